Context: an optimization exercise on an open-source flow, tuned for a short achievable clock period and few clock cycles per item. The choices shown serve that exercise and are no tape-out recipe.
RTL that was checked went through simulation tests only; none was proved equivalent to the original.
The runs stand in the order in which they began. Some may have run side by side, so a run need not build on the results above it, and the first need not be the original design.
Some runs may be left out. An edit can pass the tests and still lose a function that they never use.
The RTL of run 2 was laid out without a check of its function.

==> flow/design.v <==
`timescale 1ns / 1ps
module multiplier(
    input wire CLK,
    input wire[31:0] A,
    input wire[31:0] B,
    output wire[63:0] P
    );
    integer i;
    reg[63:0] buffer[0:5];
    wire[63:0] res = A * B;
    always @(posedge CLK) begin
        buffer[5] <= res;
        for(i=0; i<5; i=i+1) begin
            buffer[i] <= buffer[i+1];
        end
    end
    assign P = buffer[0];
endmodule
module divider(
    input wire aclk,
    input wire s_axis_dividend_tvalid,
    input wire[31:0] s_axis_dividend_tdata,
    input wire s_axis_divisor_tvalid,
    input wire[31:0] s_axis_divisor_tdata,
    output wire m_axis_dout_tvalid,
    output wire[63:0] m_axis_dout_tdata
    );
    integer i;
    reg[63:0] buffer[0:22];
    reg valid[0:22];
    wire[31:0] quo = (s_axis_divisor_tdata == 32'd0) ? 32'hFFFF_FFFF :
                     s_axis_dividend_tdata / s_axis_divisor_tdata;
    wire[31:0] rem = (s_axis_divisor_tdata == 32'd0) ? s_axis_dividend_tdata :
                     s_axis_dividend_tdata % s_axis_divisor_tdata;
    wire[63:0] res = {quo, rem};
    always @(posedge aclk) begin
        buffer[22] <= res;
        valid[22] <= s_axis_dividend_tvalid & s_axis_divisor_tvalid;
        for(i=0; i<22; i=i+1) begin
            buffer[i] <= buffer[i+1];
            valid[i] <= valid[i+1];
        end
    end
    assign m_axis_dout_tvalid = valid[0];
    assign m_axis_dout_tdata = buffer[0];
endmodule
`timescale 1ns / 1ps
module add_32(    input [31:0] a, 
				  input [31:0] b, 
				  output [31:0]c
    );
    assign c=a+b;
endmodule
`timescale 1ns / 1ps
module MUX2T1_32(input[31:0]I0,
				 input[31:0]I1,
				 input s,
				 output[31:0]o
    );
    assign o = s ? I1 : I0;
endmodule
`timescale 1ns / 1ps
module MUX8T1_32(
    input [2:0]s,
    input [31:0]I0, I1, I2, I3, I4, I5, I6, I7, 
    output [31:0]o
    );
    wire s0 = s == 3'b000;
    wire s1 = s == 3'b001;
    wire s2 = s == 3'b010;
    wire s3 = s == 3'b011;
    wire s4 = s == 3'b100;
    wire s5 = s == 3'b101;
    wire s6 = s == 3'b110;
    wire s7 = s == 3'b111;
    assign o  = {32{s0}} & I0 |
                {32{s1}} & I1 |
                {32{s2}} & I2 |
                {32{s3}} & I3 |
                {32{s4}} & I4 |
                {32{s5}} & I5 |
                {32{s6}} & I6 |
                {32{s7}} & I7;
endmodule
`timescale 1ns / 1ps
module cmp_32(  input [31:0] a,
                input [31:0] b,
                input [2:0] ctrl,
                output c
    );
    localparam cmp_EQ  = 3'b001;
    localparam cmp_NE  = 3'b010;
    localparam cmp_LT  = 3'b011;
    localparam cmp_LTU = 3'b100;
    localparam cmp_GE  = 3'b101;
    localparam cmp_GEU = 3'b110;
    wire res_EQ  = a == b;
    wire res_NE  = ~res_EQ;
    wire res_LT  = (a[31] & ~b[31]) || (~(a[31] ^ b[31]) && a < b);
    wire res_LTU = a < b;
    wire res_GE  = ~res_LT;
    wire res_GEU = ~res_LTU;
    wire EQ  = ctrl == cmp_EQ ; 
    wire NE  = ctrl == cmp_NE ; 
    wire LT  = ctrl == cmp_LT ; 
    wire LTU = ctrl == cmp_LTU;
    wire GE  = ctrl == cmp_GE ; 
    wire GEU = ctrl == cmp_GEU;
    assign c = EQ  & res_EQ  |
               NE  & res_NE  |
               LT  & res_LT  |
               LTU & res_LTU |
               GE  & res_GE  |
               GEU & res_GEU ;
endmodule
`timescale 1ns / 1ps
module REG32(
                    input clk,
					input rst,
					input CE,
					input [31:0]D,
					output reg[31:0]Q
					);
	always @(posedge clk or posedge rst)
		if (rst)  Q <= 32'h00000000;
		else if (CE) Q <= D;
endmodule
`timescale 1ns / 1ps
module    REG_ID(input clk,                                       
                    input rst,
                    input EN,                                        
                    input flush,                                     
                    input [31:0] PCOUT,                              
                    input [31:0] IR,                                 
                    output reg[31:0] IR_ID,                          
                    output reg[31:0] PCurrent_ID,                    
                    output reg valid
                );
    always @(posedge clk or posedge rst) begin
        if(rst) begin
            IR_ID <= 32'h00000013;                             
            PCurrent_ID <= 32'h00000000;                      
            valid <= 0;
        end
        else if(flush) begin
            PCurrent_ID <= PCOUT;                        
            IR_ID <= 32'h00000013;               
            valid <= 0;
        end
        else if(EN)begin
            IR_ID <= IR;                        
            PCurrent_ID <= PCOUT;              
            valid <= 1;
        end
    end
endmodule
`timescale 1ns / 1ps
module ImmGen(
            input  wire [2:0] ImmSel,
            input  wire [31:0] inst_field,
            output[31:0] Imm_out
    );
    parameter Imm_type_I = 3'b001;
    parameter Imm_type_B = 3'b010;
    parameter Imm_type_J = 3'b011;
    parameter Imm_type_S = 3'b100;
    parameter Imm_type_U = 3'b101;
    wire I = ImmSel == Imm_type_I;
    wire B = ImmSel == Imm_type_B;
    wire J = ImmSel == Imm_type_J;
    wire S = ImmSel == Imm_type_S;
    wire U = ImmSel == Imm_type_U;
    wire[31:0] Imm_I = {{20{inst_field[31]}}, inst_field[31:20]};
    wire[31:0] Imm_B = {{20{inst_field[31]}}, inst_field[7], inst_field[30:25], inst_field[11:8], 1'b0};
    wire[31:0] Imm_J = {{12{inst_field[31]}}, inst_field[19:12], inst_field[20], inst_field[30:21],1'b0};
    wire[31:0] Imm_S = {{20{inst_field[31]}}, inst_field[31:25], inst_field[11:7]};
    wire[31:0] Imm_U = {inst_field[31:12], 12'b0};
    assign Imm_out = {32{I}} & Imm_I |
                     {32{B}} & Imm_B |
                     {32{J}} & Imm_J |
                     {32{S}} & Imm_S |
                     {32{U}} & Imm_U ;
endmodule
`timescale 1ns / 1ps
module     Regs(input clk,
				input rst,
				input [4:0] R_addr_A, 
				input [4:0] R_addr_B, 
				input [4:0] Wt_addr, 
				input [31:0]Wt_data, 
				input L_S, 
				output [31:0] rdata_A, 
				output [31:0] rdata_B,
				input [4:0] Debug_addr,          
				output[31:0] Debug_regs         
			  );
reg [31:0] register [1:31]; 				 
integer i;
	assign rdata_A = (R_addr_A == 0)? 0 : register[R_addr_A]; 	  
	assign rdata_B = (R_addr_B == 0)? 0 : register[R_addr_B];     
	always @(negedge clk or posedge rst) 
      begin
		if (rst) 	 begin 			 
		    for (i=1; i<32; i=i+1)
		    register[i] <= 0;	 
		end 
		else begin
		     if ((Wt_addr != 0) && (L_S == 1)) 	 
		     register[Wt_addr] <= Wt_data;
		end
	end
    assign Debug_regs = (Debug_addr == 0) ? 0 : register[Debug_addr];                
endmodule
`timescale 1ns / 1ps
module FU_ALU(
    input clk, EN,
    input[3:0] ALUControl,
    input[31:0] ALUA, ALUB,
    output[31:0] res,
    output zero, overflow
);
    reg state;
    reg[3:0] Control;
    reg[31:0] A, B;
    reg[31:0] res_reg;
    wire[31:0] res_wire;
    always@(posedge clk) begin  
        if(EN) begin  
            Control <= ALUControl;  
            A <= ALUA;  
            B <= ALUB;
            state <= 1;  
        end
        else state <= 0;
        res_reg <= res_wire;
    end
    localparam ALU_ADD  = 4'b0001;
    localparam ALU_SUB  = 4'b0010;
    localparam ALU_AND  = 4'b0011;
    localparam ALU_OR   = 4'b0100;
    localparam ALU_XOR  = 4'b0101;
    localparam ALU_SLL  = 4'b0110;
    localparam ALU_SRL  = 4'b0111;
    localparam ALU_SLT  = 4'b1000;
    localparam ALU_SLTU = 4'b1001;
    localparam ALU_SRA  = 4'b1010;
    localparam ALU_Ap4  = 4'b1011;
    localparam ALU_Bout = 4'b1100;
    wire[4:0] shamt = B[4:0];  
    wire[32:0] res_subu = {1'b0,A} - {1'b0,B};
    wire[31:0] res_ADD  = A + B;
    wire[31:0] res_SUB  = A - B;
    wire[31:0] res_AND  = A & B;
    wire[31:0] res_OR   = A | B;
    wire[31:0] res_XOR  = A ^ B;
    wire[31:0] res_SLL  = A << shamt;
    wire[31:0] res_SRL  = A >> shamt;
    wire add_of = A[31] & B[31] & ~res_ADD[31] |  
                  ~A[31] & ~B[31] & res_ADD[31];  
    wire sub_of = ~A[31] & B[31] & res_SUB[31] |  
                  A[31] & ~B[31] & ~res_SUB[31];  
    wire[31:0] res_SLT  = {31'b0, res_SUB[31] ^ sub_of};
    wire[31:0] res_SLTU = {31'b0, res_subu[32]};
    wire[31:0] res_SRA  = {{32{A[31]}}, A} >> shamt;
    wire[31:0] res_Ap4  = A + 4;
    wire[31:0] res_Bout = B;
    wire ADD  = Control == ALU_ADD ;
    wire SUB  = Control == ALU_SUB ;
    wire AND  = Control == ALU_AND ;
    wire OR   = Control == ALU_OR  ;
    wire XOR  = Control == ALU_XOR ;
    wire SLL  = Control == ALU_SLL ;
    wire SRL  = Control == ALU_SRL ;
    wire SLT  = Control == ALU_SLT ;
    wire SLTU = Control == ALU_SLTU;
    wire SRA  = Control == ALU_SRA ;
    wire Ap4  = Control == ALU_Ap4 ;
    wire Bout = Control == ALU_Bout;
    assign zero = ~|res_wire;
    assign overflow = (Control == ALU_ADD && add_of) | 
                    (Control == ALU_SUB && sub_of);
    assign res_wire = {32{ADD }} & res_ADD  |
                 {32{SUB }} & res_SUB  |
                 {32{AND }} & res_AND  |
                 {32{OR  }} & res_OR   |
                 {32{XOR }} & res_XOR  |
                 {32{SLL }} & res_SLL  |
                 {32{SRL }} & res_SRL  |
                 {32{SLT }} & res_SLT  |
                 {32{SLTU}} & res_SLTU |
                 {32{SRA }} & res_SRA  |
                 {32{Ap4 }} & res_Ap4  |
                 {32{Bout}} & res_Bout ;
    assign res = res_reg;
endmodule
`timescale 1ns / 1ps
module FU_mem(
    input clk, EN, mem_w,
    input[2:0] bhw,
    input[31:0] rs1_data, rs2_data, imm,
    output[31:0] mem_data,
    output dmem_en,
    output dmem_we,
    output[31:0] dmem_addr,
    output[31:0] dmem_wdata,
    input[31:0] dmem_rdata
);
    reg state;
    reg mem_w_reg;
    reg[2:0] bhw_reg;
    reg[31:0] rs1_data_reg, rs2_data_reg, imm_reg,addr;
    reg [31:0] mem_data_reg;
    reg access;
    always@(posedge clk) begin
        if(EN & ~|state) begin  
            mem_w_reg <= mem_w;
            bhw_reg <= bhw;
            rs1_data_reg <= rs1_data;
            rs2_data_reg <= rs2_data;
            imm_reg <= imm;
            state <= 1'b1;
        end
        else begin
            addr <= rs1_data_reg + imm_reg;
            state <= 1'b0;
        end
        access <= state;
        mem_data_reg <= (access & ~mem_w_reg) ? dmem_rdata : 32'b0;
    end
    assign dmem_en = access;
    assign dmem_we = access & mem_w_reg;
    assign dmem_addr = addr;
    assign dmem_wdata = rs2_data_reg;
    assign mem_data = mem_data_reg;
endmodule
`timescale 1ns / 1ps
module FU_mul(
    input clk, EN,
    input[31:0] A, B,
    output[31:0] res
);
    reg[6:0] state;  
    reg[31:0] A_reg, B_reg;
    always@(posedge clk) begin
        if(EN) begin  
            A_reg <= A;
            B_reg <= B;
            state <= 7'b1000000;  
        end
        else state <= {1'b0, {state[6:1]}}; 
    end
    wire [63:0] mulres;
    multiplier mul(.CLK(clk),.A(A_reg),.B(B_reg),.P(mulres));
    assign res = mulres[31:0];  
endmodule
`timescale 1ns / 1ps
module FU_div(
    input clk, EN,
    input[31:0] A, B,
    output[31:0] res
);
    wire res_valid;
    wire[63:0] divres;
    reg [23:0] state;  
    reg A_valid, B_valid;
    reg[31:0] A_reg, B_reg;
    always@(posedge clk) begin
        if(EN) begin  
            A_reg <= A;
            B_reg <= B;
            A_valid <= 1'b1;
            B_valid <= 1'b1;
            state <= 24'b1 << 23;  
        end
        else if(res_valid) begin
            A_valid <= 0;
            B_valid <= 0;
            state <= 0;
        end
        else state <= {1'b0, {state[23:1]}};
    end
    divider div(.aclk(clk),
        .s_axis_dividend_tvalid(A_valid),
        .s_axis_dividend_tdata(A_reg),
        .s_axis_divisor_tvalid(B_valid), 
        .s_axis_divisor_tdata(B_reg),
        .m_axis_dout_tvalid(res_valid), 
        .m_axis_dout_tdata(divres)
    );
    assign res = divres[63:32];  
endmodule
`timescale 1ns / 1ps
module FU_jump(
	input clk, EN, JALR,
	input[2:0] cmp_ctrl,
	input[31:0] rs1_data, rs2_data, imm, PC,
	output[31:0] PC_jump, PC_wb,
	output cmp_res
);
    reg state; 
	reg JALR_reg;
	reg[2:0] cmp_ctrl_reg;
	reg[31:0] rs1_data_reg, rs2_data_reg, imm_reg, PC_reg;
	always@(posedge clk) begin
        if(EN & ~state) begin
            JALR_reg <= JALR;
            cmp_ctrl_reg <= cmp_ctrl;
            rs1_data_reg <= rs1_data;
            rs2_data_reg <= rs2_data;
            imm_reg <= imm;
            PC_reg <= PC;
            state <= 1;
        end
        else state <= 0;
    end
    cmp_32 cmp(.a(rs1_data_reg), .b(rs2_data_reg), .ctrl(cmp_ctrl_reg), .c(cmp_res));
    add_32 add(.a(JALR_reg? rs1_data_reg : PC_reg), .b(imm_reg), .c(PC_jump)); 
    add_32 add2(.a(PC_reg), .b(32'h4), .c(PC_wb));
endmodule
`timescale 1ns / 1ps
module CtrlUnit(
    input clk,
    input rst,
    input[31:0] inst,
    input valid_ID,
    input cmp_res_FU,
    output reg_IF_en, branch_ctrl,
    output reg_ID_en, reg_ID_flush,
    output[2:0] ImmSel,
    output ALU_en, MEM_en, MUL_en, DIV_en, JUMP_en,
    output[3:0] JUMP_op,
    output[3:0] ALU_op,
    output ALUSrcA,
    output ALUSrcB,
    output MEM_we,
    output reg[2:0] write_sel,
    output reg[4:0] rd_ctrl,
    output reg reg_write
);
    wire[6:0] funct7 = inst[31:25];
    wire[2:0] funct3 = inst[14:12];
    wire[6:0] opcode = inst[6:0];
    wire[4:0] rd = inst[11:7];
    wire[4:0] rs1 = inst[19:15];
    wire[4:0] rs2 = inst[24:20];
    wire Rop = opcode == 7'b0110011;
    wire Iop = opcode == 7'b0010011;
    wire Bop = opcode == 7'b1100011;
    wire Lop = opcode == 7'b0000011;
    wire Sop = opcode == 7'b0100011;
    wire funct7_0  = funct7 == 7'h0;
    wire funct7_1  = funct7 == 7'h1;
    wire funct7_32 = funct7 == 7'h20;
    wire funct3_0 = funct3 == 3'h0;
    wire funct3_1 = funct3 == 3'h1;
    wire funct3_2 = funct3 == 3'h2;
    wire funct3_3 = funct3 == 3'h3;
    wire funct3_4 = funct3 == 3'h4;
    wire funct3_5 = funct3 == 3'h5;
    wire funct3_6 = funct3 == 3'h6;
    wire funct3_7 = funct3 == 3'h7;
    wire ADD  = Rop & funct3_0 & funct7_0;
    wire SUB  = Rop & funct3_0 & funct7_32;
    wire SLL  = Rop & funct3_1 & funct7_0;
    wire SLT  = Rop & funct3_2 & funct7_0;
    wire SLTU = Rop & funct3_3 & funct7_0;
    wire XOR  = Rop & funct3_4 & funct7_0;
    wire SRL  = Rop & funct3_5 & funct7_0;
    wire SRA  = Rop & funct3_5 & funct7_32;
    wire OR   = Rop & funct3_6 & funct7_0;
    wire AND  = Rop & funct3_7 & funct7_0;
    wire MUL    = Rop & funct3_0 & funct7_1;
    wire MULH   = Rop & funct3_1 & funct7_1;
    wire MULHSU = Rop & funct3_2 & funct7_1;
    wire MULHU  = Rop & funct3_3 & funct7_1;
    wire DIV    = Rop & funct3_4 & funct7_1;
    wire DIVU   = Rop & funct3_5 & funct7_1;
    wire REM    = Rop & funct3_6 & funct7_1;
    wire REMU    = Rop & funct3_7 & funct7_1;
    wire ADDI  = Iop & funct3_0;	
    wire SLTI  = Iop & funct3_2;
    wire SLTIU = Iop & funct3_3;
    wire XORI  = Iop & funct3_4;
    wire ORI   = Iop & funct3_6;
    wire ANDI  = Iop & funct3_7;
    wire SLLI  = Iop & funct3_1 & funct7_0;
    wire SRLI  = Iop & funct3_5 & funct7_0;
    wire SRAI  = Iop & funct3_5 & funct7_32;
    wire BEQ = Bop & funct3_0;
    wire BNE = Bop & funct3_1;
    wire BLT = Bop & funct3_4;
    wire BGE = Bop & funct3_5;
    wire BLTU = Bop & funct3_6;
    wire BGEU = Bop & funct3_7;
    wire LB =  Lop & funct3_0;
    wire LH =  Lop & funct3_1;
    wire LW =  Lop & funct3_2;
    wire LBU = Lop & funct3_4;
    wire LHU = Lop & funct3_5;
    wire SB = Sop & funct3_0;
    wire SH = Sop & funct3_1;
    wire SW = Sop & funct3_2;
    wire LUI   = opcode == 7'b0110111;
    wire AUIPC = opcode == 7'b0010111;
    wire JAL  =  opcode == 7'b1101111;
    wire JALR = (opcode == 7'b1100111) && funct3_0;
    wire R_valid = AND | OR | ADD | XOR | SLL | SRL | SRA | SUB | SLT | SLTU 
        | MUL | MULH | MULHSU | MULHU | DIV | DIVU | REM | REMU;
    wire I_valid = ANDI | ORI | ADDI | XORI | SLLI | SRLI | SRAI | SLTI | SLTIU;
    wire B_valid = BEQ | BNE | BLT | BGE | BLTU | BGEU;
    wire L_valid = LW | LH | LB | LHU | LBU;
    wire S_valid = SW | SH | SB;
    wire rd_used = R_valid | I_valid | JAL | JALR | L_valid | LUI | AUIPC;
    wire use_ALU = AND | OR | ADD | XOR | SLL | SRL | SRA | SUB | SLT | SLTU
        | I_valid | LUI | AUIPC;
    wire use_MEM = L_valid | S_valid;
    wire use_MUL = MUL | MULH | MULHSU | MULHU;
    wire use_DIV = DIV | DIVU | REM | REMU;
    wire use_JUMP = B_valid | JAL | JALR;
    wire[2:0] use_FU =  {3{use_ALU}}  & 3'd1 |
                        {3{use_MEM}}  & 3'd2 |
                        {3{use_MUL}}  & 3'd3 |
                        {3{use_DIV}}  & 3'd4 |
                        {3{use_JUMP}} & 3'd5 ;
    reg B_in_FU, J_in_FU;  
    reg[5:0] FU_status;  
    reg[2:0] reservation_reg [0:31];  
    reg[4:0] FU_write_to [5:0];  
    reg[5:0] FU_writeback_en;  
    reg[4:0] FU_delay_cycles [5:0];  
    reg reg_ID_flush_next;
    integer i;
    wire [4:0] latency [5:0];
    assign latency[1] = reservation_reg[0] == 3'd1 ? 0 :
                 reservation_reg[1] == 3'd1 ? 1 :
                 reservation_reg[2] == 3'd1 ? 2 :
                 reservation_reg[3] == 3'd1 ? 3 :
                 reservation_reg[4] == 3'd1 ? 4 :
                 reservation_reg[5] == 3'd1 ? 5 :
                 reservation_reg[6] == 3'd1 ? 6 :
                 reservation_reg[7] == 3'd1 ? 7 :
                 reservation_reg[8] == 3'd1 ? 8 :
                 reservation_reg[9] == 3'd1 ? 9 :
                 reservation_reg[10] == 3'd1 ? 10 :
                 reservation_reg[11] == 3'd1 ? 11 :
                 reservation_reg[12] == 3'd1 ? 12 :
                 reservation_reg[13] == 3'd1 ? 13 :
                 reservation_reg[14] == 3'd1 ? 14 :
                 reservation_reg[15] == 3'd1 ? 15 :
                 reservation_reg[16] == 3'd1 ? 16 :
                 reservation_reg[17] == 3'd1 ? 17 :
                 reservation_reg[18] == 3'd1 ? 18 :
                 reservation_reg[19] == 3'd1 ? 19 :
                 reservation_reg[20] == 3'd1 ? 20 :
                 reservation_reg[21] == 3'd1 ? 21 :
                 reservation_reg[22] == 3'd1 ? 22 :
                 reservation_reg[23] == 3'd1 ? 23 :
                 reservation_reg[24] == 3'd1 ? 24 :
                 reservation_reg[25] == 3'd1 ? 25 :
                 reservation_reg[26] == 3'd1 ? 26 :
                 reservation_reg[27] == 3'd1 ? 27 :
                 reservation_reg[28] == 3'd1 ? 28 :
                 reservation_reg[29] == 3'd1 ? 29 :
                 reservation_reg[30] == 3'd1 ? 30 :
                 reservation_reg[31] == 3'd1 ? 31 : 0;
    assign latency[2] = reservation_reg[0] == 3'd2 ? 0 :
                 reservation_reg[1] == 3'd2 ? 1 :
                 reservation_reg[2] == 3'd2 ? 2 :
                 reservation_reg[3] == 3'd2 ? 3 :
                 reservation_reg[4] == 3'd2 ? 4 :
                 reservation_reg[5] == 3'd2 ? 5 :
                 reservation_reg[6] == 3'd2 ? 6 :
                 reservation_reg[7] == 3'd2 ? 7 :
                 reservation_reg[8] == 3'd2 ? 8 :
                 reservation_reg[9] == 3'd2 ? 9 :
                 reservation_reg[10] == 3'd2 ? 10 :
                 reservation_reg[11] == 3'd2 ? 11 :
                 reservation_reg[12] == 3'd2 ? 12 :
                 reservation_reg[13] == 3'd2 ? 13 :
                 reservation_reg[14] == 3'd2 ? 14 :
                 reservation_reg[15] == 3'd2 ? 15 :
                 reservation_reg[16] == 3'd2 ? 16 :
                 reservation_reg[17] == 3'd2 ? 17 :
                 reservation_reg[18] == 3'd2 ? 18 :
                 reservation_reg[19] == 3'd2 ? 19 :
                 reservation_reg[20] == 3'd2 ? 20 :
                 reservation_reg[21] == 3'd2 ? 21 :
                 reservation_reg[22] == 3'd2 ? 22 :
                 reservation_reg[23] == 3'd2 ? 23 :
                 reservation_reg[24] == 3'd2 ? 24 :
                 reservation_reg[25] == 3'd2 ? 25 :
                 reservation_reg[26] == 3'd2 ? 26 :
                 reservation_reg[27] == 3'd2 ? 27 :
                 reservation_reg[28] == 3'd2 ? 28 :
                 reservation_reg[29] == 3'd2 ? 29 :
                 reservation_reg[30] == 3'd2 ? 30 :
                 reservation_reg[31] == 3'd2 ? 31 : 0;
    assign latency[3] = reservation_reg[0] == 3'd3 ? 0 :
                 reservation_reg[1] == 3'd3 ? 1 :
                 reservation_reg[2] == 3'd3 ? 2 :
                 reservation_reg[3] == 3'd3 ? 3 :
                 reservation_reg[4] == 3'd3 ? 4 :
                 reservation_reg[5] == 3'd3 ? 5 :
                 reservation_reg[6] == 3'd3 ? 6 :
                 reservation_reg[7] == 3'd3 ? 7 :
                 reservation_reg[8] == 3'd3 ? 8 :
                 reservation_reg[9] == 3'd3 ? 9 :
                 reservation_reg[10] == 3'd3 ? 10 :
                 reservation_reg[11] == 3'd3 ? 11 :
                 reservation_reg[12] == 3'd3 ? 12 :
                 reservation_reg[13] == 3'd3 ? 13 :
                 reservation_reg[14] == 3'd3 ? 14 :
                 reservation_reg[15] == 3'd3 ? 15 :
                 reservation_reg[16] == 3'd3 ? 16 :
                 reservation_reg[17] == 3'd3 ? 17 :
                 reservation_reg[18] == 3'd3 ? 18 :
                 reservation_reg[19] == 3'd3 ? 19 :
                 reservation_reg[20] == 3'd3 ? 20 :
                 reservation_reg[21] == 3'd3 ? 21 :
                 reservation_reg[22] == 3'd3 ? 22 :
                 reservation_reg[23] == 3'd3 ? 23 :
                 reservation_reg[24] == 3'd3 ? 24 :
                 reservation_reg[25] == 3'd3 ? 25 :
                 reservation_reg[26] == 3'd3 ? 26 :
                 reservation_reg[27] == 3'd3 ? 27 :
                 reservation_reg[28] == 3'd3 ? 28 :
                 reservation_reg[29] == 3'd3 ? 29 :
                 reservation_reg[30] == 3'd3 ? 30 :
                 reservation_reg[31] == 3'd3 ? 31 : 0;
    assign latency[4] = reservation_reg[0] == 3'd4 ? 0 :
                 reservation_reg[1] == 3'd4 ? 1 :
                 reservation_reg[2] == 3'd4 ? 2 :
                 reservation_reg[3] == 3'd4 ? 3 :
                 reservation_reg[4] == 3'd4 ? 4 :
                 reservation_reg[5] == 3'd4 ? 5 :
                 reservation_reg[6] == 3'd4 ? 6 :
                 reservation_reg[7] == 3'd4 ? 7 :
                 reservation_reg[8] == 3'd4 ? 8 :
                 reservation_reg[9] == 3'd4 ? 9 :
                 reservation_reg[10] == 3'd4 ? 10 :
                 reservation_reg[11] == 3'd4 ? 11 :
                 reservation_reg[12] == 3'd4 ? 12 :
                 reservation_reg[13] == 3'd4 ? 13 :
                 reservation_reg[14] == 3'd4 ? 14 :
                 reservation_reg[15] == 3'd4 ? 15 :
                 reservation_reg[16] == 3'd4 ? 16 :
                 reservation_reg[17] == 3'd4 ? 17 :
                 reservation_reg[18] == 3'd4 ? 18 :
                 reservation_reg[19] == 3'd4 ? 19 :
                 reservation_reg[20] == 3'd4 ? 20 :
                 reservation_reg[21] == 3'd4 ? 21 :
                 reservation_reg[22] == 3'd4 ? 22 :
                 reservation_reg[23] == 3'd4 ? 23 :
                 reservation_reg[24] == 3'd4 ? 24 :
                 reservation_reg[25] == 3'd4 ? 25 :
                 reservation_reg[26] == 3'd4 ? 26 :
                 reservation_reg[27] == 3'd4 ? 27 :
                 reservation_reg[28] == 3'd4 ? 28 :
                 reservation_reg[29] == 3'd4 ? 29 :
                 reservation_reg[30] == 3'd4 ? 30 :
                 reservation_reg[31] == 3'd4 ? 31 : 0;
    assign latency[5] = reservation_reg[0] == 3'd5 ? 0 :
                 reservation_reg[1] == 3'd5 ? 1 :
                 reservation_reg[2] == 3'd5 ? 2 :
                 reservation_reg[3] == 3'd5 ? 3 :
                 reservation_reg[4] == 3'd5 ? 4 :
                 reservation_reg[5] == 3'd5 ? 5 :
                 reservation_reg[6] == 3'd5 ? 6 :
                 reservation_reg[7] == 3'd5 ? 7 :
                 reservation_reg[8] == 3'd5 ? 8 :
                 reservation_reg[9] == 3'd5 ? 9 :
                 reservation_reg[10] == 3'd5 ? 10 :
                 reservation_reg[11] == 3'd5 ? 11 :
                 reservation_reg[12] == 3'd5 ? 12 :
                 reservation_reg[13] == 3'd5 ? 13 :
                 reservation_reg[14] == 3'd5 ? 14 :
                 reservation_reg[15] == 3'd5 ? 15 :
                 reservation_reg[16] == 3'd5 ? 16 :
                 reservation_reg[17] == 3'd5 ? 17 :
                 reservation_reg[18] == 3'd5 ? 18 :
                 reservation_reg[19] == 3'd5 ? 19 :
                 reservation_reg[20] == 3'd5 ? 20 :
                 reservation_reg[21] == 3'd5 ? 21 :
                 reservation_reg[22] == 3'd5 ? 22 :
                 reservation_reg[23] == 3'd5 ? 23 :
                 reservation_reg[24] == 3'd5 ? 24 :
                 reservation_reg[25] == 3'd5 ? 25 :
                 reservation_reg[26] == 3'd5 ? 26 :
                 reservation_reg[27] == 3'd5 ? 27 :
                 reservation_reg[28] == 3'd5 ? 28 :
                 reservation_reg[29] == 3'd5 ? 29 :
                 reservation_reg[30] == 3'd5 ? 30 :
                 reservation_reg[31] == 3'd5 ? 31 : 0;
    wire WAW = (FU_status[1] & rd != 5'b0 & rd_used & rd == FU_write_to[1] & FU_delay_cycles[use_FU] < latency[1])|
               (FU_status[2] & rd != 5'b0 & rd_used & rd == FU_write_to[2] & FU_delay_cycles[use_FU] < latency[2])|
               (FU_status[3] & rd != 5'b0 & rd_used & rd == FU_write_to[3] & FU_delay_cycles[use_FU] < latency[3])|
               (FU_status[4] & rd != 5'b0 & rd_used & rd == FU_write_to[4] & FU_delay_cycles[use_FU] < latency[4])|
               (FU_status[5] & rd != 5'b0 & rd_used & rd == FU_write_to[5] & FU_delay_cycles[use_FU] < latency[5]);
    wire RAW_rs1 = (FU_status[1] & rs1 != 5'b0 & rs1 == FU_write_to[1])| 
                   (FU_status[2] & rs1 != 5'b0 & rs1 == FU_write_to[2])|
                   (FU_status[3] & rs1 != 5'b0 & rs1 == FU_write_to[3])|
                   (FU_status[4] & rs1 != 5'b0 & rs1 == FU_write_to[4])|
                   (FU_status[5] & rs1 != 5'b0 & rs1 == FU_write_to[5]);
    wire RAW_rs2 = (FU_status[1] & rs2 != 5'b0 & rs2 == FU_write_to[1])|
                   (FU_status[2] & rs2 != 5'b0 & rs2 == FU_write_to[2])|
                   (FU_status[3] & rs2 != 5'b0 & rs2 == FU_write_to[3])|
                   (FU_status[4] & rs2 != 5'b0 & rs2 == FU_write_to[4])|
                   (FU_status[5] & rs2 != 5'b0 & rs2 == FU_write_to[5]);
    wire WB_structure_hazard = |reservation_reg[(FU_delay_cycles[use_FU])];
    wire FU_structure_hazard = FU_status[use_FU] & (reservation_reg[0]!=use_FU);
    wire FU_hazard = WAW|RAW_rs1|RAW_rs2|WB_structure_hazard|FU_structure_hazard;
    always @(posedge clk or posedge rst) begin
        if(rst) begin
            B_in_FU <= 0;
            J_in_FU <= 0;
            FU_status <= 6'b0;
            FU_writeback_en <= 6'b0;
            for (i=0; i<32; i=i+1)
                reservation_reg[i] <= 0;
            for (i=0; i<6; i=i+1)
                FU_write_to[i] <= 0;
            FU_delay_cycles[1] <= 5'd1;          
            FU_delay_cycles[2] <= 5'd2;          
            FU_delay_cycles[3] <= 5'd7;          
            FU_delay_cycles[4] <= 5'd24;         
            FU_delay_cycles[5] <= 5'd2;          
            reg_write <= 0;
            rd_ctrl <= 0;
            write_sel <= 0;
        end
        else begin  
            reg_write <= FU_writeback_en[reservation_reg[0]];
            rd_ctrl <= FU_write_to[reservation_reg[0]];
            write_sel <= reservation_reg[0];
            if (reservation_reg[0] != 0) begin   
                FU_writeback_en[reservation_reg[0]] <= 1'b0;  
                FU_status[reservation_reg[0]] <= 1'b0;  
                FU_write_to[reservation_reg[0]] <= 5'b0;  
            end
            if (use_FU == 3'b0 | reg_ID_flush_next | FU_hazard  | reg_ID_flush) begin
                for (i=0; i<31; i=i+1)
                    reservation_reg[i] <= reservation_reg[i+1];
                reservation_reg[31] <= 32'b0;
                B_in_FU <= 0;
                J_in_FU <= 0;
            end
            else if(valid_ID) begin   
                for (i=0; i<31; i=i+1)
                    reservation_reg[i] <= reservation_reg[i+1];
                reservation_reg[31] <= 32'b0;
                FU_status[use_FU] <= 1'b1;  
                reservation_reg[FU_delay_cycles[use_FU]-1] <= use_FU;  
                if(rd_used)begin
                    FU_write_to[use_FU] <= rd;
                    FU_writeback_en[use_FU] <= 1'b1;
                end
                B_in_FU <= B_valid;
                J_in_FU <= JAL | JALR;
            end
        end
    end
    assign reg_IF_en = ~FU_hazard | branch_ctrl;
    assign reg_ID_en = reg_IF_en;
    assign branch_ctrl = (B_in_FU & cmp_res_FU) |  J_in_FU;
    always @ (posedge clk or posedge rst) begin
        if (rst) begin
            reg_ID_flush_next <= 0;
        end
        else begin
            reg_ID_flush_next <= branch_ctrl;
        end
    end
    assign reg_ID_flush = branch_ctrl;
    localparam Imm_type_I = 3'b001;
    localparam Imm_type_B = 3'b010;
    localparam Imm_type_J = 3'b011;
    localparam Imm_type_S = 3'b100;
    localparam Imm_type_U = 3'b101;
    assign ImmSel = {3{JALR | L_valid | I_valid}} & Imm_type_I |
                    {3{B_valid}}                  & Imm_type_B |
                    {3{JAL}}                      & Imm_type_J |
                    {3{S_valid}}                  & Imm_type_S |
                    {3{LUI | AUIPC}}              & Imm_type_U ;
    assign ALU_en = reg_IF_en & use_ALU & valid_ID & ~reg_ID_flush;
    assign MEM_en = reg_IF_en & use_MEM & valid_ID & ~reg_ID_flush;
    assign MUL_en = reg_IF_en & use_MUL & valid_ID & ~reg_ID_flush;
    assign DIV_en = reg_IF_en & use_DIV & valid_ID & ~reg_ID_flush;
    assign JUMP_en = reg_IF_en & use_JUMP & valid_ID & ~reg_ID_flush;
    localparam JUMP_BEQ  = 4'b0_001;
    localparam JUMP_BNE  = 4'b0_010;
    localparam JUMP_BLT  = 4'b0_011;
    localparam JUMP_BGE  = 4'b0_101;
    localparam JUMP_BLTU = 4'b0_100;
    localparam JUMP_BGEU = 4'b0_110;
    localparam JUMP_JAL  = 4'b0_000;
    localparam JUMP_JALR = 4'b1_000;
    assign JUMP_op ={4{BEQ}}  & JUMP_BEQ  |
                    {4{BNE}}  & JUMP_BNE  |
                    {4{BLT}}  & JUMP_BLT  |
                    {4{BGE}}  & JUMP_BGE  |
                    {4{BLTU}} & JUMP_BLTU |
                    {4{BGEU}} & JUMP_BGEU |
                    {4{JAL}}  & JUMP_JAL  |
                    {4{JALR}} & JUMP_JALR ;
    localparam ALU_ADD  = 4'b0001;
    localparam ALU_SUB  = 4'b0010;
    localparam ALU_AND  = 4'b0011;
    localparam ALU_OR   = 4'b0100;
    localparam ALU_XOR  = 4'b0101;
    localparam ALU_SLL  = 4'b0110;
    localparam ALU_SRL  = 4'b0111;
    localparam ALU_SLT  = 4'b1000;
    localparam ALU_SLTU = 4'b1001;
    localparam ALU_SRA  = 4'b1010;
    localparam ALU_Ap4  = 4'b1011;
    localparam ALU_Bout = 4'b1100;
    assign ALU_op = {4{ADD | ADDI | AUIPC}} & ALU_ADD  |
                    {4{SUB}}                & ALU_SUB  |
                    {4{AND | ANDI}}         & ALU_AND  |
                    {4{OR | ORI}}           & ALU_OR   |
                    {4{XOR | XORI}}         & ALU_XOR  |
                    {4{SLL | SLLI}}         & ALU_SLL  |
                    {4{SRL | SRLI}}         & ALU_SRL  |
                    {4{SLT | SLTI}}         & ALU_SLT  |
                    {4{SLTU | SLTIU}}       & ALU_SLTU |
                    {4{SRA | SRAI}}         & ALU_SRA  |
                    {4{LUI}}                & ALU_Bout ;
    assign ALUSrcA = AUIPC;
    assign ALUSrcB = I_valid | LUI | AUIPC;
    assign MEM_we = S_valid;
endmodule
`timescale 1ns / 1ps
module  RV32core(
        input clk,   
        input rst,   
        output[31:0] imem_addr,
        input[31:0] imem_data,
        output dmem_en,
        output dmem_we,
        output[31:0] dmem_addr,
        output[31:0] dmem_wdata,
        input[31:0] dmem_rdata,
        output wb_en,
        output[4:0] wb_rd,
        output[31:0] wb_data
    );
    wire debug_clk = clk;
    wire[4:0] debug_addr = 5'b0;
    wire[31:0] debug_regs;
        wire [31:0] PC_IF, next_PC_IF, PC_4_IF, inst_IF;
        REG32 REG_PC(.clk(debug_clk),.rst(rst),.CE(reg_IF_EN),.D(next_PC_IF),.Q(PC_IF));
        add_32 add_IF(.a(PC_IF),.b(32'd4),.c(PC_4_IF));
        MUX2T1_32 mux_IF(.I0(PC_4_IF),.I1(PC_jump_FU),.s(branch_ctrl),.o(next_PC_IF));
        assign imem_addr = PC_IF;
        assign inst_IF = imem_data;
    wire valid_ID;
    wire[31:0]inst_ID, PC_ID, Imm_out_ID, rs1_data_ID, rs2_data_ID, ALUA_ID, ALUB_ID;
    REG_ID reg_ID(.clk(debug_clk),.rst(rst),.EN(reg_ID_EN),
        .flush(reg_ID_flush),.PCOUT(PC_IF),.IR(inst_IF),
        .IR_ID(inst_ID),.PCurrent_ID(PC_ID),.valid(valid_ID));
            wire reg_IF_EN, reg_ID_EN, reg_ID_flush, FU_ALU_EN, FU_mem_EN, FU_mul_EN, FU_div_EN, FU_jump_EN;
            wire RegWrite_ctrl, ALUSrcA_ctrl, ALUSrcB_ctrl, mem_w_ctrl, branch_ctrl;
            wire[2:0] ImmSel_ctrl, DatatoReg_ctrl;
            wire[3:0] ALUControl_ctrl, Jump_ctrl;
            wire[4:0] rd_ctrl;
            CtrlUnit ctrl(
                .clk(debug_clk),
                .rst(rst),
                .inst(inst_ID),
                .valid_ID(valid_ID),
                .cmp_res_FU(cmp_res_FU),
                .reg_IF_en(reg_IF_EN),
                .branch_ctrl(branch_ctrl),
                .reg_ID_en(reg_ID_EN),
                .reg_ID_flush(reg_ID_flush),
                .ImmSel(ImmSel_ctrl),
                .ALU_en(FU_ALU_EN),
                .MEM_en(FU_mem_EN),
                .MUL_en(FU_mul_EN),
                .DIV_en(FU_div_EN),
                .JUMP_en(FU_jump_EN),
                .JUMP_op(Jump_ctrl),
                .ALU_op(ALUControl_ctrl),
                .MEM_we(mem_w_ctrl),
                .ALUSrcA(ALUSrcA_ctrl),
                .ALUSrcB(ALUSrcB_ctrl),
                .write_sel(DatatoReg_ctrl),
                .reg_write(RegWrite_ctrl),
                .rd_ctrl(rd_ctrl));
        ImmGen imm_gen(.ImmSel(ImmSel_ctrl), .inst_field(inst_ID), .Imm_out(Imm_out_ID));
        Regs register(
            .clk(debug_clk),.rst(rst),
            .R_addr_A(inst_ID[19:15]),.rdata_A(rs1_data_ID),
            .R_addr_B(inst_ID[24:20]),.rdata_B(rs2_data_ID),
            .L_S(RegWrite_ctrl),.Wt_addr(rd_ctrl),.Wt_data(wt_data_WB),
            .Debug_addr(debug_addr[4:0]),.Debug_regs(debug_regs));
        MUX2T1_32 mux_imm_ALU_ID_A(.I0(rs1_data_ID),.I1(PC_ID),.s(ALUSrcA_ctrl),.o(ALUA_ID));       
        MUX2T1_32 mux_imm_ALU_ID_B(.I0(rs2_data_ID),.I1(Imm_out_ID),.s(ALUSrcB_ctrl),.o(ALUB_ID));  
    wire cmp_res_FU;
    wire[31:0]ALUout_FU, mem_data_FU, mulres_FU, divres_FU, PC_jump_FU, PC_wb_FU;
    FU_ALU alu(.clk(debug_clk),.EN(FU_ALU_EN),
        .ALUControl(ALUControl_ctrl),.ALUA(ALUA_ID),.ALUB(ALUB_ID),.res(ALUout_FU),
        .zero(),.overflow());
    FU_mem mem(.clk(debug_clk),.EN(FU_mem_EN),
        .mem_w(mem_w_ctrl),.bhw(inst_ID[14:12]),.rs1_data(rs1_data_ID),.rs2_data(rs2_data_ID),
        .imm(Imm_out_ID),.mem_data(mem_data_FU),
        .dmem_en(dmem_en),.dmem_we(dmem_we),.dmem_addr(dmem_addr),
        .dmem_wdata(dmem_wdata),.dmem_rdata(dmem_rdata));
    FU_mul mu(.clk(debug_clk),.EN(FU_mul_EN),
        .A(rs1_data_ID),.B(rs2_data_ID),.res(mulres_FU));
    FU_div du(.clk(debug_clk),.EN(FU_div_EN),
        .A(rs1_data_ID),.B(rs2_data_ID),.res(divres_FU));
    FU_jump ju(.clk(debug_clk),.EN(FU_jump_EN),
        .JALR(Jump_ctrl[3]),.cmp_ctrl(Jump_ctrl[2:0]),.rs1_data(rs1_data_ID),.rs2_data(rs2_data_ID),
        .imm(Imm_out_ID),.PC(PC_ID),.PC_jump(PC_jump_FU),.PC_wb(PC_wb_FU),.cmp_res(cmp_res_FU));
    wire[31:0]ALUout_WB, mem_data_WB, mulres_WB, divres_WB, PC_wb_WB, wt_data_WB;
        MUX8T1_32 mux_DtR(
        .s(DatatoReg_ctrl),
        .I0(32'h0000_0000),
        .I1(ALUout_FU),
        .I2(mem_data_FU),
        .I3(mulres_FU),
        .I4(divres_FU),
        .I5(PC_wb_FU),
        .I6(32'h0000_0000),
        .I7(32'h0000_0000),
        .o(wt_data_WB));
    assign wb_en = RegWrite_ctrl;
    assign wb_rd = rd_ctrl;
    assign wb_data = wt_data_WB;
endmodule
==> flow/run.sh <==
#!/bin/bash
# synth_recipe.tcl (not shown) runs the flow's synth.tcl, then flattens the netlist and writes it again
# the make line also repeats each setting of config.mk as NAME=value (left out here)
make -C /OpenROAD-flow-scripts/flow DESIGN_CONFIG=/design/flow/config.mk WORK_HOME=/design/flow/orfs CLKGATE_MAP_FILE= SYNTH_SCRIPT=/design/flow/synth_recipe.tcl finish
==> flow/config.mk <==
export PLATFORM = sky130hd
export DESIGN_NAME = RV32core
export DESIGN_NICKNAME = RV32core
export VERILOG_FILES = /design/flow/design.v
export SDC_FILE = /design/flow/constraint.sdc
export NUM_CORES = 4
export LEC_CHECK = 0
export CAP_MARGIN = 20
export CORE_MARGIN = 2
export CORE_UTILIZATION = 30
export PLACE_DENSITY = 0.5
export SLEW_MARGIN = 20
==> flow/constraint.sdc <==
create_clock -name core_clock -period 100.0 [get_ports {clk}]
set_input_delay 20.0000 -clock core_clock [delete_from_list [all_inputs] [get_ports {clk}]]
set_output_delay 20.0000 -clock core_clock [all_outputs]
set_load 0.01 [all_outputs]
==> flow_summary_export.csv, run 1 <==
group,metric,value,unit
run_status,status,"finished clean",
global_route,grt_max_degree,155,
drt,ant_nets,0,
synthesis,postSynthCellCount,16600,
final_layout,max_flop_register,"register.register",
drt,met1Wirelength,305,mm
final_layout,layout_common_cells,"nand2_1 (1774), nor2_1 (1405), a21oi_1 (1234)",
clocking,cts.clk_slew.worst_paths,70,ps
critical_path,slowest_stage,"o21ai_0",
drt,firstDrtPassIters,7,
place,dp_hpwl,495,mm
job,cap_violations,0,
critical_path,startpoint,"du.B_reg[31]",
sta,timing.final.crit_share,0.871,
final_layout,final_common_cell,"nand2_1",
drt,num_vias,135000,
clocking,cts_made_buffers,298,
clocking,clk_latency,1000,ps
final_layout,syn2layout_area_growth,13.8,%
clocking,cts_resized,0,
critical_path,critPathMaxFanout,42,
synthesis,synthDistinctLibCells,120,
global_route,grt_pass1_wl,991,mm
final_layout,fin_nets,17900,
global_route,antenna_found_initial,91,
drt,highest_layer,"met5",
synthesis,syn_area_per_cell,9.31,um^2
floorplanning,die_h,722,um
drt,route.detailed.drc,0,
sta,slew_viol_final,0,
floorplanning,die-area,522000,um^2
floorplanning,start_util,0.301,
floorplanning,design.core.area,513000,um^2
clocking,cts_sinks,2691,
synthesis,synth_edf_count,457,
sta,skew,138,ps
clocking,htreeDepth,5,
clocking,root_buffer,"clkbuf_16",
clocking,hold_buffers,0,
floorplanning,io_pins,202,
place,port-buffer-count,201,
floorplanning,num_rows,263,
final_layout,nFillCells,52600,
drt,drtIter0Drc,18500,
sta,worstMarginPinSlew,1360,ps
critical_path,path_class,"reg -> reg",
synthesis,synth_ff_type,"dfxtp_1",
sta,setup_viol,0,
drt,vias_per_cell,5.71,
sta,final-hold-violation-count,0,
final_layout,drive_gt1_frac,0.0892,
sta,rsz0062_at_grt,"false",
clocking,cts_setup_buffers,0,
clocking,cts_tree,"done",
critical_path,cp-end-kind,"register",
clocking,clockBufferDepth,4,
sta,slew_headroom,0.0867,
synthesis,ys_warn_count,23,
final_layout,largest_reg_flops,992,
drt,met2WireLength,291,mm
min_path,hold_start,"du.div.buffer[15][57]",
global_route,grt_overflow,0,
place,gp_congestion,0.974,
final_layout,fin_cells,23600,
drt,routed_wirelength,712,mm
sta,tns,0,ps
place,dpl.cell_count,23000,
final_layout,largestRegisters,"register.register x992, du.div.buffer x736, mu.mul.buffer x192",
sta,finalCriticalPeriod,87130,ps
sta,setup_slack,12870,ps
floorplanning,die_w,722,um
final_layout,finish.utilization,0.343,
min_path,hold_path_class,"reg -> reg",
global_route,grt_pass1_vias,127000,
critical_path,arrival,87980,ps
place,dp_slack,14330,ps
synthesis,synth_area,155000,um^2
synthesis,yosysSeqAreaShare,0.418,
critical_path,cp.required,100850,ps
critical_path,r2r-start,"du.B_reg[31]",
critical_path,critPathLaunchType,"register",
drt,met3_length,77.0,mm
synthesis,synth_seq_cells,2691,
critical_path,crit_top_cell,"a21oi_1",
sta,fmaxAchievable,11.5,MHz
synthesis,async_flop_share,0.460,
global_route,track_usage,0.264,
drt,avgRoutedWirePerCell,30.2,um
critical_path,critical_path.max_stage_delay,810,ps
## Yosys cell counts (70+ instances only)
master    count  share of area
o211ai_1     96         0.0047
and2_1      203         0.0082
nand2b_1    108         0.0044
a22o_1      276          0.016
nor2_1     1480          0.036
mux2i_1     148         0.0096
a222oi_1     70         0.0045
a21oi_1    1320          0.043
a211oi_1     79         0.0038
dfxtp_1     995           0.13
a21o_1      258          0.013
or3_1        82         0.0033
o21a_1      157         0.0076
edfxtp_1    457          0.089
xor2_1      229          0.013
o21ai_0    1037          0.034
and3_1       85         0.0034
nand3_1     310          0.010
inv_1       885          0.021
xnor2_1     416          0.024
mux2_2      223          0.016
ha_1        883          0.071
dfrtp_1     244          0.039
a22oi_1     416          0.020
fa_1        412          0.053
nor3_1      304         0.0098
nor2b_1      88         0.0036
dfrtn_1     992           0.16
clkbuf_1    883          0.021
nand2_1    1783          0.043
a31oi_1     115         0.0046
nand4_1     225         0.0091
a221oi_1    300          0.017
## through the flow
step	area [um^2]	hold WS, ps
after floorplan	155000	310
after global placement	166000	310
after detailed placement	166000	312
after CTS	176000	294
after global routing	176000	305
final	176000	299
## metal layers
layer / global-route usage / vias up
met5: 0 / -
met4: 0.125 / 24
met3: 0.0708 / 1501
met2: 0.376 / 7389
met1: 0.368 / 66700
li1: - / 59100
## logic make-up after synthesis
group / after synthesis / share of synthesized area
fa+ha+maj: 1295 / 0.125
buf+inv: 1885 / 0.0462
xor+xnor: 645 / 0.0365
simple gates: 5048 / 0.150
compound gates: 4674 / 0.198
flops: 2691 / 0.418
mux: 382 / 0.0274
## layout make-up
cell class | instances | area [um^2] | area share
diodes | 104 | 260 | 0.00148
clock buffers | 405 | 8420 | 0.0478
clock inverters | 133 | 1620 | 0.00919
inverters | 892 | 3350 | 0.0190
multi-input cells | 12000 | 84400 | 0.479
flip-flops and latches | 2691 | 64700 | 0.367
well taps | 6757 | 8450 | 0.0480
repair buffers | 570 | 4940 | 0.0280
## worst paths after layout
kind / end / slack [ps] / depth (start not counted)
min in group asynchronous: ctrl.rd_ctrl[3] / 19950 / 3
worst min register to register: du.div.buffer[14][57] / 300 / 0
max in group asynchronous: register.register[17][4] / 26830 / 6
worst max-delay path: du.div.buffer[22][32] / 12870 / 310
worst max register to register: du.div.buffer[22][32] / 12870 / 310
worst min-delay path: du.div.buffer[14][57] / 300 / 0
## critical path: cells and delay by family (launching register included)
family / cells / cell delay [ps]
and+or+nand+nor: 69 / 18510
muxes: 6 / 2170
buffers and inverters: 24 / 5060
DFF: 1 / 520
AOI/OAI and AO/OA: 180 / 50520
adders and majority gates: 31 / 9850
Testbench counts, summed over its fixed seeds: cycles 86,881, instrs 35,431.
Power of run 1 is not shown: the default activity estimate is doubtful for this run.
==> inputs of run 2 (changes only) <==
==> flow/design.v (replaced) <==
`timescale 1ns / 1ps
module FU_div(
    input clk,
    input rst,
    input start,             
    input[4:0] start_rd,
    input[63:0] start_ra,    
    input[31:0] start_d,     
    input[1:0] start_cnt,    
    output reg busy,
    output fin,              
    output reg[4:0] rd,
    output[31:0] q
);
    reg[63:0] ra;
    reg[31:0] d;
    reg[1:0] cnt;
    reg[63:0] t;
    reg[32:0] r33;
    reg[33:0] diff;
    integer i;
    always @* begin
        t = ra;
        for (i = 0; i < 8; i = i + 1) begin
            r33 = t[63:31];
            diff = {1'b0, r33} - {2'b0, d};
            if (!diff[33]) t = {diff[31:0], t[30:0], 1'b1};
            else t = {t[62:0], 1'b0};
        end
    end
    assign fin = busy & (cnt == 2'd0);
    assign q = t[31:0];
    always @(posedge clk or posedge rst) begin
        if (rst) begin
            busy <= 1'b0;
            cnt <= 2'd0;
            rd <= 5'd0;
        end else if (start) begin
            busy <= 1'b1;
            cnt <= start_cnt;
            rd <= start_rd;
        end else begin
            if (fin) busy <= 1'b0;
            cnt <= cnt - 2'd1;
        end
    end
    always @(posedge clk) begin
        if (start) begin
            ra <= start_ra;
            d <= start_d;
        end else begin
            ra <= t;
        end
    end
endmodule
`timescale 1ns / 1ps
module  RV32core(
        input clk,   
        input rst,   
        output[31:0] imem_addr,
        input[31:0] imem_data,
        output dmem_en,
        output dmem_we,
        output[31:0] dmem_addr,
        output[31:0] dmem_wdata,
        input[31:0] dmem_rdata,
        output wb_en,
        output[4:0] wb_rd,
        output[31:0] wb_data
    );
    reg[31:0] pc;            
    reg[31:0] ir, ir_pc;     
    reg ir_v;
    reg p1_wen, p1_load;     
    reg[4:0] p1_rd;
    reg[31:0] p1_data;
    reg m_en, m_we;          
    reg[31:0] m_addr, m_wdata;
    reg w_en;                
    reg[4:0] w_rd;
    reg[31:0] w_data;
    reg[31:0] rf[1:31];
    assign imem_addr = pc;
    assign dmem_en = m_en;
    assign dmem_we = m_we;
    assign dmem_addr = m_addr;
    assign dmem_wdata = m_wdata;
    assign wb_en = w_en;
    assign wb_rd = w_rd;
    assign wb_data = w_data;
    wire[6:0] op = ir[6:0];
    wire[2:0] f3 = ir[14:12];
    wire[4:0] rd = ir[11:7];
    wire[4:0] rs1 = ir[19:15];
    wire[4:0] rs2 = ir[24:20];
    wire is_op    = op == 7'b0110011;
    wire is_opi   = op == 7'b0010011;
    wire is_lui   = op == 7'b0110111;
    wire is_auipc = op == 7'b0010111;
    wire is_load  = op == 7'b0000011;
    wire is_store = op == 7'b0100011;
    wire is_br    = op == 7'b1100011;
    wire is_jal   = op == 7'b1101111;
    wire is_jalr  = op == 7'b1100111;
    wire is_m     = is_op & ir[25];
    wire is_div   = is_m & f3[2];
    wire is_mul   = is_m & ~f3[2];
    wire use1 = is_op | is_opi | is_load | is_store | is_br | is_jalr;
    wire use2 = is_op | is_store | is_br;
    wire wrd  = (is_op | is_opi | is_lui | is_auipc | is_load | is_jal | is_jalr) & (rd != 5'd0);
    wire[31:0] imm_i = {{20{ir[31]}}, ir[31:20]};
    wire[31:0] imm_s = {{20{ir[31]}}, ir[31:25], ir[11:7]};
    wire[31:0] imm_b = {{20{ir[31]}}, ir[7], ir[30:25], ir[11:8], 1'b0};
    wire[31:0] imm_j = {{12{ir[31]}}, ir[19:12], ir[20], ir[30:21], 1'b0};
    wire[31:0] imm_u = {ir[31:12], 12'b0};
    wire[31:0] rf1 = (rs1 == 5'd0) ? 32'd0 : rf[rs1];
    wire[31:0] rf2 = (rs2 == 5'd0) ? 32'd0 : rf[rs2];
    wire[31:0] a = (p1_wen & (p1_rd == rs1)) ? p1_data :
                   (w_en & (w_rd == rs1)) ? w_data : rf1;
    wire[31:0] b = (p1_wen & (p1_rd == rs2)) ? p1_data :
                   (w_en & (w_rd == rs2)) ? w_data : rf2;
    wire d_busy, d_fin;
    wire[4:0] d_rd;
    wire[31:0] d_q;
    wire lu_haz = p1_wen & p1_load & ((use1 & (rs1 == p1_rd)) | (use2 & (rs2 == p1_rd)));
    wire d_wen = d_rd != 5'd0;
    wire dv_haz = d_busy & d_wen & ((use1 & (rs1 == d_rd)) | (use2 & (rs2 == d_rd)) | (wrd & (rd == d_rd)));
    wire ds_haz = is_div & d_busy & ~d_fin;
    wire dp_haz = d_fin & d_wen & wrd;
    wire stall = lu_haz | dv_haz | ds_haz | dp_haz;
    wire go = ir_v & ~stall;
    wire[31:0] opb = is_op ? b : imm_i;
    wire[4:0] sh = opb[4:0];
    wire sub = is_op & ir[30];
    wire[31:0] sum = sub ? a - opb : a + opb;
    wire lts = $signed(a) < $signed(opb);
    wire ltu = a < opb;
    reg[31:0] alu;
    always @* begin
        case (f3)
            3'd0: alu = sum;
            3'd1: alu = a << sh;
            3'd2: alu = {31'd0, lts};
            3'd3: alu = {31'd0, ltu};
            3'd4: alu = a ^ opb;
            3'd5: alu = ir[30] ? $unsigned($signed(a) >>> sh) : a >> sh;
            3'd6: alu = a | opb;
            default: alu = a & opb;
        endcase
    end
    wire[31:0] mul = a * b;
    function [5:0] clz(input [31:0] v);
        integer k;
        begin
            clz = 6'd32;
            for (k = 0; k < 32; k = k + 1)
                if (v[k]) clz = 6'd31 - k;
        end
    endfunction
    wire dz = b == 32'd0;
    wire dlt = a < b;
    wire div_long = ~dz & ~dlt;
    wire[5:0] clz_a = clz(a);
    wire[5:0] clz_b = clz(b);
    wire[4:0] dsteps = clz_b[4:0] - clz_a[4:0];        
    wire[1:0] dcnt = dsteps[4:3];
    wire[63:0] dra = {32'd0, a} << {~dcnt, 3'b000};
    wire[31:0] div_imm = dz ? 32'hFFFF_FFFF : 32'd0;
    reg br_c;
    always @* begin
        case (f3)
            3'd0: br_c = a == b;
            3'd1: br_c = a != b;
            3'd4: br_c = $signed(a) < $signed(b);
            3'd5: br_c = $signed(a) >= $signed(b);
            3'd6: br_c = a < b;
            default: br_c = a >= b;
        endcase
    end
    wire taken = is_jal | is_jalr | (is_br & br_c);
    wire[31:0] jalr_t = a + imm_i;
    wire[31:0] target = is_jalr ? {jalr_t[31:1], 1'b0} : ir_pc + (is_jal ? imm_j : imm_b);
    wire[31:0] pc4 = ir_pc + 32'd4;
    reg[31:0] res;
    always @* begin
        if (is_lui) res = imm_u;
        else if (is_auipc) res = ir_pc + imm_u;
        else if (is_jal | is_jalr) res = pc4;
        else if (is_mul) res = mul;
        else if (is_div) res = div_imm;
        else res = alu;
    end
    wire[31:0] ea = a + (is_store ? imm_s : imm_i);
    FU_div du(.clk(clk), .rst(rst),
        .start(go & is_div & div_long), .start_rd(rd), .start_ra(dra), .start_d(b),
        .start_cnt(dcnt),
        .busy(d_busy), .fin(d_fin), .rd(d_rd), .q(d_q));
    always @(posedge clk or posedge rst) begin
        if (rst) begin
            pc <= 32'd0;
            ir_v <= 1'b0;
            p1_wen <= 1'b0;
            p1_load <= 1'b0;
            m_en <= 1'b0;
            m_we <= 1'b0;
            w_en <= 1'b0;
        end else begin
            if (go & taken) begin
                pc <= target;
                ir_v <= 1'b0;
            end else if (~(ir_v & stall)) begin
                pc <= pc + 32'd4;
                ir_v <= 1'b1;
            end
            if (d_fin & d_wen) begin
                p1_wen <= 1'b1;
                p1_load <= 1'b0;
            end else begin
                p1_wen <= go & wrd & ~(is_div & div_long);
                p1_load <= is_load;
            end
            m_en <= go & (is_load | is_store);
            m_we <= go & is_store;
            w_en <= p1_wen;
        end
    end
    always @(posedge clk) begin
        if (~(ir_v & stall)) begin
            ir <= imem_data;
            ir_pc <= pc;
        end
        if (d_fin & d_wen) begin
            p1_rd <= d_rd;
            p1_data <= d_q;
        end else begin
            p1_rd <= rd;
            p1_data <= res;
        end
        m_addr <= ea;
        m_wdata <= b;
        w_rd <= p1_rd;
        w_data <= p1_load ? dmem_rdata : p1_data;
    end
    integer i;
    always @(posedge clk or posedge rst) begin
        if (rst) begin
            for (i = 1; i < 32; i = i + 1)
                rf[i] <= 32'd0;
        end else if (w_en) begin
            rf[w_rd] <= w_data;
        end
    end
endmodule
==> run 2 against run 1 <==
Compared with the run above:
- worst hold slack gained 93 ps
- largest cell class unchanged
- highest routed layer unchanged
- wire length shrank 16%
- maximum frequency grew to 2.5 times the previous value
- critical path type unchanged
- cell count shrank 29%
==> flow_summary_export.csv, run 2 <==
group,metric,value,unit
clocking,root_buffer,"clkbuf_16",
clocking,cts_tree,"done",
critical_path,crit_top_cell,"a21oi_1",
synthesis,synthDistinctLibCells,94,
drt,route.detailed.drc,0,
floorplanning,die_h,609,um
clocking,cts_made_buffers,167,
critical_path,arrival,34900,ps
final_layout,max_flop_register,"rf",
synthesis,yosysSeqAreaShare,0.300,
final_layout,multi_input_area,71500,um^2
critical_path,critical_path.max_stage_delay,920,ps
sta,final-hold-violation-count,0,
clocking,hold_buffers,0,
clocking,clk_latency,950,ps
sta,tns,0,ps
drt,vias_per_cell,6.27,
clocking,cts_setup_buffers,0,
final_layout,fin_nets,13000,
final_layout,largest_reg_flops,992,
floorplanning,die_w,609,um
place,gp_congestion,1.07,
drt,firstDrtPassIters,9,
drt,drtIter0Drc,16300,
sta,slew_viol_final,0,
clocking,clockBufferDepth,4,
run_status,status,"finished clean",
min_path,hold_path_class,"reg -> reg",
global_route,track_usage,0.311,
sta,slew_headroom,0.101,
job,cap_violations,0,
sta,setup_viol,0,
sta,rsz0062_at_grt,"false",
floorplanning,num_rows,222,
place,port-buffer-count,201,
synthesis,yosysMostFrequentCell,"mux2_2",
synthesis,synth_area_leaders,"dfrtp_1 (24%), mux2_2 (12%), fa_1 (7.7%)",
sta,worstMarginPinSlew,1340,ps
final_layout,nFillCells,37700,
floorplanning,design.core.area,365000,um^2
synthesis,syn_area_per_cell,9.20,um^2
synthesis,ys_warn_count,3,
synthesis,synth_seq_cells,1336,
final_layout,layout_common_cells,"mux2_2 (1218), dfrtp_1 (1037), nand2_1 (954)",
synthesis,async_flop_share,0.777,
critical_path,cp.required,100700,ps
critical_path,cp-end-kind,"register",
drt,num_vias,106000,
sta,finalCriticalPeriod,34210,ps
drt,avgRoutedWirePerCell,35.5,um
critical_path,path_class,"reg -> reg",
final_layout,syn2layout_area_growth,13.6,%
synthesis,synth_ff_type,"dfrtp_1",
final_layout,seqCellArea,32900,um^2
final_layout,drive_gt1_frac,0.182,
global_route,grt_max_degree,149,
final_layout,final_common_cell,"mux2_2",
clocking,cts_sinks,1336,
critical_path,critPathBufInv,10,
floorplanning,die-area,371000,um^2
global_route,grt_overflow,0,
final_layout,largestRegisters,"rf x992, du.ra x64",
sta,timing.final.crit_share,0.342,
synthesis,synthTopCellsByCount,"mux2_2 (1218), dfrtp_1 (1038), nand2_1 (967)",
drt,routed_wirelength,598,mm
synthesis,yosysTopAreaCellShare,0.237,
critical_path,critPathLaunchType,"register",
clocking,htreeDepth,4,
synthesis,postSynthCellCount,11900,
synthesis,synth_area_leader_cell,"dfrtp_1",
clocking,cts_resized,0,
synthesis,synth_edf_count,96,
floorplanning,start_util,0.301,
critical_path,critPathMaxFanout,41,
place,dp_hpwl,406,mm
critical_path,critPathTopFamily,"compound AO/OA/AOI/OAI gates",
global_route,grt_pass1_wl,818,mm
global_route,grt_pass1_vias,100000,
drt,ant_nets,0,
floorplanning,io_pins,202,
critical_path,slowest_stage,"a2111oi_0",
sta,skew,129,ps
clocking,cts.clk_slew.worst_paths,60,ps
sta,fmaxAchievable,29.2,MHz
global_route,antenna_found_initial,65,
synthesis,synth_area,110000,um^2
-- run 2: changes by cell type after synthesis, sizes merged, moves of 213 or more --
cell	delta
mux2	+995
dfrtn	-992
nand2	-817
dfrtp	+794
dfxtp	-793
nor2	-738
a21oi	-701
o21ai	-579
edfxtp	-361
ha	-269
a22oi	+224
a221oi	-222
a22o	-213
-- run 2: through the flow --
stage	hold WS, ps	area [um^2]	std cells	setup slack, ps	util
2_1_floorplan	373	110000	11900	50790	-
5_1_grt	403	125000	16800	63210	0.341
3_3_place_gp	386	119000	16500	65990	0.326
6_report	392	125000	16900	65790	0.342
3_5_place_dp	385	119000	16500	65780	0.326
4_1_cts	392	125000	16800	65640	0.341
-- run 2: final timing paths --
path,startpoint,endpoint,slack (ps),cells after the start
worst max-delay path,du.d[1],du.ra[54],65790,118
max in group asynchronous,rst,rf[30][21],77350,5
worst max register to register,du.d[1],du.ra[54],65790,118
worst min register to register,p1_rd[2],w_rd[2],390,0
worst min-delay path,p1_rd[2],w_rd[2],390,0
min in group asynchronous,rst,rf[13][6],19610,2
-- run 2: kinds of logic after synthesis --
family / after synthesis / share of synthesized area
muxes: 1397 / 0.142
DFF: 1336 / 0.300
and+or+nand+nor: 3027 / 0.131
buffers and inverters: 1702 / 0.0587
xor gates and xnor gates: 464 / 0.0372
AOI/OAI and AO/OA: 2968 / 0.184
adders and majority gates: 1036 / 0.147
-- run 2: metal layers --
metal,GRT usage,part of all wire
met5,0,0.00055
met4,0.214,0.084
met3,0.109,0.13
met2,0.427,0.39
met1,0.405,0.40
-- run 2: area by class of cell --
cell class / instances / area share
Clock buffer: 239 / 0.0398
Antenna cell: 48 / 0.000963
Clock inverter: 63 / 0.00587
Multi-Input combinational cell: 8892 / 0.573
Sequential cell: 1336 / 0.264
Timing Repair Buffer: 624 / 0.0421
Tap cell: 4816 / 0.0483
Inverter: 847 / 0.0256
Power of run 2 is left out: the tool's default activity adds up to more than one toggle a clock period on the data nets, which glitch-free logic cannot reach.
==> inputs of run 3 (changes only) <==
--- a/flow/design.v
+++ b/flow/design.v
@@ -1,4 +1,4 @@
 `timescale 1ns / 1ps
-module FU_div(
+module FU_div #(parameter LK = 2)(
     input clk,
     input rst,
@@ -7,5 +7,5 @@
     input[63:0] start_ra,    
     input[31:0] start_d,     
-    input[1:0] start_cnt,    
+    input[4-LK:0] start_cnt,    
     output reg busy,
     output fin,              
@@ -15,5 +15,5 @@
     reg[63:0] ra;
     reg[31:0] d;
-    reg[1:0] cnt;
+    reg[4-LK:0] cnt;
     reg[63:0] t;
     reg[32:0] r33;
@@ -22,5 +22,5 @@
     always @* begin
         t = ra;
-        for (i = 0; i < 8; i = i + 1) begin
+        for (i = 0; i < (1 << LK); i = i + 1) begin
             r33 = t[63:31];
             diff = {1'b0, r33} - {2'b0, d};
@@ -29,10 +29,10 @@
         end
     end
-    assign fin = busy & (cnt == 2'd0);
+    assign fin = busy & (cnt == 0);
     assign q = t[31:0];
     always @(posedge clk or posedge rst) begin
         if (rst) begin
             busy <= 1'b0;
-            cnt <= 2'd0;
+            cnt <= 0;
             rd <= 5'd0;
         end else if (start) begin
@@ -42,5 +42,5 @@
         end else begin
             if (fin) busy <= 1'b0;
-            cnt <= cnt - 2'd1;
+            cnt <= cnt - 1'b1;
         end
     end
@@ -72,4 +72,5 @@
     reg[31:0] ir, ir_pc;     
     reg ir_v;
+    reg ir_pred;             
     reg p1_wen, p1_load;     
     reg[4:0] p1_rd;
@@ -78,8 +79,12 @@
     reg[31:0] m_addr, m_wdata;
     reg w_en;                
-    reg[4:0] w_rd;
-    reg[31:0] w_data;
-    reg[31:0] rf[1:31];
-    assign imem_addr = pc;
+    reg[4:0] w_rd;           
+    reg[31:0] w_data;        
+    reg[4:0] wi_rd;
+    reg[31:0] wi_data;
+    reg[31:0] pc_o;          
+    reg[31:0] rf[1:31];      
+    reg[31:1] rf_ok;
+    assign imem_addr = pc_o;
     assign dmem_en = m_en;
     assign dmem_we = m_we;
@@ -114,10 +119,10 @@
     wire[31:0] imm_j = {{12{ir[31]}}, ir[19:12], ir[20], ir[30:21], 1'b0};
     wire[31:0] imm_u = {ir[31:12], 12'b0};
-    wire[31:0] rf1 = (rs1 == 5'd0) ? 32'd0 : rf[rs1];
-    wire[31:0] rf2 = (rs2 == 5'd0) ? 32'd0 : rf[rs2];
+    wire[31:0] rf1 = ((rs1 == 5'd0) | ~rf_ok[rs1]) ? 32'd0 : rf[rs1];
+    wire[31:0] rf2 = ((rs2 == 5'd0) | ~rf_ok[rs2]) ? 32'd0 : rf[rs2];
     wire[31:0] a = (p1_wen & (p1_rd == rs1)) ? p1_data :
-                   (w_en & (w_rd == rs1)) ? w_data : rf1;
+                   (w_en & (wi_rd == rs1)) ? wi_data : rf1;
     wire[31:0] b = (p1_wen & (p1_rd == rs2)) ? p1_data :
-                   (w_en & (w_rd == rs2)) ? w_data : rf2;
+                   (w_en & (wi_rd == rs2)) ? wi_data : rf2;
     wire d_busy, d_fin;
     wire[4:0] d_rd;
@@ -134,6 +139,7 @@
     wire sub = is_op & ir[30];
     wire[31:0] sum = sub ? a - opb : a + opb;
-    wire lts = $signed(a) < $signed(opb);
     wire ltu = a < opb;
+    wire lts = (a[31] ^ opb[31]) ? a[31] : ltu;
+    wire[63:0] sra = {{32{ir[30] & a[31]}}, a} >> sh;
     reg[31:0] alu;
     always @* begin
@@ -144,5 +150,5 @@
             3'd3: alu = {31'd0, ltu};
             3'd4: alu = a ^ opb;
-            3'd5: alu = ir[30] ? $unsigned($signed(a) >>> sh) : a >> sh;
+            3'd5: alu = sra[31:0];
             3'd6: alu = a | opb;
             default: alu = a & opb;
@@ -164,7 +170,11 @@
     wire[5:0] clz_b = clz(b);
     wire[4:0] dsteps = clz_b[4:0] - clz_a[4:0];        
-    wire[1:0] dcnt = dsteps[4:3];
-    wire[63:0] dra = {32'd0, a} << {~dcnt, 3'b000};
+    localparam LK = 2;                                 
+    wire[4-LK:0] dcnt = dsteps[4:LK];
+    wire[4:0] dskip = {~dcnt, {LK{1'b0}}};             
+    wire[63:0] dra = {32'd0, a} << dskip;
     wire[31:0] div_imm = dz ? 32'hFFFF_FFFF : 32'd0;
+    wire b_ltu = a < b;
+    wire b_lts = (a[31] ^ b[31]) ? a[31] : b_ltu;
     reg br_c;
     always @* begin
@@ -172,14 +182,22 @@
             3'd0: br_c = a == b;
             3'd1: br_c = a != b;
-            3'd4: br_c = $signed(a) < $signed(b);
-            3'd5: br_c = $signed(a) >= $signed(b);
-            3'd6: br_c = a < b;
-            default: br_c = a >= b;
+            3'd4: br_c = b_lts;
+            3'd5: br_c = ~b_lts;
+            3'd6: br_c = b_ltu;
+            default: br_c = ~b_ltu;
         endcase
     end
     wire taken = is_jal | is_jalr | (is_br & br_c);
+    wire x_redir = go & (ir_pred ? (is_br & ~br_c) : taken);
     wire[31:0] jalr_t = a + imm_i;
     wire[31:0] target = is_jalr ? {jalr_t[31:1], 1'b0} : ir_pc + (is_jal ? imm_j : imm_b);
     wire[31:0] pc4 = ir_pc + 32'd4;
+    wire[31:0] x_target = ir_pred ? pc4 : target;
+    wire fetch_ok = ~x_redir & ~(ir_v & stall);
+    wire[31:0] pc_early = x_redir ? x_target : fetch_ok ? pc + 32'd4 : pc;
+    wire f_pred;
+    wire[31:0] pc_next;
+    FetchPD fpd(.fi(imem_data), .pc(pc), .pc_early(pc_early), .en(fetch_ok),
+        .pc_next(pc_next), .pred(f_pred));
     reg[31:0] res;
     always @* begin
@@ -192,12 +210,22 @@
     end
     wire[31:0] ea = a + (is_store ? imm_s : imm_i);
-    FU_div du(.clk(clk), .rst(rst),
+    wire x_wen = go & wrd & ~(is_div & div_long);
+    wire d_out = d_fin & d_wen;
+    wire ent_v = x_wen | d_out;
+    wire ent_load = x_wen & is_load;
+    wire[4:0] ent_rd = x_wen ? rd : d_rd;
+    wire[31:0] ent_data = x_wen ? res : d_q;
+    FU_div #(.LK(LK)) du(.clk(clk), .rst(rst),
         .start(go & is_div & div_long), .start_rd(rd), .start_ra(dra), .start_d(b),
         .start_cnt(dcnt),
         .busy(d_busy), .fin(d_fin), .rd(d_rd), .q(d_q));
+    wire w_en_n = p1_wen | (ent_v & ~ent_load);
+    wire[4:0] w_rd_n = p1_wen ? p1_rd : ent_rd;
+    wire[31:0] w_data_n = (p1_wen & p1_load) ? dmem_rdata : p1_wen ? p1_data : ent_data;
     always @(posedge clk or posedge rst) begin
         if (rst) begin
-            pc <= 32'd0;
+            pc_o <= 32'd0;
             ir_v <= 1'b0;
+            ir_pred <= 1'b0;
             p1_wen <= 1'b0;
             p1_load <= 1'b0;
@@ -206,22 +234,26 @@
             w_en <= 1'b0;
         end else begin
-            if (go & taken) begin
-                pc <= target;
+            pc_o <= pc_next;
+            if (x_redir) begin
                 ir_v <= 1'b0;
+                ir_pred <= 1'b0;
             end else if (~(ir_v & stall)) begin
-                pc <= pc + 32'd4;
                 ir_v <= 1'b1;
+                ir_pred <= f_pred;
             end
-            if (d_fin & d_wen) begin
-                p1_wen <= 1'b1;
+            if (p1_wen | ent_load) begin
+                p1_wen <= ent_v;
+                p1_load <= ent_load;
+            end else begin
+                p1_wen <= 1'b0;
                 p1_load <= 1'b0;
-            end else begin
-                p1_wen <= go & wrd & ~(is_div & div_long);
-                p1_load <= is_load;
             end
             m_en <= go & (is_load | is_store);
             m_we <= go & is_store;
-            w_en <= p1_wen;
-        end
+            w_en <= w_en_n;
+        end
+    end
+    always @(posedge clk) begin
+        pc <= rst ? 32'd0 : pc_next;
     end
     always @(posedge clk) begin
@@ -230,24 +262,44 @@
             ir_pc <= pc;
         end
-        if (d_fin & d_wen) begin
-            p1_rd <= d_rd;
-            p1_data <= d_q;
-        end else begin
-            p1_rd <= rd;
-            p1_data <= res;
-        end
+        p1_rd <= ent_rd;
+        p1_data <= ent_data;
         m_addr <= ea;
         m_wdata <= b;
-        w_rd <= p1_rd;
-        w_data <= p1_load ? dmem_rdata : p1_data;
-    end
-    integer i;
+        w_rd <= w_rd_n;
+        w_data <= w_data_n;
+        if (w_en_n) begin
+            wi_rd <= w_rd_n;
+            wi_data <= w_data_n;
+        end
+    end
     always @(posedge clk or posedge rst) begin
-        if (rst) begin
-            for (i = 1; i < 32; i = i + 1)
-                rf[i] <= 32'd0;
-        end else if (w_en) begin
-            rf[w_rd] <= w_data;
-        end
+        if (rst) rf_ok <= 31'd0;
+        else if (w_en) rf_ok[wi_rd] <= 1'b1;
+    end
+    always @(posedge clk) begin
+        if (w_en) rf[wi_rd] <= wi_data;
     end
 endmodule
+module FetchPD(
+    input[31:0] fi,          
+    input[31:0] pc,          
+    input[31:0] pc_early,    
+    input en,                
+    output[31:0] pc_next,
+    output pred
+);
+    wire f_jal = fi[6:0] == 7'b1101111;
+    wire f_jalr0 = (fi[6:0] == 7'b1100111) & (fi[19:15] == 5'd0);
+    wire f_br = fi[6:0] == 7'b1100011;
+    wire[11:1] imm_j = {fi[20], fi[30:21]};                  
+    wire[11:1] imm_b = {fi[7], fi[30:25], fi[11:8]};         
+    wire j_short = fi[19:12] == {8{fi[31]}};                 
+    wire[11:0] sj = {1'b0, pc[11:1]} + {1'b0, imm_j};
+    wire[11:0] sb = {1'b0, pc[11:1]} + {1'b0, imm_b};
+    wire j_ok = j_short & (sj[11] == fi[31]);
+    wire b_ok = sb[11] == fi[31];
+    assign pred = (f_jal & j_ok) | f_jalr0 | (f_br & fi[31] & b_ok);
+    wire[31:0] ta = {{20{fi[31]}}, fi[31:21], 1'b0};
+    wire[31:0] target = f_jalr0 ? ta : {pc[31:12], f_jal ? sj[10:0] : sb[10:0], 1'b0};
+    assign pc_next = (en & pred) ? target : pc_early;
+endmodule
--- a/flow/config.mk
+++ b/flow/config.mk
@@ -11,2 +11,3 @@
 export PLACE_DENSITY = 0.5
 export SLEW_MARGIN = 20
+export SYNTH_HIERARCHICAL = 1
==> run 3 against run 2 <==
Compared with the run above:
- global-route usage is 3.3 points lower
- sequential share of layout area is 6.8 points higher
- sequential cell count is 112 higher
- design area is 1.8% lower
- worst hold slack better by 79 ps
- largest cell class unchanged
- cell count is 9.0% lower
- die area is 1.3% lower
- critical endpoint is now pc[22]
- still clean on timing, DRC and antenna
- maximum frequency is 49% higher
- highest routed layer unchanged
- critical path depth is 108 lower
==> flow_summary_export.csv, run 3 <==
group,metric,value,unit
run_status,status,"finished clean",
synthesis,yosysTopAreaCellShare,0.312,
floorplanning,num_rows,220,
floorplanning,io_pins,202,
final_layout,fin_nets,11400,
drt,num_vias,91800,
synthesis,synth_seq_cells,1448,
critical_path,r2r-start,"du.d[1]",
synthesis,async_flop_share,0.0546,
synthesis,syn_area_per_cell,10.5,um^2
clocking,clk_latency,920,ps
place,dp_slack,76240,ps
clocking,cts_sinks,1448,
final_layout,layout_common_cells,"edfxtp_1 (1125), nand2_1 (864), nor2_1 (847)",
synthesis,yosysSeqAreaShare,0.375,
final_layout,final_common_cell,"edfxtp_1",
floorplanning,design.core.area,359000,um^2
drt,firstDrtPassIters,8,
synthesis,yosysMostFrequentCell,"edfxtp_1",
sta,setup_viol,0,
synthesis,synth_top_family_by_area,"compound AO/OA/AOI/OAI gates",
clocking,cts_made_buffers,175,
floorplanning,die-area,366000,um^2
critical_path,critPathLaunchType,"input pin",
sta,slew_viol_final,0,
floorplanning,die_w,605,um
drt,ant_nets,0,
clocking,cts_resized,0,
synthesis,synth_area_leaders,"edfxtp_1 (31%), fa_1 (7.8%), mux4_2 (7.5%)",
critical_path,critPathMaxFanout,28,
synthesis,synth_edf_count,1125,
sta,timing.final.crit_share,0.229,
synthesis,synth_area,108000,um^2
global_route,grt_pass1_vias,89500,
place,dpl-instance-area,117000,um^2
place,gp_congestion,1.05,
sta,worstMarginPinSlew,1330,ps
clocking,hold_buffers,0,
critical_path,cp.required,100770,ps
global_route,grt_pass1_wl,716,mm
synthesis,synthTopCellsByCount,"edfxtp_1 (1125), nor2_1 (877), nand2_1 (866)",
global_route,use_met2,0.430,
clocking,clockBufferDepth,4,
sta,fmaxAchievable,43.7,MHz
drt,routed_wirelength,524,mm
critical_path,arrival,23660,ps
synthesis,synth-compound-area-share,0.147,
global_route,met3_usage,0.0597,
global_route,antenna_found_initial,35,
synthesis,synth_area_leader_cell,"edfxtp_1",
sta,skew,85.4,ps
place,port-buffer-count,201,
synthesis,yosys.area_share.simple,0.113,
floorplanning,start_util,0.302,
global_route,grt_max_degree,86,
synthesis,synth_xor_area_frac,0.0334,
clocking,cts.clk_slew.worst_paths,60,ps
sta,final-hold-violation-count,0,
final_layout,largestRegisters,"rf x992, du.ra x64",
synthesis,synth_adder_area_share,0.137,
final_layout,syn2layout_area_growth,13.0,%
sta,finalCriticalPeriod,22880,ps
synthesis,ys_warn_count,8,
floorplanning,die_h,605,um
sta,rsz0062_at_grt,"false",
clocking,root_buffer,"clkbuf_16",
min_path,hold_path_class,"reg -> reg",
global_route,use_met1,0.358,
final_layout,fin_area,122000,um^2
final_layout,largest_reg_flops,992,
synthesis,synthMuxAreaShare,0.139,
job,cap_violations,0,
min_path,hold_start,"pc[0]",
final_layout,max_flop_register,"rf",
drt,avgRoutedWirePerCell,34.1,um
sta,setup_slack,77120,ps
clocking,cts_tree,"done",
drt,vias_per_cell,5.99,
global_route,track_usage,0.278,
critical_path,startpoint,"imem_data[27]",
sta,slew_headroom,0.109,
final_layout,drive_gt1_frac,0.129,
critical_path,path_class,"in -> reg",
place,dp_hpwl,378,mm
clocking,cts_setup_buffers,0,
synthesis,synthDistinctLibCells,119,
clocking,htreeDepth,4,
sta,tns,0,ps
global_route,grt_overflow,0,
synthesis,synth_ff_type,"edfxtp_1",
drt,drtIter0Drc,12100,
critical_path,cp-end-kind,"register",
synthesis,postSynthCellCount,10400,
global_route,grt-busiest-layer,"met2",
drt,route.detailed.drc,0,
-- run 3: cell count changes after synthesis, sizes merged, moves of 310 or more --
cell / before / now
mux2: 1219 / 165
clkbuf: 697 / 387
dfrtp: 1038 / 79
mux4: 9 / 362
a22oi: 640 / 112
edfxtp: 96 / 1125
mux2i: 169 / 504
-- run 3: routing by layer --
| layer | up-vias | wire (um) | part of all wire |
|---|---|---|---|
| li1 | 38100 | - | - |
| met1 | 47200 | 208000 | 0.40 |
| met2 | 5255 | 232000 | 0.44 |
| met3 | 1234 | 48600 | 0.093 |
| met4 | 8 | 35200 | 0.067 |
| met5 | - | 52 | 0.000099 |
-- run 3: logic make-up after synthesis --
| family | Yosys count |
|---|---|
| xor+xnor | 406 |
| mux | 1031 |
| buf+inv | 1438 |
| other cells | 1 |
| compound gates | 2404 |
| fa+ha+maj | 937 |
| simple gates | 2692 |
| flops | 1448 |
-- run 3: per-module statistics from Yosys (local to each module, per instance), excerpt --
module	times used	flops+latches	cells inside	cell area, um^2
FetchPD	1	0	245	1620
RV32core	1	1343	8794	95600
-- run 3: path summary, 6_finish.rpt --
check                             endpoint  slack [ps]  depth (start not counted)
worst max-delay path                pc[22]       77120                         10
worst min-delay path              ir_pc[0]         470                          0
worst max register to register  wi_data[0]       83650                         52
worst min register to register    ir_pc[0]         470                          0
max in group asynchronous          ir_pred       79120                          4
min in group asynchronous             ir_v       19630                          3
-- run 3: critical path, stage by stage --
cell and delay [ps]:
clkdlybuf4s50_1 460, ha_1 490, nand2_1 190, o21ai_0 490, a311oi_2 240, xor2_1 240, a32oi_4 490, buf_4 490
mux2_2 410, nor2b_1 130
-- run 3: metrics by stage --
stage	cells	util	hold WS, ps
finish	15300	0.341	471
detailed placement	15000	0.324	450
global placement	15000	0.324	472
floorplan	10400	-	408
global route	15300	0.341	481
CTS	15300	0.340	464
-- run 3: cell type report --
class / instances / area (um^2)
Fill cell: 36100 / 237000
Multi-Input combinational cell: 7474 / 62300
Antenna cell: 15 / 37.5
Inverter: 743 / 2790
Tap cell: 4773 / 5970
Clock inverter: 95 / 967
Sequential cell: 1448 / 40700
Clock buffer: 223 / 4790
Timing Repair Buffer: 571 / 4910
Testbench counts for the RTL of run 3, summed over its fixed seeds: cycles 38,698, instrs 35,431.
Power of run 3 is not shown: the default activity estimate is doubtful for this run.
==> inputs of run 4 (changes only) <==
==> flow/flow/run.sh (new file) <==
#!/bin/bash
cp standard.sh standard_sh.txt
export SETUP_SLACK_MARGIN=78.5
export BUFFER_PORTS_ARGS="-buffer_cell sky130_fd_sc_hd__buf_4"
bash standard.sh > standard.log 2>&1
==> flow/standard.sh (new file) <==
#!/bin/bash
# synth_recipe.tcl (not shown) runs the flow's synth.tcl, then flattens the netlist and writes it again
# the make line also repeats each setting of config.mk as NAME=value (left out here)
make -C /OpenROAD-flow-scripts/flow DESIGN_CONFIG=/design/flow/config.mk WORK_HOME=/design/flow/orfs CLKGATE_MAP_FILE= SYNTH_SCRIPT=/design/flow/synth_recipe.tcl "${@:-finish}"
removed: flow/run.sh
==> run 4 against run 3 <==
Compared with the run above:
- via count down 0.40%
- worst setup slack better by 1100 ps
- cell count about the same
- critical path type unchanged
==> flow_summary_export.csv, run 4 <==
group,metric,value,unit
clocking,hold_buffers,0,
synthesis,synth_area_leader_cell,"edfxtp_1",
global_route,antenna_found_initial,50,
clocking,cts_made_buffers,174,
floorplanning,die_h,605,um
sta,final-hold-violation-count,0,
sta,rsz0062_at_grt,"true",
place,dp_hpwl,374,mm
floorplanning,io_pins,202,
final_layout,largest_reg_flops,992,
synthesis,synth_seq_cells,1448,
floorplanning,die_w,605,um
sta,worstMarginPinSlew,1350,ps
clocking,cts_tree,"done",
min_path,hold_start,"du.ra[8]",
synthesis,yosysMostFrequentCell,"edfxtp_1",
drt,firstDrtPassIters,11,
drt,routed_wirelength,527,mm
clocking,clk_latency,950,ps
synthesis,yosysSeqAreaShare,0.375,
synthesis,yosysTopAreaCellShare,0.312,
floorplanning,die-area,366000,um^2
sta,skew,118,ps
critical_path,r2r_cells,52,
synthesis,synth_area_leaders,"edfxtp_1 (31%), fa_1 (7.8%), mux4_2 (7.5%)",
sta,slew_headroom,0.0900,
floorplanning,num_rows,220,
synthesis,synthDistinctLibCells,119,
clocking,htreeDepth,4,
global_route,grt_max_degree,97,
drt,avgRoutedWirePerCell,34.3,um
synthesis,ys_warn_count,8,
final_layout,multi_input_area,62500,um^2
place,gp_congestion,1.07,
clocking,root_buffer,"clkbuf_16",
sta,setup_viol,0,
final_layout,drive_gt1_frac,0.150,
critical_path,r2r-start,"du.d[1]",
clocking,cts_sinks,1448,
sta,fmaxAchievable,45.9,MHz
place,port-buffer-count,201,
final_layout,syn2layout_area_growth,13.0,%
sta,tns,0,ps
drt,vias_per_cell,5.96,
min_path,holdPathEnd,"du.ra[12]",
final_layout,fin_nets,11400,
sta,slew_viol_final,0,
global_route,grt_pass1_wl,723,mm
drt,route.detailed.drc,0,
clocking,clockBufferDepth,4,
drt,ant_nets,0,
synthesis,synth_edf_count,1125,
final_layout,final_common_cell,"edfxtp_1",
critical_path,path_class,"in -> reg",
min_path,hold_path_depth,1,
final_layout,layout_common_cells,"edfxtp_1 (1125), nand2_1 (863), nor2_1 (847)",
synthesis,syn_area_per_cell,10.5,um^2
floorplanning,design.core.area,359000,um^2
synthesis,synth_area,108000,um^2
sta,timing.final.crit_share,0.218,
final_layout,nFillCells,36000,
critical_path,arrival,22560,ps
final_layout,max_flop_register,"rf",
critical_path,cp-end-kind,"register",
drt,drtIter0Drc,12300,
global_route,track_usage,0.280,
sta,finalCriticalPeriod,21800,ps
critical_path,critPathMaxFanout,6,
critical_path,critPathLaunchType,"input pin",
sta,hold_slack,453,ps
synthesis,postSynthCellCount,10400,
synthesis,synthTopCellsByCount,"edfxtp_1 (1125), nor2_1 (877), nand2_1 (866)",
drt,num_vias,91500,
clocking,cts.clk_slew.worst_paths,60,ps
global_route,grt_overflow,0,
job,cap_violations,0,
synthesis,async_flop_share,0.0546,
min_path,hold_path_class,"reg -> reg",
floorplanning,start_util,0.302,
run_status,status,"finished clean",
final_layout,finish.utilization,0.341,
synthesis,synth_ff_type,"edfxtp_1",
global_route,grt_pass1_vias,89500,
final_layout,seqCellArea,40700,um^2
critical_path,cp.required,100750,ps
final_layout,largestRegisters,"rf x992, du.ra x64",
critical_path,regToRegEndpoint,"wi_data[0]",
critical_path,regToRegSetupSlack,83590,ps
[run 4: cell counts after synthesis]
Identical to the previous run, type by type.
[run 4: worst max-delay path by stage]
stage	start	to	slack, ps	depth (start not counted)
5_1_grt	imem_data[27]	pc[3]	78110	11
6_report	imem_data[27]	pc[13]	78200	12
2_1_floorplan	imem_data[27]	pc[24]	77710	11
3_3_place_gp	imem_data[25]	pc[22]	76490	10
4_1_cts	imem_data[27]	pc[21]	78250	12
3_5_place_dp	imem_data[25]	pc[17]	76540	10
[run 4: critical path, stage by stage]
cell and delay [ps]:
buf_8 100, ha_4 210, a2111o_1 380, a21o_1 210
a311oi_2 350, xor2_2 250, a32oi_4 170, buf_6 170
buf_12 120, buf_16 140, mux2_4 310, nor2b_1 130
[run 4: layer usage]
metal	GRT usage	vias to the layer above	share of wire
li1	-	38100	-
met1	0.361	46700	0.40
met2	0.433	5268	0.44
met3	0.0599	1306	0.093
met4	0.167	22	0.070
met5	0	-	0.00028
[run 4: logic make-up (layout without fill, tap and decap cells)]
| family | Yosys count | count (layout) | synth area share |
|---|---|---|---|
| other | 1 | 29 | 0.0000346 |
| buffers and inverters | 1438 | 1628 | 0.0547 |
| AND/OR/NAND/NOR | 2692 | 2692 | 0.113 |
| AO/OA/AOI/OAI | 2404 | 2404 | 0.147 |
| adder cells (fa/ha/maj) | 937 | 937 | 0.137 |
| XOR/XNOR | 406 | 406 | 0.0334 |
| flip-flops | 1448 | 1448 | 0.375 |
| multiplexers | 1031 | 1031 | 0.139 |
[run 4: final cells by class]
type                       instances  area share
clock inverter                   102     0.00886
multi-input combinational       7474       0.511
clock buffer                     212      0.0382
timing repair buffer             571      0.0376
antenna                           25    0.000511
inverter                         743      0.0228
sequential                      1448       0.332
tap                             4773      0.0488
[run 4: per-module statistics from Yosys (local to each module, per instance), a selection]
module / copies in the design / cell area (um^2) / cells / flops+latches
RV32core: 1 / 95600 / 8794 / 1343
FetchPD: 1 / 1620 / 245 / 0
[run 4: timing repair]
item,CTS,global route
endpoints found under the setup margin,72,61
pin swaps,3,2
gates resized for setup,61,10
setup buffers,15,7
gates cloned,3,0
[run 4: stage by stage]
stage | setup WS (ps) | std cells | cell area [um^2]
after floorplan | 77710 | 10400 | 108000
after global placement | 76490 | 15000 | 116000
after detailed placement | 76540 | 15000 | 116000
after CTS | 78250 | 15300 | 122000
after global routing | 78110 | 15300 | 122000
final | 78200 | 15300 | 122000
Power of run 4 is not shown: the default activity estimate is doubtful for this run.
==> inputs of run 5 (changes only) <==
--- a/flow/design.v
+++ b/flow/design.v
@@ -83,8 +83,7 @@
     reg[4:0] wi_rd;
     reg[31:0] wi_data;
-    reg[31:0] pc_o;          
     reg[31:0] rf[1:31];      
     reg[31:1] rf_ok;
-    assign imem_addr = pc_o;
+    assign imem_addr = pc;
     assign dmem_en = m_en;
     assign dmem_we = m_we;
@@ -189,14 +188,16 @@
     end
     wire taken = is_jal | is_jalr | (is_br & br_c);
-    wire x_redir = go & (ir_pred ? (is_br & ~br_c) : taken);
+    wire x_redir = go & (ir_pred ? (~taken | (pc != target)) : taken);
     wire[31:0] jalr_t = a + imm_i;
     wire[31:0] target = is_jalr ? {jalr_t[31:1], 1'b0} : ir_pc + (is_jal ? imm_j : imm_b);
     wire[31:0] pc4 = ir_pc + 32'd4;
-    wire[31:0] x_target = ir_pred ? pc4 : target;
+    wire[31:0] x_target = taken ? target : pc4;
     wire fetch_ok = ~x_redir & ~(ir_v & stall);
     wire[31:0] pc_early = x_redir ? x_target : fetch_ok ? pc + 32'd4 : pc;
     wire f_pred;
     wire[31:0] pc_next;
+    wire xr_v = go & wrd & ~is_load & ~(is_div & div_long);
     FetchPD fpd(.fi(imem_data), .pc(pc), .pc_early(pc_early), .en(fetch_ok),
+        .xr_v(xr_v), .xr_rd(rd), .xr_zero(res == 32'd0), .xr_neg(res[31]),
         .pc_next(pc_next), .pred(f_pred));
     reg[31:0] res;
@@ -225,5 +226,5 @@
     always @(posedge clk or posedge rst) begin
         if (rst) begin
-            pc_o <= 32'd0;
+            pc <= 32'd0;
             ir_v <= 1'b0;
             ir_pred <= 1'b0;
@@ -234,5 +235,5 @@
             w_en <= 1'b0;
         end else begin
-            pc_o <= pc_next;
+            pc <= pc_next;
             if (x_redir) begin
                 ir_v <= 1'b0;
@@ -255,7 +256,4 @@
     end
     always @(posedge clk) begin
-        pc <= rst ? 32'd0 : pc_next;
-    end
-    always @(posedge clk) begin
         if (~(ir_v & stall)) begin
             ir <= imem_data;
@@ -286,4 +284,8 @@
     input[31:0] pc_early,    
     input en,                
+    input xr_v,              
+    input[4:0] xr_rd,        
+    input xr_zero,
+    input xr_neg,
     output[31:0] pc_next,
     output pred
@@ -294,10 +296,20 @@
     wire[11:1] imm_j = {fi[20], fi[30:21]};                  
     wire[11:1] imm_b = {fi[7], fi[30:25], fi[11:8]};         
-    wire j_short = fi[19:12] == {8{fi[31]}};                 
-    wire[11:0] sj = {1'b0, pc[11:1]} + {1'b0, imm_j};
-    wire[11:0] sb = {1'b0, pc[11:1]} + {1'b0, imm_b};
-    wire j_ok = j_short & (sj[11] == fi[31]);
-    wire b_ok = sb[11] == fi[31];
-    assign pred = (f_jal & j_ok) | f_jalr0 | (f_br & fi[31] & b_ok);
+    wire[10:0] sj = pc[11:1] + imm_j;
+    wire[10:0] sb = pc[11:1] + imm_b;
+    wire er_hit = xr_v & (fi[24:20] == 5'd0) & (fi[19:15] == xr_rd);
+    reg er_taken;
+    always @* begin
+        case (fi[14:12])
+            3'd0: er_taken = xr_zero;
+            3'd1: er_taken = ~xr_zero;
+            3'd4: er_taken = xr_neg;
+            3'd5: er_taken = ~xr_neg;
+            3'd6: er_taken = 1'b0;
+            default: er_taken = 1'b1;
+        endcase
+    end
+    wire br_pred = er_hit ? er_taken : fi[31];
+    assign pred = f_jal | f_jalr0 | (f_br & br_pred);
     wire[31:0] ta = {{20{fi[31]}}, fi[31:21], 1'b0};
     wire[31:0] target = f_jalr0 ? ta : {pc[31:12], f_jal ? sj[10:0] : sb[10:0], 1'b0};
==> flow/flow/run.sh (replaced) <==
#!/bin/bash
cp standard.sh standard_sh.txt
export SETUP_SLACK_MARGIN=79.3
export BUFFER_PORTS_ARGS="-buffer_cell sky130_fd_sc_hd__buf_4"
bash standard.sh > standard.log 2>&1
==> run 5 against run 4 <==
Compared with the run above:
- still clean
- cell count up 1.4%
- via count up 1.6%
- maximum frequency up 0.72%
- design area up 0.81%
- synthesized cell count up 1.1%
- clock skew down 17 ps
- worst setup slack better by 160 ps
- largest cell class unchanged
- highest routed layer unchanged
==> flow_summary_export.csv, run 5 <==
group,metric,value,unit
job,cap_violations,0,
final_layout,largestRegisters,"rf x992, du.ra x64",
drt,met1Wirelength,224,mm
clocking,cts_made_buffers,171,
synthesis,synth_area_leader_cell,"edfxtp_1",
floorplanning,design.core.area,362000,um^2
drt,routed_wirelength,551,mm
sta,rsz0062_at_grt,"true",
drt,met2WireLength,237,mm
floorplanning,die_w,606,um
synthesis,synth_seq_cells,1416,
min_path,hold_path_class,"reg -> reg",
place,gp_congestion,1.05,
sta,skew,101,ps
final_layout,final_common_cell,"edfxtp_1",
drt,firstDrtPassIters,9,
clocking,clk_latency,950,ps
global_route,grt_overflow,0,
drt,route.detailed.drc,0,
clocking,cts_tree,"done",
clocking,cts_sinks,1416,
critical_path,critPathLaunchType,"input pin",
clocking,clockBufferDepth,4,
place,port-buffer-count,201,
final_layout,fin_nets,11600,
final_layout,drive_gt1_frac,0.159,
synthesis,yosysTopAreaCellShare,0.310,
global_route,grt_pass1_vias,90200,
final_layout,fin_cells,15600,
synthesis,ys_warn_count,9,
clocking,hold_buffers,0,
floorplanning,die-area,368000,um^2
critical_path,cp-end-kind,"register",
sta,setup_viol,0,
synthesis,syn_area_per_cell,10.4,um^2
floorplanning,io_pins,202,
synthesis,postSynthCellCount,10500,
critical_path,arrival,22410,ps
critical_path,critical_path.max_stage_delay,360,ps
final_layout,nFillCells,36400,
drt,drtIter0Drc,12200,
sta,final-hold-violation-count,0,
critical_path,path_class,"in -> reg",
critical_path,startpoint,"imem_data[4]",
final_layout,seqCellArea,40200,um^2
sta,hold_slack,493,ps
final_layout,syn2layout_area_growth,13.3,%
final_layout,multi_input_area,63600,um^2
final_layout,max_flop_register,"rf",
clocking,cts.clk_slew.worst_paths,60,ps
clocking,root_buffer,"clkbuf_16",
synthesis,synth_area_leaders,"edfxtp_1 (31%), fa_1 (7.7%), mux2i_1 (7.2%)",
global_route,track_usage,0.291,
sta,worstMarginPinSlew,1380,ps
synthesis,synth_area,109000,um^2
floorplanning,start_util,0.301,
final_layout,largest_reg_flops,992,
drt,avgRoutedWirePerCell,35.4,um
drt,num_vias,92900,
drt,highest_layer,"met5",
sta,finalCriticalPeriod,21650,ps
drt,met3_length,52.3,mm
sta,slew_viol_final,0,
place,dp_hpwl,393,mm
place,dpl-instance-area,116000,um^2
global_route,antenna_found_initial,43,
synthesis,async_flop_share,0.0558,
place,dpl.cell_count,15200,
critical_path,critPathMaxFanout,5,
drt,ant_nets,0,
run_status,status,"finished clean",
critical_path,cp.required,100760,ps
min_path,hold_start,"rf_ok[12]",
critical_path,slowest_stage,"fa_2",
final_layout,layout_common_cells,"edfxtp_1 (1125), nor2_1 (855), nand2_1 (828)",
floorplanning,die_h,606,um
synthesis,synth_ff_type,"edfxtp_1",
sta,timing.final.crit_share,0.216,
floorplanning,num_rows,221,
critical_path,crit_chain,"buf_6, nand4b_1, buf_6, nor2_4, buf_12, mux2_4, ha_4, fa_2, nand3_2, nand2_4, a31oi_4, xor2_1, o21ai_1, mux2_4",
synthesis,yosysMostFrequentCell,"edfxtp_1",
final_layout,fin_area,123000,um^2
global_route,grt_max_degree,112,
synthesis,synth_edf_count,1125,
synthesis,synthDistinctLibCells,146,
sta,tns,0,ps
sta,fmaxAchievable,46.2,MHz
drt,vias_per_cell,5.97,
global_route,grt_pass1_wl,746,mm
clocking,htreeDepth,4,
sta,slew_headroom,0.0704,
synthesis,yosysSeqAreaShare,0.367,
synthesis,synthTopCellsByCount,"edfxtp_1 (1125), nor2_1 (890), nand2_1 (831)",
run 5: repair_timing:
item                                    4_1_cts  5_1_grt
buffers inserted                             51        3
endpoints found under the setup margin      169      169
gates resized for setup                     278       35
cloned                                        3        0
pin swaps                                    16        9
run 5: cell families after synthesis:
family,share of synthesized area
xor gates and xnor gates,0.0364
other,0.0000344
muxes,0.145
AOI/OAI and AO/OA,0.143
and+or+nand+nor,0.115
adders and majority gates,0.136
DFF,0.367
buffers and inverters,0.0574
run 5: through the flow:
step	worst slack, ps	util
2_1_floorplan	77840	-
3_3_place_gp	77100	0.322
3_5_place_dp	77120	0.322
4_1_cts	78390	0.340
5_1_grt	78270	0.341
6_report	78350	0.341
run 5: final cells by class:
type | count | area share
diodes | 32 | 0.000649
multi-input cells | 7675 | 0.515
clock buffers | 225 | 0.0381
well taps | 4794 | 0.0486
inverters | 724 | 0.0221
repair buffers | 608 | 0.0431
flip-flops and latches | 1416 | 0.326
clock inverters | 86 | 0.00619
run 5: per-layer routing:
metal	vias up	global-route usage
met4	8	0.169
li1	38600	-
met5	-	0
met2	5509	0.440
met3	1212	0.0632
met1	47600	0.383
run 5: critical path, delay by kind of cell:
kind / cells / cell delay (ps)
mux: 2 / 580
compound gates: 2 / 250
buf+inv: 3 / 390
xor+xnor: 1 / 160
fa+ha+maj: 2 / 560
simple gates: 4 / 440
run 5: Yosys stat by module (local to each module, per instance), a selection:
module    copies in the design  area, um^2
FetchPD                      1        1530
RV32core                     1       96200
run 5: path summary, 6_finish.rpt:
kind,endpoint,slack (ps),cells past startpoint
setup / recovery,pc[9],78350,14
setup reg to reg,pc[4],83450,47
max in group asynchronous,pc[11],79570,3
hold / removal,rf_ok[12],490,1
min in group asynchronous,m_we,19140,2
hold reg to reg,rf_ok[12],490,1
Testbench counts for the RTL of run 5, summed over its fixed seeds: cycles 37,674, instrs 35,431.
Power of run 5 is not shown: the default activity estimate is doubtful for this run.
==> inputs of run 6 (changes only) <==
--- a/flow/config.mk
+++ b/flow/config.mk
@@ -8,6 +8,6 @@
 export CAP_MARGIN = 20
 export CORE_MARGIN = 2
-export CORE_UTILIZATION = 30
-export PLACE_DENSITY = 0.5
+export CORE_UTILIZATION = 45
+export PLACE_DENSITY = 0.65
 export SLEW_MARGIN = 20
 export SYNTH_HIERARCHICAL = 1
==> run 6 against run 5 <==
Compared with the run above:
- via count rose by 0.82%
- non-clock buffer count fell by 23
- maximum frequency rose by 0.12%
- synthesized cell count did not move
- worst setup slack improved by 27 ps
- count of clock-buffer cells in the layout fell by 26
- first-iteration DRC count rose by 14%
- cell count fell by 11%
- critical endpoint unchanged
- highest routed layer unchanged
==> flow_summary_export.csv, run 6 <==
group,metric,value,unit
run_status,status,"finished clean",
sta,setup_slack,78380,ps
floorplanning,start_util,0.453,
drt,routed_wirelength,486,mm
synthesis,synthDistinctLibCells,146,
critical_path,path_depth,12,
clocking,htreeDepth,4,
sta,skew,75.2,ps
synthesis,synth_ff_type,"edfxtp_1",
synthesis,synthTopCellsByCount,"edfxtp_1 (1125), nor2_1 (890), nand2_1 (831)",
global_route,track_usage,0.386,
place,dp_slack,77090,ps
critical_path,regToRegSetupSlack,82990,ps
critical_path,r2r_cells,48,
sta,slew_viol_final,0,
sta,rsz0062_at_grt,"true",
critical_path,critPathLaunchType,"input pin",
critical_path,crit_chain,"buf_6, nand4b_1, nor2_4, mux2_4, ha_4, fa_2, nand3_2, nand2_4, a31oi_4, xor2_1, o21ai_1, mux2_4",
floorplanning,die_w,496,um
min_path,hold_path_depth,1,
clocking,root_buffer,"clkbuf_16",
floorplanning,num_rows,180,
synthesis,synth_edf_count,1125,
critical_path,critPathTopFamily,"simple AND/OR/NAND/NOR gates",
clocking,clk_latency,880,ps
clocking,clockBufferDepth,3,
global_route,antenna_found_initial,32,
critical_path,cp-end-kind,"register",
critical_path,startpoint,"imem_data[4]",
drt,num_vias,93700,
drt,route.detailed.drc,0,
final_layout,largestRegisters,"rf x992, du.ra x64",
synthesis,postSynthCellCount,10500,
final_layout,largest_reg_flops,992,
synthesis,yosysMostFrequentCell,"edfxtp_1",
sta,final-hold-violation-count,0,
final_layout,layout_common_cells,"edfxtp_1 (1125), nor2_1 (854), nand2_1 (825)",
floorplanning,die-area,246000,um^2
global_route,grt_pass1_vias,90200,
floorplanning,die_h,496,um
synthesis,yosysSeqAreaShare,0.367,
synthesis,synth_area_leaders,"edfxtp_1 (31%), fa_1 (7.7%), mux2i_1 (7.2%)",
min_path,hold_start,"du.ra[6]",
critical_path,arrival,22350,ps
synthesis,synth_seq_cells,1416,
sta,fmaxAchievable,46.3,MHz
job,cap_violations,0,
sta,slew_headroom,0.161,
synthesis,yosysTopAreaCellShare,0.310,
critical_path,critPathBufInv,1,
place,gp_congestion,1.09,
synthesis,ys_warn_count,9,
critical_path,path_class,"in -> reg",
drt,drtIter0Drc,13900,
final_layout,max_flop_register,"rf",
min_path,hold_path_class,"reg -> reg",
critical_path,cp.required,100730,ps
global_route,grt_max_degree,113,
floorplanning,design.core.area,241000,um^2
critical_path,regToRegEndpoint,"pc[31]",
critical_path,critPathMaxFanout,5,
clocking,cts_sinks,1416,
final_layout,fin_nets,11600,
floorplanning,io_pins,202,
clocking,hold_buffers,0,
clocking,cts.clk_slew.worst_paths,60,ps
place,dp_hpwl,342,mm
min_path,holdPathEnd,"du.ra[10]",
critical_path,r2r-start,"ir[20]",
critical_path,crit_top_cell,"mux2_4",
global_route,grt_overflow,0,
place,dpl.cell_count,13500,
sta,timing.final.crit_share,0.216,
final_layout,drive_gt1_frac,0.156,
drt,avgRoutedWirePerCell,35.0,um
place,port-buffer-count,201,
clocking,cts_made_buffers,156,
final_layout,fin_cells,13900,
global_route,grt_pass1_wl,676,mm
critical_path,critical_path.max_stage_delay,350,ps
drt,firstDrtPassIters,10,
sta,worstMarginPinSlew,1250,ps
drt,vias_per_cell,6.75,
synthesis,synth_area_leader_cell,"edfxtp_1",
sta,finalCriticalPeriod,21620,ps
clocking,cts_tree,"done",
sta,setup_viol,0,
synthesis,syn_area_per_cell,10.4,um^2
final_layout,syn2layout_area_growth,10.8,%
sta,tns,0,ps
drt,ant_nets,0,
final_layout,nFillCells,21600,
synthesis,synth_area,109000,um^2
final_layout,final_common_cell,"edfxtp_1",
critical_path,slowest_stage,"fa_2",
synthesis,async_flop_share,0.0558,
run 6: cell counts after synthesis:
Identical to the previous run, type by type.
run 6: modules after synthesis (local to each module, per instance), a selection:
module / times used / area, um^2
FetchPD: 1 / 1530
RV32core: 1 / 96200
run 6: worst max-delay path by stage:
| stage | to | slack (ps) |
|---|---|---|
| 3_5_place_dp | pc[11] | 77090 |
| 2_1_floorplan | pc[9] | 77840 |
| 6_report | pc[9] | 78380 |
| 5_1_grt | pc[9] | 78320 |
| 3_3_place_gp | pc[11] | 77090 |
| 4_1_cts | pc[9] | 78420 |
run 6: stage by stage:
stage | hold WS [ps] | cell area, um^2 | utilization
final | 493 | 121000 | 0.501
after global routing | 493 | 121000 | 0.501
after CTS | 490 | 120000 | 0.501
after detailed placement | 466 | 114000 | 0.474
after global placement | 461 | 114000 | 0.474
after floorplan | 452 | 109000 | -
run 6: kinds of logic (layout without fill, tap and decap cells):
| kind of cell | count (synthesis) | after routing | synth area share |
|---|---|---|---|
| buf+inv | 1386 | 1596 | 0.0574 |
| compound gates | 2371 | 2371 | 0.143 |
| simple gates | 2694 | 2697 | 0.115 |
| xor+xnor | 447 | 447 | 0.0364 |
| other cells | 1 | 16 | 0.0000344 |
| mux | 1226 | 1226 | 0.145 |
| fa+ha+maj | 930 | 930 | 0.136 |
| flops | 1416 | 1416 | 0.367 |
run 6: per-layer routing:
layer  global-route usage  up-vias  part of all wire  wire length [um]
met2                0.568     6850              0.42            206000
li1                     -    38500                 -                 -
met5                    0        -           0.00024               118
met3                0.116     1647              0.13             63100
met4                0.234       18             0.074             35700
met1                0.499    46700              0.37            180000
run 6: final cells by class:
type / count / area (um^2) / share of cell area
diodes: 12 / 30.0 / 0.000249
multi-input cells: 7675 / 63600 / 0.527
well taps: 3185 / 3990 / 0.0330
inverters: 724 / 2720 / 0.0226
repair buffers: 585 / 4990 / 0.0414
flip-flops and latches: 1416 / 40200 / 0.333
clock buffers: 199 / 4150 / 0.0344
clock inverters: 88 / 930 / 0.00771
run 6: repair_timing:
action,4_1_cts,5_1_grt
buffers inserted,47,8
cloned,3,0
setup endpoints to repair,169,169
gates resized for setup,286,33
pin swaps,17,19
Power of run 6 is not shown: the default activity estimate is doubtful for this run.
==> inputs of run 7 (changes only) <==
--- a/flow/design.v
+++ b/flow/design.v
@@ -8,4 +8,5 @@
     input[31:0] start_d,     
     input[4-LK:0] start_cnt,    
+    input hold,              
     output reg busy,
     output fin,              
@@ -16,4 +17,5 @@
     reg[31:0] d;
     reg[4-LK:0] cnt;
+    reg done;                
     reg[63:0] t;
     reg[32:0] r33;
@@ -29,17 +31,20 @@
         end
     end
-    assign fin = busy & (cnt == 0);
-    assign q = t[31:0];
+    assign fin = busy & ((cnt == 0) | done);
+    assign q = done ? ra[31:0] : t[31:0];
     always @(posedge clk or posedge rst) begin
         if (rst) begin
             busy <= 1'b0;
+            done <= 1'b0;
             cnt <= 0;
             rd <= 5'd0;
         end else if (start) begin
             busy <= 1'b1;
+            done <= 1'b0;
             cnt <= start_cnt;
             rd <= start_rd;
         end else begin
-            if (fin) busy <= 1'b0;
+            if (fin & ~hold) busy <= 1'b0;
+            done <= fin & hold;
             cnt <= cnt - 1'b1;
         end
@@ -49,5 +54,5 @@
             ra <= start_ra;
             d <= start_d;
-        end else begin
+        end else if (~done) begin
             ra <= t;
         end
@@ -131,6 +136,5 @@
     wire dv_haz = d_busy & d_wen & ((use1 & (rs1 == d_rd)) | (use2 & (rs2 == d_rd)) | (wrd & (rd == d_rd)));
     wire ds_haz = is_div & d_busy & ~d_fin;
-    wire dp_haz = d_fin & d_wen & wrd;
-    wire stall = lu_haz | dv_haz | ds_haz | dp_haz;
+    wire stall = lu_haz | dv_haz | ds_haz;
     wire go = ir_v & ~stall;
     wire[31:0] opb = is_op ? b : imm_i;
@@ -212,5 +216,5 @@
     wire[31:0] ea = a + (is_store ? imm_s : imm_i);
     wire x_wen = go & wrd & ~(is_div & div_long);
-    wire d_out = d_fin & d_wen;
+    wire d_out = d_fin & d_wen & ~x_wen;
     wire ent_v = x_wen | d_out;
     wire ent_load = x_wen & is_load;
@@ -219,5 +223,5 @@
     FU_div #(.LK(LK)) du(.clk(clk), .rst(rst),
         .start(go & is_div & div_long), .start_rd(rd), .start_ra(dra), .start_d(b),
-        .start_cnt(dcnt),
+        .start_cnt(dcnt), .hold(x_wen & d_wen),
         .busy(d_busy), .fin(d_fin), .rd(d_rd), .q(d_q));
     wire w_en_n = p1_wen | (ent_v & ~ent_load);
@@ -226,5 +230,4 @@
     always @(posedge clk or posedge rst) begin
         if (rst) begin
-            pc <= 32'd0;
             ir_v <= 1'b0;
             ir_pred <= 1'b0;
@@ -235,5 +238,4 @@
             w_en <= 1'b0;
         end else begin
-            pc <= pc_next;
             if (x_redir) begin
                 ir_v <= 1'b0;
@@ -256,4 +258,7 @@
     end
     always @(posedge clk) begin
+        pc <= rst ? 32'd0 : pc_next;
+    end
+    always @(posedge clk) begin
         if (~(ir_v & stall)) begin
             ir <= imem_data;
@@ -313,5 +318,11 @@
     assign pred = f_jal | f_jalr0 | (f_br & br_pred);
     wire[31:0] ta = {{20{fi[31]}}, fi[31:21], 1'b0};
-    wire[31:0] target = f_jalr0 ? ta : {pc[31:12], f_jal ? sj[10:0] : sb[10:0], 1'b0};
-    assign pc_next = (en & pred) ? target : pc_early;
+    wire sel_j = en & f_jal;
+    wire sel_a = en & f_jalr0;
+    wire sel_b = en & f_br & br_pred;
+    wire sel_e = ~(sel_j | sel_a | sel_b);
+    wire[31:0] tj = {pc[31:12], sj, 1'b0};
+    wire[31:0] tb = {pc[31:12], sb, 1'b0};
+    assign pc_next = ({32{sel_j}} & tj) | ({32{sel_b}} & tb) |
+                     ({32{sel_a}} & ta) | ({32{sel_e}} & pc_early);
 endmodule
--- a/flow/config.mk
+++ b/flow/config.mk
@@ -8,6 +8,6 @@
 export CAP_MARGIN = 20
 export CORE_MARGIN = 2
-export CORE_UTILIZATION = 45
-export PLACE_DENSITY = 0.65
+export CORE_UTILIZATION = 30
+export PLACE_DENSITY = 0.5
 export SLEW_MARGIN = 20
 export SYNTH_HIERARCHICAL = 1
==> run 7 against run 6 <==
Compared with the run above:
- cell count is 11% higher
- synthesized area is 0.52% higher
- register-to-register slack better by 430 ps
- wire length is 5.4% higher
- worst hold slack worse by 1.8 ps
- clock skew is 0.60 ps higher
- count of clock-buffer cells in the layout is 5 higher
- sequential share of layout area is 0.71 points lower
==> flow_summary_export.csv, run 7 <==
group,metric,value,unit
run_status,status,"finished clean",
sta,final-hold-violation-count,0,
final_layout,fin_cells,15400,
drt,firstDrtPassIters,8,
synthesis,synth_ff_type,"edfxtp_1",
sta,tns,0,ps
global_route,antenna_found_initial,36,
drt,route.detailed.drc,0,
final_layout,layout_common_cells,"edfxtp_1 (1189), nor2_1 (860), nand2_1 (802)",
global_route,grt_overflow,0,
clocking,htreeDepth,4,
sta,skew,75.8,ps
final_layout,syn2layout_area_growth,14.3,%
synthesis,yosysTopAreaCellShare,0.326,
sta,slew_headroom,0.0703,
clocking,cts.clk_slew.worst_paths,70,ps
drt,vias_per_cell,5.91,
critical_path,critPathMaxFanout,2,
clocking,cts_sinks,1417,
global_route,track_usage,0.268,
synthesis,yosysSeqAreaShare,0.370,
synthesis,synth_area_leaders,"edfxtp_1 (33%), mux4_2 (8.4%), fa_1 (7.7%)",
clocking,cts_tree,"done",
floorplanning,die_w,608,um
final_layout,nFillCells,36200,
place,dp_hpwl,361,mm
place,gp_congestion,1.01,
place,port-buffer-count,201,
clocking,root_buffer,"clkbuf_16",
synthesis,postSynthCellCount,10300,
clocking,clk_latency,910,ps
sta,hold_slack,491,ps
job,cap_violations,0,
sta,fmaxAchievable,46.7,MHz
synthesis,syn_area_per_cell,10.6,um^2
clocking,cts_made_buffers,170,
global_route,grt_pass1_vias,89900,
synthesis,synth_area,109000,um^2
place,dpl.cell_count,15000,
floorplanning,io_pins,202,
sta,timing.final.crit_share,0.214,
drt,drtIter0Drc,11000,
critical_path,path_class,"reg -> out",
global_route,grt_max_degree,96,
sta,setup_viol,0,
floorplanning,start_util,0.302,
sta,slew_viol_final,0,
critical_path,cp.required,80000,ps
drt,avgRoutedWirePerCell,33.3,um
synthesis,async_flop_share,0.0339,
critical_path,critPathLaunchType,"register",
critical_path,cp-end-kind,"primary output",
final_layout,fin_area,125000,um^2
sta,finalCriticalPeriod,21410,ps
min_path,hold_path_class,"reg -> reg",
clocking,clockBufferDepth,4,
critical_path,arrival,1410,ps
drt,num_vias,90800,
final_layout,max_flop_register,"rf",
synthesis,synth_seq_cells,1417,
final_layout,final_common_cell,"edfxtp_1",
synthesis,ys_warn_count,9,
final_layout,seqCellArea,40800,um^2
final_layout,multi_input_area,64200,um^2
final_layout,largestRegisters,"rf x992, du.ra x64",
floorplanning,design.core.area,363000,um^2
floorplanning,die-area,370000,um^2
sta,rsz0062_at_grt,"true",
drt,routed_wirelength,512,mm
final_layout,largest_reg_flops,992,
synthesis,synth_area_leader_cell,"edfxtp_1",
final_layout,fin_nets,11400,
synthesis,yosysMostFrequentCell,"edfxtp_1",
synthesis,synthTopCellsByCount,"edfxtp_1 (1189), nor2_1 (887), nand2_1 (815)",
floorplanning,die_h,608,um
synthesis,synth_edf_count,1189,
floorplanning,num_rows,221,
drt,ant_nets,0,
global_route,grt_pass1_wl,709,mm
place,dpl-instance-area,118000,um^2
final_layout,drive_gt1_frac,0.183,
sta,worstMarginPinSlew,1390,ps
synthesis,synthDistinctLibCells,119,
==> run 7: area by class of cell <==
class                           count  area share
Multi-Input combinational cell   7458       0.514
Sequential cell                  1417       0.326
Tap cell                         4794      0.0480
Timing Repair Buffer              615      0.0434
Clock buffer                      204      0.0362
Inverter                          771      0.0231
Clock inverter                    103     0.00913
Antenna cell                       17    0.000340
==> run 7: logic make-up (layout without fill, tap and decap cells) <==
logic type | after synthesis | in the layout | share of synthesized area
buffers and inverters | 1436 | 1693 | 0.0540
XOR/XNOR | 461 | 461 | 0.0372
AO/OA/AOI/OAI | 2386 | 2387 | 0.148
multiplexers | 1077 | 1077 | 0.148
flip-flops | 1417 | 1417 | 0.370
AND/OR/NAND/NOR | 2593 | 2594 | 0.108
other | 1 | 21 | 0.0000343
adder cells (fa/ha/maj) | 935 | 935 | 0.136
==> run 7: worst paths after layout <==
check                          start            to  slack [ps]  depth (start not counted)
min                        du.cnt[0]     du.cnt[0]         490                          1
min reg2reg                du.cnt[0]     du.cnt[0]         490                          1
min in group asynchronous        rst       ir_pred       19470                          2
max in group asynchronous        rst          w_en       79700                          3
max                            pc[3]  imem_addr[3]       78590                          2
max reg2reg                   ir[21]        pc[28]       83420                         48
==> run 7: repair_timing <==
item | CTS | global route
gates resized for setup | 313 | 62
endpoints found under the setup margin | 168 | 169
setup buffers | 51 | 10
hold buffers | 0 | 0
cloned | 5 | 1
pin swaps | 23 | 21
==> run 7: layer usage <==
metal / vias to the layer above / share of wire / GRT usage / wire length (um)
li1: 38400 / - / - / -
met5: - / 0.000068 / 0 / 35
met1: 46700 / 0.39 / 0.339 / 200000
met3: 999 / 0.082 / 0.0470 / 42100
met4: 6 / 0.060 / 0.140 / 30800
met2: 4706 / 0.47 / 0.438 / 239000
==> run 7: metrics by stage <==
stage / utilization / setup slack, ps
final: 0.345 / 78590
after global routing: 0.345 / 78590
after CTS: 0.343 / 78560
after detailed placement: 0.324 / 77560
after global placement: 0.324 / 77530
after floorplan: - / 78330
==> run 7: worst max-delay path, stage by stage (launching register included) <==
cell and delay, ps:
dfxtp_2 320, buf_12 130, buf_6 110
==> run 7: Yosys stat by module (local to each module, per instance), excerpt <==
module | cells inside | copies in the design | area, um^2
RV32core | 8698 | 1 | 95600
FetchPD | 197 | 1 | 1470
Testbench counts for the RTL of run 7, summed over its fixed seeds: cycles 37,586, instrs 35,431.
Power of run 7 is not shown: the default activity estimate is doubtful for this run.
==> inputs of run 8 (changes only) <==
--- a/flow/design.v
+++ b/flow/design.v
@@ -202,5 +202,5 @@
     wire[31:0] pc_next;
     wire xr_v = go & wrd & ~is_load & ~(is_div & div_long);
-    FetchPD fpd(.fi(imem_data), .pc(pc), .pc_early(pc_early), .en(fetch_ok),
+    FetchPD fpd(.fi(imem_data), .pc(pc), .pc_early(pc_early), .en(fetch_ok), .rst(rst),
         .xr_v(xr_v), .xr_rd(rd), .xr_zero(res == 32'd0), .xr_neg(res[31]),
         .pc_next(pc_next), .pred(f_pred));
@@ -234,7 +234,4 @@
             p1_wen <= 1'b0;
             p1_load <= 1'b0;
-            m_en <= 1'b0;
-            m_we <= 1'b0;
-            w_en <= 1'b0;
         end else begin
             if (x_redir) begin
@@ -252,11 +249,11 @@
                 p1_load <= 1'b0;
             end
-            m_en <= go & (is_load | is_store);
-            m_we <= go & is_store;
-            w_en <= w_en_n;
         end
     end
     always @(posedge clk) begin
-        pc <= rst ? 32'd0 : pc_next;
+        pc <= pc_next;
+        m_en <= ~rst & go & (is_load | is_store);
+        m_we <= ~rst & go & is_store;
+        w_en <= ~rst & w_en_n;
     end
     always @(posedge clk) begin
@@ -289,4 +286,5 @@
     input[31:0] pc_early,    
     input en,                
+    input rst,               
     input xr_v,              
     input[4:0] xr_rd,        
@@ -299,8 +297,9 @@
     wire f_jalr0 = (fi[6:0] == 7'b1100111) & (fi[19:15] == 5'd0);
     wire f_br = fi[6:0] == 7'b1100011;
+    localparam FW = 10;      
     wire[11:1] imm_j = {fi[20], fi[30:21]};                  
     wire[11:1] imm_b = {fi[7], fi[30:25], fi[11:8]};         
-    wire[10:0] sj = pc[11:1] + imm_j;
-    wire[10:0] sb = pc[11:1] + imm_b;
+    wire[FW-1:1] sj = pc[FW-1:1] + imm_j[FW-1:1];
+    wire[FW-1:1] sb = pc[FW-1:1] + imm_b[FW-1:1];
     wire er_hit = xr_v & (fi[24:20] == 5'd0) & (fi[19:15] == xr_rd);
     reg er_taken;
@@ -318,10 +317,11 @@
     assign pred = f_jal | f_jalr0 | (f_br & br_pred);
     wire[31:0] ta = {{20{fi[31]}}, fi[31:21], 1'b0};
-    wire sel_j = en & f_jal;
-    wire sel_a = en & f_jalr0;
-    wire sel_b = en & f_br & br_pred;
-    wire sel_e = ~(sel_j | sel_a | sel_b);
-    wire[31:0] tj = {pc[31:12], sj, 1'b0};
-    wire[31:0] tb = {pc[31:12], sb, 1'b0};
+    wire en_r = en & ~rst;
+    wire sel_j = en_r & f_jal;
+    wire sel_a = en_r & f_jalr0;
+    wire sel_b = en_r & f_br & br_pred;
+    wire sel_e = ~rst & ~(sel_j | sel_a | sel_b);
+    wire[31:0] tj = {pc[31:FW], sj, 1'b0};
+    wire[31:0] tb = {pc[31:FW], sb, 1'b0};
     assign pc_next = ({32{sel_j}} & tj) | ({32{sel_b}} & tb) |
                      ({32{sel_a}} & ta) | ({32{sel_e}} & pc_early);
==> run 8 against run 7 <==
Compared with the run above:
- sequential cell count unchanged
- first-iteration DRC count increased by 2.4%
- synthesized area grew 0.40%
- via count increased by 0.85%
- critical path type unchanged
- clock skew rose by 7.5 ps
- largest cell class unchanged
- still clean
==> flow_summary_export.csv, run 8 <==
group,metric,value,unit
final_layout,layout_common_cells,"edfxtp_1 (1189), nor2_1 (842), inv_1 (769)",
clocking,cts_tree,"done",
sta,fmaxAchievable,46.9,MHz
synthesis,synth_ff_type,"edfxtp_1",
drt,route.detailed.drc,0,
sta,skew,83.3,ps
clocking,cts.clk_slew.worst_paths,60,ps
final_layout,max_flop_register,"rf",
drt,firstDrtPassIters,8,
synthesis,yosysTopAreaCellShare,0.325,
synthesis,ys_warn_count,9,
drt,routed_wirelength,520,mm
min_path,hold_path_class,"reg -> reg",
synthesis,synth_area,110000,um^2
sta,worstMarginPinSlew,1330,ps
critical_path,critPathTopFamily,"flip-flops",
synthesis,syn_area_per_cell,10.6,um^2
synthesis,synth_area_leaders,"edfxtp_1 (33%), mux4_2 (8.4%), fa_1 (7.7%)",
floorplanning,die-area,371000,um^2
drt,avgRoutedWirePerCell,33.7,um
sta,final-hold-violation-count,0,
clocking,clockBufferDepth,4,
final_layout,largestRegisters,"rf x992, du.ra x64",
final_layout,multi_input_area,64100,um^2
sta,rsz0062_at_grt,"true",
clocking,htreeDepth,4,
sta,slew_headroom,0.112,
clocking,root_buffer,"clkbuf_16",
synthesis,synth_seq_cells,1417,
critical_path,critPathLaunchType,"register",
synthesis,synth_area_leader_cell,"edfxtp_1",
synthesis,synthTopCellsByCount,"edfxtp_1 (1189), nor2_1 (879), inv_1 (772)",
critical_path,cp-end-kind,"primary output",
clocking,cts_sinks,1417,
place,gp_congestion,1.03,
clocking,clk_latency,900,ps
floorplanning,die_h,609,um
final_layout,drive_gt1_frac,0.178,
critical_path,crit_chain,"buf_6",
synthesis,synthDistinctLibCells,131,
global_route,grt_overflow,0,
final_layout,final_common_cell,"edfxtp_1",
place,port-buffer-count,201,
sta,tns,0,ps
global_route,antenna_found_initial,31,
floorplanning,start_util,0.301,
final_layout,syn2layout_area_growth,13.7,%
final_layout,fin_nets,11500,
place,dp_hpwl,369,mm
floorplanning,design.core.area,365000,um^2
floorplanning,num_rows,222,
drt,num_vias,91600,
critical_path,slowest_stage,"dfxtp_4",
critical_path,critical_path.max_stage_delay,390,ps
sta,slew_viol_final,0,
critical_path,cp.required,80000,ps
final_layout,nFillCells,36500,
critical_path,critPathMaxFanout,2,
global_route,grt_pass1_vias,90400,
drt,vias_per_cell,5.93,
synthesis,yosysMostFrequentCell,"edfxtp_1",
sta,finalCriticalPeriod,21340,ps
job,cap_violations,0,
floorplanning,io_pins,202,
synthesis,async_flop_share,0.0318,
synthesis,postSynthCellCount,10400,
final_layout,seqCellArea,40800,um^2
clocking,hold_buffers,0,
critical_path,path_class,"reg -> out",
global_route,grt_max_degree,75,
critical_path,arrival,1340,ps
floorplanning,die_w,609,um
sta,setup_viol,0,
sta,timing.final.crit_share,0.213,
run_status,status,"finished clean",
global_route,grt_pass1_wl,718,mm
synthesis,yosysSeqAreaShare,0.369,
synthesis,synth_edf_count,1189,
final_layout,largest_reg_flops,992,
clocking,cts_made_buffers,170,
drt,ant_nets,0,
drt,drtIter0Drc,11300,
global_route,track_usage,0.272,
critical_path,critPathBufInv,1,
-- run 8: cell count changes in the layout (fill, tap and decap cells not counted), moves of 22 or more --
cell / before / now
nand3_1: 154 / 195
o211ai_1: 76 / 99
a31oi_1: 48 / 83
nand2_1: 802 / 743
inv_1: 733 / 769
o22ai_1: 72 / 49
xnor2_1: 304 / 282
and3_1: 43 / 82
a21o_1: 171 / 149
a22oi_1: 157 / 119
a221oi_1: 67 / 37
and2_1: 27 / 53
o21ai_1: 13 / 39
-- run 8: worst paths after layout --
path | start | end | slack, ps | cells past startpoint
max | pc[3] | imem_addr[3] | 78660 | 1
min | du.cnt[0] | du.cnt[0] | 450 | 1
max reg2reg | register | pc[23] | 83740 | 46
min reg2reg | du.cnt[0] | du.cnt[0] | 450 | 1
max in group asynchronous | rst | p1_load | 79950 | 2
min in group asynchronous | rst | du.rd[3] | 19240 | 2
-- run 8: modules after synthesis, one instance, submodules excluded, excerpt --
module / cells inside / times used / area, um^2 / flops+latches
RV32core: 8769 / 1 / 95900 / 1311
FetchPD: 172 / 1 / 1340 / 0
-- run 8: per-layer routing --
| metal | global-route usage | vias up | routed length (um) |
|---|---|---|---|
| met2 | 0.441 | 4836 | 241000 |
| met3 | 0.0438 | 1065 | 41600 |
| met4 | 0.151 | 10 | 33600 |
| met5 | 0 | - | 73 |
| met1 | 0.346 | 47100 | 204000 |
| li1 | - | 38600 | - |
-- run 8: logic make-up after synthesis --
logic type / share of synthesized area
buf+inv: 0.0559
compound gates: 0.149
simple gates: 0.108
flops: 0.369
other cells: 0.0000341
xor+xnor: 0.0365
fa+ha+maj: 0.135
mux: 0.147
-- run 8: through the flow --
step	cell area (um^2)	cells	hold WS (ps)	utilization	worst slack, ps
after floorplan	110000	10400	424	-	78430
after global placement	118000	15100	456	0.323	77390
after detailed placement	118000	15100	449	0.323	77390
after CTS	125000	15400	456	0.341	78610
after global routing	125000	15400	516	0.342	78630
final	125000	15500	454	0.342	78660
-- run 8: final cells by class --
class | instances | share of cell area
multi-input cells | 7469 | 0.514
flip-flops and latches | 1417 | 0.327
well taps | 4816 | 0.0483
repair buffers | 614 | 0.0420
clock buffers | 226 | 0.0382
inverters | 813 | 0.0245
clock inverters | 83 | 0.00640
diodes | 21 | 0.000421
repair inverters | 1 | 0.0000401
-- run 8: what timing repair did --
action | CTS | global route
gates resized for setup | 309 | 44
buffers inserted | 42 | 5
gates cloned | 6 | 1
endpoints found under the setup margin | 169 | 170
pin swaps | 8 | 14
Testbench counts for the RTL of run 8, summed over its fixed seeds: cycles 37,586, instrs 35,431.
Power of run 8 is not shown: the default activity estimate is doubtful for this run.
==> inputs of run 9 (changes only) <==
==> flow/flow/run.sh (replaced) <==
#!/bin/bash
cp standard.sh standard_sh.txt
export SETUP_SLACK_MARGIN=79.5
export BUFFER_PORTS_ARGS="-buffer_cell sky130_fd_sc_hd__buf_4"
bash standard.sh > standard.log 2>&1
--- a/flow/config.mk
+++ b/flow/config.mk
@@ -8,6 +8,6 @@
 export CAP_MARGIN = 20
 export CORE_MARGIN = 2
-export CORE_UTILIZATION = 30
-export PLACE_DENSITY = 0.5
+export CORE_UTILIZATION = 45
+export PLACE_DENSITY = 0.65
 export SLEW_MARGIN = 20
 export SYNTH_HIERARCHICAL = 1
==> run 9 against run 8 <==
Compared with the run above:
- non-clock buffer count shrank 30
- critical path depth grew 1
- cell count shrank 11%
- critical endpoint is now wb_en
- core utilization grew 16 points
- sequential cell count is the same
- wire length shrank 6.8%
- register-to-register slack lost 950 ps
- via count grew 1.3%
- worst setup slack lost 89 ps
- critical path type unchanged
- die area shrank 33%
- synthesized cell count is the same
==> flow_summary_export.csv, run 9 <==
group,metric,value,unit
critical_path,critPathMaxFanout,2,
sta,finalCriticalPeriod,21430,ps
floorplanning,num_rows,181,
drt,vias_per_cell,6.73,
synthesis,yosysTopAreaCellShare,0.325,
sta,setup_viol,0,
critical_path,arrival,1430,ps
synthesis,syn_area_per_cell,10.6,um^2
drt,routed_wirelength,485,mm
synthesis,synth_area_leaders,"edfxtp_1 (33%), mux4_2 (8.4%), fa_1 (7.7%)",
final_layout,nFillCells,21500,
min_path,hold_path_class,"reg -> reg",
synthesis,yosysMostFrequentCell,"edfxtp_1",
clocking,cts.clk_slew.worst_paths,60,ps
global_route,grt_pass1_vias,90400,
critical_path,critical_path.max_stage_delay,320,ps
synthesis,synth_area_leader_cell,"edfxtp_1",
final_layout,fin_nets,11400,
place,gp_congestion,1.06,
critical_path,cp-end-kind,"primary output",
global_route,grt_pass1_wl,677,mm
sta,rsz0062_at_grt,"true",
sta,final-hold-violation-count,0,
critical_path,crit_chain,"buf_6, buf_6",
floorplanning,die_h,498,um
final_layout,largestRegisters,"rf x992, du.ra x64",
synthesis,synthTopCellsByCount,"edfxtp_1 (1189), nor2_1 (879), inv_1 (772)",
drt,ant_nets,0,
final_layout,seqCellArea,40800,um^2
floorplanning,die-area,248000,um^2
floorplanning,io_pins,202,
final_layout,syn2layout_area_growth,11.7,%
final_layout,max_flop_register,"rf",
critical_path,path_class,"reg -> out",
sta,timing.final.crit_share,0.214,
synthesis,async_flop_share,0.0318,
synthesis,synth_ff_type,"edfxtp_1",
sta,skew,92.5,ps
synthesis,postSynthCellCount,10400,
critical_path,regToRegSetupSlack,82790,ps
clocking,clk_latency,870,ps
drt,drtIter0Drc,13600,
final_layout,largest_reg_flops,992,
critical_path,critPathLaunchType,"register",
sta,tns,0,ps
drt,num_vias,92800,
sta,slew_viol_final,0,
clocking,cts_made_buffers,158,
synthesis,synthDistinctLibCells,131,
place,dp_hpwl,347,mm
global_route,antenna_found_initial,35,
drt,route.detailed.drc,0,
place,port-buffer-count,201,
global_route,track_usage,0.381,
clocking,htreeDepth,4,
final_layout,multi_input_area,64100,um^2
critical_path,cp.required,80000,ps
synthesis,yosysSeqAreaShare,0.369,
drt,avgRoutedWirePerCell,35.2,um
floorplanning,die_w,498,um
synthesis,synth_edf_count,1189,
global_route,grt_overflow,0,
critical_path,slowest_stage,"dfxtp_2",
sta,slew_headroom,0.152,
clocking,cts_sinks,1417,
synthesis,synth_seq_cells,1417,
synthesis,synth_area,110000,um^2
floorplanning,design.core.area,243000,um^2
sta,fmaxAchievable,46.7,MHz
final_layout,final_common_cell,"edfxtp_1",
clocking,root_buffer,"clkbuf_16",
critical_path,crit_top_cell,"buf_6",
drt,firstDrtPassIters,12,
floorplanning,start_util,0.452,
clocking,clockBufferDepth,3,
final_layout,drive_gt1_frac,0.174,
clocking,cts_tree,"done",
global_route,grt_max_degree,104,
synthesis,ys_warn_count,9,
final_layout,layout_common_cells,"edfxtp_1 (1189), nor2_1 (842), inv_1 (770)",
run_status,status,"finished clean",
job,cap_violations,0,
sta,worstMarginPinSlew,1270,ps
## run 9: cell counts after synthesis
No cell type changed its count.
## run 9: cell families (layout without fill, tap and decap cells)
logic type | after synthesis | after routing | synth area share
AND/OR/NAND/NOR | 2580 | 2582 | 0.108
buffers and inverters | 1485 | 1689 | 0.0559
XOR/XNOR | 449 | 449 | 0.0365
AO/OA/AOI/OAI | 2429 | 2429 | 0.149
other | 1 | 16 | 0.0000341
flip-flops | 1417 | 1417 | 0.369
adder cells (fa/ha/maj) | 933 | 933 | 0.135
multiplexers | 1071 | 1071 | 0.147
## run 9: per-stage QoR
stage / area [um^2] / setup slack [ps] / utilization / instances / hold WS [ps]
2_1_floorplan: 110000 / 78430 / - / 10400 / 424
3_3_place_gp: 115000 / 76880 / 0.475 / 13400 / 461
3_5_place_dp: 115000 / 76910 / 0.475 / 13400 / 468
4_1_cts: 122000 / 78520 / 0.503 / 13800 / 475
5_1_grt: 123000 / 78530 / 0.505 / 13800 / 489
6_report: 123000 / 78570 / 0.505 / 13800 / 494
## run 9: routing by layer
metal | vias up | GRT usage | part of all wire
met3 | 1479 | 0.0979 | 0.11
met2 | 6211 | 0.578 | 0.44
met1 | 46700 | 0.488 | 0.37
met5 | - | 0 | 0.00031
li1 | 38400 | - | -
met4 | 24 | 0.233 | 0.075
## run 9: cell type report
class,instances,area share
clock buffers,196,0.0341
multi-input cells,7468,0.523
inverters,813,0.0250
clock inverters,95,0.0108
repair inverters,1,0.0000408
flip-flops and latches,1417,0.332
repair buffers,584,0.0423
diodes,12,0.000245
well taps,3202,0.0327
## run 9: timing repair
item | in CTS | in global routing
setup endpoints to repair | 169 | 172
hold buffers | 0 | 0
pin swaps | 3 | 19
gates cloned | 5 | 1
buffers inserted | 37 | 5
gates resized for setup | 306 | 54
## run 9: path summary, 6_finish.rpt
kind | start | endpoint | cells after the start
setup reg to reg | register | pc[10] | 44
min in group asynchronous | rst | rf_ok[30] | 2
hold reg to reg | du.cnt[0] | du.cnt[0] | 1
max in group asynchronous | rst | p1_load | 2
setup / recovery | w_en | wb_en | 2
hold / removal | du.cnt[0] | du.cnt[0] | 1
## run 9: per-module statistics from Yosys (local to each module, per instance), a selection
module    copies in the design  cells  flops+latches  cell area [um^2]
RV32core                     1   8769           1311             95900
FetchPD                      1    172              0              1340
## run 9: critical path: cells and delay by family, from the launching register on
family                 cells  cell delay, ps
buffers and inverters      2             250
flip-flops                 1             320
Power of run 9 is not shown: the default activity estimate is doubtful for this run.
==> inputs of run 10 (changes only) <==
--- a/flow/design.v
+++ b/flow/design.v
@@ -75,4 +75,5 @@
     );
     reg[31:0] pc;            
+    reg[31:0] pc_i;          
     reg[31:0] ir, ir_pc;     
     reg ir_v;
@@ -84,4 +85,5 @@
     reg[31:0] m_addr, m_wdata;
     reg w_en;                
+    reg wi_en;               
     reg[4:0] w_rd;           
     reg[31:0] w_data;        
@@ -126,7 +128,7 @@
     wire[31:0] rf2 = ((rs2 == 5'd0) | ~rf_ok[rs2]) ? 32'd0 : rf[rs2];
     wire[31:0] a = (p1_wen & (p1_rd == rs1)) ? p1_data :
-                   (w_en & (wi_rd == rs1)) ? wi_data : rf1;
+                   (wi_en & (wi_rd == rs1)) ? wi_data : rf1;
     wire[31:0] b = (p1_wen & (p1_rd == rs2)) ? p1_data :
-                   (w_en & (wi_rd == rs2)) ? wi_data : rf2;
+                   (wi_en & (wi_rd == rs2)) ? wi_data : rf2;
     wire d_busy, d_fin;
     wire[4:0] d_rd;
@@ -192,5 +194,5 @@
     end
     wire taken = is_jal | is_jalr | (is_br & br_c);
-    wire x_redir = go & (ir_pred ? (~taken | (pc != target)) : taken);
+    wire x_redir = go & (ir_pred ? (~taken | (pc_i != target)) : taken);
     wire[31:0] jalr_t = a + imm_i;
     wire[31:0] target = is_jalr ? {jalr_t[31:1], 1'b0} : ir_pc + (is_jal ? imm_j : imm_b);
@@ -198,9 +200,9 @@
     wire[31:0] x_target = taken ? target : pc4;
     wire fetch_ok = ~x_redir & ~(ir_v & stall);
-    wire[31:0] pc_early = x_redir ? x_target : fetch_ok ? pc + 32'd4 : pc;
+    wire[31:0] pc_early = x_redir ? x_target : fetch_ok ? pc_i + 32'd4 : pc_i;
     wire f_pred;
     wire[31:0] pc_next;
     wire xr_v = go & wrd & ~is_load & ~(is_div & div_long);
-    FetchPD fpd(.fi(imem_data), .pc(pc), .pc_early(pc_early), .en(fetch_ok), .rst(rst),
+    FetchPD fpd(.fi(imem_data), .pc(pc_i), .pc_early(pc_early), .en(fetch_ok), .rst(rst),
         .xr_v(xr_v), .xr_rd(rd), .xr_zero(res == 32'd0), .xr_neg(res[31]),
         .pc_next(pc_next), .pred(f_pred));
@@ -232,7 +234,11 @@
             ir_v <= 1'b0;
             ir_pred <= 1'b0;
+            pc_i <= 32'd0;
+            wi_en <= 1'b0;
             p1_wen <= 1'b0;
             p1_load <= 1'b0;
         end else begin
+            pc_i <= pc_next;
+            wi_en <= w_en_n;
             if (x_redir) begin
                 ir_v <= 1'b0;
@@ -260,5 +266,5 @@
         if (~(ir_v & stall)) begin
             ir <= imem_data;
-            ir_pc <= pc;
+            ir_pc <= pc_i;
         end
         p1_rd <= ent_rd;
@@ -275,8 +281,8 @@
     always @(posedge clk or posedge rst) begin
         if (rst) rf_ok <= 31'd0;
-        else if (w_en) rf_ok[wi_rd] <= 1'b1;
+        else if (wi_en) rf_ok[wi_rd] <= 1'b1;
     end
     always @(posedge clk) begin
-        if (w_en) rf[wi_rd] <= wi_data;
+        if (wi_en) rf[wi_rd] <= wi_data;
     end
 endmodule
==> flow/flow/run.sh (replaced) <==
#!/bin/bash
cp standard.sh standard_sh.txt
export SETUP_SLACK_MARGIN=79.3
export BUFFER_PORTS_ARGS="-buffer_cell sky130_fd_sc_hd__buf_4"
bash standard.sh > standard.log 2>&1
--- a/flow/config.mk
+++ b/flow/config.mk
@@ -8,6 +8,6 @@
 export CAP_MARGIN = 20
 export CORE_MARGIN = 2
-export CORE_UTILIZATION = 45
-export PLACE_DENSITY = 0.65
+export CORE_UTILIZATION = 30
+export PLACE_DENSITY = 0.5
 export SLEW_MARGIN = 20
 export SYNTH_HIERARCHICAL = 1
==> run 10 against run 9 <==
Compared with the run above:
- sequential cell count increased by 33
- still clean on timing, DRC and antenna
- critical endpoint is now wb_data[14]
- design area grew 2.0%
- sequential share of layout area is essentially flat
- global-route usage decreased by 12 points
- clock skew fell by 8.4 ps
- count of clock-buffer cells in the layout is 30 higher
==> flow_summary_export.csv, run 10 <==
group,metric,value,unit
synthesis,synth_seq_cells,1450,
clocking,cts_tree,"done",
sta,rsz0062_at_grt,"true",
place,dp_hpwl,356,mm
floorplanning,die-area,374000,um^2
final_layout,syn2layout_area_growth,13.2,%
drt,avgRoutedWirePerCell,32.9,um
global_route,antenna_found_initial,32,
job,cap_violations,0,
drt,route.detailed.drc,0,
final_layout,layout_common_cells,"edfxtp_1 (1189), nor2_1 (882), nand2_1 (812)",
place,dp_slack,76930,ps
place,gp_congestion,1.02,
critical_path,cp-end-kind,"primary output",
synthesis,synth_edf_count,1189,
drt,met2WireLength,227,mm
drt,highest_layer,"met5",
clocking,hold_buffers,0,
sta,fmaxAchievable,46.5,MHz
final_layout,fin_nets,11300,
synthesis,synth_ff_type,"edfxtp_1",
global_route,grt_pass1_wl,697,mm
place,port-buffer-count,201,
critical_path,path_class,"reg -> out",
floorplanning,design.core.area,366000,um^2
synthesis,ys_warn_count,9,
sta,slew_viol_final,0,
critical_path,arrival,1490,ps
clocking,clockBufferDepth,4,
drt,firstDrtPassIters,8,
clocking,htreeDepth,4,
drt,drtIter0Drc,11200,
clocking,cts_sinks,1450,
final_layout,largestRegisters,"rf x992, du.ra x64",
run_status,status,"finished clean",
floorplanning,die_h,611,um
final_layout,drive_gt1_frac,0.180,
drt,met3_length,42.6,mm
critical_path,cp.required,80000,ps
critical_path,critPathMaxFanout,1,
critical_path,slowest_stage,"dfxtp_4",
clocking,cts_made_buffers,177,
synthesis,yosysMostFrequentCell,"edfxtp_1",
critical_path,critical_path.max_stage_delay,440,ps
min_path,hold_path_class,"reg -> reg",
sta,final-hold-violation-count,0,
final_layout,max_flop_register,"rf",
sta,slew_headroom,0.146,
final_layout,nFillCells,36500,
synthesis,synthTopCellsByCount,"edfxtp_1 (1189), nor2_1 (918), nand2_1 (814)",
synthesis,synth_area,111000,um^2
global_route,grt_overflow,0,
synthesis,synth_area_leader_cell,"edfxtp_1",
drt,met1Wirelength,201,mm
sta,finalCriticalPeriod,21490,ps
clocking,clk_latency,920,ps
sta,timing.final.crit_share,0.215,
synthesis,yosysSeqAreaShare,0.374,
drt,num_vias,89900,
sta,skew,84.1,ps
floorplanning,start_util,0.302,
floorplanning,num_rows,222,
synthesis,async_flop_share,0.0538,
floorplanning,die_w,611,um
critical_path,critPathBufInv,1,
critical_path,critPathTopFamily,"flip-flops",
drt,vias_per_cell,5.90,
global_route,grt_pass1_vias,89200,
synthesis,postSynthCellCount,10200,
sta,setup_viol,0,
critical_path,crit_chain,"buf_6",
clocking,root_buffer,"clkbuf_16",
final_layout,largest_reg_flops,992,
global_route,track_usage,0.261,
drt,routed_wirelength,501,mm
sta,setup_slack,78510,ps
critical_path,critPathLaunchType,"register",
sta,worstMarginPinSlew,1270,ps
drt,ant_nets,0,
synthesis,syn_area_per_cell,10.8,um^2
synthesis,yosysTopAreaCellShare,0.323,
synthesis,synth_area_leaders,"edfxtp_1 (32%), mux4_2 (9.8%), fa_1 (7.6%)",
final_layout,final_common_cell,"edfxtp_1",
sta,tns,0,ps
floorplanning,io_pins,202,
global_route,grt_max_degree,101,
clocking,cts.clk_slew.worst_paths,60,ps
synthesis,synthDistinctLibCells,113,
[run 10: layout make-up]
cell class	count	area, um^2	share of cell area
multi-input cells	7319	64200	0.513
flip-flops and latches	1450	41500	0.332
well taps	4816	6030	0.0481
repair buffers	558	4860	0.0388
clock buffers	226	4800	0.0384
inverters	772	2910	0.0232
clock inverters	85	772	0.00617
diodes	8	20.0	0.000160
[run 10: cell families (layout without fill, tap and decap cells)]
group | after synthesis | in the layout | synth area share
AO/OA/AOI/OAI | 2221 | 2221 | 0.135
adder cells (fa/ha/maj) | 933 | 933 | 0.134
AND/OR/NAND/NOR | 2509 | 2511 | 0.101
buffers and inverters | 1431 | 1641 | 0.0528
flip-flops | 1450 | 1450 | 0.374
XOR/XNOR | 433 | 433 | 0.0361
multiplexers | 1217 | 1217 | 0.167
other | 1 | 12 | 0.0000339
[run 10: path summary, 6_finish.rpt]
path                                  from           to  slack [ps]  depth (start not counted)
worst max-delay path            w_data[14]  wb_data[14]       78510                          1
worst min-delay path             du.cnt[0]    du.cnt[0]         470                          1
worst max register to register      ir[20]     pc_i[13]       83020                         47
worst min register to register   du.cnt[0]    du.cnt[0]         470                          1
max in group asynchronous              rst       p1_wen       79950                          3
min in group asynchronous              rst      pc_i[0]       19140                          2
[run 10: Yosys stat by module, one instance, submodules excluded, a selection]
module | copies in the design | cells
FetchPD | 1 | 172
RV32core | 1 | 8599
[run 10: metrics by stage]
step | util | instance area, um^2 | cells | hold WS [ps]
after detailed placement | 0.323 | 118000 | 14900 | 465
after global placement | 0.323 | 118000 | 14900 | 451
after CTS | 0.341 | 125000 | 15200 | 471
final | 0.342 | 125000 | 15200 | 473
after floorplan | - | 111000 | 10200 | 424
after global routing | 0.342 | 125000 | 15200 | 526
[run 10: routing by layer]
metal,vias up,GRT usage
li1,37800,-
met1,46300,0.342
met2,4710,0.412
met3,1039,0.0464
met4,10,0.140
met5,-,0
[run 10: repair_timing]
item	in CTS	in global routing
buffers inserted	7	2
resized for setup	275	45
pin swaps	8	11
endpoints found under the setup margin	201	203
gates cloned	6	0
Testbench counts for the RTL of run 10, summed over its fixed seeds: cycles 37,586, instrs 35,431.
Power of run 10 is not shown: the default activity estimate is doubtful for this run.

==> static timing again, ports no longer ideal <==
In the flow no input, the clock included, has a driving cell. The finished layouts below were timed again as built, in two steps. Step 1: set_driving_cell puts a clkbuf_16 on clk and a buf_2 on each other input, an assumption about the parent block. Step 2 adds t to the input delays and takes it off the output delays; t is the mean of the earliest and latest rising clock arrival at the registers after step 1. Input paths then give back, and output paths get back, about the clock's delay inside the block. Slacks: ideal ports / drivers / drivers and shift; pairs: ideal ports / drivers.
run	shift t [ns]	setup WS [ns]	slew at the worst register clock pin (ns)
run 2	0.980	65.793 / 65.793 / 65.793	0.08 / 0.08
run 3	0.972	77.116 / 77.150 / 76.178	0.07 / 0.07
run 4	1.010	78.195 / 78.238 / 77.228	0.07 / 0.07
run 5	1.014	78.352 / 78.363 / 77.415	0.07 / 0.07
run 6	0.944	78.379 / 78.393 / 77.465	0.10 / 0.10
run 7	0.977	78.591 / 78.484 / 77.796	0.07 / 0.07
run 8	0.960	78.658 / 78.556 / 77.955	0.07 / 0.07
run 9	0.918	78.570 / 78.475 / 77.908	0.07 / 0.07
run 10	0.978	78.509 / 78.404 / 77.877	0.07 / 0.07
After both steps setup and hold are still met in every run listed. The setup slack of run 4, which loses most, moves by +0.043 ns with the drivers and by -0.967 ns with both steps.
